Context: an optimization exercise on an open-source flow, tuned for small area, a short achievable clock period and few clock cycles per item. The choices shown serve that exercise and are no tape-out recipe.
At most, simulation tests tie the RTL to the original design; equivalence was not proved.
Order is by start time. A run may have started before the one above it ended, and the first run may already hold edits.
Some runs may be left out. An edit can pass the tests and still lose a function that they never use.
No functional check of the RTL was part of runs 6 to 9.
The flow treats the clock pin as an ideal source, which a real chip does not have.

==> design.v <==
module SNN(
	clk,
	rst_n,
	in_valid,
	img,
	ker,
	weight,
	out_valid,
	out_data
);
input clk;
input rst_n;
input in_valid;
input [7:0] img;
input [7:0] ker;
input [7:0] weight;
output reg out_valid;
output reg [9:0] out_data;
reg [6:0] counter;
reg [7:0] image [0:14];
reg [7:0] ker_list [0:8];
reg [7:0] weight_list [0:3];
reg flag_feature;
reg flag_max_pool;
reg flag_swap;
reg flag_dist;
reg flag_output;
reg [7:0] feature_map[0:5];
reg [7:0] max_pool_map;
reg [7:0] quant2_map[0:3];
reg [7:0] quant2_cal[0:1];
reg [9:0] sum_l1;
reg [9:0] dist_l1;
wire feature_flag;
wire quant2_flag;
wire feature_pass;
wire max_pool_flag;
reg [7:0] feature_max,max_temp1,max_temp2;
always @(posedge clk or negedge rst_n) begin
	if(!rst_n) begin
		counter <= 7'd0;
	end
	else if(in_valid) begin
		counter <= counter + 1;
	end
	else if(out_valid) begin
		counter <= 0;
	end
	else if(flag_feature) begin
		counter <= counter + 1;
	end
end
always @(posedge clk or negedge rst_n) begin
	if(!rst_n) begin
		flag_feature <= 1'b0;
	end
	else if(in_valid) begin
		flag_feature <= 1'b1;
	end
	else if(out_valid) begin
		flag_feature <= 1'b0;
	end
end
always @(posedge clk or negedge rst_n) begin
	if(!rst_n) begin
		flag_max_pool <= 1'b0;
	end
	else if(out_valid) begin
		flag_max_pool <= 1'b0;
	end
	else if(counter == 22) begin
		flag_max_pool <= 1'b1;
	end
end
always @(posedge clk or negedge rst_n) begin
	if(!rst_n) begin
		flag_swap <= 1'b0;
	end
	else if(counter == 48) begin
		flag_swap <= 1'b1;
	end
	else begin
		flag_swap <= 1'b0;
	end
end
always @(posedge clk or negedge rst_n) begin
	if(!rst_n) begin
		flag_dist <= 1'b0;
	end
	else if((counter == 60) | (counter == 72)) begin
		flag_dist <= 1'b1;
	end
	else begin
		flag_dist <= 1'b0;
	end
end
always @(*) begin
	if(counter == 74) begin
		flag_output = 1'b1;
	end
	else begin
		flag_output = 1'b0;
	end
end
always @(posedge clk) begin
	if(in_valid) begin
		if(counter < 4) begin
			weight_list[counter] <= weight;
		end
	end
end
always @(posedge clk) begin
	if(in_valid) begin
		if(counter < 9) begin
			ker_list[counter] <= ker;
		end
	end
end
always @(posedge clk) begin
	image[0] <= image[1];
	image[1] <= image[2];
	image[2] <= image[3];
	image[3] <= image[4];
	image[4] <= image[5];
	image[5] <= image[6];
	image[6] <= image[7];
	image[7] <= image[8];
	image[8] <= image[9];
	image[9] <= image[10];
	image[10] <= image[11];
	image[11] <= image[12];
	image[12] <= image[13];
	image[13] <= image[14];
	image[14] <= img;
end
reg [7:0] sel_image [0:8];
always @(*) begin
	case(counter)
		15,16,17,18,21,22,23,24,27,28,29,30,33,34,35,36: begin
			sel_image[0] = image[0];
			sel_image[1] = image[1];
			sel_image[2] = image[2];
			sel_image[3] = image[6];
			sel_image[4] = image[7];
			sel_image[5] = image[8];
			sel_image[6] = image[12];
			sel_image[7] = image[13];
			sel_image[8] = image[14];
		end
		51,52,53,54,57,58,59,60,63,64,65,66,69,70,71,72: begin
			sel_image[0] = image[0];
			sel_image[1] = image[1];
			sel_image[2] = image[2];
			sel_image[3] = image[6];
			sel_image[4] = image[7];
			sel_image[5] = image[8];
			sel_image[6] = image[12];
			sel_image[7] = image[13];
			sel_image[8] = image[14];
		end
		default: begin
			sel_image[0] = feature_map[5];
			sel_image[1] = feature_map[5];
			sel_image[2] = feature_map[5];
			sel_image[3] = feature_map[5];
			sel_image[4] = feature_map[5];
			sel_image[5] = feature_map[5];
			sel_image[6] = feature_map[5];
			sel_image[7] = feature_map[5];
			sel_image[8] = feature_map[5];
		end
	endcase
end
assign feature_flag = ((counter > 14) & (counter < 19)) | ((counter > 20) & (counter < 25)) | ((counter > 26) & (counter < 31)) | ((counter > 32) & (counter < 37)) | ((counter > 50) & (counter < 55)) | ((counter > 56) & (counter < 61)) | ((counter > 62) & (counter < 67)) | ((counter > 68) & (counter < 73));
assign quant2_flag = (counter == 25) | (counter == 37) | (counter == 61) | (counter == 73);
assign feature_pass = ((counter > 15) & (counter < 20)) | ((counter > 21) & (counter < 25)) | ((counter > 27) & (counter < 32)) | ((counter > 33) & (counter < 37)) | ((counter > 51) & (counter < 56)) | ((counter > 57) & (counter < 61)) | ((counter > 63) & (counter < 68)) | ((counter > 69) & (counter < 73));
always @(posedge clk) begin
	feature_map[5] <= (sel_image[0] * ker_list[0] + sel_image[1] * ker_list[1] + sel_image[2] * ker_list[2] + 
					sel_image[3] * ker_list[3] + sel_image[4] * ker_list[4] + sel_image[5] * ker_list[5] + 
					sel_image[6] * ker_list[6] + sel_image[7] * ker_list[7] + sel_image[8] * ker_list[8]) / 'd2295;
end
always @(posedge clk or negedge rst_n) begin
	if(!rst_n) begin
		feature_map[0] <= 0;
		feature_map[1] <= 0;
		feature_map[2] <= 0;
		feature_map[3] <= 0;
		feature_map[4] <= 0;
	end
	else begin
		if(feature_pass) begin
			feature_map[0] <= feature_map[1];
			feature_map[1] <= feature_map[2];
			feature_map[2] <= feature_map[3];
			feature_map[3] <= feature_map[4];
			feature_map[4] <= feature_map[5];
		end
		else begin
			feature_map[0] <= feature_map[0];
			feature_map[1] <= feature_map[1];
			feature_map[2] <= feature_map[2];
			feature_map[3] <= feature_map[3];
			feature_map[4] <= feature_map[4];
		end
	end
end
always @(*) begin
	max_temp1 = (feature_map[0] > feature_map[1])? feature_map[0]:feature_map[1];
	max_temp2 = (max_temp1 > feature_map[4])? max_temp1: feature_map[4];
	feature_max = (max_temp2 > feature_map[5])? max_temp2: feature_map[5];
end
assign max_pool_flag = (counter == 23) | (counter == 29) | (counter == 35) | (counter == 41) | (counter == 53) | (counter == 59) | (counter == 65) | (counter == 71);
always @(posedge clk or negedge rst_n) begin
	if(!rst_n) begin
		max_pool_map <= 0;
	end
	else begin
		if(max_pool_flag) begin
			max_pool_map <= feature_max;
		end
	end
end
reg [7:0] sel_weight[0:3];
always @(*) begin
	if(flag_dist | quant2_flag) begin
		sel_weight[0] = weight_list[0];
		sel_weight[1] = weight_list[1];
		sel_weight[2] = weight_list[2];
		sel_weight[3] = weight_list[3];
	end
	else begin
		sel_weight[0] = feature_map[1];
		sel_weight[1] = feature_map[1];
		sel_weight[2] = feature_map[1];
		sel_weight[3] = feature_map[1];
	end
end
always @(*) begin
	quant2_cal[0] = (max_pool_map * sel_weight[0] + feature_max * sel_weight[2]) / 'd510;
	quant2_cal[1] = (max_pool_map * sel_weight[1] + feature_max * sel_weight[3]) / 'd510;
end
always @(posedge clk or negedge rst_n) begin
	if(!rst_n) begin
		quant2_map[0] <= 0;
		quant2_map[1] <= 0;
		quant2_map[2] <= 0;
		quant2_map[3] <= 0;
	end
	else begin
		if(flag_dist) begin
			quant2_map[0] <= (quant2_cal[0] > quant2_map[2])? quant2_cal[0] - quant2_map[2]: quant2_map[2] - quant2_cal[0];
			quant2_map[1] <= (quant2_cal[1] > quant2_map[3])? quant2_cal[1] - quant2_map[3]: quant2_map[3] - quant2_cal[1];
			quant2_map[2] <= quant2_map[0];
			quant2_map[3] <= quant2_map[1];
		end
		else if(flag_swap) begin
			quant2_map[0] <= quant2_map[2];
			quant2_map[1] <= quant2_map[3];
			quant2_map[2] <= quant2_map[0];
			quant2_map[3] <= quant2_map[1];
		end
		else if(quant2_flag) begin
			quant2_map[0] <= quant2_map[2];
			quant2_map[1] <= quant2_map[3];
			quant2_map[2] <= quant2_cal[0];
			quant2_map[3] <= quant2_cal[1];
		end
	end
end
always @(*) begin
	sum_l1 = quant2_map[0] + quant2_map[1] + quant2_map[2] + quant2_map[3];
	dist_l1 = (sum_l1 < 16)? 0:sum_l1;
end
always @(*) begin
	if(flag_output) begin
		out_valid = 1'b1;
		out_data = dist_l1;
	end
	else begin
		out_valid = 1'b0;
		out_data = 10'h000;
	end
end
endmodule
==> run.sh <==
#!/bin/bash
# synth_recipe.tcl (not shown) runs the flow's synth.tcl, then flattens the netlist and writes it again
# the make line also repeats each setting of config.mk as NAME=value (left out here)
make -C /OpenROAD-flow-scripts/flow DESIGN_CONFIG=/design/flow/config.mk WORK_HOME=/design/flow/orfs CLKGATE_MAP_FILE= SYNTH_SCRIPT=/design/flow/synth_recipe.tcl finish
==> config.mk <==
export PLATFORM = sky130hd
export DESIGN_NAME = SNN
export DESIGN_NICKNAME = SNN
export VERILOG_FILES = /design/flow/design.v
export SDC_FILE = /design/flow/constraint.sdc
export NUM_CORES = 4
export LEC_CHECK = 0
export CAP_MARGIN = 20
export CORE_MARGIN = 2
export CORE_UTILIZATION = 40
export SLEW_MARGIN = 20
==> constraint.sdc <==
create_clock -name core_clock -period 25.0 [get_ports {clk}]
set_input_delay 5.0000 -clock core_clock [delete_from_list [all_inputs] [get_ports {clk}]]
set_output_delay 5.0000 -clock core_clock [all_outputs]
set_load 0.01 [all_outputs]
==> results.yml, run 1 <==
synth:
  async_flop_share_pct: 28.0
  ys_seq_elements: 322
  netlist_instances: 5399
  syn_avg_cell_area_um2: 9.11
  ys_seq_area_share_pct: 16.1
  synth_ff_type: "dfxtp_1"
  ys_types: 129
  synth_area_mm2: 0.0492
  yosysWarningCount: 7
  synth_edf_count: 104
floorplan:
  die_w_um: 355
  die-area_mm2: 0.126
  core_area_mm2: 0.122
  chipHeight_um: 355
  fp-row-count: 128
  start_util_pct: 40.3
  pin_count: 38
timing:
  rsz0062_at_grt: "false"
  finClkSkew_ps: 49.6
  maxSlewHeadroom_pct: 18.8
  fmax_mhz: 43.8
  period_share_pct: 91.2
  hold_violations: 0
  setup_viol: 0
  finalSetupTns_ps: 0
  tightestPinTransition_ps: 1210
  slew_viol_final: 0
  fin_crit_ps: 22810
run:
  cap_viol_max_count: 0
setup_path:
  cp-end-kind: "flop"
  path_max_fanout: 17
  arrival_ps: 23370
  worst_ep_required_time_ps: 25550
  crit_type: "flop to flop"
  reg2reg_from: "feature_map[1][1]"
  crit_top_cell: "o21ai_0"
  start_kind: "flop"
  worstSetupStartpoint: "feature_map[1][1]"
  cp_slowest_cell: "or4b_2"
  max_stage_delay_ps: 650
clock_network:
  cts_resized: 0
  cts_root_buffer: "clkbuf_16"
  cts_tree: "yes"
  clk_pin_slew_ps: 60
  cts_max_path_buffers: 3
  cts-buffers-inserted: 45
  h-tree-depth: 2
  cts.sinks: 322
  insertion_delay_ps: 650
  post_cts_buffers: 0
  cts_hold_buf: 0
place:
  hpwl_um: 113000
  placed_area_mm2: 0.0515
  io_buffers: 37
  place.gp.congestion: 0.904
global_route:
  antenna_found_initial: 4
  grt_usage_pct: 22.0
  grt_overflow: 0
  grt_pass1_vias: 38129
  grt_pass1_wl_um: 218000
  grt_max_degree: 62
routing:
  antenna_left: 0
  vias: 37144
  wl_per_cell_um: 19.0
  drc_errors: 0
  viasPerCell: 5.24
  first_pass_iters: 5
  wl_um: 135000
  first_iter_violations: 2792
min_path:
  hold_start: "image[4][6]"
  hold_class: "flop to flop"
outcome:
  status: "timing/DRC/antenna clean"
cells_and_area:
  syn2layout_area_growth_pct: 8.25
  layout.nets: 6670
  design_area_mm2: 0.0532
  drive_above_1_share_pct: 5.73
  post-route-util_pct: 43.7
## cell type report
cell class                 instances  area (um2)
fill                           11867       68700
multi-input combinational       3894       36800
sequential                       322        7940
inverter                        1084        4070
tap                             1625        2030
clock buffer                      51        1220
timing repair buffer              83         713
clock inverter                    32         459
antenna                            2        5.00
## placed cells by master, fill, tap and decap left out, types with 28 or more instances in the layout
cell type        netlist  layout
buf_4                  4      47
clkbuf_16              0      47
nand2_1              585     585
xor2_1                45      45
mux2i_1               51      50
mux2_2                41      41
and2_1               357     357
a21oi_1              171     171
o21ai_0              180     178
dfxtp_1              128     128
fa_1                 757     757
xnor2_1              104     104
dfrtp_1               90      90
a21o_1                54      54
edfxtp_1             104     104
nor2_1               307     307
or2_2                 45      45
nor3_1                56      56
inv_1               1081    1081
nand3_1               53      53
ha_1                 456     456
clkdlybuf4s50_1        0      36
nor2b_1               28      28
o21ai_1               78      80
or3_1                 29      29
## cells in the mapped netlist, types with 45 or more instances
master | instances | area (um2)
inv_1 | 1081 | 4060
fa_1 | 757 | 15200
nand2_1 | 585 | 2200
ha_1 | 456 | 5710
and2_1 | 357 | 2230
nor2_1 | 307 | 1150
o21ai_0 | 180 | 901
a21oi_1 | 171 | 856
dfxtp_1 | 128 | 2560
edfxtp_1 | 104 | 3120
xnor2_1 | 104 | 911
dfrtp_1 | 90 | 2250
o21ai_1 | 78 | 390
clkbuf_1 | 71 | 267
nor3_1 | 56 | 280
a21o_1 | 54 | 405
nand3_1 | 53 | 265
mux2i_1 | 51 | 510
or2_2 | 45 | 282
xor2_1 | 45 | 394
## kinds of logic (layout without fill, tap and decap cells)
| group | after synthesis | count (layout) | share of synthesized area (%) |
|---|---|---|---|
| simple gates | 1614 | 1614 | 16.1 |
| fa+ha+maj | 1222 | 1222 | 42.6 |
| buf+inv | 1183 | 1250 | 9.14 |
| compound gates | 809 | 809 | 11.1 |
| flops | 322 | 322 | 16.1 |
| xor+xnor | 154 | 154 | 2.85 |
| mux | 95 | 95 | 2.06 |
| other cells | 0 | 2 | 0 |
## critical path: cells and delay by family, from the launching register on
family                   cells  cell delay, ps
buffers and inverters        8            1000
adder cells (fa/ha/maj)     12            4860
XOR/XNOR                     3             920
multiplexers                 5            1300
AND/OR/NAND/NOR             15            4280
AO/OA/AOI/OAI               45            9930
flip-flops                   1             390
## final timing paths
kind | to | slack [ps] | cells after the start
setup / recovery | quant2_map[0][5] | 2190 | 88
hold / removal | image[3][6] | 320 | 0
setup reg to reg | quant2_map[0][5] | 2190 | 88
hold reg to reg | image[3][6] | 320 | 0
max in group asynchronous | quant2_map[0][1] | 19470 | 2
min in group asynchronous | feature_map[0][7] | 4300 | 1
## through the flow
step	worst slack [ps]	hold WS (ps)	instances
3_5_place_dp	2430	312	7008
4_1_cts	2340	318	7091
2_1_floorplan	4530	310	5399
6_report	2190	316	7093
3_3_place_gp	2420	310	7008
5_1_grt	437	329	7091
## per-layer routing
layer / GRT usage, % / wire (um) / vias to the layer above
li1: - / - / 17392
met1: 31.9 / 61800 / 18382
met2: 33.5 / 59200 / 1204
met3: 4.81 / 10700 / 162
met4: 5.07 / 3310 / 4
met5: 0 / 26 / -
## sequential cells by signal, indices dropped and copies added, names as in the netlist
name	flops
quant2_map	32
ker_list	72
image	120
counter	7
feature_map	48
max_pool_map	8
weight_list	32
flag_dist	1
flag_swap	1
flag_feature	1
Testbench counts, summed over its fixed seeds: cycles 9,600, items 128.
Power of run 1 is left out: the tool's default activity adds up to more than one toggle a clock period on the data nets, which glitch-free logic cannot reach.
==> run 2: changes to the inputs <==
==> design.v (replaced) <==
module SNN(
	clk,
	rst_n,
	in_valid,
	img,
	ker,
	weight,
	out_valid,
	out_data
);
input clk;
input rst_n;
input in_valid;
input [7:0] img;
input [7:0] ker;
input [7:0] weight;
output reg out_valid;
output reg [9:0] out_data;
reg [6:0] cnt;
reg [2:0] dec_d;
always @(*) begin
  case (cnt)
    7'd16: dec_d = 3'b110;
    7'd17: dec_d = 3'b100;
    7'd18: dec_d = 3'b111;
    7'd19: dec_d = 3'b101;
    7'd22: dec_d = 3'b100;
    7'd23: dec_d = 3'b100;
    7'd24: dec_d = 3'b101;
    7'd25: dec_d = 3'b101;
    7'd28: dec_d = 3'b110;
    7'd29: dec_d = 3'b100;
    7'd30: dec_d = 3'b111;
    7'd31: dec_d = 3'b101;
    7'd34: dec_d = 3'b100;
    7'd35: dec_d = 3'b100;
    7'd36: dec_d = 3'b101;
    7'd37: dec_d = 3'b101;
    7'd52: dec_d = 3'b110;
    7'd53: dec_d = 3'b100;
    7'd54: dec_d = 3'b111;
    7'd55: dec_d = 3'b101;
    7'd58: dec_d = 3'b100;
    7'd59: dec_d = 3'b100;
    7'd60: dec_d = 3'b101;
    7'd61: dec_d = 3'b101;
    7'd64: dec_d = 3'b110;
    7'd65: dec_d = 3'b100;
    7'd66: dec_d = 3'b111;
    7'd67: dec_d = 3'b101;
    7'd70: dec_d = 3'b100;
    7'd71: dec_d = 3'b100;
    7'd72: dec_d = 3'b101;
    7'd73: dec_d = 3'b101;
    default: dec_d = 3'b000;
  endcase
end
reg [1:0] dec_fc;
always @(*) begin
  case (cnt)
    7'd24: dec_fc = 2'b10;
    7'd26: dec_fc = 2'b11;
    7'd36: dec_fc = 2'b10;
    7'd38: dec_fc = 2'b11;
    7'd60: dec_fc = 2'b10;
    7'd62: dec_fc = 2'b11;
    7'd72: dec_fc = 2'b10;
    7'd74: dec_fc = 2'b11;
    default: dec_fc = 2'b00;
  endcase
end
reg [2:0] dec_dist;
always @(*) begin
  case (cnt)
    7'd28: dec_dist = 3'b100;
    7'd40: dec_dist = 3'b110;
    7'd64: dec_dist = 3'b100;
    7'd76: dec_dist = 3'b111;
    default: dec_dist = 3'b000;
  endcase
end
always @(posedge clk or negedge rst_n) begin
	if (!rst_n) cnt <= 7'd0;
	else if (cnt == 7'd76) cnt <= 7'd0;
	else if (in_valid || cnt != 7'd0) cnt <= cnt + 7'd1;
end
reg [7:0] k0, k1, k2, k3, k4, k5, k6, k7, k8;
reg [7:0] w0, w1, w2, w3;
always @(posedge clk) begin
	if (cnt < 7'd9) begin
		k0 <= k1; k1 <= k2; k2 <= k3; k3 <= k4; k4 <= k5;
		k5 <= k6; k6 <= k7; k7 <= k8; k8 <= ker;
	end
end
always @(posedge clk) begin
	if (cnt < 7'd4) begin
		w0 <= w1; w1 <= w2; w2 <= w3; w3 <= weight;
	end
end
reg [7:0] sr [0:13];
integer i;
always @(posedge clk) begin
	sr[0] <= img;
	for (i = 1; i < 14; i = i + 1) sr[i] <= sr[i-1];
end
reg [18:0] acc_a;
reg [19:0] acc_s;
always @(posedge clk) begin
	acc_a <= k0 * sr[13] + k1 * sr[12] + k2 * sr[11] + k3 * sr[7] + k4 * sr[6];
	acc_s <= acc_a + k5 * sr[6] + k6 * sr[2] + k7 * sr[1] + k8 * sr[0];
end
wire [37:0] s_x = {18'd0, acc_s};
wire [37:0] q_prod = (s_x << 18) - (s_x << 15) + (s_x << 12) + (s_x << 9)
                   - (s_x << 6) + (s_x << 4) - (s_x << 2) - s_x;
wire [7:0] fq = q_prod[36:29];
reg [7:0] pm0, pm1;
wire [7:0] pm_cur = dec_d[0] ? pm1 : pm0;
wire [7:0] pm_new = (dec_d[1] || fq > pm_cur) ? fq : pm_cur;
always @(posedge clk) begin
	if (dec_d[2] && !dec_d[0]) pm0 <= pm_new;
	if (dec_d[2] && dec_d[0]) pm1 <= pm_new;
end
reg [16:0] n0, n1;
wire [7:0] fp = dec_fc[0] ? pm1 : pm0;
wire [7:0] fwa = dec_fc[0] ? w2 : w0;
wire [7:0] fwb = dec_fc[0] ? w3 : w1;
always @(posedge clk) begin
	if (dec_fc[1]) begin
		n0 <= (dec_fc[0] ? n0 : 17'd0) + fp * fwa;
		n1 <= (dec_fc[0] ? n1 : 17'd0) + fp * fwb;
	end
end
wire [30:0] m0 = {15'd0, n0[16:1]};
wire [30:0] m1 = {15'd0, n1[16:1]};
wire [30:0] t0 = (m0 << 15) + (m0 << 7) + m0;
wire [30:0] t1 = (m1 << 15) + (m1 << 7) + m1;
reg [7:0] v0, v1;
always @(posedge clk) begin
	v0 <= t0[30:23];
	v1 <= t1[30:23];
end
reg [7:0] q0a, q0b, q1a, q1b;
reg [9:0] d;
wire [7:0] da = (v0 > q1a) ? v0 - q1a : q1a - v0;
wire [7:0] db = (v1 > q1b) ? v1 - q1b : q1b - v1;
wire [9:0] dsum = (dec_dist[1] ? d : 10'd0) + da + db;
always @(posedge clk) begin
	if (dec_dist[2]) begin
		q0a <= v0; q0b <= v1;
		q1a <= q0a; q1b <= q0b;
		d <= dsum;
	end
end
always @(posedge clk or negedge rst_n) begin
	if (!rst_n) begin
		out_valid <= 1'b0;
		out_data <= 10'd0;
	end else begin
		out_valid <= dec_dist[0];
		out_data <= (dec_dist[0] && dsum >= 10'd16) ? dsum : 10'd0;
	end
end
endmodule
==> run 2 against run 1 <==
Design area shrank 10%. Area after synthesis shrank 11%. Sequential share of layout area grew 5.4 points. Worst hold slack gained 3.8 ps. Utilization grew 0.17 points. Critical endpoint is now n0[16]. Largest cell class unchanged.
==> results.yml, run 2 <==
outcome:
  status: "timing/DRC/antenna clean"
cells_and_area:
  largest_reg_flops: 112
  syn2layout_area_growth_pct: 8.82
  drive_above_1_share_pct: 3.37
  largest-register: "sr"
  layout.nets: 5561
  top_regs: "sr x112, acc_s x20, acc_a x19"
  final_cell_mix: "inv_1, fa_1, ha_1"
  layout_commonest_cell: "inv_1"
setup_path:
  start_kind: "flop"
  worst_ep_required_time_ps: 25390
  max_stage_delay_ps: 680
  cp_cell_sequence: "inv_1, nor3_1, a31oi_1, o32ai_1, buf_4, and2_2, buf_4, mux2i_1, buf_4, nor2_1, fa_1, inv_1, fa_1, fa_1, inv_1, fa_1, ha_1, and3_1, a31o_2, o41ai_1, o21bai_1, a21oi_1, xnor2_1"
  arrival_ps: 8200
  critical_path_buf_inv_count: 6
  cp_slowest_cell: "mux2i_1"
  cp-end-kind: "flop"
  r2r_setup_slack_ps: 17190
  path_max_fanout: 34
  worstSetupStartpoint: "cnt[2]"
  path_delay_family: "adder cells"
  reg2reg_from: "cnt[2]"
  crit_type: "flop to flop"
  crit_top_cell: "fa_1"
synth:
  synth.area.top_cells: "fa_1, ha_1, edfxtp_1"
  synth_ff_type: "edfxtp_1"
  synth_edf_count: 196
  synth_area_mm2: 0.0438
  yosysMostFrequentCell: "inv_1"
  yosysWarningCount: 2
  ys_types: 71
  async_flop_share_pct: 4.72
  synth_common_cells: "inv_1, fa_1, ha_1"
  syn_avg_cell_area_um2: 10.5
  synth_top_area_share_pct: 33.7
  yosys.area.top_type: "fa_1"
  ys_seq_area_share_pct: 22.1
  netlist_instances: 4166
  ys_seq_elements: 381
clock_network:
  insertion_delay_ps: 650
  h-tree-depth: 2
  cts_resized: 0
  cts_hold_buf: 0
  cts_tree: "yes"
  cts_root_buffer: "clkbuf_16"
  post_cts_buffers: 0
  cts-buffers-inserted: 52
  cts.sinks: 381
  cts_max_path_buffers: 3
  clk_pin_slew_ps: 60
place:
  place.gp.congestion: 0.863
  hpwl_um: 79000
  io_buffers: 37
  place_ws_ps: 17220
routing:
  first_pass_iters: 5
  antenna_left: 0
  vias: 27495
  wl_per_cell_um: 16.9
  first_iter_violations: 1411
  viasPerCell: 4.84
  wl_um: 96400
  drc_errors: 0
timing:
  slew_viol_final: 0
  finalSetupTns_ps: 0
  hold_violations: 0
  fmax_mhz: 128
  tightestPinTransition_ps: 942
  fin_ws_ps: 17190
  setup_viol: 0
  fin_crit_ps: 7810
  period_share_pct: 31.2
  maxSlewHeadroom_pct: 35.4
  finClkSkew_ps: 30.1
  rsz0062_at_grt: "false"
floorplan:
  chipHeight_um: 335
  die-area_mm2: 0.112
  die_w_um: 335
  core_area_mm2: 0.109
  start_util_pct: 40.3
  fp-row-count: 121
  pin_count: 38
global_route:
  grt_max_degree: 50
  grt_pass1_vias: 29907
  grt_usage_pct: 18.2
  grt_pass1_wl_um: 162000
  antenna_found_initial: 0
  grt_overflow: 0
min_path:
  hold_class: "flop to flop"
  hold_start: "sr[5][7]"
run:
  cap_viol_max_count: 0
run 2: cell types whose count changed after synthesis, sizes merged, moves of 92 or more:
cell    change
nor2      -183
edfxtp     +92
nand2     -234
a21oi     -110
ha        +113
o21ai     -222
run 2: cell families (layout without fill, tap and decap cells):
kind of cell / count (synthesis) / count (layout) / synth area share [%]
buf+inv: 1074 / 1177 / 9.29
fa+ha+maj: 1307 / 1307 / 49.9
mux: 63 / 63 / 1.51
flops: 381 / 381 / 22.1
compound gates: 259 / 259 / 4.01
xor+xnor: 100 / 100 / 2.00
other cells: 0 / 2 / 0
simple gates: 982 / 982 / 11.2
run 2: through the flow:
step / area, um2 / std cells / hold WS (ps) / utilization, %
finish: 47700 / 5685 / 320 / 43.8
global route: 47700 / 5683 / 328 / 43.8
CTS: 47700 / 5683 / 319 / 43.8
detailed placement: 45900 / 5587 / 312 / 42.2
global placement: 45900 / 5587 / 310 / 42.2
floorplan: 43800 / 4166 / 310 / -
run 2: path summary, 6_finish.rpt:
check                              endpoint  cells after the start
worst max-delay path                 n0[16]                     23
worst min-delay path               sr[6][7]                      0
worst max register to register       n0[16]                     23
worst min register to register     sr[6][7]                      0
max in group asynchronous       out_data[4]                      1
min in group asynchronous            cnt[0]                      1
run 2: cell type report:
| cell class | instances | area, um2 |
|---|---|---|
| inverters | 1035 | 3880 |
| flip-flops and latches | 381 | 9680 |
| clock inverters | 37 | 468 |
| multi-input cells | 2711 | 30100 |
| well taps | 1414 | 1770 |
| fillers | 10266 | 61100 |
| clock buffers | 59 | 1340 |
| diodes | 2 | 5.00 |
| repair buffers | 46 | 438 |
run 2: worst reg2reg max path: stages, from the launching register on:
cell      delay, ps
dfrtp_1         660
inv_1           280
nor3_1          240
a31oi_1          70
o32ai_1         180
buf_4           230
and2_2          580
buf_4           550
mux2i_1         700
buf_4           280
nor2_1           80
fa_1            560
inv_1            60
fa_1            480
fa_1            500
inv_1            50
fa_1            430
ha_1            350
and3_1          200
a31o_2          250
o41ai_1         450
o21bai_1        110
a21oi_1         190
xnor2_1          70
run 2: per-layer routing:
layer / wire (um) / track usage (%) / vias to the layer above / part of all wire, %
met3: 3690 / 1.99 / 108 / 3.8
met2: 45500 / 30.0 / 449 / 47
li1: - / - / 12973 / -
met4: 2010 / 4.32 / 0 / 2.1
met1: 45200 / 25.8 / 13965 / 47
met5: 0 / 0 / - / 0
Testbench counts for the RTL of run 2, summed over its fixed seeds: cycles 9,984, items 128.
Power of run 2 is left out for the same reason.
--- run 3: outline of the changes from run 2 ---
design.v: 163 -> 1645 lines; modules unchanged: 0
  SNN: edited, 163 -> 1642 lines, shown in part
  FA: new, 3 lines
==> module SNN as of run 3, first 37 of 1642 lines <==
module SNN(
	clk,
	rst_n,
	in_valid,
	img,
	ker,
	weight,
	out_valid,
	out_data
);
input clk;
input rst_n;
input in_valid;
input [7:0] img;
input [7:0] ker;
input [7:0] weight;
output reg out_valid;
output reg [9:0] out_data;
reg [6:0] cnt;
always @(posedge clk or negedge rst_n) begin
	if (!rst_n) cnt <= 7'd0;
	else if (cnt == 7'd76) cnt <= 7'd0;
	else if (in_valid || cnt != 7'd0) cnt <= cnt + 7'd1;
end
reg d_en0, d_en1, d_first, fc_psel, fc_add, fc_rot, di_en, di_k, di_first, di_final;
reg n_d_en0, n_d_en1, n_d_first, n_fc_psel, n_fc_add, n_fc_rot, n_di_en, n_di_k, n_di_first, n_di_final;
always @(*) begin
	{n_d_en0, n_d_en1, n_d_first, n_fc_psel, n_fc_add, n_fc_rot, n_di_en, n_di_k, n_di_first, n_di_final} = 10'd0;
	case (cnt)
		7'd15: {n_d_en0, n_d_en1, n_d_first, n_fc_psel, n_fc_add, n_fc_rot, n_di_en, n_di_k, n_di_first, n_di_final} = 10'b1010000000;
		7'd16: {n_d_en0, n_d_en1, n_d_first, n_fc_psel, n_fc_add, n_fc_rot, n_di_en, n_di_k, n_di_first, n_di_final} = 10'b1000000000;
		7'd17: {n_d_en0, n_d_en1, n_d_first, n_fc_psel, n_fc_add, n_fc_rot, n_di_en, n_di_k, n_di_first, n_di_final} = 10'b0110000000;
		7'd18: {n_d_en0, n_d_en1, n_d_first, n_fc_psel, n_fc_add, n_fc_rot, n_di_en, n_di_k, n_di_first, n_di_final} = 10'b0100000000;
		7'd21: {n_d_en0, n_d_en1, n_d_first, n_fc_psel, n_fc_add, n_fc_rot, n_di_en, n_di_k, n_di_first, n_di_final} = 10'b1000000000;
		7'd22: {n_d_en0, n_d_en1, n_d_first, n_fc_psel, n_fc_add, n_fc_rot, n_di_en, n_di_k, n_di_first, n_di_final} = 10'b1000000000;
		7'd23: {n_d_en0, n_d_en1, n_d_first, n_fc_psel, n_fc_add, n_fc_rot, n_di_en, n_di_k, n_di_first, n_di_final} = 10'b0100010000;
		7'd24: {n_d_en0, n_d_en1, n_d_first, n_fc_psel, n_fc_add, n_fc_rot, n_di_en, n_di_k, n_di_first, n_di_final} = 10'b0100010000;
==> module FA as of run 3 <==
module FA(input a, input b, input c, output s, output co);
assign {co, s} = a + b + c;
endmodule
--- a/config.mk
+++ b/config.mk
@@ -11 +11,2 @@
 export SLEW_MARGIN = 20
+export SYNTH_HIERARCHICAL = 1
==> run 3 against run 2 <==
Worst hold slack lost 11 ps. Maximum frequency is 18% higher. Sequential share of layout area is 7.2 points higher. Non-clock buffer count is 3 lower. Design area fell by 27%. Critical path type unchanged. Highest routed layer unchanged.
==> results.yml, run 3 <==
timing:
  hold_violations: 0
  fin_crit_ps: 6620
  rsz0062_at_grt: "false"
  maxSlewHeadroom_pct: 48.1
  setup_viol: 0
  period_share_pct: 26.5
  fmax_mhz: 151
  finalSetupTns_ps: 0
  finClkSkew_ps: 33.3
  slew_viol_final: 0
  tightestPinTransition_ps: 778
synth:
  synth_top_family_by_area: "adder cells"
  ys_seq_elements: 391
  synth_top_area_share_pct: 41.5
  synth.area.mux_share_pct: 0.589
  yosysMostFrequentCell: "fa_1"
  synth_ff_type: "dfxtp_1"
  synth_common_cells: "fa_1, nand2_1, inv_1"
  synth_simple_gate_area_share_pct: 11.4
  yosys.area_share.xor_xnor_pct: 1.77
  synth_compound_area_share_pct: 3.65
  synth_edf_count: 162
  synth_fa_ha_area_share_pct: 47.8
  synth_area_mm2: 0.0321
  synth.area.top_cells: "fa_1, edfxtp_1, dfxtp_1"
  yosysWarningCount: 7
  netlist_instances: 2742
  ys_seq_area_share_pct: 29.9
  yosys.area.top_type: "fa_1"
  syn_avg_cell_area_um2: 11.7
  async_flop_share_pct: 6.91
  ys_types: 70
setup_path:
  crit_top_cell: "fa_1"
  arrival_ps: 7110
  max_stage_delay_ps: 790
  r2r_setup_slack_ps: 18380
  worstSetupStartpoint: "sr1[6]"
  cp_cell_sequence: "nand2_1, fa_1, fa_1, fa_1, fa_1, fa_1, fa_1, inv_1, ha_1, a21oi_1, nor2b_1, o21ai_0, o211ai_1, a21oi_1, o22ai_1, o41ai_1, o21bai_1, a41o_1"
  reg2reg_from: "sr1[6]"
  start_kind: "flop"
  worst_ep_required_time_ps: 25490
  cp_slowest_cell: "dfxtp_1"
  crit_type: "flop to flop"
  critical_path_buf_inv_count: 1
  path_delay_family: "adder cells"
  cp-end-kind: "flop"
  path_max_fanout: 17
run:
  cap_viol_max_count: 0
cells_and_area:
  largest-register: "acc_s"
  layout_commonest_cell: "fa_1"
  final_cell_mix: "fa_1, nand2_1, inv_1"
  design_area_mm2: 0.0349
  instances_no_fill: 3773
  fillCellCount: 7305
  largest_reg_flops: 20
  drive_above_1_share_pct: 4.33
  top_regs: "acc_s x20, cs0 x18, cs1 x18"
  layout.nets: 3539
  antennaDiodeCount: 0
  syn2layout_area_growth_pct: 8.67
global_route:
  grt_pass1_wl_um: 121000
  grt_pass1_vias: 21395
  grt_overflow: 0
  grt_usage_pct: 19.2
  grt_max_degree: 48
  antenna_found_initial: 1
place:
  dp_cells: 3687
  place.gp.congestion: 0.863
  placed_area_mm2: 0.0333
  io_buffers: 37
  hpwl_um: 61600
clock_network:
  h-tree-depth: 2
  post_cts_buffers: 0
  insertion_delay_ps: 610
  cts_tree: "yes"
  cts-buffers-inserted: 46
  cts_root_buffer: "clkbuf_16"
  cts_max_path_buffers: 3
  clk_pin_slew_ps: 60
  cts_hold_buf: 0
  cts_resized: 0
  cts.sinks: 391
floorplan:
  chipHeight_um: 287
  fp-row-count: 103
  die-area_mm2: 0.0825
  core_area_mm2: 0.0791
  start_util_pct: 40.5
  pin_count: 38
  die_w_um: 287
routing:
  antenna_left: 0
  first_iter_violations: 1242
  viasPerCell: 5.07
  first_pass_iters: 7
  wl_um: 75600
  wl_per_cell_um: 20.0
  vias: 19132
  drc_errors: 0
min_path:
  hold_start: "sr2[2]"
  hold_class: "flop to flop"
outcome:
  status: "timing/DRC/antenna clean"
-- run 3: cell types whose count changed in the layout (fill, tap and decap cells not counted), sizes merged, moves of 12 or more --
cell and delta:
nand2 +289, edfxtp -34, a21o -17, mux2 -12, dfxtp +35, xnor2 -31
nor2 -78, ha -407, a21oi -16, inv -763, fa -73, and2 -294
o21ai -16, mux2i -34
-- run 3: cells by family (layout without fill, tap and decap cells) --
family,Yosys count,in the layout
simple gates,862,862
mux,17,17
fa+ha+maj,827,827
buf+inv,418,399
compound gates,164,164
flops,391,391
xor+xnor,63,63
-- run 3: worst paths after layout --
check | end | depth (start not counted)
min | sr3[2] | 0
max | acc_s[19] | 18
min in group asynchronous | cnt[4] | 2
max reg2reg | acc_s[19] | 18
max in group asynchronous | di_final | 2
min reg2reg | sr3[2] | 0
-- run 3: routing by layer --
| layer | global-route usage (%) | part of all wire [%] |
|---|---|---|
| met3 | 2.71 | 5.5 |
| met2 | 32.0 | 49 |
| met1 | 26.4 | 43 |
| met4 | 5.12 | 2.5 |
| met5 | 0.174 | 0 |
-- run 3: area by class of cell --
class | instances | area, um2 | area share, %
tap | 1050 | 1310 | 3.77
sequential | 391 | 9580 | 27.5
timing repair buffer | 43 | 415 | 1.19
inverter | 270 | 1010 | 2.91
multi-input combinational | 1933 | 20900 | 60.0
clock buffer | 64 | 1330 | 3.80
clock inverter | 22 | 274 | 0.786
-- run 3: per-module statistics from Yosys, one instance, submodules excluded --
| module | area (um2) | times used |
|---|---|---|
| FA | 20.0 | 662 |
| SNN | 18800 | 1 |
-- run 3: through the flow --
| stage | worst slack, ps | hold slack (ps) | utilization [%] |
|---|---|---|---|
| floorplan | 19000 | 310 | - |
| global placement | 18420 | 311 | 42.0 |
| detailed placement | 18300 | 312 | 42.0 |
| CTS | 18300 | 307 | 44.1 |
| global route | 17780 | 307 | 44.1 |
| finish | 18380 | 309 | 44.1 |
Testbench counts for the RTL of run 3, summed over its fixed seeds: cycles 9,984, items 128.
Power of run 3 is not shown: the default activity estimate is doubtful for this run.
==> run 4: changes to the inputs <==
--- a/config.mk
+++ b/config.mk
@@ -9,3 +9,4 @@
 export CORE_MARGIN = 2
-export CORE_UTILIZATION = 40
+export CORE_UTILIZATION = 55
+export GPL_TIMING_DRIVEN = 0
 export SLEW_MARGIN = 20
==> run 4 against run 3 <==
Utilization is 16 points higher. Worst hold slack improved by 16 ps. Critical endpoint is now acc_s[18]. Via count is 3.7% higher. Register-to-register slack worse by 630 ps. Still clean on timing, DRC and antenna. Cell count down 3.9%. Critical path depth up 1. Flip-flop and latch count unchanged.
==> results.yml, run 4 <==
outcome:
  status: "timing/DRC/antenna clean"
global_route:
  grt_usage_pct: 27.7
  grt_pass1_vias: 22379
  grt_overflow: 0
  grt_max_degree: 40
  antenna_found_initial: 0
  grt_pass1_wl_um: 125000
cells_and_area:
  multi_input_area_mm2: 0.0209
  layout_commonest_cell: "fa_1"
  fillCellCount: 4754
  top_regs: "acc_s x20, cs0 x18, cs1 x18"
  final_cell_mix: "fa_1, nand2_1, inv_1"
  antennaDiodeCount: 0
  layout.nets: 3681
  largest-register: "acc_s"
  syn2layout_area_growth_pct: 8.88
  drive_above_1_share_pct: 3.74
  largest_reg_flops: 20
  ff_latch_area_mm2: 0.00959
min_path:
  hold_class: "flop to flop"
  hold_depth: 0
timing:
  maxSlewHeadroom_pct: 35.6
  period_share_pct: 29.0
  finClkSkew_ps: 17.0
  hold_violations: 0
  tightestPinTransition_ps: 954
  setup_viol: 0
  slew_viol_final: 0
  finalSetupTns_ps: 0
  fin_crit_ps: 7250
  fmax_mhz: 138
  rsz0062_at_grt: "false"
synth:
  synth_edf_count: 162
  ys_types: 70
  ys_seq_elements: 391
  netlist_instances: 2742
  synth_top_area_share_pct: 41.5
  yosysWarningCount: 7
  syn_avg_cell_area_um2: 11.7
  synth_ff_type: "dfxtp_1"
  synth_area_mm2: 0.0321
  yosysMostFrequentCell: "fa_1"
  yosys.area.top_type: "fa_1"
  synth.area.top_cells: "fa_1, edfxtp_1, dfxtp_1"
  async_flop_share_pct: 6.91
  synth_common_cells: "fa_1, nand2_1, inv_1"
  ys_seq_area_share_pct: 29.9
setup_path:
  path_max_fanout: 10
  cp-end-kind: "flop"
  arrival_ps: 7650
  crit_type: "flop to flop"
  worst_ep_required_time_ps: 25400
  rr_worst_depth: 19
  start_kind: "flop"
clock_network:
  clk_pin_slew_ps: 60
  cts_root_buffer: "clkbuf_16"
  cts_tree: "yes"
  cts_resized: 0
  post_cts_buffers: 0
  insertion_delay_ps: 570
  cts_max_path_buffers: 3
  h-tree-depth: 2
  cts.sinks: 391
  cts-buffers-inserted: 44
  cts_hold_buf: 0
place:
  hpwl_um: 65400
  place.gp.congestion: 0.902
  io_buffers: 37
floorplan:
  pin_count: 38
  die-area_mm2: 0.0603
  start_util_pct: 55.6
  fp-row-count: 88
  chipHeight_um: 246
  core_area_mm2: 0.0577
  die_w_um: 246
run:
  cap_viol_max_count: 0
routing:
  first_pass_iters: 5
  viasPerCell: 5.47
  wl_per_cell_um: 21.7
  vias: 19834
  drc_errors: 0
  antenna_left: 0
  wl_um: 78800
  first_iter_violations: 1198
[run 4: final cells by class]
class                      count  share of cell area (%)
buffer                       148                    1.59
clock buffer                  65                    3.80
clock inverter                15                   0.401
inverter                     270                    2.90
multi-input combinational   1933                    59.9
sequential                   391                    27.4
tap                          765                    2.74
timing repair buffer          39                    1.18
[run 4: worst paths after layout]
check	startpoint	to	slack [ps]
hold reg to reg	sr9[1]	sr10[1]	320
max in group asynchronous	rst_n	di_en	20080
hold / removal	sr9[1]	sr10[1]	320
setup / recovery	sr1[7]	acc_s[18]	17750
setup reg to reg	sr1[7]	acc_s[18]	17750
min in group asynchronous	rst_n	out_data[5]	4450
[run 4: cells by family after synthesis]
logic type,count (synthesis),synth area share (%)
flip-flops,391,29.9
XOR/XNOR,63,1.77
buffers and inverters,418,4.89
AO/OA/AOI/OAI,164,3.65
AND/OR/NAND/NOR,862,11.4
multiplexers,17,0.589
adder cells (fa/ha/maj),827,47.8
[run 4: critical path, cell delays in order, from the launching register on]
cell and delay (ps):
dfxtp_1 330, clkbuf_1 440, clkbuf_1 480, nand2_1 150
fa_1 530, fa_1 540, fa_1 520, fa_1 530
fa_1 520, fa_1 560, inv_1 50, ha_1 340
and3_1 210, a21oi_1 120, o21ai_1 180, o41a_1 400
and4_1 250, a2111oi_4 370, a21oi_1 140, xor2_1 420
[run 4: modules after synthesis (local to each module, per instance)]
module | area, um2 | times used
FA | 20.0 | 662
SNN | 18800 | 1
[run 4: stage by stage]
step | area (um2) | hold slack (ps) | worst slack, ps | std cells | utilization (%)
detailed placement | 33500 | 313 | 17810 | 3546 | 58.0
floorplan | 32100 | 310 | 19000 | 2742 | -
global placement | 33400 | 311 | 17850 | 3544 | 57.9
CTS | 34900 | 327 | 17760 | 3626 | 60.5
finish | 34900 | 324 | 17750 | 3626 | 60.5
global route | 34900 | 329 | 17470 | 3626 | 60.5
[run 4: per-layer routing]
layer	track usage (%)	vias to the layer above	routed length, um
met5	0	-	0
met4	12.9	0	4170
met3	3.68	163	3790
met2	49.0	606	41500
met1	33.7	10352	29400
li1	-	8713	-
Power of run 4 is not shown: the default activity estimate is doubtful for this run.
==> run 5: changes to the inputs <==
==> flow/run.sh (new file) <==
#!/bin/bash
set -o pipefail
cp standard.sh standard_sh.log
export BUFFER_PORTS_ARGS="-buffer_cell sky130_fd_sc_hd__buf_2"
bash standard.sh > standard.log 2>&1
==> standard.sh (new file) <==
#!/bin/bash
# synth_recipe.tcl (not shown) runs the flow's synth.tcl, then flattens the netlist and writes it again
# the make line also repeats each setting of config.mk as NAME=value (left out here)
make -C /OpenROAD-flow-scripts/flow DESIGN_CONFIG=/design/flow/config.mk WORK_HOME=/design/flow/orfs CLKGATE_MAP_FILE= SYNTH_SCRIPT=/design/flow/synth_recipe.tcl "${@:-finish}"
--- a/config.mk
+++ b/config.mk
@@ -9,4 +9,3 @@
 export CORE_MARGIN = 2
-export CORE_UTILIZATION = 55
-export GPL_TIMING_DRIVEN = 0
+export CORE_UTILIZATION = 40
 export SLEW_MARGIN = 20
removed: run.sh
==> run 5 against run 4 <==
Utilization fell by 17 points. Highest routed layer is now met5. Maximum frequency rose by 9.5%. Still clean on timing, DRC and antenna. Non-clock buffer count fell by 145. Critical path depth rose by 4. Global-route usage fell by 8.5 points.
==> results.yml, run 5 <==
floorplan:
  start_util_pct: 40.5
  die_w_um: 287
  chipHeight_um: 287
  core_area_mm2: 0.0791
  fp-row-count: 103
  pin_count: 38
  die-area_mm2: 0.0825
synth:
  netlist_instances: 2742
  yosysMostFrequentCell: "fa_1"
  synth_edf_count: 162
  yosysWarningCount: 7
  synth_ff_type: "dfxtp_1"
  synth_fa_ha_area_share_pct: 47.8
  synth.area.mux_share_pct: 0.589
  synth.area.top_cells: "fa_1, edfxtp_1, dfxtp_1"
  synth_simple_gate_area_share_pct: 11.4
  ys_seq_area_share_pct: 29.9
  yosys.area.top_type: "fa_1"
  synth_top_area_share_pct: 41.5
  synth_compound_area_share_pct: 3.65
  synth_common_cells: "fa_1, nand2_1, inv_1"
  ys_types: 70
  synth_top_family_by_area: "adder cells"
  async_flop_share_pct: 6.91
  yosys.area_share.xor_xnor_pct: 1.77
  synth_area_mm2: 0.0321
  syn_avg_cell_area_um2: 11.7
  ys_seq_elements: 391
place:
  io_buffers: 37
  placed_area_mm2: 0.0331
  place.gp.congestion: 0.864
  hpwl_um: 61800
  place_ws_ps: 18310
  dp_cells: 3686
timing:
  hold_violations: 0
  setup_viol: 0
  fin_crit_ps: 6620
  finalSetupTns_ps: 0
  rsz0062_at_grt: "false"
  period_share_pct: 26.5
  finClkSkew_ps: 35.8
  fin_ws_ps: 18380
  fmax_mhz: 151
  tightestPinTransition_ps: 766
  maxSlewHeadroom_pct: 48.6
  slew_viol_final: 0
cells_and_area:
  design_area_mm2: 0.0347
  largest_reg_flops: 20
  top_regs: "acc_s x20, cs0 x18, cs1 x18"
  instances_no_fill: 3772
  largest-register: "acc_s"
  layout.nets: 3538
  layout_commonest_cell: "fa_1"
  syn2layout_area_growth_pct: 8.20
  drive_above_1_share_pct: 5.66
  final_cell_mix: "fa_1, nand2_1, inv_1"
setup_path:
  path_delay_family: "adder cells"
  worst_ep_required_time_ps: 25320
  path_max_fanout: 8
  max_stage_delay_ps: 680
  r2r-end: "pm0[6]"
  reg2reg_from: "acc_s[18]"
  start_kind: "flop"
  rr_worst_depth: 23
  cp_slowest_cell: "dfxtp_1"
  arrival_ps: 6940
  cp_cell_sequence: "inv_1, fa_1, fa_1, fa_1, fa_1, inv_1, ha_1, a21oi_1, o22ai_1, o21ai_0, nand2b_1, a21oi_1, o41ai_1, a221o_1, o41a_1, a21oi_1, xnor2_1, ha_1, nand3_1, nor2_1, a211oi_1, a21oi_1, o21a_1"
  r2r_setup_slack_ps: 18380
  crit_type: "flop to flop"
  worstSetupStartpoint: "acc_s[18]"
  critical_path_buf_inv_count: 2
  cp-end-kind: "flop"
routing:
  wl_um: 75500
  first_pass_iters: 5
  viasPerCell: 5.13
  antenna_left: 0
  first_iter_violations: 1357
  drc_errors: 0
  wl_per_cell_um: 20.0
  vias: 19339
global_route:
  grt_overflow: 0
  grt_pass1_wl_um: 122000
  grt_usage_pct: 19.3
  grt_max_degree: 48
  grt_pass1_vias: 21748
  antenna_found_initial: 3
clock_network:
  cts.sinks: 391
  h-tree-depth: 2
  cts_max_path_buffers: 3
  cts-buffers-inserted: 46
  cts_root_buffer: "clkbuf_16"
  cts_resized: 0
  cts_tree: "yes"
  clk_pin_slew_ps: 60
  post_cts_buffers: 0
  insertion_delay_ps: 620
  cts_hold_buf: 0
run:
  cap_viol_max_count: 0
min_path:
  hold_depth: 0
  hold_class: "flop to flop"
  min_to: "sr5[5]"
  hold_start: "sr4[5]"
outcome:
  status: "timing/DRC/antenna clean"
## run 5: cell count changes in the layout (fill, tap and decap cells not counted), moves of 2 or more
cell / before / now
clkinv_16: 0 / 2
buf_1: 9 / 0
bufinv_16: 2 / 6
inv_8: 1 / 3
buf_2: 1 / 37
clkbuf_8: 4 / 6
clkbuf_1: 151 / 8
buf_4: 0 / 5
clkbuf_16: 49 / 46
clkdlybuf4s50_1: 36 / 0
## run 5: cell families (layout without fill, tap and decap cells)
kind of cell | after synthesis | count (layout)
buffers and inverters | 418 | 397
and+or+nand+nor | 862 | 862
DFF | 391 | 391
muxes | 17 | 17
other | 0 | 1
AOI/OAI and AO/OA | 164 | 164
adders and majority gates | 827 | 827
xor gates and xnor gates | 63 | 63
## run 5: worst max path at each step
stage	cells past startpoint	endpoint	slack (ps)
after global placement	23	pm1[1]	18440
after CTS	23	pm0[7]	18330
after detailed placement	23	pm0[1]	18310
after floorplan	19	acc_s[18]	19000
after global routing	23	pm1[5]	17890
final	23	pm0[6]	18380
## run 5: per-module statistics from Yosys, one instance, submodules excluded
module | flops+latches | cells inside | area (um2)
FA | 0 | 1 | 20.0
SNN | 391 | 2080 | 18800
## run 5: stage by stage
| step | utilization [%] | hold slack, ps |
|---|---|---|
| 6_report | 43.9 | 312 |
| 5_1_grt | 43.9 | 324 |
| 4_1_cts | 43.9 | 317 |
| 3_5_place_dp | 41.8 | 312 |
| 3_3_place_gp | 41.8 | 311 |
| 2_1_floorplan | - | 310 |
## run 5: metal layers
| metal | wire, um | track usage [%] | up-vias | share of wire, % |
|---|---|---|---|---|
| li1 | - | - | 8420 | - |
| met1 | 32000 | 26.2 | 10199 | 42 |
| met2 | 36600 | 31.6 | 597 | 48 |
| met3 | 4540 | 3.15 | 121 | 6.0 |
| met4 | 2380 | 6.18 | 2 | 3.2 |
| met5 | 12 | 0 | - | 0.016 |
## run 5: cell type report
class,count,area [um2]
clock inverter,24,369
clock buffer,61,1270
multi-input combinational,1933,20900
antenna,1,2.50
sequential,391,9580
tap,1050,1310
inverter,270,1010
fill,7379,44400
timing repair buffer,42,223
Power of run 5 is not shown: the default activity estimate is doubtful for this run.
==> run 6: changes to the inputs <==
--- a/design.v
+++ b/design.v
@@ -113,5 +113,6 @@
 end
+reg [7:0] sr1b;
 reg [7:0] sr0, sr1, sr2, sr3, sr4, sr5, sr6, sr7, sr8, sr9, sr10, sr11, sr12, sr13;
 always @(posedge clk) begin
-	sr0 <= img; sr1 <= sr0; sr2 <= sr1; sr3 <= sr2; sr4 <= sr3; sr5 <= sr4; sr6 <= sr5;
+	sr0 <= img; sr1 <= sr0; sr1b <= sr0; sr2 <= sr1; sr3 <= sr2; sr4 <= sr3; sr5 <= sr4; sr6 <= sr5;
 	sr7 <= sr6; sr8 <= sr7; sr9 <= sr8; sr10 <= sr9; sr11 <= sr10; sr12 <= sr11; sr13 <= sr12;
@@ -121,3 +122,4 @@
 wire [7:0] qsub = q3 & {8{di_k}};
-reg [19:0] acc_s;
+reg [9:0] acc_hi, acc_lo;
+reg acc_c;
 reg [7:0] pm0, pm1;
@@ -987,14 +989,14 @@
 wire [19:0] m1_r1 = {1'b1, 1'b1, n858, n856, n854, n852, n850, n848, n846, n844, n842, n840, n838, n836, n834, n832, n830, n828, n826, ~(k6[0] & sr1[0])};
-wire n859 = ~(~(k7[0] & sr1[5]) ^ ~(k7[1] & sr1[4]));
-wire n860 = ~(k7[0] & sr1[5]) | ~(k7[1] & sr1[4]);
+wire n859 = ~(~(k7[0] & sr1b[5]) ^ ~(k7[1] & sr1b[4]));
+wire n860 = ~(k7[0] & sr1b[5]) | ~(k7[1] & sr1b[4]);
 wire n861, n862;
-FA u_n861 (.a(~(k7[0] & sr1[6])), .b(~(k7[1] & sr1[5])), .c(~(k7[2] & sr1[4])), .s(n861), .co(n862));
+FA u_n861 (.a(~(k7[0] & sr1b[6])), .b(~(k7[1] & sr1b[5])), .c(~(k7[2] & sr1b[4])), .s(n861), .co(n862));
 wire n863, n864;
-FA u_n863 (.a(~(k7[3] & sr1[3])), .b(~(k7[4] & sr1[2])), .c(~(k7[5] & sr1[1])), .s(n863), .co(n864));
+FA u_n863 (.a(~(k7[3] & sr1b[3])), .b(~(k7[4] & sr1b[2])), .c(~(k7[5] & sr1b[1])), .s(n863), .co(n864));
 wire n865, n866;
-FA u_n865 (.a(~(k7[0] & sr1[7])), .b(~(k7[1] & sr1[6])), .c(~(k7[2] & sr1[5])), .s(n865), .co(n866));
+FA u_n865 (.a(~(k7[0] & sr1b[7])), .b(~(k7[1] & sr1b[6])), .c(~(k7[2] & sr1b[5])), .s(n865), .co(n866));
 wire n867, n868;
-FA u_n867 (.a(~(k7[3] & sr1[4])), .b(~(k7[4] & sr1[3])), .c(~(k7[5] & sr1[2])), .s(n867), .co(n868));
+FA u_n867 (.a(~(k7[3] & sr1b[4])), .b(~(k7[4] & sr1b[3])), .c(~(k7[5] & sr1b[2])), .s(n867), .co(n868));
 wire n869, n870;
-FA u_n869 (.a(~(k7[6] & sr1[1])), .b(~(k7[7] & sr1[0])), .c(~(k8[0] & sr0[7])), .s(n869), .co(n870));
+FA u_n869 (.a(~(k7[6] & sr1b[1])), .b(~(k7[7] & sr1b[0])), .c(~(k8[0] & sr0[7])), .s(n869), .co(n870));
 wire n871 = ~(~(k8[1] & sr0[6]) ^ ~(k8[2] & sr0[5]));
@@ -1002,7 +1004,7 @@
 wire n873, n874;
-FA u_n873 (.a(~(k7[1] & sr1[7])), .b(~(k7[2] & sr1[6])), .c(~(k7[3] & sr1[5])), .s(n873), .co(n874));
+FA u_n873 (.a(~(k7[1] & sr1b[7])), .b(~(k7[2] & sr1b[6])), .c(~(k7[3] & sr1b[5])), .s(n873), .co(n874));
 wire n875, n876;
-FA u_n875 (.a(~(k7[4] & sr1[4])), .b(~(k7[5] & sr1[3])), .c(~(k7[6] & sr1[2])), .s(n875), .co(n876));
+FA u_n875 (.a(~(k7[4] & sr1b[4])), .b(~(k7[5] & sr1b[3])), .c(~(k7[6] & sr1b[2])), .s(n875), .co(n876));
 wire n877, n878;
-FA u_n877 (.a(~(k7[7] & sr1[1])), .b(~(k8[1] & sr0[7])), .c(~(k8[2] & sr0[6])), .s(n877), .co(n878));
+FA u_n877 (.a(~(k7[7] & sr1b[1])), .b(~(k8[1] & sr0[7])), .c(~(k8[2] & sr0[6])), .s(n877), .co(n878));
 wire n879 = ~(~(k8[3] & sr0[5]) ^ ~(k8[4] & sr0[4]));
@@ -1010,5 +1012,5 @@
 wire n881, n882;
-FA u_n881 (.a(~(k7[2] & sr1[7])), .b(~(k7[3] & sr1[6])), .c(~(k7[4] & sr1[5])), .s(n881), .co(n882));
+FA u_n881 (.a(~(k7[2] & sr1b[7])), .b(~(k7[3] & sr1b[6])), .c(~(k7[4] & sr1b[5])), .s(n881), .co(n882));
 wire n883, n884;
-FA u_n883 (.a(~(k7[5] & sr1[4])), .b(~(k7[6] & sr1[3])), .c(~(k7[7] & sr1[2])), .s(n883), .co(n884));
+FA u_n883 (.a(~(k7[5] & sr1b[4])), .b(~(k7[6] & sr1b[3])), .c(~(k7[7] & sr1b[2])), .s(n883), .co(n884));
 wire n885 = ~(~(k8[2] & sr0[7]) ^ ~(k8[3] & sr0[6]));
@@ -1016,13 +1018,13 @@
 wire n887, n888;
-FA u_n887 (.a(~(k7[3] & sr1[7])), .b(~(k7[4] & sr1[6])), .c(~(k7[5] & sr1[5])), .s(n887), .co(n888));
-wire n889 = ~(~(k7[0] & sr1[3]) ^ ~(k7[1] & sr1[2]));
-wire n890 = ~(k7[0] & sr1[3]) | ~(k7[1] & sr1[2]);
+FA u_n887 (.a(~(k7[3] & sr1b[7])), .b(~(k7[4] & sr1b[6])), .c(~(k7[5] & sr1b[5])), .s(n887), .co(n888));
+wire n889 = ~(~(k7[0] & sr1b[3]) ^ ~(k7[1] & sr1b[2]));
+wire n890 = ~(k7[0] & sr1b[3]) | ~(k7[1] & sr1b[2]);
 wire n891, n892;
-FA u_n891 (.a(~(k7[0] & sr1[4])), .b(~(k7[1] & sr1[3])), .c(~(k7[2] & sr1[2])), .s(n891), .co(n892));
+FA u_n891 (.a(~(k7[0] & sr1b[4])), .b(~(k7[1] & sr1b[3])), .c(~(k7[2] & sr1b[2])), .s(n891), .co(n892));
 wire n893, n894;
-FA u_n893 (.a(~(k7[3] & sr1[1])), .b(~(k7[4] & sr1[0])), .c(~(k8[0] & sr0[4])), .s(n893), .co(n894));
+FA u_n893 (.a(~(k7[3] & sr1b[1])), .b(~(k7[4] & sr1b[0])), .c(~(k8[0] & sr0[4])), .s(n893), .co(n894));
 wire n895, n896;
-FA u_n895 (.a(n859), .b(~(k7[2] & sr1[3])), .c(~(k7[3] & sr1[2])), .s(n895), .co(n896));
+FA u_n895 (.a(n859), .b(~(k7[2] & sr1b[3])), .c(~(k7[3] & sr1b[2])), .s(n895), .co(n896));
 wire n897, n898;
-FA u_n897 (.a(~(k7[4] & sr1[1])), .b(~(k7[5] & sr1[0])), .c(~(k8[0] & sr0[5])), .s(n897), .co(n898));
+FA u_n897 (.a(~(k7[4] & sr1b[1])), .b(~(k7[5] & sr1b[0])), .c(~(k8[0] & sr0[5])), .s(n897), .co(n898));
 wire n899, n900;
@@ -1030,3 +1032,3 @@
 wire n901, n902;
-FA u_n901 (.a(n861), .b(n863), .c(~(k7[6] & sr1[0])), .s(n901), .co(n902));
+FA u_n901 (.a(n861), .b(n863), .c(~(k7[6] & sr1b[0])), .s(n901), .co(n902));
 wire n903, n904;
@@ -1062,3 +1064,3 @@
 wire n933, n934;
-FA u_n933 (.a(n887), .b(~(k7[6] & sr1[4])), .c(~(k7[7] & sr1[3])), .s(n933), .co(n934));
+FA u_n933 (.a(n887), .b(~(k7[6] & sr1b[4])), .c(~(k7[7] & sr1b[3])), .s(n933), .co(n934));
 wire n935, n936;
@@ -1070,5 +1072,5 @@
 wire n941, n942;
-FA u_n941 (.a(~(k7[4] & sr1[7])), .b(~(k7[5] & sr1[6])), .c(~(k7[6] & sr1[5])), .s(n941), .co(n942));
+FA u_n941 (.a(~(k7[4] & sr1b[7])), .b(~(k7[5] & sr1b[6])), .c(~(k7[6] & sr1b[5])), .s(n941), .co(n942));
 wire n943, n944;
-FA u_n943 (.a(~(k7[7] & sr1[4])), .b(~(k8[4] & sr0[7])), .c(~(k8[5] & sr0[6])), .s(n943), .co(n944));
+FA u_n943 (.a(~(k7[7] & sr1b[4])), .b(~(k8[4] & sr0[7])), .c(~(k8[5] & sr0[6])), .s(n943), .co(n944));
 wire n945, n946;
@@ -1076,7 +1078,7 @@
 wire n947, n948;
-FA u_n947 (.a(~(k7[5] & sr1[7])), .b(~(k7[6] & sr1[6])), .c(~(k7[7] & sr1[5])), .s(n947), .co(n948));
+FA u_n947 (.a(~(k7[5] & sr1b[7])), .b(~(k7[6] & sr1b[6])), .c(~(k7[7] & sr1b[5])), .s(n947), .co(n948));
 wire n949, n950;
-FA u_n949 (.a(~(k7[0] & sr1[2])), .b(~(k7[1] & sr1[1])), .c(~(k7[2] & sr1[0])), .s(n949), .co(n950));
+FA u_n949 (.a(~(k7[0] & sr1b[2])), .b(~(k7[1] & sr1b[1])), .c(~(k7[2] & sr1b[0])), .s(n949), .co(n950));
 wire n951, n952;
-FA u_n951 (.a(n889), .b(~(k7[2] & sr1[1])), .c(~(k7[3] & sr1[0])), .s(n951), .co(n952));
+FA u_n951 (.a(n889), .b(~(k7[2] & sr1b[1])), .c(~(k7[3] & sr1b[0])), .s(n951), .co(n952));
 wire n953, n954;
@@ -1138,3 +1140,3 @@
 wire n1009, n1010;
-FA u_n1009 (.a(~(k7[6] & sr1[7])), .b(~(k7[7] & sr1[6])), .c(~(k8[6] & sr0[7])), .s(n1009), .co(n1010));
+FA u_n1009 (.a(~(k7[6] & sr1b[7])), .b(~(k7[7] & sr1b[6])), .c(~(k8[6] & sr0[7])), .s(n1009), .co(n1010));
 wire n1011, n1012;
@@ -1142,3 +1144,3 @@
 wire n1013, n1014;
-FA u_n1013 (.a(~(k7[0] & sr1[1])), .b(~(k7[1] & sr1[0])), .c(~(k8[0] & sr0[1])), .s(n1013), .co(n1014));
+FA u_n1013 (.a(~(k7[0] & sr1b[1])), .b(~(k7[1] & sr1b[0])), .c(~(k8[0] & sr0[1])), .s(n1013), .co(n1014));
 wire n1015, n1016;
@@ -1192,7 +1194,7 @@
 wire n1063, n1064;
-FA u_n1063 (.a(~(k7[7] & sr1[7])), .b(~(k8[7] & sr0[7])), .c(cs0[14]), .s(n1063), .co(n1064));
+FA u_n1063 (.a(~(k7[7] & sr1b[7])), .b(~(k8[7] & sr0[7])), .c(cs0[14]), .s(n1063), .co(n1064));
 wire n1065, n1066;
 FA u_n1065 (.a(cs1[14]), .b(n1010), .c(n1012), .s(n1065), .co(n1066));
-wire n1067 = ~(~(k7[0] & sr1[0]) ^ ~(k8[0] & sr0[0]));
-wire n1068 = ~(k7[0] & sr1[0]) | ~(k8[0] & sr0[0]);
+wire n1067 = ~(~(k7[0] & sr1b[0]) ^ ~(k8[0] & sr0[0]));
+wire n1068 = ~(k7[0] & sr1b[0]) | ~(k8[0] & sr0[0]);
 wire n1069, n1070;
@@ -1263,347 +1265,381 @@
 wire n1134 = cs0[17] | cs1[17];
-wire [19:0] m2_sum_r0 = ~{1'b1, n1134, n1133, n1131, n1129, n1127, n1125, n1123, n1121, n1119, n1117, n1115, n1113, n1111, n1109, n1107, n1105, n1103, n1101, n1099};
-wire [19:0] m2_sum_r1 = ~{1'b1, 1'b1, n1132, n1130, n1128, n1126, n1124, n1122, n1120, n1118, n1116, n1114, n1112, n1110, n1108, n1106, n1104, n1102, n1100, cs1[0]};
-wire [19:0] m2_sum = m2_sum_r0 + m2_sum_r1;
-wire n1135 = ~(acc_s[19]);
-wire n1136 = ~(acc_s[18]);
-wire n1137 = ~(acc_s[19]);
-wire n1138 = ~(~(acc_s[19]));
-wire n1139 = ~(acc_s[18]);
-wire n1140 = ~(acc_s[19]);
-wire n1141 = ~(~(acc_s[18]));
-wire n1142 = ~(~(acc_s[19]));
-wire n1143 = ~(~(acc_s[17]));
-wire n1144 = ~(~(acc_s[18]));
-wire n1145 = ~(~(acc_s[19]));
-wire n1146 = ~(acc_s[17]);
-wire n1147 = ~(acc_s[18]);
-wire n1148 = ~(acc_s[19]);
-wire n1149 = ~(~(acc_s[18]));
-wire n1150, n1151;
-FA u_n1150 (.a(acc_s[18]), .b(acc_s[15]), .c(acc_s[13]), .s(n1150), .co(n1151));
-wire n1152, n1153;
-FA u_n1152 (.a(acc_s[16]), .b(acc_s[14]), .c(~(acc_s[12])), .s(n1152), .co(n1153));
-wire n1154 = ~(acc_s[10] ^ ~(acc_s[7]));
-wire n1155 = acc_s[10] | ~(acc_s[7]);
-wire n1156, n1157;
-FA u_n1156 (.a(acc_s[17]), .b(acc_s[15]), .c(~(acc_s[13])), .s(n1156), .co(n1157));
-wire n1158, n1159;
-FA u_n1158 (.a(acc_s[11]), .b(~(acc_s[8])), .c(~(acc_s[5])), .s(n1158), .co(n1159));
-wire n1160, n1161;
-FA u_n1160 (.a(acc_s[18]), .b(acc_s[16]), .c(~(acc_s[14])), .s(n1160), .co(n1161));
-wire n1162, n1163;
-FA u_n1162 (.a(acc_s[12]), .b(~(acc_s[9])), .c(~(acc_s[6])), .s(n1162), .co(n1163));
-wire n1164, n1165;
-FA u_n1164 (.a(acc_s[19]), .b(acc_s[17]), .c(~(acc_s[15])), .s(n1164), .co(n1165));
-wire n1166, n1167;
-FA u_n1166 (.a(acc_s[13]), .b(~(acc_s[10])), .c(~(acc_s[7])), .s(n1166), .co(n1167));
-wire n1168, n1169;
-FA u_n1168 (.a(~(acc_s[16])), .b(acc_s[14]), .c(~(acc_s[11])), .s(n1168), .co(n1169));
-wire n1170 = ~(~(acc_s[8]) ^ acc_s[5]);
-wire n1171 = ~(acc_s[8]) | acc_s[5];
-wire n1172, n1173;
-FA u_n1172 (.a(~(acc_s[17])), .b(acc_s[15]), .c(~(acc_s[12])), .s(n1172), .co(n1173));
-wire n1174, n1175;
-FA u_n1174 (.a(~(acc_s[9])), .b(acc_s[6]), .c(~(acc_s[3])), .s(n1174), .co(n1175));
-wire n1176, n1177;
-FA u_n1176 (.a(~(acc_s[18])), .b(acc_s[16]), .c(~(acc_s[13])), .s(n1176), .co(n1177));
-wire n1178 = ~(~(acc_s[10]) ^ acc_s[7]);
-wire n1179 = ~(acc_s[10]) | acc_s[7];
-wire n1180, n1181;
-FA u_n1180 (.a(acc_s[17]), .b(~(acc_s[14])), .c(~(acc_s[11])), .s(n1180), .co(n1181));
-wire n1182 = ~(~(acc_s[15]) ^ ~(acc_s[12]));
-wire n1183 = ~(acc_s[15]) | ~(acc_s[12]);
-wire n1184 = ~(~(acc_s[16]) ^ ~(acc_s[13]));
-wire n1185 = ~(acc_s[16]) | ~(acc_s[13]);
-wire n1186, n1187;
-FA u_n1186 (.a(n1150), .b(~(acc_s[11])), .c(acc_s[9]), .s(n1186), .co(n1187));
-wire n1188, n1189;
-FA u_n1188 (.a(n1152), .b(n1154), .c(~(acc_s[4])), .s(n1188), .co(n1189));
-wire n1190 = ~(acc_s[1] ^ n1135);
-wire n1191 = acc_s[1] | n1135;
-wire n1192, n1193;
-FA u_n1192 (.a(n1156), .b(n1158), .c(acc_s[2]), .s(n1192), .co(n1193));
-wire n1194, n1195;
-FA u_n1194 (.a(acc_s[19]), .b(n1153), .c(n1155), .s(n1194), .co(n1195));
-wire n1196, n1197;
-FA u_n1196 (.a(n1160), .b(n1162), .c(acc_s[3]), .s(n1196), .co(n1197));
-wire n1198, n1199;
-FA u_n1198 (.a(~(acc_s[0])), .b(n1157), .c(n1159), .s(n1198), .co(n1199));
-wire n1200, n1201;
-FA u_n1200 (.a(n1164), .b(n1166), .c(acc_s[4]), .s(n1200), .co(n1201));
-wire n1202, n1203;
-FA u_n1202 (.a(~(acc_s[1])), .b(n1161), .c(n1163), .s(n1202), .co(n1203));
-wire n1204, n1205;
-FA u_n1204 (.a(n1168), .b(n1170), .c(~(acc_s[2])), .s(n1204), .co(n1205));
-wire n1206, n1207;
-FA u_n1206 (.a(n1136), .b(n1165), .c(n1167), .s(n1206), .co(n1207));
-wire n1208, n1209;
-FA u_n1208 (.a(n1172), .b(n1174), .c(acc_s[18]), .s(n1208), .co(n1209));
-wire n1210, n1211;
-FA u_n1210 (.a(n1137), .b(n1169), .c(n1171), .s(n1210), .co(n1211));
-wire n1212, n1213;
-FA u_n1212 (.a(n1176), .b(n1178), .c(~(acc_s[4])), .s(n1212), .co(n1213));
-wire n1214, n1215;
-FA u_n1214 (.a(acc_s[19]), .b(n1173), .c(n1175), .s(n1214), .co(n1215));
-wire n1216, n1217;
-FA u_n1216 (.a(n1180), .b(acc_s[8]), .c(~(acc_s[5])), .s(n1216), .co(n1217));
-wire n1218, n1219;
-FA u_n1218 (.a(n1138), .b(n1177), .c(n1179), .s(n1218), .co(n1219));
-wire n1220, n1221;
-FA u_n1220 (.a(n1182), .b(acc_s[9]), .c(~(acc_s[6])), .s(n1220), .co(n1221));
-wire n1222, n1223;
-FA u_n1222 (.a(~(acc_s[19])), .b(n1139), .c(n1181), .s(n1222), .co(n1223));
-wire n1224, n1225;
-FA u_n1224 (.a(n1184), .b(acc_s[10]), .c(~(acc_s[7])), .s(n1224), .co(n1225));
-wire n1226, n1227;
-FA u_n1226 (.a(acc_s[18]), .b(n1140), .c(n1183), .s(n1226), .co(n1227));
-wire n1228, n1229;
-FA u_n1228 (.a(~(acc_s[17])), .b(~(acc_s[14])), .c(acc_s[11]), .s(n1228), .co(n1229));
-wire n1230, n1231;
-FA u_n1230 (.a(~(acc_s[8])), .b(acc_s[19]), .c(n1185), .s(n1230), .co(n1231));
-wire n1232, n1233;
-FA u_n1232 (.a(~(acc_s[15])), .b(acc_s[12]), .c(~(acc_s[9])), .s(n1232), .co(n1233));
-wire n1234, n1235;
-FA u_n1234 (.a(~(acc_s[16])), .b(acc_s[13]), .c(~(acc_s[10])), .s(n1234), .co(n1235));
-wire n1236 = ~(acc_s[14] ^ ~(acc_s[11]));
-wire n1237 = acc_s[14] | ~(acc_s[11]);
-wire n1238 = ~(acc_s[15] ^ ~(acc_s[12]));
-wire n1239 = acc_s[15] | ~(acc_s[12]);
-wire n1240 = ~(acc_s[16] ^ ~(acc_s[13]));
-wire n1241 = acc_s[16] | ~(acc_s[13]);
-wire n1242 = ~(n1186 ^ ~(acc_s[6]));
-wire n1243 = n1186 | ~(acc_s[6]);
-wire n1244, n1245;
-FA u_n1244 (.a(n1188), .b(n1190), .c(n1151), .s(n1244), .co(n1245));
-wire n1246, n1247;
-FA u_n1246 (.a(n1192), .b(n1194), .c(n1189), .s(n1246), .co(n1247));
-wire n1248, n1249;
-FA u_n1248 (.a(n1196), .b(n1198), .c(n1193), .s(n1248), .co(n1249));
-wire n1250, n1251;
-FA u_n1250 (.a(n1200), .b(n1202), .c(n1197), .s(n1250), .co(n1251));
-wire n1252, n1253;
-FA u_n1252 (.a(n1204), .b(n1206), .c(n1201), .s(n1252), .co(n1253));
-wire n1254, n1255;
-FA u_n1254 (.a(n1208), .b(n1210), .c(n1205), .s(n1254), .co(n1255));
-wire n1256, n1257;
-FA u_n1256 (.a(n1212), .b(n1214), .c(n1209), .s(n1256), .co(n1257));
-wire n1258, n1259;
-FA u_n1258 (.a(n1216), .b(n1218), .c(n1213), .s(n1258), .co(n1259));
-wire n1260, n1261;
-FA u_n1260 (.a(n1220), .b(n1222), .c(n1217), .s(n1260), .co(n1261));
-wire n1262, n1263;
-FA u_n1262 (.a(n1224), .b(n1226), .c(n1221), .s(n1262), .co(n1263));
-wire n1264, n1265;
-FA u_n1264 (.a(n1228), .b(n1230), .c(n1225), .s(n1264), .co(n1265));
-wire n1266, n1267;
-FA u_n1266 (.a(n1232), .b(n1141), .c(n1229), .s(n1266), .co(n1267));
-wire n1268, n1269;
-FA u_n1268 (.a(n1234), .b(~(acc_s[18])), .c(n1142), .s(n1268), .co(n1269));
-wire n1270, n1271;
-FA u_n1270 (.a(n1236), .b(~(acc_s[19])), .c(n1143), .s(n1270), .co(n1271));
-wire n1272, n1273;
-FA u_n1272 (.a(n1238), .b(~(acc_s[17])), .c(n1144), .s(n1272), .co(n1273));
-wire n1274, n1275;
-FA u_n1274 (.a(n1240), .b(~(acc_s[18])), .c(n1145), .s(n1274), .co(n1275));
-wire n1276, n1277;
-FA u_n1276 (.a(~(acc_s[14])), .b(~(acc_s[19])), .c(n1146), .s(n1276), .co(n1277));
-wire n1278 = ~(~(acc_s[15]) ^ acc_s[17]);
-wire n1279 = ~(acc_s[15]) | acc_s[17];
-wire n1280 = ~(~(acc_s[16]) ^ acc_s[18]);
-wire n1281 = ~(acc_s[16]) | acc_s[18];
-wire n1282 = ~(n1242 ^ ~(acc_s[3]));
-wire n1283 = n1242 | ~(acc_s[3]);
-wire n1284, n1285;
-FA u_n1284 (.a(n1244), .b(n1187), .c(n1243), .s(n1284), .co(n1285));
-wire n1286, n1287;
-FA u_n1286 (.a(n1246), .b(n1191), .c(n1245), .s(n1286), .co(n1287));
-wire n1288, n1289;
-FA u_n1288 (.a(n1248), .b(n1195), .c(n1247), .s(n1288), .co(n1289));
-wire n1290, n1291;
-FA u_n1290 (.a(n1250), .b(n1199), .c(n1249), .s(n1290), .co(n1291));
-wire n1292, n1293;
-FA u_n1292 (.a(n1252), .b(n1203), .c(n1251), .s(n1292), .co(n1293));
-wire n1294, n1295;
-FA u_n1294 (.a(n1254), .b(n1207), .c(n1253), .s(n1294), .co(n1295));
-wire n1296, n1297;
-FA u_n1296 (.a(n1256), .b(n1211), .c(n1255), .s(n1296), .co(n1297));
-wire n1298, n1299;
-FA u_n1298 (.a(n1258), .b(n1215), .c(n1257), .s(n1298), .co(n1299));
-wire n1300, n1301;
-FA u_n1300 (.a(n1260), .b(n1219), .c(n1259), .s(n1300), .co(n1301));
-wire n1302, n1303;
-FA u_n1302 (.a(n1262), .b(n1223), .c(n1261), .s(n1302), .co(n1303));
-wire n1304, n1305;
-FA u_n1304 (.a(n1264), .b(n1227), .c(n1263), .s(n1304), .co(n1305));
-wire n1306, n1307;
-FA u_n1306 (.a(n1266), .b(n1231), .c(n1265), .s(n1306), .co(n1307));
-wire n1308, n1309;
-FA u_n1308 (.a(n1268), .b(n1233), .c(n1267), .s(n1308), .co(n1309));
-wire n1310, n1311;
-FA u_n1310 (.a(n1270), .b(n1235), .c(n1269), .s(n1310), .co(n1311));
-wire n1312, n1313;
-FA u_n1312 (.a(n1272), .b(n1237), .c(n1271), .s(n1312), .co(n1313));
-wire n1314, n1315;
-FA u_n1314 (.a(n1274), .b(n1239), .c(n1273), .s(n1314), .co(n1315));
-wire n1316, n1317;
-FA u_n1316 (.a(n1276), .b(n1241), .c(n1275), .s(n1316), .co(n1317));
-wire n1318, n1319;
-FA u_n1318 (.a(n1278), .b(n1147), .c(n1277), .s(n1318), .co(n1319));
-wire n1320, n1321;
-FA u_n1320 (.a(n1280), .b(n1148), .c(n1279), .s(n1320), .co(n1321));
-wire n1322, n1323;
-FA u_n1322 (.a(~(acc_s[17])), .b(acc_s[19]), .c(n1281), .s(n1322), .co(n1323));
-wire [21:0] fq_full_r0 = ~{n1149, n1322, n1320, n1318, n1316, n1314, n1312, n1310, n1308, n1306, n1304, n1302, n1300, n1298, n1296, n1294, n1292, n1290, n1288, n1286, n1284, n1282};
-wire [21:0] fq_full_r1 = ~{n1323, n1321, n1319, n1317, n1315, n1313, n1311, n1309, n1307, n1305, n1303, n1301, n1299, n1297, n1295, n1293, n1291, n1289, n1287, n1285, n1283, acc_s[0]};
-wire [21:0] fq_full = fq_full_r0 + fq_full_r1;
-wire [7:0] fq = fq_full[21:14];
-wire n1324 = ~(~(fc_p[0] & w0[5]) ^ ~(fc_p[1] & w0[4]));
-wire n1325 = ~(fc_p[0] & w0[5]) | ~(fc_p[1] & w0[4]);
-wire n1326, n1327;
-FA u_n1326 (.a(~(fc_p[0] & w0[6])), .b(~(fc_p[1] & w0[5])), .c(~(fc_p[2] & w0[4])), .s(n1326), .co(n1327));
-wire n1328 = ~(~(fc_p[3] & w0[3]) ^ ~(fc_p[4] & w0[2]));
-wire n1329 = ~(fc_p[3] & w0[3]) | ~(fc_p[4] & w0[2]);
-wire n1330, n1331;
-FA u_n1330 (.a(~(fc_p[0] & w0[7])), .b(~(fc_p[1] & w0[6])), .c(~(fc_p[2] & w0[5])), .s(n1330), .co(n1331));
-wire n1332, n1333;
-FA u_n1332 (.a(~(fc_p[3] & w0[4])), .b(~(fc_p[4] & w0[3])), .c(~(fc_p[5] & w0[2])), .s(n1332), .co(n1333));
-wire n1334 = ~(~(fc_p[6] & w0[1]) ^ ~(fc_p[7] & w0[0]));
-wire n1335 = ~(fc_p[6] & w0[1]) | ~(fc_p[7] & w0[0]);
-wire n1336, n1337;
-FA u_n1336 (.a(~(fc_p[1] & w0[7])), .b(~(fc_p[2] & w0[6])), .c(~(fc_p[3] & w0[5])), .s(n1336), .co(n1337));
-wire n1338, n1339;
-FA u_n1338 (.a(~(fc_p[4] & w0[4])), .b(~(fc_p[5] & w0[3])), .c(~(fc_p[6] & w0[2])), .s(n1338), .co(n1339));
-wire n1340 = ~(~(fc_p[7] & w0[1]) ^ ~(x2g[8]));
-wire n1341 = ~(fc_p[7] & w0[1]) | ~(x2g[8]);
-wire n1342, n1343;
-FA u_n1342 (.a(~(fc_p[2] & w0[7])), .b(~(fc_p[3] & w0[6])), .c(~(fc_p[4] & w0[5])), .s(n1342), .co(n1343));
-wire n1344, n1345;
-FA u_n1344 (.a(~(fc_p[5] & w0[4])), .b(~(fc_p[6] & w0[3])), .c(~(fc_p[7] & w0[2])), .s(n1344), .co(n1345));
-wire n1346, n1347;
-FA u_n1346 (.a(~(fc_p[3] & w0[7])), .b(~(fc_p[4] & w0[6])), .c(~(fc_p[5] & w0[5])), .s(n1346), .co(n1347));
-wire n1348 = ~(~(fc_p[0] & w0[3]) ^ ~(fc_p[1] & w0[2]));
-wire n1349 = ~(fc_p[0] & w0[3]) | ~(fc_p[1] & w0[2]);
-wire n1350, n1351;
-FA u_n1350 (.a(~(fc_p[0] & w0[4])), .b(~(fc_p[1] & w0[3])), .c(~(fc_p[2] & w0[2])), .s(n1350), .co(n1351));
-wire n1352 = ~(~(fc_p[3] & w0[1]) ^ ~(fc_p[4] & w0[0]));
-wire n1353 = ~(fc_p[3] & w0[1]) | ~(fc_p[4] & w0[0]);
-wire n1354, n1355;
-FA u_n1354 (.a(n1324), .b(~(fc_p[2] & w0[3])), .c(~(fc_p[3] & w0[2])), .s(n1354), .co(n1355));
-wire n1356, n1357;
-FA u_n1356 (.a(~(fc_p[4] & w0[1])), .b(~(fc_p[5] & w0[0])), .c(~(x2g[5])), .s(n1356), .co(n1357));
-wire n1358, n1359;
-FA u_n1358 (.a(n1326), .b(n1328), .c(~(fc_p[5] & w0[1])), .s(n1358), .co(n1359));
-wire n1360, n1361;
-FA u_n1360 (.a(~(fc_p[6] & w0[0])), .b(~(x2g[6])), .c(n1325), .s(n1360), .co(n1361));
-wire n1362, n1363;
-FA u_n1362 (.a(n1330), .b(n1332), .c(n1334), .s(n1362), .co(n1363));
-wire n1364, n1365;
-FA u_n1364 (.a(~(x2g[7])), .b(n1327), .c(n1329), .s(n1364), .co(n1365));
-wire n1366, n1367;
-FA u_n1366 (.a(n1336), .b(n1338), .c(n1340), .s(n1366), .co(n1367));
-wire n1368, n1369;
-FA u_n1368 (.a(n1331), .b(n1333), .c(n1335), .s(n1368), .co(n1369));
-wire n1370, n1371;
-FA u_n1370 (.a(n1342), .b(n1344), .c(~(x2g[9])), .s(n1370), .co(n1371));
-wire n1372, n1373;
-FA u_n1372 (.a(n1337), .b(n1339), .c(n1341), .s(n1372), .co(n1373));
-wire n1374, n1375;
-FA u_n1374 (.a(n1346), .b(~(fc_p[6] & w0[4])), .c(~(fc_p[7] & w0[3])), .s(n1374), .co(n1375));
-wire n1376, n1377;
-FA u_n1376 (.a(~(x2g[10])), .b(n1343), .c(n1345), .s(n1376), .co(n1377));
-wire n1378, n1379;
-FA u_n1378 (.a(~(fc_p[4] & w0[7])), .b(~(fc_p[5] & w0[6])), .c(~(fc_p[6] & w0[5])), .s(n1378), .co(n1379));
-wire n1380, n1381;
-FA u_n1380 (.a(~(fc_p[7] & w0[4])), .b(~(x2g[11])), .c(n1347), .s(n1380), .co(n1381));
-wire n1382, n1383;
-FA u_n1382 (.a(~(fc_p[5] & w0[7])), .b(~(fc_p[6] & w0[6])), .c(~(fc_p[7] & w0[5])), .s(n1382), .co(n1383));
-wire n1384 = ~(~(fc_p[0] & w0[2]) ^ ~(fc_p[1] & w0[1]));
-wire n1385 = ~(fc_p[0] & w0[2]) | ~(fc_p[1] & w0[1]);
-wire n1386, n1387;
-FA u_n1386 (.a(n1348), .b(~(fc_p[2] & w0[1])), .c(~(fc_p[3] & w0[0])), .s(n1386), .co(n1387));
-wire n1388, n1389;
-FA u_n1388 (.a(n1350), .b(n1352), .c(~(x2g[4])), .s(n1388), .co(n1389));
-wire n1390, n1391;
-FA u_n1390 (.a(n1354), .b(n1356), .c(n1351), .s(n1390), .co(n1391));
-wire n1392, n1393;
-FA u_n1392 (.a(n1358), .b(n1360), .c(n1355), .s(n1392), .co(n1393));
-wire n1394, n1395;
-FA u_n1394 (.a(n1362), .b(n1364), .c(n1359), .s(n1394), .co(n1395));
-wire n1396, n1397;
-FA u_n1396 (.a(n1366), .b(n1368), .c(n1363), .s(n1396), .co(n1397));
-wire n1398, n1399;
-FA u_n1398 (.a(n1370), .b(n1372), .c(n1367), .s(n1398), .co(n1399));
-wire n1400, n1401;
-FA u_n1400 (.a(n1374), .b(n1376), .c(n1371), .s(n1400), .co(n1401));
-wire n1402, n1403;
-FA u_n1402 (.a(n1378), .b(n1380), .c(n1375), .s(n1402), .co(n1403));
-wire n1404, n1405;
-FA u_n1404 (.a(n1382), .b(~(x2g[12])), .c(n1379), .s(n1404), .co(n1405));
-wire n1406, n1407;
-FA u_n1406 (.a(~(fc_p[6] & w0[7])), .b(~(fc_p[7] & w0[6])), .c(~(x2g[13])), .s(n1406), .co(n1407));
-wire n1408 = ~(~(fc_p[0] & w0[1]) ^ ~(fc_p[1] & w0[0]));
-wire n1409 = ~(fc_p[0] & w0[1]) | ~(fc_p[1] & w0[0]);
-wire n1410, n1411;
-FA u_n1410 (.a(n1384), .b(~(fc_p[2] & w0[0])), .c(~(x2g[2])), .s(n1410), .co(n1411));
-wire n1412, n1413;
-FA u_n1412 (.a(n1386), .b(~(x2g[3])), .c(n1385), .s(n1412), .co(n1413));
-wire n1414, n1415;
-FA u_n1414 (.a(n1388), .b(n1349), .c(n1387), .s(n1414), .co(n1415));
-wire n1416, n1417;
-FA u_n1416 (.a(n1390), .b(n1353), .c(n1389), .s(n1416), .co(n1417));
-wire n1418, n1419;
-FA u_n1418 (.a(n1392), .b(n1357), .c(n1391), .s(n1418), .co(n1419));
-wire n1420, n1421;
-FA u_n1420 (.a(n1394), .b(n1361), .c(n1393), .s(n1420), .co(n1421));
-wire n1422, n1423;
-FA u_n1422 (.a(n1396), .b(n1365), .c(n1395), .s(n1422), .co(n1423));
-wire n1424, n1425;
-FA u_n1424 (.a(n1398), .b(n1369), .c(n1397), .s(n1424), .co(n1425));
-wire n1426, n1427;
-FA u_n1426 (.a(n1400), .b(n1373), .c(n1399), .s(n1426), .co(n1427));
-wire n1428, n1429;
-FA u_n1428 (.a(n1402), .b(n1377), .c(n1401), .s(n1428), .co(n1429));
-wire n1430, n1431;
-FA u_n1430 (.a(n1404), .b(n1381), .c(n1403), .s(n1430), .co(n1431));
-wire n1432, n1433;
-FA u_n1432 (.a(n1406), .b(n1383), .c(n1405), .s(n1432), .co(n1433));
-wire n1434, n1435;
-FA u_n1434 (.a(~(fc_p[7] & w0[7])), .b(~(x2g[14])), .c(n1407), .s(n1434), .co(n1435));
-wire [16:0] fc_sum_r0 = ~{~(x2g[16]), ~(x2g[15]), n1434, n1432, n1430, n1428, n1426, n1424, n1422, n1420, n1418, n1416, n1414, n1412, n1410, n1408, ~(fc_p[0] & w0[0])};
-wire [16:0] fc_sum_r1 = ~{1'b1, n1435, n1433, n1431, n1429, n1427, n1425, n1423, n1421, n1419, n1417, n1415, n1413, n1411, n1409, ~(x2g[1]), ~(x2g[0])};
+wire [19:0] m2_r0 = ~{1'b1, n1134, n1133, n1131, n1129, n1127, n1125, n1123, n1121, n1119, n1117, n1115, n1113, n1111, n1109, n1107, n1105, n1103, n1101, n1099};
+wire [19:0] m2_r1 = ~{1'b1, 1'b1, n1132, n1130, n1128, n1126, n1124, n1122, n1120, n1118, n1116, n1114, n1112, n1110, n1108, n1106, n1104, n1102, n1100, cs1[0]};
+wire [10:0] m2_lo = m2_r0[9:0] + m2_r1[9:0];
+wire [9:0] m2_hi = m2_r0[19:10] + m2_r1[19:10];
+wire n1135 = ~(acc_hi[8]);
+wire n1136 = ~(acc_hi[7]);
+wire n1137 = ~(acc_hi[8]);
+wire n1138 = ~(acc_hi[9]);
+wire n1139 = ~(acc_hi[9]);
+wire n1140 = ~(~(acc_hi[9]));
+wire n1141 = ~(acc_hi[8]);
+wire n1142 = ~(~(acc_hi[8]));
+wire n1143 = ~(~(acc_hi[9]));
+wire n1144 = ~(~(acc_hi[7]));
+wire n1145 = ~(~(acc_hi[8]));
+wire n1146 = ~(~(acc_hi[9]));
+wire n1147 = ~(acc_hi[7]);
+wire n1148 = ~(acc_hi[8]);
+wire n1149 = ~(acc_hi[9]);
+wire n1150 = ~(~(acc_hi[8]));
+wire n1151 = ~(~(acc_hi[9]));
+wire n1152 = ~(~(acc_hi[9]));
+wire n1153 = ~(acc_hi[9] ^ acc_hi[6]);
+wire n1154 = acc_hi[9] | acc_hi[6];
+wire n1155 = ~(acc_hi[7] ^ ~(acc_hi[5]));
+wire n1156 = acc_hi[7] | ~(acc_hi[5]);
+wire n1157, n1158;
+FA u_n1157 (.a(acc_hi[7]), .b(acc_hi[4]), .c(acc_hi[2]), .s(n1157), .co(n1158));
+wire n1159, n1160;
+FA u_n1159 (.a(acc_hi[5]), .b(acc_hi[3]), .c(~(acc_hi[1])), .s(n1159), .co(n1160));
+wire n1161 = ~(acc_lo[9] ^ ~(acc_lo[6]));
+wire n1162 = acc_lo[9] | ~(acc_lo[6]);
+wire n1163, n1164;
+FA u_n1163 (.a(n1153), .b(acc_hi[4]), .c(~(acc_hi[2])), .s(n1163), .co(n1164));
+wire n1165, n1166;
+FA u_n1165 (.a(acc_hi[0]), .b(acc_c), .c(~(acc_lo[7])), .s(n1165), .co(n1166));
+wire n1167 = ~(~(acc_lo[4]) ^ acc_lo[1]);
+wire n1168 = ~(acc_lo[4]) | acc_lo[1];
+wire n1169, n1170;
+FA u_n1169 (.a(acc_hi[5]), .b(~(acc_hi[3])), .c(acc_hi[1]), .s(n1169), .co(n1170));
+wire n1171, n1172;
+FA u_n1171 (.a(~(acc_lo[8])), .b(~(acc_lo[5])), .c(acc_lo[2]), .s(n1171), .co(n1172));
+wire n1173 = ~(n1136 ^ n1154);
+wire n1174 = n1136 | n1154;
+wire n1175, n1176;
+FA u_n1175 (.a(acc_hi[6]), .b(~(acc_hi[4])), .c(acc_hi[2]), .s(n1175), .co(n1176));
+wire n1177, n1178;
+FA u_n1177 (.a(~(acc_lo[9])), .b(~(acc_lo[6])), .c(acc_lo[3]), .s(n1177), .co(n1178));
+wire n1179, n1180;
+FA u_n1179 (.a(~(acc_lo[0])), .b(acc_hi[7]), .c(n1137), .s(n1179), .co(n1180));
+wire n1181, n1182;
+FA u_n1181 (.a(n1155), .b(acc_hi[3]), .c(~(acc_hi[0])), .s(n1181), .co(n1182));
+wire n1183, n1184;
+FA u_n1183 (.a(~(acc_c)), .b(~(acc_lo[7])), .c(acc_lo[4]), .s(n1183), .co(n1184));
+wire n1185, n1186;
+FA u_n1185 (.a(~(acc_lo[1])), .b(acc_hi[8]), .c(n1138), .s(n1185), .co(n1186));
+wire n1187, n1188;
+FA u_n1187 (.a(acc_hi[8]), .b(~(acc_hi[6])), .c(acc_hi[4]), .s(n1187), .co(n1188));
+wire n1189, n1190;
+FA u_n1189 (.a(~(acc_hi[1])), .b(~(acc_lo[8])), .c(acc_lo[5]), .s(n1189), .co(n1190));
+wire n1191, n1192;
+FA u_n1191 (.a(~(acc_lo[2])), .b(acc_hi[9]), .c(n1156), .s(n1191), .co(n1192));
+wire n1193, n1194;
+FA u_n1193 (.a(~(acc_hi[7])), .b(acc_hi[5]), .c(~(acc_hi[2])), .s(n1193), .co(n1194));
+wire n1195, n1196;
+FA u_n1195 (.a(~(acc_lo[9])), .b(acc_lo[6]), .c(~(acc_lo[3])), .s(n1195), .co(n1196));
+wire n1197, n1198;
+FA u_n1197 (.a(~(acc_hi[8])), .b(acc_hi[6]), .c(~(acc_hi[3])), .s(n1197), .co(n1198));
+wire n1199, n1200;
+FA u_n1199 (.a(~(acc_hi[0])), .b(~(acc_c)), .c(acc_lo[7]), .s(n1199), .co(n1200));
+wire n1201, n1202;
+FA u_n1201 (.a(acc_hi[7]), .b(~(acc_hi[4])), .c(~(acc_hi[1])), .s(n1201), .co(n1202));
+wire n1203 = ~(~(acc_hi[5]) ^ ~(acc_hi[2]));
+wire n1204 = ~(acc_hi[5]) | ~(acc_hi[2]);
+wire n1205, n1206;
+FA u_n1205 (.a(acc_hi[9]), .b(~(acc_hi[6])), .c(~(acc_hi[3])), .s(n1205), .co(n1206));
+wire n1207, n1208;
+FA u_n1207 (.a(n1157), .b(~(acc_hi[0])), .c(~(acc_c)), .s(n1207), .co(n1208));
+wire n1209, n1210;
+FA u_n1209 (.a(n1159), .b(n1161), .c(~(acc_lo[3])), .s(n1209), .co(n1210));
+wire n1211 = ~(acc_lo[0] ^ n1135);
+wire n1212 = acc_lo[0] | n1135;
+wire n1213, n1214;
+FA u_n1213 (.a(n1163), .b(n1165), .c(n1167), .s(n1213), .co(n1214));
+wire n1215, n1216;
+FA u_n1215 (.a(acc_hi[8]), .b(n1160), .c(n1162), .s(n1215), .co(n1216));
+wire n1217, n1218;
+FA u_n1217 (.a(n1169), .b(n1171), .c(n1173), .s(n1217), .co(n1218));
+wire n1219, n1220;
+FA u_n1219 (.a(n1164), .b(n1166), .c(n1168), .s(n1219), .co(n1220));
+wire n1221, n1222;
+FA u_n1221 (.a(n1175), .b(n1177), .c(n1179), .s(n1221), .co(n1222));
+wire n1223, n1224;
+FA u_n1223 (.a(n1170), .b(n1172), .c(n1174), .s(n1223), .co(n1224));
+wire n1225, n1226;
+FA u_n1225 (.a(n1181), .b(n1183), .c(n1185), .s(n1225), .co(n1226));
+wire n1227, n1228;
+FA u_n1227 (.a(n1176), .b(n1178), .c(n1180), .s(n1227), .co(n1228));
+wire n1229, n1230;
+FA u_n1229 (.a(n1187), .b(n1189), .c(n1191), .s(n1229), .co(n1230));
+wire n1231, n1232;
+FA u_n1231 (.a(n1182), .b(n1184), .c(n1186), .s(n1231), .co(n1232));
+wire n1233, n1234;
+FA u_n1233 (.a(n1193), .b(n1195), .c(n1139), .s(n1233), .co(n1234));
+wire n1235, n1236;
+FA u_n1235 (.a(n1188), .b(n1190), .c(n1192), .s(n1235), .co(n1236));
+wire n1237, n1238;
+FA u_n1237 (.a(n1197), .b(n1199), .c(~(acc_lo[4])), .s(n1237), .co(n1238));
+wire n1239, n1240;
+FA u_n1239 (.a(acc_hi[9]), .b(n1194), .c(n1196), .s(n1239), .co(n1240));
+wire n1241, n1242;
+FA u_n1241 (.a(n1201), .b(acc_lo[8]), .c(~(acc_lo[5])), .s(n1241), .co(n1242));
+wire n1243, n1244;
+FA u_n1243 (.a(n1140), .b(n1198), .c(n1200), .s(n1243), .co(n1244));
+wire n1245, n1246;
+FA u_n1245 (.a(n1203), .b(acc_lo[9]), .c(~(acc_lo[6])), .s(n1245), .co(n1246));
+wire n1247, n1248;
+FA u_n1247 (.a(~(acc_hi[9])), .b(n1141), .c(n1202), .s(n1247), .co(n1248));
+wire n1249, n1250;
+FA u_n1249 (.a(n1205), .b(acc_hi[0]), .c(acc_c), .s(n1249), .co(n1250));
+wire n1251, n1252;
+FA u_n1251 (.a(~(acc_lo[7])), .b(acc_hi[8]), .c(n1204), .s(n1251), .co(n1252));
+wire n1253, n1254;
+FA u_n1253 (.a(~(acc_hi[7])), .b(~(acc_hi[4])), .c(acc_hi[1]), .s(n1253), .co(n1254));
+wire n1255 = ~(~(acc_lo[8]) ^ n1206);
+wire n1256 = ~(acc_lo[8]) | n1206;
+wire n1257, n1258;
+FA u_n1257 (.a(~(acc_hi[5])), .b(acc_hi[2]), .c(~(acc_lo[9])), .s(n1257), .co(n1258));
+wire n1259, n1260;
+FA u_n1259 (.a(~(acc_hi[6])), .b(acc_hi[3]), .c(~(acc_hi[0])), .s(n1259), .co(n1260));
+wire n1261 = ~(~(acc_c) ^ ~(acc_hi[8]));
+wire n1262 = ~(acc_c) | ~(acc_hi[8]);
+wire n1263, n1264;
+FA u_n1263 (.a(acc_hi[4]), .b(~(acc_hi[1])), .c(~(acc_hi[9])), .s(n1263), .co(n1264));
+wire n1265 = ~(acc_hi[5] ^ ~(acc_hi[2]));
+wire n1266 = acc_hi[5] | ~(acc_hi[2]);
+wire n1267 = ~(acc_hi[6] ^ ~(acc_hi[3]));
+wire n1268 = acc_hi[6] | ~(acc_hi[3]);
+wire n1269 = ~(n1207 ^ acc_lo[8]);
+wire n1270 = n1207 | acc_lo[8];
+wire n1271, n1272;
+FA u_n1271 (.a(n1209), .b(n1211), .c(n1158), .s(n1271), .co(n1272));
+wire n1273, n1274;
+FA u_n1273 (.a(n1213), .b(n1215), .c(n1210), .s(n1273), .co(n1274));
+wire n1275, n1276;
+FA u_n1275 (.a(n1217), .b(n1219), .c(n1214), .s(n1275), .co(n1276));
+wire n1277, n1278;
+FA u_n1277 (.a(n1221), .b(n1223), .c(n1218), .s(n1277), .co(n1278));
+wire n1279, n1280;
+FA u_n1279 (.a(n1225), .b(n1227), .c(n1222), .s(n1279), .co(n1280));
+wire n1281, n1282;
+FA u_n1281 (.a(n1229), .b(n1231), .c(n1226), .s(n1281), .co(n1282));
+wire n1283, n1284;
+FA u_n1283 (.a(n1233), .b(n1235), .c(n1230), .s(n1283), .co(n1284));
+wire n1285, n1286;
+FA u_n1285 (.a(n1237), .b(n1239), .c(n1234), .s(n1285), .co(n1286));
+wire n1287, n1288;
+FA u_n1287 (.a(n1241), .b(n1243), .c(n1238), .s(n1287), .co(n1288));
+wire n1289, n1290;
+FA u_n1289 (.a(n1245), .b(n1247), .c(n1242), .s(n1289), .co(n1290));
+wire n1291, n1292;
+FA u_n1291 (.a(n1249), .b(n1251), .c(n1246), .s(n1291), .co(n1292));
+wire n1293, n1294;
+FA u_n1293 (.a(n1253), .b(n1255), .c(n1250), .s(n1293), .co(n1294));
+wire n1295, n1296;
+FA u_n1295 (.a(n1257), .b(n1142), .c(n1254), .s(n1295), .co(n1296));
+wire n1297, n1298;
+FA u_n1297 (.a(n1259), .b(n1261), .c(n1143), .s(n1297), .co(n1298));
+wire n1299, n1300;
+FA u_n1299 (.a(n1263), .b(n1144), .c(n1260), .s(n1299), .co(n1300));
+wire n1301, n1302;
+FA u_n1301 (.a(n1265), .b(~(acc_hi[7])), .c(n1145), .s(n1301), .co(n1302));
+wire n1303, n1304;
+FA u_n1303 (.a(n1267), .b(~(acc_hi[8])), .c(n1146), .s(n1303), .co(n1304));
+wire n1305, n1306;
+FA u_n1305 (.a(~(acc_hi[4])), .b(~(acc_hi[9])), .c(n1147), .s(n1305), .co(n1306));
+wire n1307 = ~(~(acc_hi[5]) ^ acc_hi[7]);
+wire n1308 = ~(acc_hi[5]) | acc_hi[7];
+wire n1309 = ~(~(acc_hi[6]) ^ acc_hi[8]);
+wire n1310 = ~(acc_hi[6]) | acc_hi[8];
+wire n1311 = ~(n1269 ^ ~(acc_lo[5]));
+wire n1312 = n1269 | ~(acc_lo[5]);
+wire n1313, n1314;
+FA u_n1313 (.a(n1271), .b(n1208), .c(n1270), .s(n1313), .co(n1314));
+wire n1315, n1316;
+FA u_n1315 (.a(n1273), .b(n1212), .c(n1272), .s(n1315), .co(n1316));
+wire n1317, n1318;
+FA u_n1317 (.a(n1275), .b(n1216), .c(n1274), .s(n1317), .co(n1318));
+wire n1319, n1320;
+FA u_n1319 (.a(n1277), .b(n1220), .c(n1276), .s(n1319), .co(n1320));
+wire n1321, n1322;
+FA u_n1321 (.a(n1279), .b(n1224), .c(n1278), .s(n1321), .co(n1322));
+wire n1323, n1324;
+FA u_n1323 (.a(n1281), .b(n1228), .c(n1280), .s(n1323), .co(n1324));
+wire n1325, n1326;
+FA u_n1325 (.a(n1283), .b(n1232), .c(n1282), .s(n1325), .co(n1326));
+wire n1327, n1328;
+FA u_n1327 (.a(n1285), .b(n1236), .c(n1284), .s(n1327), .co(n1328));
+wire n1329, n1330;
+FA u_n1329 (.a(n1287), .b(n1240), .c(n1286), .s(n1329), .co(n1330));
+wire n1331, n1332;
+FA u_n1331 (.a(n1289), .b(n1244), .c(n1288), .s(n1331), .co(n1332));
+wire n1333, n1334;
+FA u_n1333 (.a(n1291), .b(n1248), .c(n1290), .s(n1333), .co(n1334));
+wire n1335, n1336;
+FA u_n1335 (.a(n1293), .b(n1252), .c(n1292), .s(n1335), .co(n1336));
+wire n1337, n1338;
+FA u_n1337 (.a(n1295), .b(n1256), .c(n1294), .s(n1337), .co(n1338));
+wire n1339, n1340;
+FA u_n1339 (.a(n1297), .b(n1258), .c(n1296), .s(n1339), .co(n1340));
+wire n1341, n1342;
+FA u_n1341 (.a(n1299), .b(n1262), .c(n1298), .s(n1341), .co(n1342));
+wire n1343, n1344;
+FA u_n1343 (.a(n1301), .b(n1264), .c(n1300), .s(n1343), .co(n1344));
+wire n1345, n1346;
+FA u_n1345 (.a(n1303), .b(n1266), .c(n1302), .s(n1345), .co(n1346));
+wire n1347, n1348;
+FA u_n1347 (.a(n1305), .b(n1268), .c(n1304), .s(n1347), .co(n1348));
+wire n1349, n1350;
+FA u_n1349 (.a(n1307), .b(n1148), .c(n1306), .s(n1349), .co(n1350));
+wire n1351, n1352;
+FA u_n1351 (.a(n1309), .b(n1149), .c(n1308), .s(n1351), .co(n1352));
+wire n1353, n1354;
+FA u_n1353 (.a(~(acc_hi[7])), .b(acc_hi[9]), .c(n1310), .s(n1353), .co(n1354));
+wire [24:0] dv_r0 = ~{n1152, ~(acc_hi[8]), n1150, n1353, n1351, n1349, n1347, n1345, n1343, n1341, n1339, n1337, n1335, n1333, n1331, n1329, n1327, n1325, n1323, n1321, n1319, n1317, n1315, n1313, n1311};
+wire [24:0] dv_r1 = ~{1'b1, n1151, n1354, n1352, n1350, n1348, n1346, n1344, n1342, n1340, n1338, n1336, n1334, n1332, n1330, n1328, n1326, n1324, n1322, n1320, n1318, n1316, n1314, n1312, ~(acc_lo[2])};
+wire [15:0] dv_lo = dv_r0[14:0] + dv_r1[14:0];
+wire dv_c = dv_lo[15];
+wire [9:0] dv_h0 = dv_r0[24:15];
+wire [9:0] dv_h1 = dv_r1[24:15];
+wire n1355 = ~(~(fc_p[0] & w0[5]) ^ ~(fc_p[1] & w0[4]));
+wire n1356 = ~(fc_p[0] & w0[5]) | ~(fc_p[1] & w0[4]);
+wire n1357, n1358;
+FA u_n1357 (.a(~(fc_p[0] & w0[6])), .b(~(fc_p[1] & w0[5])), .c(~(fc_p[2] & w0[4])), .s(n1357), .co(n1358));
+wire n1359 = ~(~(fc_p[3] & w0[3]) ^ ~(fc_p[4] & w0[2]));
+wire n1360 = ~(fc_p[3] & w0[3]) | ~(fc_p[4] & w0[2]);
+wire n1361, n1362;
+FA u_n1361 (.a(~(fc_p[0] & w0[7])), .b(~(fc_p[1] & w0[6])), .c(~(fc_p[2] & w0[5])), .s(n1361), .co(n1362));
+wire n1363, n1364;
+FA u_n1363 (.a(~(fc_p[3] & w0[4])), .b(~(fc_p[4] & w0[3])), .c(~(fc_p[5] & w0[2])), .s(n1363), .co(n1364));
+wire n1365 = ~(~(fc_p[6] & w0[1]) ^ ~(fc_p[7] & w0[0]));
+wire n1366 = ~(fc_p[6] & w0[1]) | ~(fc_p[7] & w0[0]);
+wire n1367, n1368;
+FA u_n1367 (.a(~(fc_p[1] & w0[7])), .b(~(fc_p[2] & w0[6])), .c(~(fc_p[3] & w0[5])), .s(n1367), .co(n1368));
+wire n1369, n1370;
+FA u_n1369 (.a(~(fc_p[4] & w0[4])), .b(~(fc_p[5] & w0[3])), .c(~(fc_p[6] & w0[2])), .s(n1369), .co(n1370));
+wire n1371 = ~(~(fc_p[7] & w0[1]) ^ ~(x2g[8]));
+wire n1372 = ~(fc_p[7] & w0[1]) | ~(x2g[8]);
+wire n1373, n1374;
+FA u_n1373 (.a(~(fc_p[2] & w0[7])), .b(~(fc_p[3] & w0[6])), .c(~(fc_p[4] & w0[5])), .s(n1373), .co(n1374));
+wire n1375, n1376;
+FA u_n1375 (.a(~(fc_p[5] & w0[4])), .b(~(fc_p[6] & w0[3])), .c(~(fc_p[7] & w0[2])), .s(n1375), .co(n1376));
+wire n1377, n1378;
+FA u_n1377 (.a(~(fc_p[3] & w0[7])), .b(~(fc_p[4] & w0[6])), .c(~(fc_p[5] & w0[5])), .s(n1377), .co(n1378));
+wire n1379 = ~(~(fc_p[0] & w0[3]) ^ ~(fc_p[1] & w0[2]));
+wire n1380 = ~(fc_p[0] & w0[3]) | ~(fc_p[1] & w0[2]);
+wire n1381, n1382;
+FA u_n1381 (.a(~(fc_p[0] & w0[4])), .b(~(fc_p[1] & w0[3])), .c(~(fc_p[2] & w0[2])), .s(n1381), .co(n1382));
+wire n1383 = ~(~(fc_p[3] & w0[1]) ^ ~(fc_p[4] & w0[0]));
+wire n1384 = ~(fc_p[3] & w0[1]) | ~(fc_p[4] & w0[0]);
+wire n1385, n1386;
+FA u_n1385 (.a(n1355), .b(~(fc_p[2] & w0[3])), .c(~(fc_p[3] & w0[2])), .s(n1385), .co(n1386));
+wire n1387, n1388;
+FA u_n1387 (.a(~(fc_p[4] & w0[1])), .b(~(fc_p[5] & w0[0])), .c(~(x2g[5])), .s(n1387), .co(n1388));
+wire n1389, n1390;
+FA u_n1389 (.a(n1357), .b(n1359), .c(~(fc_p[5] & w0[1])), .s(n1389), .co(n1390));
+wire n1391, n1392;
+FA u_n1391 (.a(~(fc_p[6] & w0[0])), .b(~(x2g[6])), .c(n1356), .s(n1391), .co(n1392));
+wire n1393, n1394;
+FA u_n1393 (.a(n1361), .b(n1363), .c(n1365), .s(n1393), .co(n1394));
+wire n1395, n1396;
+FA u_n1395 (.a(~(x2g[7])), .b(n1358), .c(n1360), .s(n1395), .co(n1396));
+wire n1397, n1398;
+FA u_n1397 (.a(n1367), .b(n1369), .c(n1371), .s(n1397), .co(n1398));
+wire n1399, n1400;
+FA u_n1399 (.a(n1362), .b(n1364), .c(n1366), .s(n1399), .co(n1400));
+wire n1401, n1402;
+FA u_n1401 (.a(n1373), .b(n1375), .c(~(x2g[9])), .s(n1401), .co(n1402));
+wire n1403, n1404;
+FA u_n1403 (.a(n1368), .b(n1370), .c(n1372), .s(n1403), .co(n1404));
+wire n1405, n1406;
+FA u_n1405 (.a(n1377), .b(~(fc_p[6] & w0[4])), .c(~(fc_p[7] & w0[3])), .s(n1405), .co(n1406));
+wire n1407, n1408;
+FA u_n1407 (.a(~(x2g[10])), .b(n1374), .c(n1376), .s(n1407), .co(n1408));
+wire n1409, n1410;
+FA u_n1409 (.a(~(fc_p[4] & w0[7])), .b(~(fc_p[5] & w0[6])), .c(~(fc_p[6] & w0[5])), .s(n1409), .co(n1410));
+wire n1411, n1412;
+FA u_n1411 (.a(~(fc_p[7] & w0[4])), .b(~(x2g[11])), .c(n1378), .s(n1411), .co(n1412));
+wire n1413, n1414;
+FA u_n1413 (.a(~(fc_p[5] & w0[7])), .b(~(fc_p[6] & w0[6])), .c(~(fc_p[7] & w0[5])), .s(n1413), .co(n1414));
+wire n1415 = ~(~(fc_p[0] & w0[2]) ^ ~(fc_p[1] & w0[1]));
+wire n1416 = ~(fc_p[0] & w0[2]) | ~(fc_p[1] & w0[1]);
+wire n1417, n1418;
+FA u_n1417 (.a(n1379), .b(~(fc_p[2] & w0[1])), .c(~(fc_p[3] & w0[0])), .s(n1417), .co(n1418));
+wire n1419, n1420;
+FA u_n1419 (.a(n1381), .b(n1383), .c(~(x2g[4])), .s(n1419), .co(n1420));
+wire n1421, n1422;
+FA u_n1421 (.a(n1385), .b(n1387), .c(n1382), .s(n1421), .co(n1422));
+wire n1423, n1424;
+FA u_n1423 (.a(n1389), .b(n1391), .c(n1386), .s(n1423), .co(n1424));
+wire n1425, n1426;
+FA u_n1425 (.a(n1393), .b(n1395), .c(n1390), .s(n1425), .co(n1426));
+wire n1427, n1428;
+FA u_n1427 (.a(n1397), .b(n1399), .c(n1394), .s(n1427), .co(n1428));
+wire n1429, n1430;
+FA u_n1429 (.a(n1401), .b(n1403), .c(n1398), .s(n1429), .co(n1430));
+wire n1431, n1432;
+FA u_n1431 (.a(n1405), .b(n1407), .c(n1402), .s(n1431), .co(n1432));
+wire n1433, n1434;
+FA u_n1433 (.a(n1409), .b(n1411), .c(n1406), .s(n1433), .co(n1434));
+wire n1435, n1436;
+FA u_n1435 (.a(n1413), .b(~(x2g[12])), .c(n1410), .s(n1435), .co(n1436));
+wire n1437, n1438;
+FA u_n1437 (.a(~(fc_p[6] & w0[7])), .b(~(fc_p[7] & w0[6])), .c(~(x2g[13])), .s(n1437), .co(n1438));
+wire n1439 = ~(~(fc_p[0] & w0[1]) ^ ~(fc_p[1] & w0[0]));
+wire n1440 = ~(fc_p[0] & w0[1]) | ~(fc_p[1] & w0[0]);
+wire n1441, n1442;
+FA u_n1441 (.a(n1415), .b(~(fc_p[2] & w0[0])), .c(~(x2g[2])), .s(n1441), .co(n1442));
+wire n1443, n1444;
+FA u_n1443 (.a(n1417), .b(~(x2g[3])), .c(n1416), .s(n1443), .co(n1444));
+wire n1445, n1446;
+FA u_n1445 (.a(n1419), .b(n1380), .c(n1418), .s(n1445), .co(n1446));
+wire n1447, n1448;
+FA u_n1447 (.a(n1421), .b(n1384), .c(n1420), .s(n1447), .co(n1448));
+wire n1449, n1450;
+FA u_n1449 (.a(n1423), .b(n1388), .c(n1422), .s(n1449), .co(n1450));
+wire n1451, n1452;
+FA u_n1451 (.a(n1425), .b(n1392), .c(n1424), .s(n1451), .co(n1452));
+wire n1453, n1454;
+FA u_n1453 (.a(n1427), .b(n1396), .c(n1426), .s(n1453), .co(n1454));
+wire n1455, n1456;
+FA u_n1455 (.a(n1429), .b(n1400), .c(n1428), .s(n1455), .co(n1456));
+wire n1457, n1458;
+FA u_n1457 (.a(n1431), .b(n1404), .c(n1430), .s(n1457), .co(n1458));
+wire n1459, n1460;
+FA u_n1459 (.a(n1433), .b(n1408), .c(n1432), .s(n1459), .co(n1460));
+wire n1461, n1462;
+FA u_n1461 (.a(n1435), .b(n1412), .c(n1434), .s(n1461), .co(n1462));
+wire n1463, n1464;
+FA u_n1463 (.a(n1437), .b(n1414), .c(n1436), .s(n1463), .co(n1464));
+wire n1465, n1466;
+FA u_n1465 (.a(~(fc_p[7] & w0[7])), .b(~(x2g[14])), .c(n1438), .s(n1465), .co(n1466));
+wire [16:0] fc_sum_r0 = ~{~(x2g[16]), ~(x2g[15]), n1465, n1463, n1461, n1459, n1457, n1455, n1453, n1451, n1449, n1447, n1445, n1443, n1441, n1439, ~(fc_p[0] & w0[0])};
+wire [16:0] fc_sum_r1 = ~{1'b1, n1466, n1464, n1462, n1460, n1458, n1456, n1454, n1452, n1450, n1448, n1446, n1444, n1442, n1440, ~(x2g[1]), ~(x2g[0])};
 wire [16:0] fc_sum = fc_sum_r0 + fc_sum_r1;
-wire n1436 = ~(~(x1h[8]));
-wire n1437 = ~(~(x1h[8]));
-wire n1438 = ~(~(x1h[9]) ^ ~(x1h[1]));
-wire n1439 = ~(x1h[9]) | ~(x1h[1]);
-wire n1440 = ~(~(x1h[10]) ^ ~(x1h[2]));
-wire n1441 = ~(x1h[10]) | ~(x1h[2]);
-wire n1442 = ~(~(x1h[11]) ^ ~(x1h[3]));
-wire n1443 = ~(x1h[11]) | ~(x1h[3]);
-wire n1444 = ~(~(x1h[12]) ^ ~(x1h[4]));
-wire n1445 = ~(x1h[12]) | ~(x1h[4]);
-wire n1446 = ~(~(x1h[13]) ^ ~(x1h[5]));
-wire n1447 = ~(x1h[13]) | ~(x1h[5]);
-wire n1448 = ~(~(x1h[14]) ^ ~(x1h[6]));
-wire n1449 = ~(x1h[14]) | ~(x1h[6]);
-wire n1450 = ~(~(x1h[15]) ^ ~(x1h[7]));
-wire n1451 = ~(x1h[15]) | ~(x1h[7]);
-wire n1452 = ~(qsub[0] ^ n1437);
-wire n1453 = qsub[0] | n1437;
-wire n1454, n1455;
-FA u_n1454 (.a(~(x1h[9])), .b(qsub[1]), .c(~(x1h[8])), .s(n1454), .co(n1455));
-wire n1456 = ~(~(x1h[10]) ^ qsub[2]);
-wire n1457 = ~(x1h[10]) | qsub[2];
-wire n1458 = ~(~(x1h[11]) ^ qsub[3]);
-wire n1459 = ~(x1h[11]) | qsub[3];
-wire n1460 = ~(~(x1h[12]) ^ qsub[4]);
-wire n1461 = ~(x1h[12]) | qsub[4];
-wire n1462 = ~(~(x1h[13]) ^ qsub[5]);
-wire n1463 = ~(x1h[13]) | qsub[5];
-wire n1464 = ~(~(x1h[14]) ^ qsub[6]);
-wire n1465 = ~(x1h[14]) | qsub[6];
-wire n1466 = ~(~(x1h[15]) ^ qsub[7]);
-wire n1467 = ~(x1h[15]) | qsub[7];
-wire [16:0] vdiff_full_r0 = ~{1'b0, n1466, n1464, n1462, n1460, n1458, n1456, n1454, n1452, n1450, n1448, n1446, n1444, n1442, n1440, n1438, ~(x1h[0])};
-wire [16:0] vdiff_full_r1 = ~{n1467, n1465, n1463, n1461, n1459, n1457, n1455, n1453, n1451, n1449, n1447, n1445, n1443, n1441, n1439, ~(x1h[8]), n1436};
+wire n1467 = ~(~(x1h[8]));
+wire n1468 = ~(~(x1h[8]));
+wire n1469 = ~(~(x1h[9]) ^ ~(x1h[1]));
+wire n1470 = ~(x1h[9]) | ~(x1h[1]);
+wire n1471 = ~(~(x1h[10]) ^ ~(x1h[2]));
+wire n1472 = ~(x1h[10]) | ~(x1h[2]);
+wire n1473 = ~(~(x1h[11]) ^ ~(x1h[3]));
+wire n1474 = ~(x1h[11]) | ~(x1h[3]);
+wire n1475 = ~(~(x1h[12]) ^ ~(x1h[4]));
+wire n1476 = ~(x1h[12]) | ~(x1h[4]);
+wire n1477 = ~(~(x1h[13]) ^ ~(x1h[5]));
+wire n1478 = ~(x1h[13]) | ~(x1h[5]);
+wire n1479 = ~(~(x1h[14]) ^ ~(x1h[6]));
+wire n1480 = ~(x1h[14]) | ~(x1h[6]);
+wire n1481 = ~(~(x1h[15]) ^ ~(x1h[7]));
+wire n1482 = ~(x1h[15]) | ~(x1h[7]);
+wire n1483 = ~(qsub[0] ^ n1468);
+wire n1484 = qsub[0] | n1468;
+wire n1485, n1486;
+FA u_n1485 (.a(~(x1h[9])), .b(qsub[1]), .c(~(x1h[8])), .s(n1485), .co(n1486));
+wire n1487 = ~(~(x1h[10]) ^ qsub[2]);
+wire n1488 = ~(x1h[10]) | qsub[2];
+wire n1489 = ~(~(x1h[11]) ^ qsub[3]);
+wire n1490 = ~(x1h[11]) | qsub[3];
+wire n1491 = ~(~(x1h[12]) ^ qsub[4]);
+wire n1492 = ~(x1h[12]) | qsub[4];
+wire n1493 = ~(~(x1h[13]) ^ qsub[5]);
+wire n1494 = ~(x1h[13]) | qsub[5];
+wire n1495 = ~(~(x1h[14]) ^ qsub[6]);
+wire n1496 = ~(x1h[14]) | qsub[6];
+wire n1497 = ~(~(x1h[15]) ^ qsub[7]);
+wire n1498 = ~(x1h[15]) | qsub[7];
+wire [16:0] vdiff_full_r0 = ~{1'b0, n1497, n1495, n1493, n1491, n1489, n1487, n1485, n1483, n1481, n1479, n1477, n1475, n1473, n1471, n1469, ~(x1h[0])};
+wire [16:0] vdiff_full_r1 = ~{n1498, n1496, n1494, n1492, n1490, n1488, n1486, n1484, n1482, n1480, n1478, n1476, n1474, n1472, n1470, ~(x1h[8]), n1467};
 wire [16:0] vdiff_full = vdiff_full_r0 + vdiff_full_r1;
@@ -1613,7 +1649,17 @@
 	cs1 <= m1_r1;
-	acc_s <= m2_sum;
+	acc_hi <= m2_hi;
+	acc_lo <= m2_lo[9:0];
+	acc_c <= m2_lo[10];
 end
+wire [7:0] fqa, fqb;
+ADD8 u_fqa (.a(dv_h0[7:0]), .b(dv_h1[7:0]), .y(fqa));
+ADD8P1 u_fqb (.a(dv_h0[7:0]), .b(dv_h1[7:0]), .y(fqb));
+wire [7:0] fq = dv_c ? fqb : fqa;
+wire [7:0] pms = d_en1 ? pm1 : pm0;
+wire [9:0] cmp0 = dv_h0 + dv_h1 + {2'b11, ~pms};
+wire [9:0] cmp1 = dv_h0 + dv_h1 + {2'b11, ~pms} + 10'd1;
+wire fgt = dv_c ? ~cmp1[9] : ~cmp0[9];
 always @(posedge clk) begin
-	if (d_en0) pm0 <= (d_first || fq > pm0) ? fq : pm0;
-	if (d_en1) pm1 <= (d_first || fq > pm1) ? fq : pm1;
+	if (d_en0 && (d_first || fgt)) pm0 <= fq;
+	if (d_en1 && (d_first || fgt)) pm1 <= fq;
 end
@@ -1645 +1691,7 @@
 endmodule
+module ADD8(input [7:0] a, input [7:0] b, output [7:0] y);
+assign y = a + b;
+endmodule
+module ADD8P1(input [7:0] a, input [7:0] b, output [7:0] y);
+assign y = a + b + 8'd1;
+endmodule
==> run 6 against run 5 <==
Via count up 2.8%. Synthesized cell count up 2.6%. Critical path type unchanged. Critical endpoint is now pm0[5]. Clock-buffer cell count down 3. Setup slack better by 310 ps. Global-route usage up 0.26 points. Design area up 2.3%. Worst hold slack better by 7.5 ps. Register-to-register slack better by 310 ps. Utilization down 0.41 points.
==> results.yml, run 6 <==
global_route:
  grt_overflow: 0
  grt_pass1_vias: 22581
  antenna_found_initial: 2
  grt_max_degree: 48
  grt_usage_pct: 19.5
  grt_pass1_wl_um: 128000
synth:
  netlist_instances: 2812
  synth_top_area_share_pct: 41.9
  yosysMostFrequentCell: "fa_1"
  synth_fa_ha_area_share_pct: 48.2
  ys_seq_elements: 392
  synth_compound_area_share_pct: 3.68
  ys_types: 70
  synth_area_mm2: 0.0329
  ys_seq_area_share_pct: 29.2
  synth_common_cells: "fa_1, nand2_1, inv_1"
  async_flop_share_pct: 6.89
  synth_edf_count: 162
  yosys.area_share.xor_xnor_pct: 2.00
  yosysWarningCount: 7
  synth_simple_gate_area_share_pct: 10.7
  synth.area.top_cells: "fa_1, edfxtp_1, dfxtp_1"
  synth.area.mux_share_pct: 1.28
  yosys.area.top_type: "fa_1"
  synth_top_family_by_area: "adder cells"
  syn_avg_cell_area_um2: 11.7
  synth_ff_type: "dfxtp_1"
place:
  hpwl_um: 64000
  place.gp.congestion: 0.875
  io_buffers: 37
  place_ws_ps: 18300
floorplan:
  die_w_um: 291
  fp-row-count: 105
  chipHeight_um: 291
  start_util_pct: 40.3
  die-area_mm2: 0.0846
  core_area_mm2: 0.0817
  pin_count: 38
setup_path:
  max_stage_delay_ps: 700
  cp-end-kind: "flop"
  worst_ep_required_time_ps: 25210
  critical_path_buf_inv_count: 2
  cp.depth: 17
  cp_cell_sequence: "inv_1, fa_1, fa_1, fa_1, fa_1, inv_1, ha_1, fa_1, a21o_1, a21o_1, a21o_1, a21o_1, a21o_1, a21oi_1, xnor2_1, xnor2_1, a21boi_1"
  rr_worst_depth: 17
  r2r-end: "pm0[5]"
  cp_slowest_cell: "a21boi_1"
  arrival_ps: 6530
  path_max_fanout: 9
  crit_type: "flop to flop"
  r2r_setup_slack_ps: 18690
  crit_path_end: "pm0[5]"
  worstSetupStartpoint: "acc_hi[9]"
  reg2reg_from: "acc_hi[9]"
  path_delay_family: "adder cells"
  start_kind: "flop"
timing:
  setup_viol: 0
  fin_crit_ps: 6310
  fmax_mhz: 158
  slew_viol_final: 0
  period_share_pct: 25.3
  finClkSkew_ps: 21.1
  fin_ws_ps: 18690
  hold_violations: 0
  rsz0062_at_grt: "false"
  finalSetupTns_ps: 0
  tightestPinTransition_ps: 896
  maxSlewHeadroom_pct: 40.1
cells_and_area:
  final_cell_mix: "fa_1, nand2_1, inv_1"
  top_regs: "cs0 x18, cs1 x18"
  layout_commonest_cell: "fa_1"
  fillCellCount: 7579
  layout.nets: 3633
  syn2layout_area_growth_pct: 7.92
  drive_above_1_share_pct: 6.13
  antennaDiodeCount: 0
routing:
  drc_errors: 0
  first_iter_violations: 1172
  viasPerCell: 5.15
  antenna_left: 0
  first_pass_iters: 5
  wl_per_cell_um: 20.6
  vias: 19889
  wl_um: 79400
clock_network:
  insertion_delay_ps: 600
  cts_max_path_buffers: 3
  h-tree-depth: 2
  clk_pin_slew_ps: 70
  cts.sinks: 392
  cts-buffers-inserted: 46
  cts_tree: "yes"
  cts_resized: 0
  cts_root_buffer: "clkbuf_16"
  cts_hold_buf: 0
  post_cts_buffers: 0
outcome:
  status: "timing/DRC/antenna clean"
run:
  cap_viol_max_count: 0
min_path:
  hold_class: "flop to flop"
  hold_depth: 0
run 6: changes by cell type in the layout (fill, tap and decap cells not counted), sizes merged, moves of 8 or more:
cell / change
fa: +24
o21a: -8
nor2: -13
inv: +22
a21o: +12
xnor2: +12
mux2: +21
nor3: -10
run 6: metal layers:
layer	share of wire (%)	wire, um	GRT usage, %	up-vias
li1	-	-	-	8631
met4	3.9	3130	7.53	0
met1	41	32500	25.6	10498
met2	50	39300	32.6	606
met3	5.6	4470	3.18	154
met5	0	0	0	-
run 6: cell families after synthesis:
logic type                 count (synthesis)
xor gates and xnor gates                  75
DFF                                      392
buffers and inverters                    439
and+or+nand+nor                          834
adders and majority gates                853
AOI/OAI and AO/OA                        181
muxes                                     38
run 6: worst min-delay path by stage:
stage           start  endpoint  slack [ps]
3_5_place_dp   sr3[0]    sr4[0]         310
2_1_floorplan  sr9[0]   sr10[0]         310
4_1_cts        sr3[3]    sr4[3]         320
6_report       sr3[3]    sr4[3]         320
3_3_place_gp   sr2[2]    sr3[2]         310
5_1_grt        sr3[3]    sr4[3]         330
run 6: worst reg2reg max path, cell delays in order (launching register included):
cell,delay (ps)
dfxtp_1,680
inv_1,370
fa_1,550
fa_1,520
fa_1,480
fa_1,540
inv_1,40
ha_1,210
fa_1,410
a21o_1,190
a21o_1,210
a21o_1,190
a21o_1,180
a21o_1,170
a21oi_1,170
xnor2_1,160
xnor2_1,150
a21boi_1,700
run 6: modules after synthesis (local to each module, per instance):
| module | area (um2) | cells |
|---|---|---|
| ADD8 | 332 | 42 |
| FA | 20.0 | 1 |
| SNN | 18700 | 2049 |
| ADD8P1 | 332 | 47 |
run 6: cell type report:
type	count	area, um2	area share (%)
Timing Repair Buffer	41	215	0.606
Clock buffer	58	1270	3.58
Tap cell	1070	1340	3.77
Multi-Input combinational cell	1981	21700	61.0
Inverter	291	1090	3.08
Sequential cell	392	9600	27.0
Clock inverter	28	332	0.934
run 6: metrics by stage:
stage               area [um2]  utilization (%)  std cells  hold slack, ps
floorplan                32900                -       2812             310
global placement         33900             41.5       3775             310
detailed placement       33900             41.5       3775             312
CTS                      35500             43.5       3861             318
global route             35500             43.5       3861             325
finish                   35500             43.5       3861             319
Power of run 6 is not shown: the default activity estimate is doubtful for this run.
==> run 7: changes to the inputs <==
--- a/config.mk
+++ b/config.mk
@@ -7,6 +7,6 @@
 export LEC_CHECK = 0
-export CAP_MARGIN = 20
+export CAP_MARGIN = 70
 export CORE_MARGIN = 2
 export CORE_UTILIZATION = 40
-export SLEW_MARGIN = 20
+export SLEW_MARGIN = 85
 export SYNTH_HIERARCHICAL = 1
==> run 7 against run 6 <==
Setup slack got worse by 6500 ps. Synthesized cell count unchanged. Design area increased by 7.6%. Area after synthesis unchanged. Utilization increased by 3.3 points. Die area unchanged. Critical path type unchanged. Highest routed layer unchanged.
==> results.yml, run 7 <==
routing:
  wl_per_cell_um: 19.7
  wl_um: 81400
  vias: 20751
  viasPerCell: 5.03
  antenna_left: 0
  drc_errors: 0
  first_pass_iters: 7
  first_iter_violations: 1232
run:
  cap_viol_max_count: 0
clock_network:
  post_cts_buffers: 0
  clk_pin_slew_ps: 60
  cts_resized: 0
  h-tree-depth: 2
  insertion_delay_ps: 590
  cts_max_path_buffers: 3
  cts.sinks: 392
  cts-buffers-inserted: 46
  cts_tree: "yes"
  cts_root_buffer: "clkbuf_16"
  cts_hold_buf: 0
setup_path:
  crit_type: "flop to flop"
  reg2reg_from: "di_k"
  cp_slowest_cell: "clkdlybuf4s50_1"
  arrival_ps: 13250
  worstSetupStartpoint: "di_k"
  crit_top_cell: "clkdlybuf4s50_1"
  path_max_fanout: 8
  worst_ep_required_time_ps: 25460
  max_stage_delay_ps: 550
  cp-end-kind: "flop"
  start_kind: "flop"
synth:
  synth.area.top_cells: "fa_1, edfxtp_1, dfxtp_1"
  synth_area_mm2: 0.0329
  synth_edf_count: 162
  ys_seq_elements: 392
  synth_ff_type: "dfxtp_1"
  ys_seq_area_share_pct: 29.2
  synth_top_area_share_pct: 41.9
  synth_common_cells: "fa_1, nand2_1, inv_1"
  yosysWarningCount: 7
  async_flop_share_pct: 6.89
  ys_types: 70
  yosys.area.top_type: "fa_1"
  syn_avg_cell_area_um2: 11.7
  yosysMostFrequentCell: "fa_1"
  netlist_instances: 2812
timing:
  rsz0062_at_grt: "false"
  hold_violations: 0
  finClkSkew_ps: 16.5
  fin_ws_ps: 12210
  fin_crit_ps: 12790
  whs_ps: 323
  fmax_mhz: 78.2
  tightestPinTransition_ps: 262
  setup_viol: 0
  maxSlewHeadroom_pct: 82.5
  period_share_pct: 51.2
  slew_viol_final: 0
  finalSetupTns_ps: 0
global_route:
  grt_usage_pct: 19.7
  grt_max_degree: 26
  grt_pass1_vias: 23644
  grt_pass1_wl_um: 130000
  grt_overflow: 0
  antenna_found_initial: 1
floorplan:
  chipHeight_um: 291
  start_util_pct: 40.3
  core_area_mm2: 0.0817
  die_w_um: 291
  fp-row-count: 105
  pin_count: 38
  die-area_mm2: 0.0846
min_path:
  hold_start: "sr4[0]"
  hold_class: "flop to flop"
cells_and_area:
  layout_commonest_cell: "fa_1"
  post-route-util_pct: 46.8
  final_cell_mix: "fa_1, nand2_1, inv_1"
  drive_above_1_share_pct: 17.4
  layout.nets: 3898
  antennaDiodeCount: 0
  top_regs: "cs0 x18, cs1 x18"
  syn2layout_area_growth_pct: 16.2
place:
  io_buffers: 37
  hpwl_um: 67600
  place.gp.congestion: 0.875
  place_ws_ps: 14710
outcome:
  status: "timing/DRC/antenna clean"
run 7: cell counts after synthesis:
No cell type changed its count.
run 7: cell families (layout without fill, tap and decap cells):
family | after synthesis | count (layout) | share of synthesized area [%]
DFF | 392 | 392 | 29.2
adders and majority gates | 853 | 853 | 48.2
and+or+nand+nor | 834 | 834 | 10.7
AOI/OAI and AO/OA | 181 | 181 | 3.68
muxes | 38 | 38 | 1.28
xor gates and xnor gates | 75 | 75 | 2.00
buffers and inverters | 439 | 682 | 5.01
run 7: stage by stage:
step,instances,instance area [um2]
after detailed placement,4020,35900
after global routing,4125,38200
after CTS,4105,37600
final,4125,38200
after global placement,3775,33900
after floorplan,2812,32900
run 7: worst max-delay path: cells and delay by family (launching register included):
family                     cells  cell delay [ps]
buffers and inverters         20             8510
AOI/OAI and AO/OA              7             1410
DFF                            1              450
xor gates and xnor gates       2              290
adders and majority gates      3             1230
and+or+nand+nor                4              770
run 7: per-layer routing:
layer	share of wire [%]	global-route usage, %
met1	41	25.9
met2	50	33.8
met3	5.0	2.39
met4	3.5	6.76
met5	0	0
run 7: final timing paths:
check	slack (ps)	end	cells after the start
worst max register to register	12210	out_data[3]	36
max in group asynchronous	20470	di_k	2
worst min-delay path	320	sr5[0]	0
min in group asynchronous	4210	out_data[8]	1
worst min register to register	320	sr5[0]	0
worst max-delay path	12210	out_data[3]	36
run 7: layout make-up:
type / count / area [um2]
Clock buffer: 56 / 1250
Clock inverter: 29 / 399
Fill cell: 7345 / 43500
Inverter: 291 / 1100
Multi-Input combinational cell: 1981 / 22400
Sequential cell: 392 / 9890
Tap cell: 1070 / 1340
Timing Repair Buffer: 306 / 1800
run 7: per-module statistics from Yosys (local to each module, per instance):
module	flops+latches	cell area, um2
ADD8	0	332
ADD8P1	0	332
SNN	392	18700
FA	0	20.0
Power of run 7 is not shown: the default activity estimate is doubtful for this run.
==> run 8: changes to the inputs <==
--- a/config.mk
+++ b/config.mk
@@ -7,6 +7,6 @@
 export LEC_CHECK = 0
-export CAP_MARGIN = 70
+export CAP_MARGIN = 40
 export CORE_MARGIN = 2
 export CORE_UTILIZATION = 40
-export SLEW_MARGIN = 85
+export SLEW_MARGIN = 60
 export SYNTH_HIERARCHICAL = 1
==> run 8 against run 7 <==
Via count decreased by 4.2%. Die area unchanged. Routed wire length decreased by 2.6%. Critical path depth decreased by 35. Worst hold slack got worse by 13 ps. Utilization decreased by 3.2 points. Non-clock buffer count decreased by 264. Flip-flop and latch count unchanged. Clock-buffer cell count increased by 5. Register-to-register slack improved by 7000 ps.
==> results.yml, run 8 <==
setup_path:
  worst_ep_required_time_ps: 20000
  cp_slowest_cell: "dfrtp_1"
  path_max_fanout: 1
  arrival_ps: 1110
  start_kind: "flop"
  crit_type: "flop to output pin"
  cp_cell_sequence: "buf_2"
  max_stage_delay_ps: 360
  path_delay_family: "flip-flops"
  critical_path_buf_inv_count: 1
  cp-end-kind: "output pin"
timing:
  fmax_mhz: 164
  hold_violations: 0
  period_share_pct: 24.4
  finalSetupTns_ps: 0
  finClkSkew_ps: 64.9
  maxSlewHeadroom_pct: 58.5
  setup_viol: 0
  tightestPinTransition_ps: 621
  rsz0062_at_grt: "false"
  slew_viol_final: 0
  whs_ps: 310
  fin_crit_ps: 6110
cells_and_area:
  antennaDiodeCount: 0
  instances_no_fill: 3864
  final_cell_mix: "fa_1, nand2_1, inv_1"
  top_regs: "cs0 x18, cs1 x18"
  syn2layout_area_growth_pct: 8.31
  drive_above_1_share_pct: 6.87
  multi_input_area_mm2: 0.0217
  fillCellCount: 7526
  design_area_mm2: 0.0356
  layout_commonest_cell: "fa_1"
  ff_latch_area_mm2: 0.00962
  layout.nets: 3635
synth:
  async_flop_share_pct: 6.89
  ys_seq_area_share_pct: 29.2
  yosysWarningCount: 7
  synth_top_area_share_pct: 41.9
  yosysMostFrequentCell: "fa_1"
  syn_avg_cell_area_um2: 11.7
  synth_ff_type: "dfxtp_1"
  synth_edf_count: 162
  ys_seq_elements: 392
  netlist_instances: 2812
  ys_types: 70
  synth_area_mm2: 0.0329
  yosys.area.top_type: "fa_1"
  synth_common_cells: "fa_1, nand2_1, inv_1"
  synth.area.top_cells: "fa_1, edfxtp_1, dfxtp_1"
clock_network:
  cts-buffers-inserted: 47
  cts_max_path_buffers: 3
  insertion_delay_ps: 610
  cts.sinks: 392
  cts_hold_buf: 0
  clk_pin_slew_ps: 60
  cts_tree: "yes"
  post_cts_buffers: 0
  h-tree-depth: 2
  cts_root_buffer: "clkbuf_16"
  cts_resized: 0
place:
  io_buffers: 37
  dp_cells: 3775
  placed_area_mm2: 0.0339
  place.gp.congestion: 0.875
  hpwl_um: 64000
floorplan:
  fp-row-count: 105
  pin_count: 38
  start_util_pct: 40.3
  die_w_um: 291
  core_area_mm2: 0.0817
  chipHeight_um: 291
  die-area_mm2: 0.0846
min_path:
  hold_class: "flop to flop"
routing:
  first_iter_violations: 1303
  wl_um: 79300
  first_pass_iters: 5
  vias: 19873
  drc_errors: 0
  wl_per_cell_um: 20.5
  viasPerCell: 5.14
  antenna_left: 0
run:
  cap_viol_max_count: 0
global_route:
  antenna_found_initial: 2
  grt_max_degree: 48
  grt_overflow: 0
  grt_pass1_vias: 22721
  grt_usage_pct: 19.5
  grt_pass1_wl_um: 128000
outcome:
  status: "timing/DRC/antenna clean"
[run 8: path summary, 6_finish.rpt]
path	from	endpoint	slack, ps	cells past startpoint
max	out_data[1]	out_data[1]	18890	1
min	sr10[2]	sr11[2]	310	0
max reg2reg	k7[3]	acc_hi[9]	19230	17
min reg2reg	sr10[2]	sr11[2]	310	0
max in group asynchronous	rst_n	cnt[2]	20390	1
min in group asynchronous	rst_n	out_data[5]	4310	1
[run 8: cell type report]
cell class | count | share of cell area (%)
Clock buffer | 61 | 3.75
Clock inverter | 27 | 0.899
Inverter | 291 | 3.07
Multi-Input combinational cell | 1981 | 60.9
Sequential cell | 392 | 27.0
Tap cell | 1070 | 3.76
Timing Repair Buffer | 42 | 0.653
[run 8: through the flow]
step                      worst slack, ps  util (%)
after global routing                18840      43.6
after CTS                           18850      43.6
final                               18890      43.6
after detailed placement            18900      41.5
after global placement              18660      41.5
after floorplan                     19180         -
[run 8: cell families (layout without fill, tap and decap cells)]
logic type | count (synthesis) | count (layout) | share of synthesized area (%)
adder cells (fa/ha/maj) | 853 | 853 | 48.2
AND/OR/NAND/NOR | 834 | 834 | 10.7
buffers and inverters | 439 | 421 | 5.01
flip-flops | 392 | 392 | 29.2
AO/OA/AOI/OAI | 181 | 181 | 3.68
XOR/XNOR | 75 | 75 | 2.00
multiplexers | 38 | 38 | 1.28
[run 8: layer usage]
| metal | track usage (%) | routed length, um | vias up |
|---|---|---|---|
| met5 | 0 | 0 | - |
| met4 | 7.08 | 2840 | 0 |
| met3 | 2.98 | 4210 | 144 |
| met2 | 32.9 | 39500 | 612 |
| met1 | 25.5 | 32700 | 10470 |
| li1 | - | - | 8647 |
[run 8: per-module statistics from Yosys (local to each module, per instance)]
module / copies in the design / flops+latches / area (um2)
SNN: 1 / 392 / 18700
ADD8P1: 1 / 0 / 332
FA: 674 / 0 / 20.0
ADD8: 1 / 0 / 332
Power of run 8 is not shown: the default activity estimate is doubtful for this run.
==> run 9: changes to the inputs <==
--- a/design.v
+++ b/design.v
@@ -19,6 +19,11 @@
 reg [6:0] cnt;
+reg iv1;
+always @(posedge clk or negedge rst_n) begin
+	if (!rst_n) iv1 <= 1'b0;
+	else iv1 <= in_valid;
+end
 always @(posedge clk or negedge rst_n) begin
 	if (!rst_n) cnt <= 7'd0;
-	else if (cnt == 7'd76) cnt <= 7'd0;
-	else if (in_valid || cnt != 7'd0) cnt <= cnt + 7'd1;
+	else if (cnt == 7'd75) cnt <= 7'd0;
+	else if (iv1 || cnt != 7'd0) cnt <= cnt + 7'd1;
 end
@@ -29,44 +34,44 @@
 	case (cnt)
-		7'd15: {n_d_en0, n_d_en1, n_d_first, n_fc_psel, n_fc_add, n_fc_rot, n_di_en, n_di_k, n_di_first, n_di_final} = 10'b1010000000;
-		7'd16: {n_d_en0, n_d_en1, n_d_first, n_fc_psel, n_fc_add, n_fc_rot, n_di_en, n_di_k, n_di_first, n_di_final} = 10'b1000000000;
-		7'd17: {n_d_en0, n_d_en1, n_d_first, n_fc_psel, n_fc_add, n_fc_rot, n_di_en, n_di_k, n_di_first, n_di_final} = 10'b0110000000;
-		7'd18: {n_d_en0, n_d_en1, n_d_first, n_fc_psel, n_fc_add, n_fc_rot, n_di_en, n_di_k, n_di_first, n_di_final} = 10'b0100000000;
+		7'd14: {n_d_en0, n_d_en1, n_d_first, n_fc_psel, n_fc_add, n_fc_rot, n_di_en, n_di_k, n_di_first, n_di_final} = 10'b1010000000;
+		7'd15: {n_d_en0, n_d_en1, n_d_first, n_fc_psel, n_fc_add, n_fc_rot, n_di_en, n_di_k, n_di_first, n_di_final} = 10'b1000000000;
+		7'd16: {n_d_en0, n_d_en1, n_d_first, n_fc_psel, n_fc_add, n_fc_rot, n_di_en, n_di_k, n_di_first, n_di_final} = 10'b0110000000;
+		7'd17: {n_d_en0, n_d_en1, n_d_first, n_fc_psel, n_fc_add, n_fc_rot, n_di_en, n_di_k, n_di_first, n_di_final} = 10'b0100000000;
+		7'd20: {n_d_en0, n_d_en1, n_d_first, n_fc_psel, n_fc_add, n_fc_rot, n_di_en, n_di_k, n_di_first, n_di_final} = 10'b1000000000;
 		7'd21: {n_d_en0, n_d_en1, n_d_first, n_fc_psel, n_fc_add, n_fc_rot, n_di_en, n_di_k, n_di_first, n_di_final} = 10'b1000000000;
-		7'd22: {n_d_en0, n_d_en1, n_d_first, n_fc_psel, n_fc_add, n_fc_rot, n_di_en, n_di_k, n_di_first, n_di_final} = 10'b1000000000;
+		7'd22: {n_d_en0, n_d_en1, n_d_first, n_fc_psel, n_fc_add, n_fc_rot, n_di_en, n_di_k, n_di_first, n_di_final} = 10'b0100010000;
 		7'd23: {n_d_en0, n_d_en1, n_d_first, n_fc_psel, n_fc_add, n_fc_rot, n_di_en, n_di_k, n_di_first, n_di_final} = 10'b0100010000;
-		7'd24: {n_d_en0, n_d_en1, n_d_first, n_fc_psel, n_fc_add, n_fc_rot, n_di_en, n_di_k, n_di_first, n_di_final} = 10'b0100010000;
-		7'd25: {n_d_en0, n_d_en1, n_d_first, n_fc_psel, n_fc_add, n_fc_rot, n_di_en, n_di_k, n_di_first, n_di_final} = 10'b0001110000;
-		7'd26: {n_d_en0, n_d_en1, n_d_first, n_fc_psel, n_fc_add, n_fc_rot, n_di_en, n_di_k, n_di_first, n_di_final} = 10'b0001111010;
-		7'd27: {n_d_en0, n_d_en1, n_d_first, n_fc_psel, n_fc_add, n_fc_rot, n_di_en, n_di_k, n_di_first, n_di_final} = 10'b1010001000;
-		7'd28: {n_d_en0, n_d_en1, n_d_first, n_fc_psel, n_fc_add, n_fc_rot, n_di_en, n_di_k, n_di_first, n_di_final} = 10'b1000000000;
-		7'd29: {n_d_en0, n_d_en1, n_d_first, n_fc_psel, n_fc_add, n_fc_rot, n_di_en, n_di_k, n_di_first, n_di_final} = 10'b0110000000;
-		7'd30: {n_d_en0, n_d_en1, n_d_first, n_fc_psel, n_fc_add, n_fc_rot, n_di_en, n_di_k, n_di_first, n_di_final} = 10'b0100000000;
+		7'd24: {n_d_en0, n_d_en1, n_d_first, n_fc_psel, n_fc_add, n_fc_rot, n_di_en, n_di_k, n_di_first, n_di_final} = 10'b0001110000;
+		7'd25: {n_d_en0, n_d_en1, n_d_first, n_fc_psel, n_fc_add, n_fc_rot, n_di_en, n_di_k, n_di_first, n_di_final} = 10'b0001111010;
+		7'd26: {n_d_en0, n_d_en1, n_d_first, n_fc_psel, n_fc_add, n_fc_rot, n_di_en, n_di_k, n_di_first, n_di_final} = 10'b1010001000;
+		7'd27: {n_d_en0, n_d_en1, n_d_first, n_fc_psel, n_fc_add, n_fc_rot, n_di_en, n_di_k, n_di_first, n_di_final} = 10'b1000000000;
+		7'd28: {n_d_en0, n_d_en1, n_d_first, n_fc_psel, n_fc_add, n_fc_rot, n_di_en, n_di_k, n_di_first, n_di_final} = 10'b0110000000;
+		7'd29: {n_d_en0, n_d_en1, n_d_first, n_fc_psel, n_fc_add, n_fc_rot, n_di_en, n_di_k, n_di_first, n_di_final} = 10'b0100000000;
+		7'd32: {n_d_en0, n_d_en1, n_d_first, n_fc_psel, n_fc_add, n_fc_rot, n_di_en, n_di_k, n_di_first, n_di_final} = 10'b1000000000;
 		7'd33: {n_d_en0, n_d_en1, n_d_first, n_fc_psel, n_fc_add, n_fc_rot, n_di_en, n_di_k, n_di_first, n_di_final} = 10'b1000000000;
-		7'd34: {n_d_en0, n_d_en1, n_d_first, n_fc_psel, n_fc_add, n_fc_rot, n_di_en, n_di_k, n_di_first, n_di_final} = 10'b1000000000;
+		7'd34: {n_d_en0, n_d_en1, n_d_first, n_fc_psel, n_fc_add, n_fc_rot, n_di_en, n_di_k, n_di_first, n_di_final} = 10'b0100010000;
 		7'd35: {n_d_en0, n_d_en1, n_d_first, n_fc_psel, n_fc_add, n_fc_rot, n_di_en, n_di_k, n_di_first, n_di_final} = 10'b0100010000;
-		7'd36: {n_d_en0, n_d_en1, n_d_first, n_fc_psel, n_fc_add, n_fc_rot, n_di_en, n_di_k, n_di_first, n_di_final} = 10'b0100010000;
-		7'd37: {n_d_en0, n_d_en1, n_d_first, n_fc_psel, n_fc_add, n_fc_rot, n_di_en, n_di_k, n_di_first, n_di_final} = 10'b0001110000;
-		7'd38: {n_d_en0, n_d_en1, n_d_first, n_fc_psel, n_fc_add, n_fc_rot, n_di_en, n_di_k, n_di_first, n_di_final} = 10'b0001111000;
-		7'd39: {n_d_en0, n_d_en1, n_d_first, n_fc_psel, n_fc_add, n_fc_rot, n_di_en, n_di_k, n_di_first, n_di_final} = 10'b0000001000;
-		7'd51: {n_d_en0, n_d_en1, n_d_first, n_fc_psel, n_fc_add, n_fc_rot, n_di_en, n_di_k, n_di_first, n_di_final} = 10'b1010000000;
-		7'd52: {n_d_en0, n_d_en1, n_d_first, n_fc_psel, n_fc_add, n_fc_rot, n_di_en, n_di_k, n_di_first, n_di_final} = 10'b1000000000;
-		7'd53: {n_d_en0, n_d_en1, n_d_first, n_fc_psel, n_fc_add, n_fc_rot, n_di_en, n_di_k, n_di_first, n_di_final} = 10'b0110000000;
-		7'd54: {n_d_en0, n_d_en1, n_d_first, n_fc_psel, n_fc_add, n_fc_rot, n_di_en, n_di_k, n_di_first, n_di_final} = 10'b0100000000;
+		7'd36: {n_d_en0, n_d_en1, n_d_first, n_fc_psel, n_fc_add, n_fc_rot, n_di_en, n_di_k, n_di_first, n_di_final} = 10'b0001110000;
+		7'd37: {n_d_en0, n_d_en1, n_d_first, n_fc_psel, n_fc_add, n_fc_rot, n_di_en, n_di_k, n_di_first, n_di_final} = 10'b0001111000;
+		7'd38: {n_d_en0, n_d_en1, n_d_first, n_fc_psel, n_fc_add, n_fc_rot, n_di_en, n_di_k, n_di_first, n_di_final} = 10'b0000001000;
+		7'd50: {n_d_en0, n_d_en1, n_d_first, n_fc_psel, n_fc_add, n_fc_rot, n_di_en, n_di_k, n_di_first, n_di_final} = 10'b1010000000;
+		7'd51: {n_d_en0, n_d_en1, n_d_first, n_fc_psel, n_fc_add, n_fc_rot, n_di_en, n_di_k, n_di_first, n_di_final} = 10'b1000000000;
+		7'd52: {n_d_en0, n_d_en1, n_d_first, n_fc_psel, n_fc_add, n_fc_rot, n_di_en, n_di_k, n_di_first, n_di_final} = 10'b0110000000;
+		7'd53: {n_d_en0, n_d_en1, n_d_first, n_fc_psel, n_fc_add, n_fc_rot, n_di_en, n_di_k, n_di_first, n_di_final} = 10'b0100000000;
+		7'd56: {n_d_en0, n_d_en1, n_d_first, n_fc_psel, n_fc_add, n_fc_rot, n_di_en, n_di_k, n_di_first, n_di_final} = 10'b1000000000;
 		7'd57: {n_d_en0, n_d_en1, n_d_first, n_fc_psel, n_fc_add, n_fc_rot, n_di_en, n_di_k, n_di_first, n_di_final} = 10'b1000000000;
-		7'd58: {n_d_en0, n_d_en1, n_d_first, n_fc_psel, n_fc_add, n_fc_rot, n_di_en, n_di_k, n_di_first, n_di_final} = 10'b1000000000;
+		7'd58: {n_d_en0, n_d_en1, n_d_first, n_fc_psel, n_fc_add, n_fc_rot, n_di_en, n_di_k, n_di_first, n_di_final} = 10'b0100010000;
 		7'd59: {n_d_en0, n_d_en1, n_d_first, n_fc_psel, n_fc_add, n_fc_rot, n_di_en, n_di_k, n_di_first, n_di_final} = 10'b0100010000;
-		7'd60: {n_d_en0, n_d_en1, n_d_first, n_fc_psel, n_fc_add, n_fc_rot, n_di_en, n_di_k, n_di_first, n_di_final} = 10'b0100010000;
-		7'd61: {n_d_en0, n_d_en1, n_d_first, n_fc_psel, n_fc_add, n_fc_rot, n_di_en, n_di_k, n_di_first, n_di_final} = 10'b0001110000;
-		7'd62: {n_d_en0, n_d_en1, n_d_first, n_fc_psel, n_fc_add, n_fc_rot, n_di_en, n_di_k, n_di_first, n_di_final} = 10'b0001111110;
-		7'd63: {n_d_en0, n_d_en1, n_d_first, n_fc_psel, n_fc_add, n_fc_rot, n_di_en, n_di_k, n_di_first, n_di_final} = 10'b1010001100;
-		7'd64: {n_d_en0, n_d_en1, n_d_first, n_fc_psel, n_fc_add, n_fc_rot, n_di_en, n_di_k, n_di_first, n_di_final} = 10'b1000000000;
-		7'd65: {n_d_en0, n_d_en1, n_d_first, n_fc_psel, n_fc_add, n_fc_rot, n_di_en, n_di_k, n_di_first, n_di_final} = 10'b0110000000;
-		7'd66: {n_d_en0, n_d_en1, n_d_first, n_fc_psel, n_fc_add, n_fc_rot, n_di_en, n_di_k, n_di_first, n_di_final} = 10'b0100000000;
+		7'd60: {n_d_en0, n_d_en1, n_d_first, n_fc_psel, n_fc_add, n_fc_rot, n_di_en, n_di_k, n_di_first, n_di_final} = 10'b0001110000;
+		7'd61: {n_d_en0, n_d_en1, n_d_first, n_fc_psel, n_fc_add, n_fc_rot, n_di_en, n_di_k, n_di_first, n_di_final} = 10'b0001111110;
+		7'd62: {n_d_en0, n_d_en1, n_d_first, n_fc_psel, n_fc_add, n_fc_rot, n_di_en, n_di_k, n_di_first, n_di_final} = 10'b1010001100;
+		7'd63: {n_d_en0, n_d_en1, n_d_first, n_fc_psel, n_fc_add, n_fc_rot, n_di_en, n_di_k, n_di_first, n_di_final} = 10'b1000000000;
+		7'd64: {n_d_en0, n_d_en1, n_d_first, n_fc_psel, n_fc_add, n_fc_rot, n_di_en, n_di_k, n_di_first, n_di_final} = 10'b0110000000;
+		7'd65: {n_d_en0, n_d_en1, n_d_first, n_fc_psel, n_fc_add, n_fc_rot, n_di_en, n_di_k, n_di_first, n_di_final} = 10'b0100000000;
+		7'd68: {n_d_en0, n_d_en1, n_d_first, n_fc_psel, n_fc_add, n_fc_rot, n_di_en, n_di_k, n_di_first, n_di_final} = 10'b1000000000;
 		7'd69: {n_d_en0, n_d_en1, n_d_first, n_fc_psel, n_fc_add, n_fc_rot, n_di_en, n_di_k, n_di_first, n_di_final} = 10'b1000000000;
-		7'd70: {n_d_en0, n_d_en1, n_d_first, n_fc_psel, n_fc_add, n_fc_rot, n_di_en, n_di_k, n_di_first, n_di_final} = 10'b1000000000;
+		7'd70: {n_d_en0, n_d_en1, n_d_first, n_fc_psel, n_fc_add, n_fc_rot, n_di_en, n_di_k, n_di_first, n_di_final} = 10'b0100010000;
 		7'd71: {n_d_en0, n_d_en1, n_d_first, n_fc_psel, n_fc_add, n_fc_rot, n_di_en, n_di_k, n_di_first, n_di_final} = 10'b0100010000;
-		7'd72: {n_d_en0, n_d_en1, n_d_first, n_fc_psel, n_fc_add, n_fc_rot, n_di_en, n_di_k, n_di_first, n_di_final} = 10'b0100010000;
-		7'd73: {n_d_en0, n_d_en1, n_d_first, n_fc_psel, n_fc_add, n_fc_rot, n_di_en, n_di_k, n_di_first, n_di_final} = 10'b0001110000;
-		7'd74: {n_d_en0, n_d_en1, n_d_first, n_fc_psel, n_fc_add, n_fc_rot, n_di_en, n_di_k, n_di_first, n_di_final} = 10'b0001111100;
-		7'd75: {n_d_en0, n_d_en1, n_d_first, n_fc_psel, n_fc_add, n_fc_rot, n_di_en, n_di_k, n_di_first, n_di_final} = 10'b0000001101;
+		7'd72: {n_d_en0, n_d_en1, n_d_first, n_fc_psel, n_fc_add, n_fc_rot, n_di_en, n_di_k, n_di_first, n_di_final} = 10'b0001110000;
+		7'd73: {n_d_en0, n_d_en1, n_d_first, n_fc_psel, n_fc_add, n_fc_rot, n_di_en, n_di_k, n_di_first, n_di_final} = 10'b0001111100;
+		7'd74: {n_d_en0, n_d_en1, n_d_first, n_fc_psel, n_fc_add, n_fc_rot, n_di_en, n_di_k, n_di_first, n_di_final} = 10'b0000001101;
 		default: ;
@@ -102,3 +107,3 @@
 always @(posedge clk) begin
-	if (cnt < 7'd9) begin
+	if (cnt < 7'd8) begin
 		k0 <= k1; k1 <= k2; k2 <= k3; k3 <= k4; k4 <= k5;
@@ -107,3 +112,3 @@
 end
-wire w_load = (cnt < 7'd4);
+wire w_load = (cnt < 7'd3);
 always @(posedge clk) begin
@@ -120,11 +125,11 @@
 reg [19:0] cs0, cs1;
-reg [7:0] q0, q1, q2, q3;
-wire [7:0] qsub = q3 & {8{di_k}};
-reg [9:0] acc_hi, acc_lo;
-reg acc_c;
+reg [7:0] q0_n, q1_n, q2_n, q3_n;    
+wire [7:0] qsub = ~q3_n & {8{di_k}};
+reg [9:0] acc_hi_n, acc_lo_n;    
+reg acc_c_n;
 reg [7:0] pm0, pm1;
-reg [16:0] x1, x2;
+reg [16:0] x1_n, x2_n;    
 wire [7:0] fc_p = fc_psel ? pm1 : pm0;
-wire [16:0] x2g = x2 & {17{fc_add}};
-wire [15:0] x1h = x1[16:1];
+wire [16:0] x2gc = x2_n | {17{~fc_add}};    
+wire [15:0] x1h_n = x1_n[16:1];
 wire n1, n2;
@@ -1265,44 +1270,44 @@
 wire n1134 = cs0[17] | cs1[17];
-wire [19:0] m2_r0 = ~{1'b1, n1134, n1133, n1131, n1129, n1127, n1125, n1123, n1121, n1119, n1117, n1115, n1113, n1111, n1109, n1107, n1105, n1103, n1101, n1099};
-wire [19:0] m2_r1 = ~{1'b1, 1'b1, n1132, n1130, n1128, n1126, n1124, n1122, n1120, n1118, n1116, n1114, n1112, n1110, n1108, n1106, n1104, n1102, n1100, cs1[0]};
-wire [10:0] m2_lo = m2_r0[9:0] + m2_r1[9:0];
-wire [9:0] m2_hi = m2_r0[19:10] + m2_r1[19:10];
-wire n1135 = ~(acc_hi[8]);
-wire n1136 = ~(acc_hi[7]);
-wire n1137 = ~(acc_hi[8]);
-wire n1138 = ~(acc_hi[9]);
-wire n1139 = ~(acc_hi[9]);
-wire n1140 = ~(~(acc_hi[9]));
-wire n1141 = ~(acc_hi[8]);
-wire n1142 = ~(~(acc_hi[8]));
-wire n1143 = ~(~(acc_hi[9]));
-wire n1144 = ~(~(acc_hi[7]));
-wire n1145 = ~(~(acc_hi[8]));
-wire n1146 = ~(~(acc_hi[9]));
-wire n1147 = ~(acc_hi[7]);
-wire n1148 = ~(acc_hi[8]);
-wire n1149 = ~(acc_hi[9]);
-wire n1150 = ~(~(acc_hi[8]));
-wire n1151 = ~(~(acc_hi[9]));
-wire n1152 = ~(~(acc_hi[9]));
-wire n1153 = ~(acc_hi[9] ^ acc_hi[6]);
-wire n1154 = acc_hi[9] | acc_hi[6];
-wire n1155 = ~(acc_hi[7] ^ ~(acc_hi[5]));
-wire n1156 = acc_hi[7] | ~(acc_hi[5]);
+wire [19:0] m2_c0 = {1'b1, n1134, n1133, n1131, n1129, n1127, n1125, n1123, n1121, n1119, n1117, n1115, n1113, n1111, n1109, n1107, n1105, n1103, n1101, n1099};
+wire [19:0] m2_c1 = {1'b1, 1'b1, n1132, n1130, n1128, n1126, n1124, n1122, n1120, n1118, n1116, n1114, n1112, n1110, n1108, n1106, n1104, n1102, n1100, cs1[0]};
+wire [10:0] m2_lo_n = {1'b0, m2_c0[9:0]} - {1'b1, ~m2_c1[9:0]};
+wire [9:0] m2_hi_n = m2_c0[19:10] - ~m2_c1[19:10];
+wire n1135 = ~(~(acc_hi_n[8]));
+wire n1136 = ~(~(acc_hi_n[7]));
+wire n1137 = ~(~(acc_hi_n[8]));
+wire n1138 = ~(~(acc_hi_n[9]));
+wire n1139 = ~(~(acc_hi_n[9]));
+wire n1140 = ~(acc_hi_n[9]);
+wire n1141 = ~(~(acc_hi_n[8]));
+wire n1142 = ~(acc_hi_n[8]);
+wire n1143 = ~(acc_hi_n[9]);
+wire n1144 = ~(acc_hi_n[7]);
+wire n1145 = ~(acc_hi_n[8]);
+wire n1146 = ~(acc_hi_n[9]);
+wire n1147 = ~(~(acc_hi_n[7]));
+wire n1148 = ~(~(acc_hi_n[8]));
+wire n1149 = ~(~(acc_hi_n[9]));
+wire n1150 = ~(acc_hi_n[8]);
+wire n1151 = ~(acc_hi_n[9]);
+wire n1152 = ~(acc_hi_n[9]);
+wire n1153 = ~(~(acc_hi_n[9]) ^ ~(acc_hi_n[6]));
+wire n1154 = ~(acc_hi_n[9]) | ~(acc_hi_n[6]);
+wire n1155 = ~(~(acc_hi_n[7]) ^ acc_hi_n[5]);
+wire n1156 = ~(acc_hi_n[7]) | acc_hi_n[5];
 wire n1157, n1158;
-FA u_n1157 (.a(acc_hi[7]), .b(acc_hi[4]), .c(acc_hi[2]), .s(n1157), .co(n1158));
+FA u_n1157 (.a(~(acc_hi_n[7])), .b(~(acc_hi_n[4])), .c(~(acc_hi_n[2])), .s(n1157), .co(n1158));
 wire n1159, n1160;
-FA u_n1159 (.a(acc_hi[5]), .b(acc_hi[3]), .c(~(acc_hi[1])), .s(n1159), .co(n1160));
-wire n1161 = ~(acc_lo[9] ^ ~(acc_lo[6]));
-wire n1162 = acc_lo[9] | ~(acc_lo[6]);
+FA u_n1159 (.a(~(acc_hi_n[5])), .b(~(acc_hi_n[3])), .c(acc_hi_n[1]), .s(n1159), .co(n1160));
+wire n1161 = ~(~(acc_lo_n[9]) ^ acc_lo_n[6]);
+wire n1162 = ~(acc_lo_n[9]) | acc_lo_n[6];
 wire n1163, n1164;
-FA u_n1163 (.a(n1153), .b(acc_hi[4]), .c(~(acc_hi[2])), .s(n1163), .co(n1164));
+FA u_n1163 (.a(n1153), .b(~(acc_hi_n[4])), .c(acc_hi_n[2]), .s(n1163), .co(n1164));
 wire n1165, n1166;
-FA u_n1165 (.a(acc_hi[0]), .b(acc_c), .c(~(acc_lo[7])), .s(n1165), .co(n1166));
-wire n1167 = ~(~(acc_lo[4]) ^ acc_lo[1]);
-wire n1168 = ~(acc_lo[4]) | acc_lo[1];
+FA u_n1165 (.a(~(acc_hi_n[0])), .b(~(acc_c_n)), .c(acc_lo_n[7]), .s(n1165), .co(n1166));
+wire n1167 = ~(acc_lo_n[4] ^ ~(acc_lo_n[1]));
+wire n1168 = acc_lo_n[4] | ~(acc_lo_n[1]);
 wire n1169, n1170;
-FA u_n1169 (.a(acc_hi[5]), .b(~(acc_hi[3])), .c(acc_hi[1]), .s(n1169), .co(n1170));
+FA u_n1169 (.a(~(acc_hi_n[5])), .b(acc_hi_n[3]), .c(~(acc_hi_n[1])), .s(n1169), .co(n1170));
 wire n1171, n1172;
-FA u_n1171 (.a(~(acc_lo[8])), .b(~(acc_lo[5])), .c(acc_lo[2]), .s(n1171), .co(n1172));
+FA u_n1171 (.a(acc_lo_n[8]), .b(acc_lo_n[5]), .c(~(acc_lo_n[2])), .s(n1171), .co(n1172));
 wire n1173 = ~(n1136 ^ n1154);
@@ -1310,39 +1315,39 @@
 wire n1175, n1176;
-FA u_n1175 (.a(acc_hi[6]), .b(~(acc_hi[4])), .c(acc_hi[2]), .s(n1175), .co(n1176));
+FA u_n1175 (.a(~(acc_hi_n[6])), .b(acc_hi_n[4]), .c(~(acc_hi_n[2])), .s(n1175), .co(n1176));
 wire n1177, n1178;
-FA u_n1177 (.a(~(acc_lo[9])), .b(~(acc_lo[6])), .c(acc_lo[3]), .s(n1177), .co(n1178));
+FA u_n1177 (.a(acc_lo_n[9]), .b(acc_lo_n[6]), .c(~(acc_lo_n[3])), .s(n1177), .co(n1178));
 wire n1179, n1180;
-FA u_n1179 (.a(~(acc_lo[0])), .b(acc_hi[7]), .c(n1137), .s(n1179), .co(n1180));
+FA u_n1179 (.a(acc_lo_n[0]), .b(~(acc_hi_n[7])), .c(n1137), .s(n1179), .co(n1180));
 wire n1181, n1182;
-FA u_n1181 (.a(n1155), .b(acc_hi[3]), .c(~(acc_hi[0])), .s(n1181), .co(n1182));
+FA u_n1181 (.a(n1155), .b(~(acc_hi_n[3])), .c(acc_hi_n[0]), .s(n1181), .co(n1182));
 wire n1183, n1184;
-FA u_n1183 (.a(~(acc_c)), .b(~(acc_lo[7])), .c(acc_lo[4]), .s(n1183), .co(n1184));
+FA u_n1183 (.a(acc_c_n), .b(acc_lo_n[7]), .c(~(acc_lo_n[4])), .s(n1183), .co(n1184));
 wire n1185, n1186;
-FA u_n1185 (.a(~(acc_lo[1])), .b(acc_hi[8]), .c(n1138), .s(n1185), .co(n1186));
+FA u_n1185 (.a(acc_lo_n[1]), .b(~(acc_hi_n[8])), .c(n1138), .s(n1185), .co(n1186));
 wire n1187, n1188;
-FA u_n1187 (.a(acc_hi[8]), .b(~(acc_hi[6])), .c(acc_hi[4]), .s(n1187), .co(n1188));
+FA u_n1187 (.a(~(acc_hi_n[8])), .b(acc_hi_n[6]), .c(~(acc_hi_n[4])), .s(n1187), .co(n1188));
 wire n1189, n1190;
-FA u_n1189 (.a(~(acc_hi[1])), .b(~(acc_lo[8])), .c(acc_lo[5]), .s(n1189), .co(n1190));
+FA u_n1189 (.a(acc_hi_n[1]), .b(acc_lo_n[8]), .c(~(acc_lo_n[5])), .s(n1189), .co(n1190));
 wire n1191, n1192;
-FA u_n1191 (.a(~(acc_lo[2])), .b(acc_hi[9]), .c(n1156), .s(n1191), .co(n1192));
+FA u_n1191 (.a(acc_lo_n[2]), .b(~(acc_hi_n[9])), .c(n1156), .s(n1191), .co(n1192));
 wire n1193, n1194;
-FA u_n1193 (.a(~(acc_hi[7])), .b(acc_hi[5]), .c(~(acc_hi[2])), .s(n1193), .co(n1194));
+FA u_n1193 (.a(acc_hi_n[7]), .b(~(acc_hi_n[5])), .c(acc_hi_n[2]), .s(n1193), .co(n1194));
 wire n1195, n1196;
-FA u_n1195 (.a(~(acc_lo[9])), .b(acc_lo[6]), .c(~(acc_lo[3])), .s(n1195), .co(n1196));
+FA u_n1195 (.a(acc_lo_n[9]), .b(~(acc_lo_n[6])), .c(acc_lo_n[3]), .s(n1195), .co(n1196));
 wire n1197, n1198;
-FA u_n1197 (.a(~(acc_hi[8])), .b(acc_hi[6]), .c(~(acc_hi[3])), .s(n1197), .co(n1198));
+FA u_n1197 (.a(acc_hi_n[8]), .b(~(acc_hi_n[6])), .c(acc_hi_n[3]), .s(n1197), .co(n1198));
 wire n1199, n1200;
-FA u_n1199 (.a(~(acc_hi[0])), .b(~(acc_c)), .c(acc_lo[7]), .s(n1199), .co(n1200));
+FA u_n1199 (.a(acc_hi_n[0]), .b(acc_c_n), .c(~(acc_lo_n[7])), .s(n1199), .co(n1200));
 wire n1201, n1202;
-FA u_n1201 (.a(acc_hi[7]), .b(~(acc_hi[4])), .c(~(acc_hi[1])), .s(n1201), .co(n1202));
-wire n1203 = ~(~(acc_hi[5]) ^ ~(acc_hi[2]));
-wire n1204 = ~(acc_hi[5]) | ~(acc_hi[2]);
+FA u_n1201 (.a(~(acc_hi_n[7])), .b(acc_hi_n[4]), .c(acc_hi_n[1]), .s(n1201), .co(n1202));
+wire n1203 = ~(acc_hi_n[5] ^ acc_hi_n[2]);
+wire n1204 = acc_hi_n[5] | acc_hi_n[2];
 wire n1205, n1206;
-FA u_n1205 (.a(acc_hi[9]), .b(~(acc_hi[6])), .c(~(acc_hi[3])), .s(n1205), .co(n1206));
+FA u_n1205 (.a(~(acc_hi_n[9])), .b(acc_hi_n[6]), .c(acc_hi_n[3]), .s(n1205), .co(n1206));
 wire n1207, n1208;
-FA u_n1207 (.a(n1157), .b(~(acc_hi[0])), .c(~(acc_c)), .s(n1207), .co(n1208));
+FA u_n1207 (.a(n1157), .b(acc_hi_n[0]), .c(acc_c_n), .s(n1207), .co(n1208));
 wire n1209, n1210;
-FA u_n1209 (.a(n1159), .b(n1161), .c(~(acc_lo[3])), .s(n1209), .co(n1210));
-wire n1211 = ~(acc_lo[0] ^ n1135);
-wire n1212 = acc_lo[0] | n1135;
+FA u_n1209 (.a(n1159), .b(n1161), .c(acc_lo_n[3]), .s(n1209), .co(n1210));
+wire n1211 = ~(~(acc_lo_n[0]) ^ n1135);
+wire n1212 = ~(acc_lo_n[0]) | n1135;
 wire n1213, n1214;
@@ -1350,3 +1355,3 @@
 wire n1215, n1216;
-FA u_n1215 (.a(acc_hi[8]), .b(n1160), .c(n1162), .s(n1215), .co(n1216));
+FA u_n1215 (.a(~(acc_hi_n[8])), .b(n1160), .c(n1162), .s(n1215), .co(n1216));
 wire n1217, n1218;
@@ -1372,7 +1377,7 @@
 wire n1237, n1238;
-FA u_n1237 (.a(n1197), .b(n1199), .c(~(acc_lo[4])), .s(n1237), .co(n1238));
+FA u_n1237 (.a(n1197), .b(n1199), .c(acc_lo_n[4]), .s(n1237), .co(n1238));
 wire n1239, n1240;
-FA u_n1239 (.a(acc_hi[9]), .b(n1194), .c(n1196), .s(n1239), .co(n1240));
+FA u_n1239 (.a(~(acc_hi_n[9])), .b(n1194), .c(n1196), .s(n1239), .co(n1240));
 wire n1241, n1242;
-FA u_n1241 (.a(n1201), .b(acc_lo[8]), .c(~(acc_lo[5])), .s(n1241), .co(n1242));
+FA u_n1241 (.a(n1201), .b(~(acc_lo_n[8])), .c(acc_lo_n[5]), .s(n1241), .co(n1242));
 wire n1243, n1244;
@@ -1380,27 +1385,27 @@
 wire n1245, n1246;
-FA u_n1245 (.a(n1203), .b(acc_lo[9]), .c(~(acc_lo[6])), .s(n1245), .co(n1246));
+FA u_n1245 (.a(n1203), .b(~(acc_lo_n[9])), .c(acc_lo_n[6]), .s(n1245), .co(n1246));
 wire n1247, n1248;
-FA u_n1247 (.a(~(acc_hi[9])), .b(n1141), .c(n1202), .s(n1247), .co(n1248));
+FA u_n1247 (.a(acc_hi_n[9]), .b(n1141), .c(n1202), .s(n1247), .co(n1248));
 wire n1249, n1250;
-FA u_n1249 (.a(n1205), .b(acc_hi[0]), .c(acc_c), .s(n1249), .co(n1250));
+FA u_n1249 (.a(n1205), .b(~(acc_hi_n[0])), .c(~(acc_c_n)), .s(n1249), .co(n1250));
 wire n1251, n1252;
-FA u_n1251 (.a(~(acc_lo[7])), .b(acc_hi[8]), .c(n1204), .s(n1251), .co(n1252));
+FA u_n1251 (.a(acc_lo_n[7]), .b(~(acc_hi_n[8])), .c(n1204), .s(n1251), .co(n1252));
 wire n1253, n1254;
-FA u_n1253 (.a(~(acc_hi[7])), .b(~(acc_hi[4])), .c(acc_hi[1]), .s(n1253), .co(n1254));
-wire n1255 = ~(~(acc_lo[8]) ^ n1206);
-wire n1256 = ~(acc_lo[8]) | n1206;
+FA u_n1253 (.a(acc_hi_n[7]), .b(acc_hi_n[4]), .c(~(acc_hi_n[1])), .s(n1253), .co(n1254));
+wire n1255 = ~(acc_lo_n[8] ^ n1206);
+wire n1256 = acc_lo_n[8] | n1206;
 wire n1257, n1258;
-FA u_n1257 (.a(~(acc_hi[5])), .b(acc_hi[2]), .c(~(acc_lo[9])), .s(n1257), .co(n1258));
+FA u_n1257 (.a(acc_hi_n[5]), .b(~(acc_hi_n[2])), .c(acc_lo_n[9]), .s(n1257), .co(n1258));
 wire n1259, n1260;
-FA u_n1259 (.a(~(acc_hi[6])), .b(acc_hi[3]), .c(~(acc_hi[0])), .s(n1259), .co(n1260));
-wire n1261 = ~(~(acc_c) ^ ~(acc_hi[8]));
-wire n1262 = ~(acc_c) | ~(acc_hi[8]);
+FA u_n1259 (.a(acc_hi_n[6]), .b(~(acc_hi_n[3])), .c(acc_hi_n[0]), .s(n1259), .co(n1260));
+wire n1261 = ~(acc_c_n ^ acc_hi_n[8]);
+wire n1262 = acc_c_n | acc_hi_n[8];
 wire n1263, n1264;
-FA u_n1263 (.a(acc_hi[4]), .b(~(acc_hi[1])), .c(~(acc_hi[9])), .s(n1263), .co(n1264));
-wire n1265 = ~(acc_hi[5] ^ ~(acc_hi[2]));
-wire n1266 = acc_hi[5] | ~(acc_hi[2]);
-wire n1267 = ~(acc_hi[6] ^ ~(acc_hi[3]));
-wire n1268 = acc_hi[6] | ~(acc_hi[3]);
-wire n1269 = ~(n1207 ^ acc_lo[8]);
-wire n1270 = n1207 | acc_lo[8];
+FA u_n1263 (.a(~(acc_hi_n[4])), .b(acc_hi_n[1]), .c(acc_hi_n[9]), .s(n1263), .co(n1264));
+wire n1265 = ~(~(acc_hi_n[5]) ^ acc_hi_n[2]);
+wire n1266 = ~(acc_hi_n[5]) | acc_hi_n[2];
+wire n1267 = ~(~(acc_hi_n[6]) ^ acc_hi_n[3]);
+wire n1268 = ~(acc_hi_n[6]) | acc_hi_n[3];
+wire n1269 = ~(n1207 ^ ~(acc_lo_n[8]));
+wire n1270 = n1207 | ~(acc_lo_n[8]);
 wire n1271, n1272;
@@ -1436,13 +1441,13 @@
 wire n1301, n1302;
-FA u_n1301 (.a(n1265), .b(~(acc_hi[7])), .c(n1145), .s(n1301), .co(n1302));
+FA u_n1301 (.a(n1265), .b(acc_hi_n[7]), .c(n1145), .s(n1301), .co(n1302));
 wire n1303, n1304;
-FA u_n1303 (.a(n1267), .b(~(acc_hi[8])), .c(n1146), .s(n1303), .co(n1304));
+FA u_n1303 (.a(n1267), .b(acc_hi_n[8]), .c(n1146), .s(n1303), .co(n1304));
 wire n1305, n1306;
-FA u_n1305 (.a(~(acc_hi[4])), .b(~(acc_hi[9])), .c(n1147), .s(n1305), .co(n1306));
-wire n1307 = ~(~(acc_hi[5]) ^ acc_hi[7]);
-wire n1308 = ~(acc_hi[5]) | acc_hi[7];
-wire n1309 = ~(~(acc_hi[6]) ^ acc_hi[8]);
-wire n1310 = ~(acc_hi[6]) | acc_hi[8];
-wire n1311 = ~(n1269 ^ ~(acc_lo[5]));
-wire n1312 = n1269 | ~(acc_lo[5]);
+FA u_n1305 (.a(acc_hi_n[4]), .b(acc_hi_n[9]), .c(n1147), .s(n1305), .co(n1306));
+wire n1307 = ~(acc_hi_n[5] ^ ~(acc_hi_n[7]));
+wire n1308 = acc_hi_n[5] | ~(acc_hi_n[7]);
+wire n1309 = ~(acc_hi_n[6] ^ ~(acc_hi_n[8]));
+wire n1310 = acc_hi_n[6] | ~(acc_hi_n[8]);
+wire n1311 = ~(n1269 ^ acc_lo_n[5]);
+wire n1312 = n1269 | acc_lo_n[5];
 wire n1313, n1314;
@@ -1488,7 +1493,7 @@
 wire n1353, n1354;
-FA u_n1353 (.a(~(acc_hi[7])), .b(acc_hi[9]), .c(n1310), .s(n1353), .co(n1354));
-wire [24:0] dv_r0 = ~{n1152, ~(acc_hi[8]), n1150, n1353, n1351, n1349, n1347, n1345, n1343, n1341, n1339, n1337, n1335, n1333, n1331, n1329, n1327, n1325, n1323, n1321, n1319, n1317, n1315, n1313, n1311};
-wire [24:0] dv_r1 = ~{1'b1, n1151, n1354, n1352, n1350, n1348, n1346, n1344, n1342, n1340, n1338, n1336, n1334, n1332, n1330, n1328, n1326, n1324, n1322, n1320, n1318, n1316, n1314, n1312, ~(acc_lo[2])};
-wire [15:0] dv_lo = dv_r0[14:0] + dv_r1[14:0];
-wire dv_c = dv_lo[15];
+FA u_n1353 (.a(acc_hi_n[7]), .b(~(acc_hi_n[9])), .c(n1310), .s(n1353), .co(n1354));
+wire [24:0] dv_r0 = {n1152, acc_hi_n[8], n1150, n1353, n1351, n1349, n1347, n1345, n1343, n1341, n1339, n1337, n1335, n1333, n1331, n1329, n1327, n1325, n1323, n1321, n1319, n1317, n1315, n1313, n1311};
+wire [24:0] dv_r1 = {1'b1, n1151, n1354, n1352, n1350, n1348, n1346, n1344, n1342, n1340, n1338, n1336, n1334, n1332, n1330, n1328, n1326, n1324, n1322, n1320, n1318, n1316, n1314, n1312, acc_lo_n[2]};
+wire [15:0] dv_lo_n = {1'b0, dv_r0[14:0]} - {1'b1, ~dv_r1[14:0]};
+wire dv_c = ~dv_lo_n[15];
 wire [9:0] dv_h0 = dv_r0[24:15];
@@ -1511,4 +1516,4 @@
 FA u_n1369 (.a(~(fc_p[4] & w0[4])), .b(~(fc_p[5] & w0[3])), .c(~(fc_p[6] & w0[2])), .s(n1369), .co(n1370));
-wire n1371 = ~(~(fc_p[7] & w0[1]) ^ ~(x2g[8]));
-wire n1372 = ~(fc_p[7] & w0[1]) | ~(x2g[8]);
+wire n1371 = ~(~(fc_p[7] & w0[1]) ^ x2gc[8]);
+wire n1372 = ~(fc_p[7] & w0[1]) | x2gc[8];
 wire n1373, n1374;
@@ -1528,3 +1533,3 @@
 wire n1387, n1388;
-FA u_n1387 (.a(~(fc_p[4] & w0[1])), .b(~(fc_p[5] & w0[0])), .c(~(x2g[5])), .s(n1387), .co(n1388));
+FA u_n1387 (.a(~(fc_p[4] & w0[1])), .b(~(fc_p[5] & w0[0])), .c(x2gc[5]), .s(n1387), .co(n1388));
 wire n1389, n1390;
@@ -1532,3 +1537,3 @@
 wire n1391, n1392;
-FA u_n1391 (.a(~(fc_p[6] & w0[0])), .b(~(x2g[6])), .c(n1356), .s(n1391), .co(n1392));
+FA u_n1391 (.a(~(fc_p[6] & w0[0])), .b(x2gc[6]), .c(n1356), .s(n1391), .co(n1392));
 wire n1393, n1394;
@@ -1536,3 +1541,3 @@
 wire n1395, n1396;
-FA u_n1395 (.a(~(x2g[7])), .b(n1358), .c(n1360), .s(n1395), .co(n1396));
+FA u_n1395 (.a(x2gc[7]), .b(n1358), .c(n1360), .s(n1395), .co(n1396));
 wire n1397, n1398;
@@ -1542,3 +1547,3 @@
 wire n1401, n1402;
-FA u_n1401 (.a(n1373), .b(n1375), .c(~(x2g[9])), .s(n1401), .co(n1402));
+FA u_n1401 (.a(n1373), .b(n1375), .c(x2gc[9]), .s(n1401), .co(n1402));
 wire n1403, n1404;
@@ -1548,3 +1553,3 @@
 wire n1407, n1408;
-FA u_n1407 (.a(~(x2g[10])), .b(n1374), .c(n1376), .s(n1407), .co(n1408));
+FA u_n1407 (.a(x2gc[10]), .b(n1374), .c(n1376), .s(n1407), .co(n1408));
 wire n1409, n1410;
@@ -1552,3 +1557,3 @@
 wire n1411, n1412;
-FA u_n1411 (.a(~(fc_p[7] & w0[4])), .b(~(x2g[11])), .c(n1378), .s(n1411), .co(n1412));
+FA u_n1411 (.a(~(fc_p[7] & w0[4])), .b(x2gc[11]), .c(n1378), .s(n1411), .co(n1412));
 wire n1413, n1414;
@@ -1560,3 +1565,3 @@
 wire n1419, n1420;
-FA u_n1419 (.a(n1381), .b(n1383), .c(~(x2g[4])), .s(n1419), .co(n1420));
+FA u_n1419 (.a(n1381), .b(n1383), .c(x2gc[4]), .s(n1419), .co(n1420));
 wire n1421, n1422;
@@ -1576,5 +1581,5 @@
 wire n1435, n1436;
-FA u_n1435 (.a(n1413), .b(~(x2g[12])), .c(n1410), .s(n1435), .co(n1436));
+FA u_n1435 (.a(n1413), .b(x2gc[12]), .c(n1410), .s(n1435), .co(n1436));
 wire n1437, n1438;
-FA u_n1437 (.a(~(fc_p[6] & w0[7])), .b(~(fc_p[7] & w0[6])), .c(~(x2g[13])), .s(n1437), .co(n1438));
+FA u_n1437 (.a(~(fc_p[6] & w0[7])), .b(~(fc_p[7] & w0[6])), .c(x2gc[13]), .s(n1437), .co(n1438));
 wire n1439 = ~(~(fc_p[0] & w0[1]) ^ ~(fc_p[1] & w0[0]));
@@ -1582,5 +1587,5 @@
 wire n1441, n1442;
-FA u_n1441 (.a(n1415), .b(~(fc_p[2] & w0[0])), .c(~(x2g[2])), .s(n1441), .co(n1442));
+FA u_n1441 (.a(n1415), .b(~(fc_p[2] & w0[0])), .c(x2gc[2]), .s(n1441), .co(n1442));
 wire n1443, n1444;
-FA u_n1443 (.a(n1417), .b(~(x2g[3])), .c(n1416), .s(n1443), .co(n1444));
+FA u_n1443 (.a(n1417), .b(x2gc[3]), .c(n1416), .s(n1443), .co(n1444));
 wire n1445, n1446;
@@ -1606,22 +1611,22 @@
 wire n1465, n1466;
-FA u_n1465 (.a(~(fc_p[7] & w0[7])), .b(~(x2g[14])), .c(n1438), .s(n1465), .co(n1466));
-wire [16:0] fc_sum_r0 = ~{~(x2g[16]), ~(x2g[15]), n1465, n1463, n1461, n1459, n1457, n1455, n1453, n1451, n1449, n1447, n1445, n1443, n1441, n1439, ~(fc_p[0] & w0[0])};
-wire [16:0] fc_sum_r1 = ~{1'b1, n1466, n1464, n1462, n1460, n1458, n1456, n1454, n1452, n1450, n1448, n1446, n1444, n1442, n1440, ~(x2g[1]), ~(x2g[0])};
-wire [16:0] fc_sum = fc_sum_r0 + fc_sum_r1;
-wire n1467 = ~(~(x1h[8]));
-wire n1468 = ~(~(x1h[8]));
-wire n1469 = ~(~(x1h[9]) ^ ~(x1h[1]));
-wire n1470 = ~(x1h[9]) | ~(x1h[1]);
-wire n1471 = ~(~(x1h[10]) ^ ~(x1h[2]));
-wire n1472 = ~(x1h[10]) | ~(x1h[2]);
-wire n1473 = ~(~(x1h[11]) ^ ~(x1h[3]));
-wire n1474 = ~(x1h[11]) | ~(x1h[3]);
-wire n1475 = ~(~(x1h[12]) ^ ~(x1h[4]));
-wire n1476 = ~(x1h[12]) | ~(x1h[4]);
-wire n1477 = ~(~(x1h[13]) ^ ~(x1h[5]));
-wire n1478 = ~(x1h[13]) | ~(x1h[5]);
-wire n1479 = ~(~(x1h[14]) ^ ~(x1h[6]));
-wire n1480 = ~(x1h[14]) | ~(x1h[6]);
-wire n1481 = ~(~(x1h[15]) ^ ~(x1h[7]));
-wire n1482 = ~(x1h[15]) | ~(x1h[7]);
+FA u_n1465 (.a(~(fc_p[7] & w0[7])), .b(x2gc[14]), .c(n1438), .s(n1465), .co(n1466));
+wire [16:0] fc_c0 = {x2gc[16], x2gc[15], n1465, n1463, n1461, n1459, n1457, n1455, n1453, n1451, n1449, n1447, n1445, n1443, n1441, n1439, ~(fc_p[0] & w0[0])};
+wire [16:0] fc_c1 = {1'b1, n1466, n1464, n1462, n1460, n1458, n1456, n1454, n1452, n1450, n1448, n1446, n1444, n1442, n1440, x2gc[1], x2gc[0]};
+wire [16:0] fc_sum_n = fc_c0 - ~fc_c1;
+wire n1467 = ~(x1h_n[8]);
+wire n1468 = ~(x1h_n[8]);
+wire n1469 = ~(x1h_n[9] ^ x1h_n[1]);
+wire n1470 = x1h_n[9] | x1h_n[1];
+wire n1471 = ~(x1h_n[10] ^ x1h_n[2]);
+wire n1472 = x1h_n[10] | x1h_n[2];
+wire n1473 = ~(x1h_n[11] ^ x1h_n[3]);
+wire n1474 = x1h_n[11] | x1h_n[3];
+wire n1475 = ~(x1h_n[12] ^ x1h_n[4]);
+wire n1476 = x1h_n[12] | x1h_n[4];
+wire n1477 = ~(x1h_n[13] ^ x1h_n[5]);
+wire n1478 = x1h_n[13] | x1h_n[5];
+wire n1479 = ~(x1h_n[14] ^ x1h_n[6]);
+wire n1480 = x1h_n[14] | x1h_n[6];
+wire n1481 = ~(x1h_n[15] ^ x1h_n[7]);
+wire n1482 = x1h_n[15] | x1h_n[7];
 wire n1483 = ~(qsub[0] ^ n1468);
@@ -1629,19 +1634,19 @@
 wire n1485, n1486;
-FA u_n1485 (.a(~(x1h[9])), .b(qsub[1]), .c(~(x1h[8])), .s(n1485), .co(n1486));
-wire n1487 = ~(~(x1h[10]) ^ qsub[2]);
-wire n1488 = ~(x1h[10]) | qsub[2];
-wire n1489 = ~(~(x1h[11]) ^ qsub[3]);
-wire n1490 = ~(x1h[11]) | qsub[3];
-wire n1491 = ~(~(x1h[12]) ^ qsub[4]);
-wire n1492 = ~(x1h[12]) | qsub[4];
-wire n1493 = ~(~(x1h[13]) ^ qsub[5]);
-wire n1494 = ~(x1h[13]) | qsub[5];
-wire n1495 = ~(~(x1h[14]) ^ qsub[6]);
-wire n1496 = ~(x1h[14]) | qsub[6];
-wire n1497 = ~(~(x1h[15]) ^ qsub[7]);
-wire n1498 = ~(x1h[15]) | qsub[7];
-wire [16:0] vdiff_full_r0 = ~{1'b0, n1497, n1495, n1493, n1491, n1489, n1487, n1485, n1483, n1481, n1479, n1477, n1475, n1473, n1471, n1469, ~(x1h[0])};
-wire [16:0] vdiff_full_r1 = ~{n1498, n1496, n1494, n1492, n1490, n1488, n1486, n1484, n1482, n1480, n1478, n1476, n1474, n1472, n1470, ~(x1h[8]), n1467};
-wire [16:0] vdiff_full = vdiff_full_r0 + vdiff_full_r1;
-wire [8:0] vdiff = vdiff_full[16:8];
+FA u_n1485 (.a(x1h_n[9]), .b(qsub[1]), .c(x1h_n[8]), .s(n1485), .co(n1486));
+wire n1487 = ~(x1h_n[10] ^ qsub[2]);
+wire n1488 = x1h_n[10] | qsub[2];
+wire n1489 = ~(x1h_n[11] ^ qsub[3]);
+wire n1490 = x1h_n[11] | qsub[3];
+wire n1491 = ~(x1h_n[12] ^ qsub[4]);
+wire n1492 = x1h_n[12] | qsub[4];
+wire n1493 = ~(x1h_n[13] ^ qsub[5]);
+wire n1494 = x1h_n[13] | qsub[5];
+wire n1495 = ~(x1h_n[14] ^ qsub[6]);
+wire n1496 = x1h_n[14] | qsub[6];
+wire n1497 = ~(x1h_n[15] ^ qsub[7]);
+wire n1498 = x1h_n[15] | qsub[7];
+wire [16:0] vdiff_c0 = {1'b0, n1497, n1495, n1493, n1491, n1489, n1487, n1485, n1483, n1481, n1479, n1477, n1475, n1473, n1471, n1469, x1h_n[0]};
+wire [16:0] vdiff_c1 = {n1498, n1496, n1494, n1492, n1490, n1488, n1486, n1484, n1482, n1480, n1478, n1476, n1474, n1472, n1470, x1h_n[8], n1467};
+wire [16:0] vdiff_full_n = vdiff_c0 - ~vdiff_c1;
+wire [8:0] vdiff_n = vdiff_full_n[16:8];
 always @(posedge clk) begin
@@ -1649,14 +1654,25 @@
 	cs1 <= m1_r1;
-	acc_hi <= m2_hi;
-	acc_lo <= m2_lo[9:0];
-	acc_c <= m2_lo[10];
+	acc_hi_n <= m2_hi_n;
+	acc_lo_n <= m2_lo_n[9:0];
+	acc_c_n <= m2_lo_n[10];
 end
-wire [7:0] fqa, fqb;
-ADD8 u_fqa (.a(dv_h0[7:0]), .b(dv_h1[7:0]), .y(fqa));
-ADD8P1 u_fqb (.a(dv_h0[7:0]), .b(dv_h1[7:0]), .y(fqb));
-wire [7:0] fq = dv_c ? fqb : fqa;
+wire [7:0] fqa_n, fqb_n;
+ADD8P1 u_fqa (.a(dv_h0[7:0]), .b(dv_h1[7:0]), .y(fqa_n));
+ADD8 u_fqb (.a(dv_h0[7:0]), .b(dv_h1[7:0]), .y(fqb_n));
+wire [7:0] fq = ~(dv_c ? fqb_n : fqa_n);
 wire [7:0] pms = d_en1 ? pm1 : pm0;
-wire [9:0] cmp0 = dv_h0 + dv_h1 + {2'b11, ~pms};
-wire [9:0] cmp1 = dv_h0 + dv_h1 + {2'b11, ~pms} + 10'd1;
-wire fgt = dv_c ? ~cmp1[9] : ~cmp0[9];
+wire [9:0] cmp_s, cmp_c;
+genvar gi;
+generate for (gi = 0; gi < 10; gi = gi + 1) begin : g_cmp
+	if (gi < 8) begin : g_fa
+		FA u_fa (.a(dv_h0[gi]), .b(dv_h1[gi]), .c(pms[gi]), .s(cmp_s[gi]), .co(cmp_c[gi]));
+	end else begin : g_ha
+		assign cmp_s[gi] = dv_h0[gi] ^ dv_h1[gi];
+		assign cmp_c[gi] = dv_h0[gi] & dv_h1[gi];
+	end
+end endgenerate
+wire cmp1, cmp2;
+SGN1 u_cmp1 (.a(cmp_s), .b({cmp_c[8:0], 1'b0}), .y(cmp1));
+SGN2 u_cmp2 (.a(cmp_s), .b({cmp_c[8:0], 1'b0}), .y(cmp2));
+wire fgt = dv_c ? cmp1 : cmp2;
 always @(posedge clk) begin
@@ -1666,11 +1682,11 @@
 always @(posedge clk) begin
-	x1 <= fc_sum;
-	x2 <= x1;
+	x1_n <= fc_sum_n;
+	x2_n <= x1_n;
 end
 reg [9:0] d;
-wire vneg = vdiff[8];
-wire [9:0] dsum = (di_first ? 10'd0 : d) + {2'b00, vdiff[7:0] ^ {8{vneg}}} + {9'd0, vneg};
+wire vneg = ~vdiff_n[8];
+wire [9:0] dsum = (di_first ? 10'd0 : d) + {2'b00, vdiff_n[7:0] ^ {8{vdiff_n[8]}}} + {9'd0, vneg};
 always @(posedge clk) begin
 	if (di_en) begin
-		q0 <= vdiff[7:0]; q1 <= q0; q2 <= q1; q3 <= q2;
+		q0_n <= vdiff_n[7:0]; q1_n <= q0_n; q2_n <= q1_n; q3_n <= q2_n;
 		d <= dsum;
@@ -1695,3 +1711,11 @@
 module ADD8P1(input [7:0] a, input [7:0] b, output [7:0] y);
-assign y = a + b + 8'd1;
+assign y = a - ~b;
+endmodule
+module SGN1(input [9:0] a, input [9:0] b, output y);
+wire [9:0] t = a - ~b;
+assign y = t[9];
+endmodule
+module SGN2(input [9:0] a, input [9:0] b, output y);
+wire [9:0] t = a + b + 10'd2;
+assign y = t[9];
 endmodule
==> run 9 against run 8 <==
Sequential share of layout area fell by 0.074 points. Worst hold slack better by 11 ps. Critical path type unchanged. Via count increased by 1.5%. Utilization is 0.071 points higher. Critical endpoint is now out_data[3]. First-iteration DRC count up 7.4%. Maximum frequency up 0.48%. Critical path depth is the same. Register-to-register slack worse by 100 ps. Synthesized cell count barely moved. Clock-buffer cell count grew 1.
==> results.yml, run 9 <==
outcome:
  status: "timing/DRC/antenna clean"
routing:
  first_iter_violations: 1400
  vias: 20179
  first_pass_iters: 6
  antenna_left: 0
  drc_errors: 0
  viasPerCell: 5.22
  wl_um: 80000
  wl_per_cell_um: 20.7
timing:
  finClkSkew_ps: 30.9
  setup_viol: 0
  finalSetupTns_ps: 0
  hold_violations: 0
  slew_viol_final: 0
  fin_crit_ps: 6080
  fmax_mhz: 165
  tightestPinTransition_ps: 585
  period_share_pct: 24.3
  maxSlewHeadroom_pct: 60.9
  rsz0062_at_grt: "false"
synth:
  yosysWarningCount: 7
  synth_top_area_share_pct: 41.6
  synth.area.top_cells: "fa_1, edfxtp_1, dfxtp_1"
  synth_common_cells: "fa_1, nand2_1, inv_1"
  yosysMostFrequentCell: "fa_1"
  ys_types: 72
  async_flop_share_pct: 7.12
  syn_avg_cell_area_um2: 11.8
  synth_ff_type: "dfxtp_1"
  yosys.area.top_type: "fa_1"
  ys_seq_elements: 393
  synth_edf_count: 162
  synth_area_mm2: 0.0331
  netlist_instances: 2811
  ys_seq_area_share_pct: 29.1
setup_path:
  cp_cell_sequence: "buf_2"
  arrival_ps: 1080
  crit_type: "flop to output pin"
  path_max_fanout: 1
  cp_slowest_cell: "dfrtp_1"
  critical_path_buf_inv_count: 1
  worst_ep_required_time_ps: 20000
  path_delay_family: "flip-flops"
  start_kind: "flop"
  cp-end-kind: "output pin"
  max_stage_delay_ps: 360
global_route:
  grt_max_degree: 43
  grt_usage_pct: 19.4
  grt_overflow: 0
  grt_pass1_vias: 22786
  antenna_found_initial: 2
  grt_pass1_wl_um: 128000
floorplan:
  fp-row-count: 105
  core_area_mm2: 0.0820
  die-area_mm2: 0.0851
  die_w_um: 292
  start_util_pct: 40.4
  pin_count: 38
  chipHeight_um: 292
cells_and_area:
  fillCellCount: 7583
  final_cell_mix: "fa_1, nand2_1, inv_1"
  layout_commonest_cell: "fa_1"
  drive_above_1_share_pct: 6.90
  layout.nets: 3654
  top_regs: "cs0 x18, cs1 x18"
  ff_latch_area_mm2: 0.00964
  syn2layout_area_growth_pct: 8.17
  multi_input_area_mm2: 0.0221
  antennaDiodeCount: 0
clock_network:
  insertion_delay_ps: 600
  cts_tree: "yes"
  h-tree-depth: 2
  cts.sinks: 393
  post_cts_buffers: 0
  clk_pin_slew_ps: 60
  cts_hold_buf: 0
  cts_root_buffer: "clkbuf_16"
  cts_resized: 0
  cts_max_path_buffers: 3
  cts-buffers-inserted: 46
min_path:
  hold_class: "flop to flop"
run:
  cap_viol_max_count: 0
place:
  io_buffers: 37
  hpwl_um: 64700
  place.gp.congestion: 0.895
run 9: final cells by class:
class,instances,area share [%]
sequential,393,26.9
timing repair buffer,47,0.723
tap,1070,3.74
multi-input combinational,2037,61.7
clock buffer,62,3.82
clock inverter,24,0.604
inverter,234,2.45
run 9: per-layer routing:
metal	track usage, %	part of all wire [%]	vias to the layer above	wire length (um)
met4	6.93	3.7	0	2960
li1	-	-	8762	-
met1	24.7	39	10601	31400
met5	0	0	-	0
met3	3.22	6.0	156	4810
met2	33.5	51	660	40800
run 9: logic make-up (layout without fill, tap and decap cells):
group	Yosys count	after routing	synth area share (%)
compound gates	190	190	3.89
xor+xnor	59	59	1.58
fa+ha+maj	868	868	48.4
buf+inv	382	367	4.34
flops	393	393	29.1
mux	38	38	1.25
other cells	1	2	0.0113
simple gates	880	880	11.4
run 9: worst paths after layout:
path / from / endpoint / slack (ps) / depth (start not counted)
worst min-delay path: sr10[4] / sr11[4] / 320 / 0
worst min register to register: sr10[4] / sr11[4] / 320 / 0
worst max-delay path: out_data[3] / out_data[3] / 18920 / 1
min in group asynchronous: rst_n / out_data[6] / 4350 / 1
worst max register to register: sr1[7] / acc_hi_n[8] / 19130 / 19
max in group asynchronous: rst_n / cnt[5] / 20330 / 1
run 9: Yosys stat by module, one instance, submodules excluded:
module,flip-flops and latches,copies in the design
ADD8,0,1
SGN1,0,1
SGN2,0,1
FA,0,682
SNN,393,1
ADD8P1,0,1
run 9: through the flow:
step | cell area [um2] | hold WS, ps | worst slack (ps) | util (%) | std cells
after floorplan | 33100 | 310 | 18470 | - | 2812
after global placement | 34100 | 310 | 18960 | 41.6 | 3776
after detailed placement | 34200 | 312 | 19180 | 41.7 | 3781
after CTS | 35800 | 321 | 18880 | 43.7 | 3867
after global routing | 35800 | 324 | 18820 | 43.7 | 3867
final | 35800 | 320 | 18920 | 43.7 | 3867
Power of run 9 is left out: the tool's default activity adds up to more than one toggle a clock period on the data nets, which glitch-free logic cannot reach.
==> run 10: changes to the inputs <==
--- a/design.v
+++ b/design.v
@@ -1675,3 +1675,3 @@
 SGN1 u_cmp1 (.a(cmp_s), .b({cmp_c[8:0], 1'b0}), .y(cmp1));
-SGN2 u_cmp2 (.a(cmp_s), .b({cmp_c[8:0], 1'b0}), .y(cmp2));
+SGN1 u_cmp2 (.a(cmp_s), .b({cmp_c[8:0], 1'b1}), .y(cmp2));
 wire fgt = dv_c ? cmp1 : cmp2;
@@ -1716,6 +1716,2 @@
 assign y = t[9];
-endmodule
-module SGN2(input [9:0] a, input [9:0] b, output y);
-wire [9:0] t = a + b + 10'd2;
-assign y = t[9];
 endmodule
--- a/config.mk
+++ b/config.mk
@@ -9,3 +9,3 @@
 export CORE_MARGIN = 2
-export CORE_UTILIZATION = 40
+export CORE_UTILIZATION = 65
 export SLEW_MARGIN = 60
==> run 10 against run 9 <==
Critical path depth rose by 18. Via count barely moved. Still clean on timing, DRC and antenna. First-iteration DRC count rose by 2.9%.
==> results.yml, run 10 <==
outcome:
  status: "timing/DRC/antenna clean"
global_route:
  grt_max_degree: 43
  antenna_found_initial: 0
  grt_overflow: 0
  grt_pass1_vias: 22987
  grt_usage_pct: 32.1
  grt_pass1_wl_um: 127000
setup_path:
  cp_slowest_cell: "dfxtp_2"
  worst_ep_required_time_ps: 25420
  cp_cell_sequence: "nand2_1, fa_1, fa_1, fa_1, fa_1, fa_1, fa_1, inv_1, ha_1, inv_1, fa_1, nand2_1, nand2_1, a21oi_1, o21bai_1, a21oi_1, o21bai_1, a21oi_1, xnor2_1"
  reg2reg_from: "sr1[7]"
  arrival_ps: 6540
  worstSetupStartpoint: "sr1[7]"
  cp.depth: 19
  crit_type: "flop to flop"
  path_max_fanout: 17
  critical_path_buf_inv_count: 2
  start_kind: "flop"
  cp-end-kind: "flop"
  crit_top_cell: "fa_1"
  max_stage_delay_ps: 590
  path_delay_family: "adder cells"
  rr_worst_depth: 19
routing:
  viasPerCell: 5.87
  wl_met3_um: 4640
  first_iter_violations: 1441
  vias: 20161
  wl_per_cell_um: 23.0
  wl_met1_um: 29600
  wl_met2_um: 40100
  first_pass_iters: 7
  drc_errors: 0
  topRoutingLayerUsed: "met4"
  antenna_left: 0
  wl_um: 79100
timing:
  maxSlewHeadroom_pct: 60.3
  finalSetupTns_ps: 0
  whs_ps: 323
  slew_viol_final: 0
  tightestPinTransition_ps: 593
  period_share_pct: 24.5
  finClkSkew_ps: 26.1
  fin_crit_ps: 6120
  hold_violations: 0
  setup_viol: 0
  fmax_mhz: 163
  rsz0062_at_grt: "false"
floorplan:
  core_area_mm2: 0.0501
  pin_count: 38
  die-area_mm2: 0.0525
  fp-row-count: 82
  start_util_pct: 65.8
  chipHeight_um: 229
  die_w_um: 229
cells_and_area:
  syn2layout_area_growth_pct: 6.60
  antennaDiodeCount: 0
  top_regs: "cs0 x18, cs1 x18"
  layout_commonest_cell: "fa_1"
  fillCellCount: 3629
  drive_above_1_share_pct: 6.52
  layout.nets: 3615
  final_cell_mix: "fa_1, nand2_1, inv_1"
synth:
  ys_seq_area_share_pct: 29.2
  ys_seq_elements: 393
  synth_area_mm2: 0.0330
  synth_edf_count: 162
  synth_ff_type: "dfxtp_1"
  yosys.area.top_type: "fa_1"
  ys_types: 71
  synth.area.top_cells: "fa_1, edfxtp_1, dfxtp_1"
  syn_avg_cell_area_um2: 11.8
  yosysWarningCount: 7
  synth_common_cells: "fa_1, nand2_1, inv_1"
  netlist_instances: 2782
  async_flop_share_pct: 7.12
  synth_top_area_share_pct: 41.8
  yosysMostFrequentCell: "fa_1"
min_path:
  hold_class: "flop to flop"
  hold_depth: 0
  hold_start: "sr8[2]"
clock_network:
  cts_resized: 0
  clk_pin_slew_ps: 60
  insertion_delay_ps: 580
  h-tree-depth: 2
  cts_max_path_buffers: 3
  cts_hold_buf: 0
  cts_root_buffer: "clkbuf_16"
  cts-buffers-inserted: 44
  cts_tree: "yes"
  cts.sinks: 393
  post_cts_buffers: 0
place:
  io_buffers: 37
  place.gp.congestion: 0.944
  hpwl_um: 62700
run:
  cap_viol_max_count: 0
run 10: changes by cell type after synthesis, moves of 7 or more:
cell and change:
inv_1 -12, o211ai_1 -7, o21ai_0 -10, o21ai_1 +7
nand2_1 -13, and3_1 +8, a211oi_1 -8, nor2_1 +14
run 10: routing by layer:
layer / vias up / global-route usage (%)
met5: - / 0
met4: 0 / 16.9
met3: 256 / 5.37
met2: 792 / 53.7
met1: 10478 / 40.6
li1: 8635 / -
run 10: logic make-up (layout without fill, tap and decap cells):
group	count (synthesis)	in the layout	synth area share [%]
AOI/OAI and AO/OA	172	172	3.59
adders and majority gates	862	862	48.4
and+or+nand+nor	883	883	11.5
buffers and inverters	368	348	4.19
other	2	2	0.0228
muxes	40	40	1.34
DFF	393	393	29.2
xor gates and xnor gates	62	62	1.71
run 10: through the flow:
| stage | utilization (%) | instances | area, um2 | setup WS (ps) |
|---|---|---|---|---|
| floorplan | - | 2782 | 33000 | 18580 |
| finish | 70.2 | 3434 | 35100 | 18880 |
| global route | 70.2 | 3434 | 35100 | 18580 |
| detailed placement | 67.0 | 3351 | 33500 | 19100 |
| CTS | 70.1 | 3433 | 35100 | 18880 |
| global placement | 66.9 | 3349 | 33500 | 18960 |
run 10: area by class of cell:
| cell class | instances | area [um2] | area share (%) |
|---|---|---|---|
| clock buffers | 60 | 1280 | 3.66 |
| repair buffers | 45 | 262 | 0.744 |
| flip-flops and latches | 393 | 9640 | 27.4 |
| well taps | 672 | 841 | 2.39 |
| clock inverters | 22 | 267 | 0.758 |
| multi-input cells | 2021 | 22000 | 62.6 |
| inverters | 221 | 830 | 2.36 |
run 10: worst register-to-register path, stage by stage, from the launching register on:
cell and delay (ps):
dfxtp_2 590, nand2_1 150, fa_1 520, fa_1 530
fa_1 520, fa_1 520, fa_1 520, fa_1 490
inv_1 80, ha_1 170, inv_1 60, fa_1 390
nand2_1 90, nand2_1 50, a21oi_1 260, o21bai_1 100
a21oi_1 320, o21bai_1 120, a21oi_1 200, xnor2_1 280
run 10: worst paths after layout:
| kind | endpoint | slack, ps |
|---|---|---|
| worst max-delay path | acc_hi_n[8] | 18880 |
| worst min register to register | sr9[2] | 320 |
| worst max register to register | acc_hi_n[8] | 18880 |
| min in group asynchronous | cnt[0] | 4330 |
| max in group asynchronous | cnt[5] | 20380 |
| worst min-delay path | sr9[2] | 320 |
run 10: per-module statistics from Yosys, one instance, submodules excluded:
module,cell area (um2),cells,flip-flops and latches
ADD8,332,42,0
FA,20.0,1,0
SGN1,189,21,0
ADD8P1,347,49,0
SNN,18300,1967,393
Testbench counts for the RTL of run 10, summed over its fixed seeds: cycles 9,984, items 128.
Power of run 10 is left out for the same reason.
==> run 11: changes to the inputs <==
--- a/config.mk
+++ b/config.mk
@@ -10,2 +10,3 @@
 export CORE_UTILIZATION = 65
+export CTS_BUF_LIST = sky130_fd_sc_hd__clkbuf_8
 export SLEW_MARGIN = 60
==> run 11 against run 10 <==
Highest routed layer unchanged. Still clean. Cell count rose by 1.2%. First-iteration DRC count rose by 3.5%. Critical path type is now flop to output pin. Design area fell by 0.65%.
==> results.yml, run 11 <==
setup_path:
  start_kind: "flop"
  critical_path_buf_inv_count: 1
  path_max_fanout: 1
  path_delay_family: "flip-flops"
  cp-end-kind: "output pin"
  reg2reg_from: "sr1[7]"
  cp_slowest_cell: "dfrtp_1"
  arrival_ps: 1160
  worst_ep_required_time_ps: 20000
  worstSetupStartpoint: "out_data[6]"
  max_stage_delay_ps: 370
  cp_cell_sequence: "buf_2"
  crit_type: "flop to output pin"
cells_and_area:
  multi_input_area_mm2: 0.0220
  fillCellCount: 3707
  instances_no_fill: 3475
  antennaDiodeCount: 0
  ff_latch_area_mm2: 0.00964
  top_regs: "cs0 x18, cs1 x18"
  syn2layout_area_growth_pct: 5.91
  layout.nets: 3637
  final_cell_mix: "fa_1, nand2_1, inv_1"
  layout_commonest_cell: "fa_1"
  drive_above_1_share_pct: 7.14
place:
  place.gp.congestion: 0.944
  io_buffers: 37
  hpwl_um: 62700
  dp_cells: 3351
clock_network:
  cts_resized: 0
  insertion_delay_ps: 670
  cts-buffers-inserted: 67
  cts_tree: "yes"
  cts_root_buffer: "clkbuf_8"
  post_cts_buffers: 0
  cts.sinks: 393
  h-tree-depth: 3
  cts_hold_buf: 0
  clk_pin_slew_ps: 60
  cts_max_path_buffers: 3
global_route:
  grt_pass1_wl_um: 128000
  grt_pass1_vias: 23092
  grt_max_degree: 43
  antenna_found_initial: 0
  grt_overflow: 0
  grt_usage_pct: 32.3
synth:
  yosysWarningCount: 7
  synth_common_cells: "fa_1, nand2_1, inv_1"
  synth_top_area_share_pct: 41.8
  synth_ff_type: "dfxtp_1"
  ys_seq_elements: 393
  ys_types: 71
  ys_seq_area_share_pct: 29.2
  synth_area_mm2: 0.0330
  syn_avg_cell_area_um2: 11.8
  synth_edf_count: 162
  synth.area.top_cells: "fa_1, edfxtp_1, dfxtp_1"
  yosysMostFrequentCell: "fa_1"
  async_flop_share_pct: 7.12
  yosys.area.top_type: "fa_1"
  netlist_instances: 2782
timing:
  period_share_pct: 24.6
  maxSlewHeadroom_pct: 60.3
  fin_crit_ps: 6160
  fmax_mhz: 162
  hold_violations: 0
  setup_viol: 0
  slew_viol_final: 0
  finalSetupTns_ps: 0
  rsz0062_at_grt: "false"
  finClkSkew_ps: 30.1
  whs_ps: 309
  tightestPinTransition_ps: 591
outcome:
  status: "timing/DRC/antenna clean"
floorplan:
  die_w_um: 229
  fp-row-count: 82
  core_area_mm2: 0.0501
  start_util_pct: 65.8
  chipHeight_um: 229
  die-area_mm2: 0.0525
  pin_count: 38
routing:
  drc_errors: 0
  wl_per_cell_um: 22.8
  first_iter_violations: 1491
  vias: 20224
  wl_um: 79100
  antenna_left: 0
  first_pass_iters: 6
  viasPerCell: 5.82
min_path:
  hold_start: "sr4[2]"
  hold_class: "flop to flop"
run:
  cap_viol_max_count: 0
[run 11: cell counts after synthesis]
No cell type changed its count.
[run 11: per-module statistics from Yosys, one instance, submodules excluded]
module / copies in the design / cells / flip-flops and latches / cell area, um2
FA: 682 / 1 / 0 / 20.0
ADD8P1: 1 / 49 / 0 / 347
SNN: 1 / 1967 / 393 / 18300
ADD8: 1 / 42 / 0 / 332
SGN1: 2 / 21 / 0 / 189
[run 11: layer usage]
metal,part of all wire [%],vias up,global-route usage (%)
met1,37,10459,41.0
met3,6.4,255,5.70
met4,5.8,0,17.1
met5,0,-,0
met2,51,823,53.6
li1,-,8687,-
[run 11: logic make-up (layout without fill, tap and decap cells)]
family	Yosys count	count (layout)	share of synthesized area, %
other	2	2	0.0228
flip-flops	393	393	29.2
multiplexers	40	40	1.34
AO/OA/AOI/OAI	172	172	3.59
buffers and inverters	368	389	4.19
XOR/XNOR	62	62	1.71
adder cells (fa/ha/maj)	862	862	48.4
AND/OR/NAND/NOR	883	883	11.5
[run 11: final cells by class]
class	instances	share of cell area, %
clock buffer	79	3.11
clock inverter	45	0.778
inverter	221	2.38
multi-input combinational	2021	63.0
sequential	393	27.6
tap	672	2.41
timing repair buffer	44	0.692
[run 11: stage by stage]
stage | setup WS, ps | util (%) | cell area, um2
5_1_grt | 18670 | 69.7 | 34900
4_1_cts | 18780 | 69.7 | 34900
3_3_place_gp | 18960 | 66.9 | 33500
6_report | 18840 | 69.7 | 34900
3_5_place_dp | 19100 | 67.0 | 33500
2_1_floorplan | 18580 | - | 33000
[run 11: path summary, 6_finish.rpt]
check                         endpoint  slack [ps]  cells past startpoint
min in group asynchronous       cnt[0]        4260                      1
hold reg to reg                 sr5[2]         310                      0
setup reg to reg           acc_hi_n[8]       19020                     19
setup / recovery           out_data[6]       18840                      1
max in group asynchronous       cnt[5]       20440                      1
hold / removal                  sr5[2]         310                      0
Power of run 11 is left out for the same reason.
==> run 12: changes to the inputs <==
--- a/config.mk
+++ b/config.mk
@@ -9,4 +9,3 @@
 export CORE_MARGIN = 2
-export CORE_UTILIZATION = 65
-export CTS_BUF_LIST = sky130_fd_sc_hd__clkbuf_8
+export CORE_UTILIZATION = 40
 export SLEW_MARGIN = 60
==> run 12 against run 11 <==
Setup slack better by 55 ps. Worst hold slack gained 12 ps. Die area grew 61%. Area after synthesis unchanged. Utilization is 26 points lower. Clock-buffer cell count down 14. Cell count up 10%. Non-clock buffer count rose by 4. Critical path depth is the same. Clock skew is 7.8 ps higher. Critical endpoint is now out_data[4].
==> results.yml, run 12 <==
outcome:
  status: "timing/DRC/antenna clean"
place:
  hpwl_um: 64200
  place_ws_ps: 18980
  place.gp.congestion: 0.940
  io_buffers: 37
  placed_area_mm2: 0.0341
cells_and_area:
  drive_above_1_share_pct: 6.83
  top_regs: "cs0 x18, cs1 x18"
  antennaDiodeCount: 0
  layout.nets: 3619
  fillCellCount: 7473
  design_area_mm2: 0.0356
  final_cell_mix: "fa_1, nand2_1, inv_1"
  post-route-util_pct: 43.5
  syn2layout_area_growth_pct: 8.08
  layout_commonest_cell: "fa_1"
floorplan:
  pin_count: 38
  start_util_pct: 40.3
  fp-row-count: 105
  core_area_mm2: 0.0818
  chipHeight_um: 291
  die-area_mm2: 0.0847
  die_w_um: 291
clock_network:
  h-tree-depth: 2
  cts_resized: 0
  cts_root_buffer: "clkbuf_16"
  cts_tree: "yes"
  cts_hold_buf: 0
  post_cts_buffers: 0
  cts.sinks: 393
  clk_pin_slew_ps: 60
  insertion_delay_ps: 600
  cts_max_path_buffers: 3
  cts-buffers-inserted: 45
global_route:
  grt_usage_pct: 19.6
  grt_overflow: 0
  grt_max_degree: 43
  grt_pass1_wl_um: 128000
  grt_pass1_vias: 22744
  antenna_found_initial: 1
setup_path:
  rr_worst_depth: 19
  max_stage_delay_ps: 370
  cp_slowest_cell: "dfrtp_1"
  start_kind: "flop"
  path_delay_family: "flip-flops"
  cp-end-kind: "output pin"
  r2r_setup_slack_ps: 19150
  reg2reg_from: "k7[5]"
  r2r-end: "acc_hi_n[8]"
  worst_ep_required_time_ps: 20000
  crit_type: "flop to output pin"
  arrival_ps: 1100
  path_max_fanout: 1
  critical_path_buf_inv_count: 1
  cp_cell_sequence: "buf_2"
synth:
  synth_top_area_share_pct: 41.8
  synth_common_cells: "fa_1, nand2_1, inv_1"
  syn_avg_cell_area_um2: 11.8
  synth_ff_type: "dfxtp_1"
  ys_types: 71
  synth.area.top_cells: "fa_1, edfxtp_1, dfxtp_1"
  synth_edf_count: 162
  ys_seq_elements: 393
  yosys.area.top_type: "fa_1"
  synth_area_mm2: 0.0330
  ys_seq_area_share_pct: 29.2
  yosysWarningCount: 7
  async_flop_share_pct: 7.12
  yosysMostFrequentCell: "fa_1"
  netlist_instances: 2782
timing:
  fin_ws_ps: 18900
  tightestPinTransition_ps: 601
  period_share_pct: 24.4
  maxSlewHeadroom_pct: 59.9
  hold_violations: 0
  finClkSkew_ps: 37.9
  slew_viol_final: 0
  fmax_mhz: 164
  finalSetupTns_ps: 0
  rsz0062_at_grt: "false"
  setup_viol: 0
  fin_crit_ps: 6100
routing:
  first_iter_violations: 1390
  wl_um: 80200
  drc_errors: 0
  viasPerCell: 5.21
  first_pass_iters: 9
  wl_per_cell_um: 20.9
  antenna_left: 0
  vias: 20007
min_path:
  hold_start: "sr3[7]"
  min_to: "sr4[7]"
  hold_depth: 0
  hold_class: "flop to flop"
run:
  cap_viol_max_count: 0
==> run 12: worst max path at each step <==
| stage | cells past startpoint | startpoint | slack (ps) | to |
|---|---|---|---|---|
| floorplan | 5 | cnt[5] | 18580 | w0[0] |
| finish | 1 | out_data[4] | 18900 | out_data[4] |
| global placement | 16 | sr1[7] | 18890 | acc_hi_n[7] |
| global route | 21 | x1_n[14] | 18720 | out_data[0] |
| CTS | 1 | out_data[4] | 18850 | out_data[4] |
| detailed placement | 16 | sr1[7] | 18980 | acc_hi_n[7] |
==> run 12: modules after synthesis (local to each module, per instance) <==
module  cell area [um2]  flops+latches  times used
ADD8                332              0           1
SNN               18300            393           1
ADD8P1              347              0           1
SGN1                189              0           2
FA                 20.0              0         682
==> run 12: kinds of logic after synthesis <==
family	share of synthesized area (%)
AOI/OAI and AO/OA	3.59
DFF	29.2
buffers and inverters	4.19
other	0.0228
muxes	1.34
adders and majority gates	48.4
and+or+nand+nor	11.5
xor gates and xnor gates	1.71
==> run 12: routing by layer <==
layer / wire length, um / up-vias / part of all wire, % / global-route usage [%]
met3: 4370 / 166 / 5.4 / 2.72
li1: - / 8636 / - / -
met2: 40600 / 678 / 51 / 33.6
met1: 32000 / 10527 / 40 / 25.1
met4: 3260 / 0 / 4.1 / 7.72
met5: 0 / - / 0 / 0
==> run 12: area by class of cell <==
cell class              count  area [um2]  share of cell area [%]
repair buffers             48         289                   0.811
flip-flops and latches    393        9650                    27.1
well taps                1070        1340                    3.76
clock buffers              65        1330                    3.72
clock inverters            19         190                   0.534
multi-input cells        2021       22000                    61.8
inverters                 221         830                    2.33
==> run 12: through the flow <==
| step | std cells | hold slack, ps |
|---|---|---|
| 2_1_floorplan | 2782 | 310 |
| 3_5_place_dp | 3752 | 312 |
| 5_1_grt | 3837 | 329 |
| 4_1_cts | 3836 | 322 |
| 6_report | 3837 | 321 |
| 3_3_place_gp | 3748 | 310 |
Power of run 12 is left out for the same reason.
==> run 13: changes to the inputs <==
--- a/config.mk
+++ b/config.mk
@@ -10,2 +10,4 @@
 export CORE_UTILIZATION = 40
+export CTS_CLUSTER_DIAMETER = 140
+export CTS_CLUSTER_SIZE = 26
 export SLEW_MARGIN = 60
==> run 13 against run 12 <==
Synthesized cell count is the same. Critical endpoint unchanged. Critical path type unchanged. Critical path depth stayed put. Design area fell by 2.5%. Utilization shrank 1.1 points. Cell count fell by 1.3%. Still clean.
==> results.yml, run 13 <==
routing:
  wl_per_cell_um: 20.9
  vias: 19827
  wl_um: 79300
  first_iter_violations: 1408
  first_pass_iters: 5
  viasPerCell: 5.23
  antenna_left: 0
  drc_errors: 0
clock_network:
  cts_resized: 0
  h-tree-depth: 1
  post_cts_buffers: 0
  cts_max_path_buffers: 3
  cts_hold_buf: 0
  cts_tree: "yes"
  clk_pin_slew_ps: 100
  cts.sinks: 393
  cts_root_buffer: "clkbuf_16"
  cts-buffers-inserted: 20
  insertion_delay_ps: 590
cells_and_area:
  layout.nets: 3594
  fillCellCount: 7526
  layout_commonest_cell: "fa_1"
  instances_no_fill: 3789
  final_cell_mix: "fa_1, nand2_1, inv_1"
  syn2layout_area_growth_pct: 5.33
  drive_above_1_share_pct: 5.08
  antennaDiodeCount: 0
  top_regs: "cs0 x18, cs1 x18"
floorplan:
  start_util_pct: 40.3
  die_w_um: 291
  pin_count: 38
  chipHeight_um: 291
  fp-row-count: 105
  core_area_mm2: 0.0818
  die-area_mm2: 0.0847
synth:
  yosys.area.top_type: "fa_1"
  synth_area_mm2: 0.0330
  yosysMostFrequentCell: "fa_1"
  synth.area.top_cells: "fa_1, edfxtp_1, dfxtp_1"
  synth_top_area_share_pct: 41.8
  synth_ff_type: "dfxtp_1"
  ys_seq_area_share_pct: 29.2
  ys_seq_elements: 393
  synth_edf_count: 162
  synth_common_cells: "fa_1, nand2_1, inv_1"
  ys_types: 71
  async_flop_share_pct: 7.12
  netlist_instances: 2782
  syn_avg_cell_area_um2: 11.8
  yosysWarningCount: 7
setup_path:
  path_max_fanout: 1
  cp-end-kind: "output pin"
  start_kind: "flop"
  critical_path_buf_inv_count: 1
  worst_ep_required_time_ps: 20000
  arrival_ps: 1110
  path_delay_family: "flip-flops"
  crit_type: "flop to output pin"
  max_stage_delay_ps: 390
  cp_cell_sequence: "buf_2"
  cp_slowest_cell: "dfrtp_1"
global_route:
  grt_pass1_wl_um: 127000
  grt_pass1_vias: 22552
  grt_usage_pct: 19.3
  grt_max_degree: 43
  grt_overflow: 0
  antenna_found_initial: 1
timing:
  fin_ws_ps: 18890
  finClkSkew_ps: 28.6
  tightestPinTransition_ps: 626
  slew_viol_final: 0
  maxSlewHeadroom_pct: 58.0
  whs_ps: 320
  setup_viol: 0
  hold_violations: 0
  period_share_pct: 24.4
  fmax_mhz: 164
  fin_crit_ps: 6110
  rsz0062_at_grt: "false"
  finalSetupTns_ps: 0
place:
  hpwl_um: 64200
  dp_cells: 3752
  place_ws_ps: 18980
  place.gp.congestion: 0.940
  io_buffers: 37
run:
  cap_viol_max_count: 0
outcome:
  status: "timing/DRC/antenna clean"
min_path:
  hold_class: "flop to flop"
run 13: cell count changes in the layout (fill, tap and decap cells not counted), sizes merged:
cell	previous run	this run
inv	228	223
clkinv	11	4
clkbuf	65	30
clkinvlp	1	0
run 13: final timing paths:
kind / from / to / slack, ps / cells after the start
worst max register to register: k7[3] / acc_hi_n[7] / 19160 / 16
worst min register to register: sr10[2] / sr11[2] / 320 / 0
worst max-delay path: out_data[4] / out_data[4] / 18890 / 1
worst min-delay path: sr10[2] / sr11[2] / 320 / 0
min in group asynchronous: rst_n / out_data[0] / 4330 / 1
max in group asynchronous: rst_n / cnt[5] / 20360 / 1
run 13: logic make-up (layout without fill, tap and decap cells):
logic type,Yosys count,count (layout),share of synthesized area (%)
AO/OA/AOI/OAI,172,172,3.59
XOR/XNOR,62,62,1.71
flip-flops,393,393,29.2
other,2,2,0.0228
multiplexers,40,40,1.34
adder cells (fa/ha/maj),862,862,48.4
AND/OR/NAND/NOR,883,883,11.5
buffers and inverters,368,305,4.19
run 13: metal layers:
metal | track usage, % | up-vias | routed length (um)
li1 | - | 8557 | -
met1 | 25.3 | 10478 | 31900
met2 | 33.6 | 642 | 40500
met3 | 2.02 | 150 | 3930
met4 | 6.55 | 0 | 2980
met5 | 0 | - | 0
run 13: layout make-up:
| class | instances | area [um2] | area share, % |
|---|---|---|---|
| Tap cell | 1070 | 1340 | 3.86 |
| Sequential cell | 393 | 9650 | 27.8 |
| Timing Repair Buffer | 48 | 289 | 0.832 |
| Inverter | 221 | 830 | 2.39 |
| Clock buffer | 30 | 538 | 1.55 |
| Clock inverter | 6 | 80.1 | 0.231 |
| Multi-Input combinational cell | 2021 | 22000 | 63.4 |
run 13: per-module statistics from Yosys, one instance, submodules excluded:
module / cells inside / cell area, um2
ADD8P1: 49 / 347
ADD8: 42 / 332
FA: 1 / 20.0
SGN1: 21 / 189
SNN: 1967 / 18300
run 13: metrics by stage:
stage / util [%] / area (um2)
4_1_cts: 42.4 / 34700
5_1_grt: 42.4 / 34700
3_3_place_gp: 41.5 / 34000
3_5_place_dp: 41.6 / 34100
2_1_floorplan: - / 33000
6_report: 42.4 / 34700
Power of run 13 is left out for the same reason.
==> run 14: changes to the inputs <==
--- a/config.mk
+++ b/config.mk
@@ -10,4 +10,4 @@
 export CORE_UTILIZATION = 40
-export CTS_CLUSTER_DIAMETER = 140
-export CTS_CLUSTER_SIZE = 26
+export CTS_CLUSTER_DIAMETER = 100
+export CTS_CLUSTER_SIZE = 22
 export SLEW_MARGIN = 60
==> run 14 against run 13 <==
Still clean. Maximum frequency is essentially flat. Register-to-register slack barely moved. Non-clock buffer count grew 1. Setup slack better by 5.8 ps. Critical path type unchanged.
==> results.yml, run 14 <==
routing:
  vias: 19841
  viasPerCell: 5.22
  first_iter_violations: 1391
  drc_errors: 0
  first_pass_iters: 5
  antenna_left: 0
  wl_um: 79300
  wl_per_cell_um: 20.9
clock_network:
  cts_root_buffer: "clkbuf_16"
  cts_max_path_buffers: 3
  post_cts_buffers: 0
  cts.sinks: 393
  h-tree-depth: 1
  cts_resized: 0
  cts_hold_buf: 0
  insertion_delay_ps: 600
  clk_pin_slew_ps: 90
  cts-buffers-inserted: 26
  cts_tree: "yes"
timing:
  slew_viol_final: 0
  finClkSkew_ps: 23.0
  hold_violations: 0
  tightestPinTransition_ps: 626
  period_share_pct: 24.4
  setup_viol: 0
  finalSetupTns_ps: 0
  rsz0062_at_grt: "false"
  maxSlewHeadroom_pct: 58.0
  fin_crit_ps: 6100
  fmax_mhz: 164
setup_path:
  cp_slowest_cell: "dfrtp_1"
  critical_path_buf_inv_count: 1
  path_max_fanout: 1
  max_stage_delay_ps: 370
  crit_type: "flop to output pin"
  arrival_ps: 1100
  cp-end-kind: "output pin"
  worst_ep_required_time_ps: 20000
  start_kind: "flop"
  cp_cell_sequence: "buf_2"
  path_delay_family: "flip-flops"
outcome:
  status: "timing/DRC/antenna clean"
synth:
  ys_types: 71
  synth_simple_gate_area_share_pct: 11.5
  synth.area.top_cells: "fa_1, edfxtp_1, dfxtp_1"
  synth_ff_type: "dfxtp_1"
  yosys.area.top_type: "fa_1"
  yosysMostFrequentCell: "fa_1"
  async_flop_share_pct: 7.12
  netlist_instances: 2782
  syn_avg_cell_area_um2: 11.8
  ys_seq_elements: 393
  synth_edf_count: 162
  synth_fa_ha_area_share_pct: 48.4
  synth_top_area_share_pct: 41.8
  synth.area.mux_share_pct: 1.34
  synth_top_family_by_area: "adder cells"
  synth_common_cells: "fa_1, nand2_1, inv_1"
  synth_area_mm2: 0.0330
  yosysWarningCount: 7
  yosys.area_share.xor_xnor_pct: 1.71
  ys_seq_area_share_pct: 29.2
  synth_compound_area_share_pct: 3.59
global_route:
  antenna_found_initial: 1
  grt_usage_pct: 19.3
  grt_pass1_vias: 22529
  grt_pass1_wl_um: 127000
  grt_max_degree: 43
  grt_overflow: 0
cells_and_area:
  layout_commonest_cell: "fa_1"
  antennaDiodeCount: 0
  fillCellCount: 7498
  syn2layout_area_growth_pct: 6.23
  top_regs: "cs0 x18, cs1 x18"
  layout.nets: 3601
  drive_above_1_share_pct: 5.53
  final_cell_mix: "fa_1, nand2_1, inv_1"
floorplan:
  die_w_um: 291
  chipHeight_um: 291
  start_util_pct: 40.3
  die-area_mm2: 0.0847
  fp-row-count: 105
  pin_count: 38
  core_area_mm2: 0.0818
place:
  hpwl_um: 64200
  io_buffers: 37
  place.gp.congestion: 0.940
run:
  cap_viol_max_count: 0
min_path:
  hold_class: "flop to flop"
## run 14: cell counts after synthesis
No cell type changed its count.
## run 14: per-stage QoR
stage          hold WS (ps)  setup WS (ps)  cells  cell area [um2]  util (%)
2_1_floorplan           310          18580   2782            33000         -
3_3_place_gp            310          18890   3748            34000      41.5
3_5_place_dp            312          18980   3752            34100      41.6
4_1_cts                 332          18850   3800            35000      42.7
5_1_grt                 337          18730   3802            35000      42.8
6_report                329          18900   3802            35000      42.8
## run 14: per-module statistics from Yosys, one instance, submodules excluded
module,area [um2],times used
ADD8,332,1
ADD8P1,347,1
FA,20.0,682
SGN1,189,2
SNN,18300,1
## run 14: final cells by class
cell class / count / area, um2 / area share [%]
Clock inverter: 9 / 145 / 0.414
Inverter: 221 / 830 / 2.37
Multi-Input combinational cell: 2021 / 22000 / 62.8
Timing Repair Buffer: 49 / 297 / 0.847
Sequential cell: 393 / 9650 / 27.5
Clock buffer: 39 / 763 / 2.18
Tap cell: 1070 / 1340 / 3.82
## run 14: worst paths after layout
path                             start  slack (ps)  depth (start not counted)          end
setup / recovery           out_data[2]       18900                          1  out_data[2]
hold / removal                  sr4[7]         330                          0       sr5[7]
setup reg to reg                 k7[5]       19170                         16  acc_hi_n[7]
hold reg to reg                 sr4[7]         330                          0       sr5[7]
max in group asynchronous        rst_n       20360                          1      fc_psel
min in group asynchronous        rst_n        4320                          1  out_data[0]
## run 14: cells by family (layout without fill, tap and decap cells)
| family | Yosys count | count (layout) |
|---|---|---|
| fa+ha+maj | 862 | 862 |
| other cells | 2 | 2 |
| compound gates | 172 | 172 |
| simple gates | 883 | 883 |
| flops | 393 | 393 |
| xor+xnor | 62 | 62 |
| buf+inv | 368 | 318 |
| mux | 40 | 40 |
## run 14: metal layers
metal	vias to the layer above	track usage [%]	part of all wire, %
met1	10448	25.1	40
met2	667	33.7	51
met3	141	2.21	5.1
li1	8585	-	-
met4	0	6.36	3.7
met5	-	0	0
Power of run 14 is left out for the same reason.
==> run 15: changes to the inputs <==
--- a/config.mk
+++ b/config.mk
@@ -10,4 +10,4 @@
 export CORE_UTILIZATION = 40
-export CTS_CLUSTER_DIAMETER = 100
-export CTS_CLUSTER_SIZE = 22
+export CTS_CLUSTER_DIAMETER = 120
+export CTS_CLUSTER_SIZE = 20
 export SLEW_MARGIN = 60
==> run 15 against run 14 <==
Non-clock buffer count did not move. Clock-buffer cell count rose by 4. Area after synthesis did not move. Worst hold slack barely moved. Routed wire length rose by 0.15%. Critical path depth did not move. Register-to-register slack got worse by 30 ps. Maximum frequency rose by 0.16%. Die area did not move. Cell count did not move. Via count fell by 0.17%. Sequential share of layout area rose by 0.050 points. Critical path type unchanged. Critical endpoint is now out_data[4]. Highest routed layer unchanged.
==> results.yml, run 15 <==
synth:
  synth_fa_ha_area_share_pct: 48.4
  async_flop_share_pct: 7.12
  yosys.area.top_type: "fa_1"
  synth_edf_count: 162
  synth_area_mm2: 0.0330
  synth_top_area_share_pct: 41.8
  synth.area.top_cells: "fa_1, edfxtp_1, dfxtp_1"
  synth_top_family_by_area: "adder cells"
  yosysWarningCount: 7
  synth.area.mux_share_pct: 1.34
  yosys.area_share.xor_xnor_pct: 1.71
  ys_types: 71
  netlist_instances: 2782
  ys_seq_elements: 393
  synth_simple_gate_area_share_pct: 11.5
  yosysMostFrequentCell: "fa_1"
  ys_seq_area_share_pct: 29.2
  syn_avg_cell_area_um2: 11.8
  synth_ff_type: "dfxtp_1"
  synth_compound_area_share_pct: 3.59
  synth_common_cells: "fa_1, nand2_1, inv_1"
global_route:
  grt_max_degree: 43
  grt_pass1_vias: 22554
  grt_usage_pct: 19.3
  antenna_found_initial: 1
  grt_overflow: 0
  grt_pass1_wl_um: 127000
place:
  dp_cells: 3752
  place.gp.congestion: 0.940
  io_buffers: 37
  hpwl_um: 64200
  place_ws_ps: 18980
timing:
  fin_crit_ps: 6090
  slew_viol_final: 0
  fin_ws_ps: 18910
  setup_viol: 0
  rsz0062_at_grt: "false"
  period_share_pct: 24.4
  hold_violations: 0
  fmax_mhz: 164
  finalSetupTns_ps: 0
  maxSlewHeadroom_pct: 61.1
  tightestPinTransition_ps: 580
  whs_ps: 329
  finClkSkew_ps: 23.2
floorplan:
  start_util_pct: 40.3
  fp-row-count: 105
  die_w_um: 291
  pin_count: 38
  chipHeight_um: 291
  core_area_mm2: 0.0818
  die-area_mm2: 0.0847
routing:
  wl_met3_um: 3930
  antenna_left: 0
  drc_errors: 0
  wl_per_cell_um: 20.9
  wl_met1_um: 32000
  vias: 19807
  wl_um: 79400
  topRoutingLayerUsed: "met4"
  viasPerCell: 5.21
  first_pass_iters: 5
  first_iter_violations: 1349
  wl_met2_um: 40100
clock_network:
  cts-buffers-inserted: 26
  cts_tree: "yes"
  cts_max_path_buffers: 3
  insertion_delay_ps: 600
  cts_resized: 0
  cts_root_buffer: "clkbuf_16"
  cts_hold_buf: 0
  cts.sinks: 393
  h-tree-depth: 1
  post_cts_buffers: 0
  clk_pin_slew_ps: 80
setup_path:
  path_max_fanout: 1
  start_kind: "flop"
  cp-end-kind: "output pin"
  cp_cell_sequence: "buf_2"
  crit_type: "flop to output pin"
  arrival_ps: 1090
  critical_path_buf_inv_count: 1
  cp_slowest_cell: "dfrtp_1"
  max_stage_delay_ps: 380
  worst_ep_required_time_ps: 20000
  path_delay_family: "flip-flops"
run:
  cap_viol_max_count: 0
cells_and_area:
  drive_above_1_share_pct: 5.42
  instances_no_fill: 3802
  final_cell_mix: "fa_1, nand2_1, inv_1"
  top_regs: "cs0 x18, cs1 x18"
  layout_commonest_cell: "fa_1"
  fillCellCount: 7526
  syn2layout_area_growth_pct: 6.04
  antennaDiodeCount: 0
  layout.nets: 3601
outcome:
  status: "timing/DRC/antenna clean"
min_path:
  hold_class: "flop to flop"
run 15: cell count changes in the layout (fill, tap and decap cells not counted):
| cell | before | now |
|---|---|---|
| inv_16 | 2 | 1 |
| xnor2_1 | 48 | 47 |
| bufinv_16 | 1 | 0 |
| clkbuf_1 | 10 | 14 |
| xnor2_2 | 1 | 2 |
| inv_8 | 1 | 0 |
| clkbuf_16 | 29 | 28 |
| inv_6 | 1 | 2 |
| inv_4 | 1 | 0 |
| clkbuf_8 | 0 | 1 |
| inv_12 | 2 | 1 |
run 15: path summary, 6_finish.rpt:
check / from / end / slack, ps / depth (start not counted)
worst max register to register: k7[5] / acc_hi_n[8] / 19140 / 19
worst min-delay path: sr4[7] / sr5[7] / 330 / 0
worst max-delay path: out_data[4] / out_data[4] / 18910 / 1
max in group asynchronous: rst_n / fc_psel / 20350 / 1
worst min register to register: sr4[7] / sr5[7] / 330 / 0
min in group asynchronous: rst_n / out_data[0] / 4330 / 1
run 15: modules after synthesis, one instance, submodules excluded:
module  flip-flops and latches  cells inside  times used  cell area [um2]
FA                           0             1         682             20.0
ADD8                         0            42           1              332
SGN1                         0            21           2              189
SNN                        393          1967           1            18300
ADD8P1                       0            49           1              347
run 15: layout make-up:
cell class                 count  area [um2]  area share [%]
clock inverter                 5        70.1           0.200
clock buffer                  43         767            2.19
tap                         1070        1340            3.83
multi-input combinational   2021       22000            63.0
timing repair buffer          49         297           0.848
inverter                     221         830            2.37
sequential                   393        9650            27.6
run 15: per-stage QoR:
stage / utilization (%) / area (um2)
2_1_floorplan: - / 33000
3_3_place_gp: 41.5 / 34000
3_5_place_dp: 41.6 / 34100
4_1_cts: 42.6 / 34900
5_1_grt: 42.7 / 35000
6_report: 42.7 / 35000
run 15: routing by layer:
layer	track usage, %	vias up
met3	2.51	158
met2	33.1	596
met5	0	-
met1	25.0	10470
li1	-	8583
met4	7.46	0
run 15: logic make-up after synthesis:
group	Yosys count
simple gates	883
fa+ha+maj	862
flops	393
buf+inv	368
compound gates	172
xor+xnor	62
mux	40
other cells	2
Power of run 15 is left out for the same reason.
==> run 16: changes to the inputs <==
==> flow/run.sh (replaced) <==
#!/bin/bash
set -eo pipefail
cp standard.sh standard_sh.log
export BUFFER_PORTS_ARGS="-buffer_cell sky130_fd_sc_hd__buf_2"
bash standard.sh cts > standard_cts.log 2>&1
ODB=$(ls orfs/results/*/SNN/base/4_cts.odb)
ODB=$ODB openroad -no_init -exit flow/unroot.tcl > unroot.log 2>&1
bash standard.sh finish > standard_finish.log 2>&1
==> flow/unroot.tcl (new file) <==
# Drop the clock tree's root buffer: the clock port then drives the first
# level of the tree directly (it has only a few loads there).
set f $::env(ODB)
read_db $f
set block [ord::get_db_block]
set clk_bterm [$block findBTerm clk]
set clk_net [$clk_bterm getNet]
set loads {}
foreach it [$clk_net getITerms] { lappend loads $it }
if {[llength $loads] != 1} { puts "UNROOT: clock port has [llength $loads] loads, left as is"; exit 0 }
set root [[lindex $loads 0] getInst]
set master [[$root getMaster] getName]
if {![string match "sky130_fd_sc_hd__clkbuf_*" $master]} { puts "UNROOT: root is $master, left as is"; exit 0 }
set out_net ""
foreach it [$root getITerms] {
  if {[$it isOutputSignal]} { set out_net [$it getNet] }
}
set moved {}
foreach it [$out_net getITerms] {
  if {[$it getInst] != $root} { lappend moved $it }
}
if {[llength $moved] > 4} { puts "UNROOT: root drives [llength $moved] cells, left as is"; exit 0 }
foreach it $moved {
  $it disconnect
  $it connect $clk_net
}
puts "UNROOT: removed [$root getName] ($master), clock port now drives [llength $moved] cells"
odb::dbInst_destroy $root
odb::dbNet_destroy $out_net
write_db $f
==> run 16 against run 15 <==
Cell count about the same. Critical path depth stayed put. Register-to-register slack hardly changed. Non-clock buffer count stayed put. Design area about the same. Synthesized cell count stayed put. Flip-flop and latch count is the same. Global-route usage about the same. Routed wire length is 0.12% lower.
==> results.yml, run 16 <==
outcome:
  status: "timing/DRC/antenna clean"
floorplan:
  chipHeight_um: 291
  fp-row-count: 105
  core_area_mm2: 0.0818
  start_util_pct: 40.3
  die_w_um: 291
  pin_count: 38
  die-area_mm2: 0.0847
setup_path:
  path_delay_family: "flip-flops"
  cp-end-kind: "output pin"
  cp_cell_sequence: "buf_2"
  crit_type: "flop to output pin"
  arrival_ps: 950
  cp_slowest_cell: "dfrtp_1"
  r2r-end: "acc_hi_n[8]"
  r2r_setup_slack_ps: 19140
  reg2reg_from: "k7[5]"
  path_max_fanout: 1
  worst_ep_required_time_ps: 20000
  rr_worst_depth: 19
  start_kind: "flop"
  max_stage_delay_ps: 370
  critical_path_buf_inv_count: 1
min_path:
  min_to: "sr5[7]"
  hold_depth: 0
  hold_start: "sr4[7]"
  hold_class: "flop to flop"
place:
  place.gp.congestion: 0.940
  io_buffers: 37
  dp_cells: 3752
  hpwl_um: 64200
clock_network:
  cts_hold_buf: 0
  cts_tree: "yes"
  cts.sinks: 393
  insertion_delay_ps: 460
  clk_pin_slew_ps: 80
  cts_resized: 0
  h-tree-depth: 1
  cts_max_path_buffers: 3
  cts_root_buffer: "clkbuf_16"
  post_cts_buffers: 0
  cts-buffers-inserted: 26
synth:
  synth_edf_count: 162
  ys_seq_elements: 393
  async_flop_share_pct: 7.12
  yosysMostFrequentCell: "fa_1"
  synth_ff_type: "dfxtp_1"
  synth_common_cells: "fa_1, nand2_1, inv_1"
  ys_types: 71
  synth.area.top_cells: "fa_1, edfxtp_1, dfxtp_1"
  synth_area_mm2: 0.0330
  yosys.area.top_type: "fa_1"
  synth_top_area_share_pct: 41.8
  syn_avg_cell_area_um2: 11.8
  yosysWarningCount: 7
  netlist_instances: 2782
  ys_seq_area_share_pct: 29.2
timing:
  maxSlewHeadroom_pct: 60.7
  period_share_pct: 23.8
  finClkSkew_ps: 23.6
  setup_viol: 0
  slew_viol_final: 0
  rsz0062_at_grt: "false"
  finalSetupTns_ps: 0
  whs_ps: 329
  tightestPinTransition_ps: 585
  hold_violations: 0
  fin_crit_ps: 5950
  fmax_mhz: 168
cells_and_area:
  drive_above_1_share_pct: 5.38
  instances_no_fill: 3801
  post-route-util_pct: 42.7
  multi_input_area_mm2: 0.0220
  ff_latch_area_mm2: 0.00965
  top_regs: "cs0 x18, cs1 x18"
  layout.nets: 3600
  antennaDiodeCount: 0
  final_cell_mix: "fa_1, nand2_1, inv_1"
  syn2layout_area_growth_pct: 5.96
  layout_commonest_cell: "fa_1"
  fillCellCount: 7528
global_route:
  grt_max_degree: 43
  grt_overflow: 0
  grt_usage_pct: 19.3
  grt_pass1_vias: 22547
  grt_pass1_wl_um: 127000
  antenna_found_initial: 1
routing:
  first_iter_violations: 1404
  first_pass_iters: 5
  wl_per_cell_um: 20.9
  vias: 19810
  wl_um: 79300
  drc_errors: 0
  viasPerCell: 5.21
  antenna_left: 0
run:
  cap_viol_max_count: 0
-- run 16: layer usage --
layer	share of wire [%]	GRT usage, %	wire length [um]
met2	50	33.1	39900
met4	4.3	7.43	3420
met3	5.1	2.41	4010
met1	40	25.0	31900
met5	0	0	0
-- run 16: area by class of cell --
cell class / count / area share [%]
Multi-Input combinational cell: 2021 / 63.0
Clock inverter: 5 / 0.201
Timing Repair Buffer: 49 / 0.849
Inverter: 221 / 2.38
Tap cell: 1070 / 3.83
Sequential cell: 393 / 27.6
Clock buffer: 42 / 2.12
-- run 16: metrics by stage --
| step | cell area, um2 | setup slack (ps) |
|---|---|---|
| 6_report | 34900 | 19050 |
| 2_1_floorplan | 33000 | 18580 |
| 5_1_grt | 34900 | 18730 |
| 3_5_place_dp | 34100 | 18980 |
| 4_1_cts | 34900 | 18860 |
| 3_3_place_gp | 34000 | 18890 |
-- run 16: per-module statistics from Yosys, one instance, submodules excluded --
module | flip-flops and latches | cells inside | cell area (um2)
SGN1 | 0 | 21 | 189
ADD8P1 | 0 | 49 | 347
ADD8 | 0 | 42 | 332
FA | 0 | 1 | 20.0
SNN | 393 | 1967 | 18300
-- run 16: logic make-up after synthesis --
logic type      after synthesis  synth area share (%)
buf+inv                     368                  4.19
xor+xnor                     62                  1.71
mux                          40                  1.34
compound gates              172                  3.59
simple gates                883                  11.5
fa+ha+maj                   862                  48.4
flops                       393                  29.2
other cells                   2                0.0228
-- run 16: worst max path at each step --
stage	start	to	slack, ps	cells after the start
after floorplan	cnt[5]	w0[0]	18580	5
after global placement	sr1[7]	acc_hi_n[7]	18890	16
after detailed placement	sr1[7]	acc_hi_n[7]	18980	16
after CTS	out_data[4]	out_data[4]	18860	1
after global routing	x1_n[14]	out_data[2]	18730	21
final	out_data[4]	out_data[4]	19050	1
Power of run 16 is left out for the same reason.
==> run 17: changes to the inputs <==
--- a/config.mk
+++ b/config.mk
@@ -7,3 +7,3 @@
 export LEC_CHECK = 0
-export CAP_MARGIN = 40
+export CAP_MARGIN = 20
 export CORE_MARGIN = 2
@@ -12,3 +12,3 @@
 export CTS_CLUSTER_SIZE = 20
-export SLEW_MARGIN = 60
+export SLEW_MARGIN = 20
 export SYNTH_HIERARCHICAL = 1
==> run 17 against run 16 <==
Still clean. Register-to-register slack worse by 460 ps. Synthesized cell count did not move. Cell count decreased by 0.16%. Critical path depth is 15 higher. Flip-flop and latch count is the same. Global-route usage is essentially flat. Non-clock buffer count fell by 5. Largest cell class unchanged.
==> results.yml, run 17 <==
clock_network:
  cts.sinks: 393
  cts-buffers-inserted: 25
  insertion_delay_ps: 460
  cts_tree: "yes"
  cts_resized: 0
  cts_max_path_buffers: 3
  cts_hold_buf: 0
  cts_root_buffer: "clkbuf_16"
  h-tree-depth: 1
  clk_pin_slew_ps: 90
  post_cts_buffers: 0
cells_and_area:
  layout_commonest_cell: "fa_1"
  layout.nets: 3594
  top_regs: "cs0 x18, cs1 x18"
  post-route-util_pct: 42.5
  final_cell_mix: "fa_1, nand2_1, inv_1"
  syn2layout_area_growth_pct: 5.42
  drive_above_1_share_pct: 4.33
synth:
  synth_ff_type: "dfxtp_1"
  ys_types: 71
  yosysWarningCount: 7
  yosys.area.top_type: "fa_1"
  ys_seq_elements: 393
  synth_area_mm2: 0.0330
  async_flop_share_pct: 7.12
  synth.area.top_cells: "fa_1, edfxtp_1, dfxtp_1"
  netlist_instances: 2782
  synth_top_area_share_pct: 41.8
  synth_common_cells: "fa_1, nand2_1, inv_1"
  synth_edf_count: 162
  yosysMostFrequentCell: "fa_1"
  syn_avg_cell_area_um2: 11.8
  ys_seq_area_share_pct: 29.2
global_route:
  antenna_found_initial: 1
  grt_pass1_vias: 22532
  grt_pass1_wl_um: 127000
  grt_max_degree: 43
  grt_overflow: 0
  grt_usage_pct: 19.3
outcome:
  status: "timing/DRC/antenna clean"
floorplan:
  pin_count: 38
  die_w_um: 291
  die-area_mm2: 0.0847
  chipHeight_um: 291
  fp-row-count: 105
  start_util_pct: 40.3
  core_area_mm2: 0.0818
setup_path:
  cp-end-kind: "flop"
  arrival_ps: 6590
  crit_top_cell: "fa_1"
  cp_cell_sequence: "nand2_1, fa_1, fa_1, fa_1, fa_1, fa_1, fa_1, ha_1, nor2b_1, o21ai_0, a21boi_0, o21a_1, nor2_1, o21bai_1, a21o_1, xor2_1"
  crit_type: "flop to flop"
  path_max_fanout: 17
  critical_path_buf_inv_count: 0
  worstSetupStartpoint: "sr1[7]"
  path_delay_family: "adder cells"
  cp_slowest_cell: "dfxtp_1"
  reg2reg_from: "sr1[7]"
  start_kind: "flop"
  worst_ep_required_time_ps: 25280
  max_stage_delay_ps: 770
timing:
  fmax_mhz: 158
  rsz0062_at_grt: "false"
  fin_crit_ps: 6320
  tightestPinTransition_ps: 900
  setup_viol: 0
  hold_violations: 0
  finalSetupTns_ps: 0
  period_share_pct: 25.3
  finClkSkew_ps: 27.4
  slew_viol_final: 0
  maxSlewHeadroom_pct: 40.0
routing:
  wl_per_cell_um: 20.8
  first_pass_iters: 7
  antenna_left: 0
  wl_um: 79000
  drc_errors: 0
  vias: 19771
  first_iter_violations: 1301
  viasPerCell: 5.21
place:
  hpwl_um: 64100
  io_buffers: 37
  place.gp.congestion: 0.940
min_path:
  hold_start: "sr10[6]"
  hold_class: "flop to flop"
run:
  cap_viol_max_count: 0
[run 17: final cells by class]
cell class,instances,area [um2]
Fill cell,7641,47100
Multi-Input combinational cell,2021,22000
Sequential cell,393,9630
Tap cell,1070,1340
Inverter,221,830
Clock buffer,39,657
Timing Repair Buffer,44,250
Clock inverter,6,73.8
Antenna cell,1,2.50
[run 17: kinds of logic after synthesis]
kind of cell | share of synthesized area [%]
buffers and inverters | 4.19
other | 0.0228
AOI/OAI and AO/OA | 3.59
adders and majority gates | 48.4
and+or+nand+nor | 11.5
xor gates and xnor gates | 1.71
muxes | 1.34
DFF | 29.2
[run 17: routing by layer]
layer / share of wire (%) / vias up / track usage (%)
met3: 4.9 / 154 / 2.31
met4: 4.3 / 0 / 7.48
met2: 50 / 615 / 33.1
met1: 40 / 10414 / 25.1
li1: - / 8588 / -
met5: 0 / - / 0
[run 17: metrics by stage]
| step | cells | instance area [um2] | setup slack, ps | hold WS (ps) |
|---|---|---|---|---|
| after global routing | 3794 | 34700 | 18360 | 332 |
| after global placement | 3748 | 34000 | 18890 | 310 |
| after CTS | 3794 | 34700 | 18750 | 330 |
| final | 3795 | 34700 | 18680 | 330 |
| after floorplan | 2782 | 33000 | 18580 | 310 |
| after detailed placement | 3748 | 34000 | 18770 | 313 |
[run 17: per-module statistics from Yosys (local to each module, per instance)]
module	area, um2	times used
ADD8	332	1
ADD8P1	347	1
FA	20.0	682
SGN1	189	2
SNN	18300	1
[run 17: final timing paths]
path,slack [ps],endpoint,depth (start not counted)
min in group asynchronous,4570,out_data[2],1
max,18680,acc_hi_n[7],16
max reg2reg,18680,acc_hi_n[7],16
max in group asynchronous,19990,fc_psel,1
min reg2reg,330,sr11[6],0
min,330,sr11[6],0
[run 17: worst reg2reg max path, delay by kind of cell, from the launching register on]
| family | cells | cell delay [ps] |
|---|---|---|
| AND/OR/NAND/NOR | 3 | 500 |
| AO/OA/AOI/OAI | 5 | 880 |
| adder cells (fa/ha/maj) | 7 | 3400 |
| flip-flops | 1 | 770 |
| XOR/XNOR | 1 | 560 |
Power of run 17 is left out for the same reason.
==> run 18: changes to the inputs <==
--- a/design.v
+++ b/design.v
@@ -1614,3 +1614,4 @@
 wire [16:0] fc_c1 = {1'b1, n1466, n1464, n1462, n1460, n1458, n1456, n1454, n1452, n1450, n1448, n1446, n1444, n1442, n1440, x2gc[1], x2gc[0]};
-wire [16:0] fc_sum_n = fc_c0 - ~fc_c1;
+wire [16:0] fc_sum_n;
+ADDBK17 u_fc (.a(fc_c0), .b(fc_c1), .y(fc_sum_n));
 wire n1467 = ~(x1h_n[8]);
@@ -1708,6 +1709,103 @@
 module ADD8(input [7:0] a, input [7:0] b, output [7:0] y);
-assign y = a + b;
+wire [7:0] p = a ^ b;
+wire [7:0] g = a & b;
+wire G0_1 = g[1] | (p[1] & g[0]);
+wire P0_1 = p[1] & p[0];
+wire G0_3 = g[3] | (p[3] & g[2]);
+wire P0_3 = p[3] & p[2];
+wire G0_5 = g[5] | (p[5] & g[4]);
+wire P0_5 = p[5] & p[4];
+wire G0_7 = g[7] | (p[7] & g[6]);
+wire P0_7 = p[7] & p[6];
+wire G1_2 = g[2] | (p[2] & G0_1);
+wire P1_2 = p[2] & P0_1;
+wire G1_3 = G0_3 | (P0_3 & G0_1);
+wire P1_3 = P0_3 & P0_1;
+wire G1_6 = g[6] | (p[6] & G0_5);
+wire P1_6 = p[6] & P0_5;
+wire G1_7 = G0_7 | (P0_7 & G0_5);
+wire P1_7 = P0_7 & P0_5;
+wire G2_4 = g[4] | (p[4] & G1_3);
+wire P2_4 = p[4] & P1_3;
+wire G2_5 = G0_5 | (P0_5 & G1_3);
+wire P2_5 = P0_5 & P1_3;
+wire G2_6 = G1_6 | (P1_6 & G1_3);
+wire P2_6 = P1_6 & P1_3;
+wire G2_7 = G1_7 | (P1_7 & G1_3);
+wire P2_7 = P1_7 & P1_3;
+assign y = p ^ {G2_6, G2_5, G2_4, G1_3, G1_2, G0_1, g[0], 1'b0};
 endmodule
 module ADD8P1(input [7:0] a, input [7:0] b, output [7:0] y);
-assign y = a - ~b;
+wire [7:0] p = a ^ b;
+wire [7:0] g = a & b;
+wire g0c = g[0] | p[0];
+wire G0_1 = g[1] | (p[1] & g0c);
+wire P0_1 = p[1] & p[0];
+wire G0_3 = g[3] | (p[3] & g[2]);
+wire P0_3 = p[3] & p[2];
+wire G0_5 = g[5] | (p[5] & g[4]);
+wire P0_5 = p[5] & p[4];
+wire G0_7 = g[7] | (p[7] & g[6]);
+wire P0_7 = p[7] & p[6];
+wire G1_2 = g[2] | (p[2] & G0_1);
+wire P1_2 = p[2] & P0_1;
+wire G1_3 = G0_3 | (P0_3 & G0_1);
+wire P1_3 = P0_3 & P0_1;
+wire G1_6 = g[6] | (p[6] & G0_5);
+wire P1_6 = p[6] & P0_5;
+wire G1_7 = G0_7 | (P0_7 & G0_5);
+wire P1_7 = P0_7 & P0_5;
+wire G2_4 = g[4] | (p[4] & G1_3);
+wire P2_4 = p[4] & P1_3;
+wire G2_5 = G0_5 | (P0_5 & G1_3);
+wire P2_5 = P0_5 & P1_3;
+wire G2_6 = G1_6 | (P1_6 & G1_3);
+wire P2_6 = P1_6 & P1_3;
+wire G2_7 = G1_7 | (P1_7 & G1_3);
+wire P2_7 = P1_7 & P1_3;
+assign y = p ^ {G2_6, G2_5, G2_4, G1_3, G1_2, G0_1, g0c, 1'b1};
+endmodule
+module ADDBK17(input [16:0] a, input [16:0] b, output [16:0] y);
+wire [16:0] p = a ^ b;
+wire [16:0] g = a & b;
+wire g0c = g[0] | p[0];
+wire G_1_0 = g[1] | (p[1] & g0c);
+wire G_3_2 = g[3] | (p[3] & g[2]);
+wire P_3_2 = p[3] & p[2];
+wire G_5_4 = g[5] | (p[5] & g[4]);
+wire P_5_4 = p[5] & p[4];
+wire G_7_6 = g[7] | (p[7] & g[6]);
+wire P_7_6 = p[7] & p[6];
+wire G_9_8 = g[9] | (p[9] & g[8]);
+wire P_9_8 = p[9] & p[8];
+wire G_11_10 = g[11] | (p[11] & g[10]);
+wire P_11_10 = p[11] & p[10];
+wire G_13_12 = g[13] | (p[13] & g[12]);
+wire P_13_12 = p[13] & p[12];
+wire G_15_14 = g[15] | (p[15] & g[14]);
+wire P_15_14 = p[15] & p[14];
+wire G_3_0 = G_3_2 | (P_3_2 & G_1_0);
+wire G_7_4 = G_7_6 | (P_7_6 & G_5_4);
+wire P_7_4 = P_7_6 & P_5_4;
+wire G_11_8 = G_11_10 | (P_11_10 & G_9_8);
+wire P_11_8 = P_11_10 & P_9_8;
+wire G_15_12 = G_15_14 | (P_15_14 & G_13_12);
+wire P_15_12 = P_15_14 & P_13_12;
+wire G_7_0 = G_7_4 | (P_7_4 & G_3_0);
+wire G_15_8 = G_15_12 | (P_15_12 & G_11_8);
+wire P_15_8 = P_15_12 & P_11_8;
+wire G_15_0 = G_15_8 | (P_15_8 & G_7_0);
+wire G_11_0 = G_11_8 | (P_11_8 & G_7_0);
+wire G_5_0 = G_5_4 | (P_5_4 & G_3_0);
+wire G_9_0 = G_9_8 | (P_9_8 & G_7_0);
+wire G_13_0 = G_13_12 | (P_13_12 & G_11_0);
+wire G_2_0 = g[2] | (p[2] & G_1_0);
+wire G_4_0 = g[4] | (p[4] & G_3_0);
+wire G_6_0 = g[6] | (p[6] & G_5_0);
+wire G_8_0 = g[8] | (p[8] & G_7_0);
+wire G_10_0 = g[10] | (p[10] & G_9_0);
+wire G_12_0 = g[12] | (p[12] & G_11_0);
+wire G_14_0 = g[14] | (p[14] & G_13_0);
+wire G_16_0 = g[16] | (p[16] & G_15_0);
+assign y[16:0] = p ^ {G_15_0, G_14_0, G_13_0, G_12_0, G_11_0, G_10_0, G_9_0, G_8_0, G_7_0, G_6_0, G_5_0, G_4_0, G_3_0, G_2_0, G_1_0, g0c, 1'b1};
 endmodule
--- a/config.mk
+++ b/config.mk
@@ -7,3 +7,3 @@
 export LEC_CHECK = 0
-export CAP_MARGIN = 20
+export CAP_MARGIN = 40
 export CORE_MARGIN = 2
@@ -12,3 +12,3 @@
 export CTS_CLUSTER_SIZE = 20
-export SLEW_MARGIN = 20
+export SLEW_MARGIN = 60
 export SYNTH_HIERARCHICAL = 1
==> run 18 against run 17 <==
Critical path depth decreased by 15. Setup slack better by 350 ps. Highest routed layer unchanged. Clock-buffer cell count is 1 lower. First-iteration DRC count is 9.5% lower. Design area down 0.28%. Maximum frequency up 5.8%. Register-to-register slack gained 460 ps. Critical path type is now flop to output pin. Via count is 3.0% lower. Non-clock buffer count down 3. Area after synthesis shrank 0.57%. Still clean.
==> results.yml, run 18 <==
outcome:
  status: "timing/DRC/antenna clean"
setup_path:
  cp_slowest_cell: "dfrtp_1"
  critical_path_buf_inv_count: 1
  worst_ep_required_time_ps: 20000
  start_kind: "flop"
  path_max_fanout: 1
  cp_cell_sequence: "buf_2"
  cp-end-kind: "output pin"
  crit_type: "flop to output pin"
  arrival_ps: 970
  path_delay_family: "flip-flops"
  max_stage_delay_ps: 370
timing:
  rsz0062_at_grt: "false"
  slew_viol_final: 0
  fin_ws_ps: 19030
  maxSlewHeadroom_pct: 63.0
  setup_viol: 0
  finClkSkew_ps: 38.6
  tightestPinTransition_ps: 540
  fmax_mhz: 168
  finalSetupTns_ps: 0
  fin_crit_ps: 5970
  hold_violations: 0
  period_share_pct: 23.9
floorplan:
  start_util_pct: 40.6
  pin_count: 38
  fp-row-count: 104
  die-area_mm2: 0.0842
  core_area_mm2: 0.0808
  chipHeight_um: 290
  die_w_um: 290
place:
  place.gp.congestion: 0.882
  place_ws_ps: 19150
  hpwl_um: 63800
  io_buffers: 37
cells_and_area:
  final_cell_mix: "fa_1, nand2_1, inv_1"
  layout.nets: 3549
  layout_commonest_cell: "fa_1"
  syn2layout_area_growth_pct: 5.72
  top_regs: "cs0 x18, cs1 x18"
  drive_above_1_share_pct: 5.43
  antennaDiodeCount: 0
synth:
  synth_area_mm2: 0.0328
  synth_ff_type: "dfxtp_1"
  synth_top_area_share_pct: 42.7
  yosysWarningCount: 7
  netlist_instances: 2732
  yosys.area.top_type: "fa_1"
  synth.area.top_cells: "fa_1, edfxtp_1, dfxtp_1"
  synth_edf_count: 162
  ys_seq_area_share_pct: 29.4
  yosysMostFrequentCell: "fa_1"
  synth_common_cells: "fa_1, nand2_1, inv_1"
  ys_types: 68
  ys_seq_elements: 393
  syn_avg_cell_area_um2: 12.0
  async_flop_share_pct: 7.12
clock_network:
  cts_root_buffer: "clkbuf_16"
  cts_hold_buf: 0
  cts_resized: 0
  cts.sinks: 393
  h-tree-depth: 1
  cts-buffers-inserted: 26
  clk_pin_slew_ps: 90
  cts_tree: "yes"
  post_cts_buffers: 0
  insertion_delay_ps: 460
  cts_max_path_buffers: 3
routing:
  viasPerCell: 5.14
  antenna_left: 0
  vias: 19178
  wl_um: 78300
  drc_errors: 0
  first_pass_iters: 5
  wl_per_cell_um: 21.0
  first_iter_violations: 1177
min_path:
  hold_class: "flop to flop"
global_route:
  grt_pass1_wl_um: 126000
  antenna_found_initial: 2
  grt_overflow: 0
  grt_max_degree: 43
  grt_pass1_vias: 21995
  grt_usage_pct: 19.2
run:
  cap_viol_max_count: 0
[run 18: through the flow]
| step | util [%] | std cells | hold WS, ps | instance area, um2 |
|---|---|---|---|---|
| after global routing | 42.9 | 3731 | 316 | 34700 |
| after CTS | 42.9 | 3732 | 308 | 34600 |
| final | 42.9 | 3731 | 326 | 34700 |
| after global placement | 41.8 | 3685 | 310 | 33800 |
| after detailed placement | 41.9 | 3686 | 312 | 33900 |
| after floorplan | - | 2733 | 310 | 32800 |
[run 18: cells by family after synthesis]
| logic type | synth area share [%] |
|---|---|
| flip-flops | 29.4 |
| adder cells (fa/ha/maj) | 49.2 |
| buffers and inverters | 4.49 |
| AND/OR/NAND/NOR | 10.2 |
| XOR/XNOR | 1.73 |
| multiplexers | 1.35 |
| AO/OA/AOI/OAI | 3.60 |
| other | 0.0229 |
[run 18: cell type report]
type / count / area [um2]
fill: 7400 / 46200
multi-input combinational: 1948 / 21800
sequential: 393 / 9650
tap: 1060 / 1330
inverter: 244 / 916
clock buffer: 38 / 674
timing repair buffer: 41 / 233
clock inverter: 7 / 88.8
[run 18: modules after synthesis, one instance, submodules excluded]
module	cell area [um2]	cells
FA	20.0	1
ADD8P1	273	32
ADDBK17	679	78
SNN	17500	1870
ADD8	258	28
SGN1	189	21
[run 18: worst paths after layout]
kind,from,to,slack [ps],cells past startpoint
worst max-delay path,out_valid,out_valid,19030,1
worst min-delay path,sr3[0],sr4[0],330,0
worst max register to register,k7[3],acc_hi_n[8],19140,19
worst min register to register,sr3[0],sr4[0],330,0
max in group asynchronous,rst_n,cnt[5],20240,1
min in group asynchronous,rst_n,out_data[0],4450,1
[run 18: layer usage]
metal / track usage [%] / up-vias / part of all wire, %
li1: - / 8339 / -
met3: 1.95 / 113 / 4.3
met2: 34.2 / 538 / 52
met5: 0 / - / 0
met4: 5.26 / 0 / 3.2
met1: 25.1 / 10188 / 41
Testbench counts for the RTL of run 18, summed over its fixed seeds: cycles 9,984, items 128.
Power of run 18 is left out for the same reason.
==> run 19: changes to the inputs <==
--- a/config.mk
+++ b/config.mk
@@ -10,4 +10,4 @@
 export CORE_UTILIZATION = 40
-export CTS_CLUSTER_DIAMETER = 120
-export CTS_CLUSTER_SIZE = 20
+export CTS_CLUSTER_DIAMETER = 130
+export CTS_CLUSTER_SIZE = 24
 export SLEW_MARGIN = 60
==> run 19 against run 18 <==
Highest routed layer unchanged. Cell count is 0.16% lower. Worst hold slack worse by 5.6 ps. Area after synthesis stayed put. Die area stayed put. Non-clock buffer count stayed put. Routed wire length is 0.32% lower. Maximum frequency is 0.11% higher. Global-route usage is 0.097 points lower. Synthesized cell count stayed put. Largest cell class unchanged. Utilization is 0.13 points lower. Via count hardly changed. Sequential share of layout area is 0.086 points higher.
==> results.yml, run 19 <==
clock_network:
  insertion_delay_ps: 450
  cts_root_buffer: "clkbuf_16"
  cts_max_path_buffers: 3
  cts-buffers-inserted: 22
  cts_tree: "yes"
  cts_hold_buf: 0
  cts.sinks: 393
  clk_pin_slew_ps: 100
  post_cts_buffers: 0
  h-tree-depth: 1
  cts_resized: 0
synth:
  syn_avg_cell_area_um2: 12.0
  synth_common_cells: "fa_1, nand2_1, inv_1"
  ys_types: 68
  yosysMostFrequentCell: "fa_1"
  synth_area_mm2: 0.0328
  yosys.area.top_type: "fa_1"
  synth_edf_count: 162
  synth_ff_type: "dfxtp_1"
  synth_top_area_share_pct: 42.7
  ys_seq_elements: 393
  synth.area.top_cells: "fa_1, edfxtp_1, dfxtp_1"
  yosysWarningCount: 7
  async_flop_share_pct: 7.12
  ys_seq_area_share_pct: 29.4
  netlist_instances: 2732
setup_path:
  max_stage_delay_ps: 380
  start_kind: "flop"
  path_delay_family: "flip-flops"
  cp_slowest_cell: "dfrtp_1"
  critical_path_buf_inv_count: 1
  cp-end-kind: "output pin"
  worst_ep_required_time_ps: 20000
  cp_cell_sequence: "buf_2"
  arrival_ps: 960
  path_max_fanout: 1
  crit_type: "flop to output pin"
timing:
  tightestPinTransition_ps: 539
  rsz0062_at_grt: "false"
  finalSetupTns_ps: 0
  fmax_mhz: 168
  maxSlewHeadroom_pct: 63.0
  finClkSkew_ps: 24.7
  slew_viol_final: 0
  fin_crit_ps: 5960
  hold_violations: 0
  setup_viol: 0
  period_share_pct: 23.9
place:
  place.gp.congestion: 0.882
  hpwl_um: 63800
  io_buffers: 37
cells_and_area:
  antennaDiodeCount: 0
  top_regs: "cs0 x18, cs1 x18"
  final_cell_mix: "fa_1, nand2_1, inv_1"
  syn2layout_area_growth_pct: 5.40
  fillCellCount: 7415
  layout_commonest_cell: "fa_1"
  layout.nets: 3545
  drive_above_1_share_pct: 5.25
floorplan:
  pin_count: 38
  die-area_mm2: 0.0842
  start_util_pct: 40.6
  die_w_um: 290
  chipHeight_um: 290
  core_area_mm2: 0.0808
  fp-row-count: 104
routing:
  wl_per_cell_um: 21.0
  vias: 19177
  wl_um: 78100
  first_iter_violations: 1370
  first_pass_iters: 5
  antenna_left: 0
  drc_errors: 0
  viasPerCell: 5.15
global_route:
  grt_overflow: 0
  grt_usage_pct: 19.1
  grt_max_degree: 43
  grt_pass1_wl_um: 125000
  grt_pass1_vias: 21832
  antenna_found_initial: 2
outcome:
  status: "timing/DRC/antenna clean"
run:
  cap_viol_max_count: 0
min_path:
  hold_class: "flop to flop"
[run 19: cell types whose count changed in the layout (fill, tap and decap cells not counted)]
cell       delta
inv_4         -1
inv_16        +1
inv_12        -1
clkbuf_1      -1
clkbuf_16     -4
[run 19: metal layers]
metal / track usage (%) / part of all wire [%] / up-vias
li1: - / - / 8326
met1: 25.0 / 40 / 10175
met5: 0 / 0 / -
met4: 4.94 / 2.9 / 0
met2: 34.0 / 52 / 569
met3: 2.10 / 4.9 / 107
[run 19: layout make-up]
class	count	area, um2	area share, %
clock buffer	33	571	1.65
clock inverter	6	86.3	0.250
inverter	244	916	2.65
multi-input combinational	1948	21800	63.0
sequential	393	9650	27.9
tap	1060	1330	3.84
timing repair buffer	41	233	0.674
[run 19: path summary, 6_finish.rpt]
| kind | cells past startpoint | start | endpoint | slack (ps) |
|---|---|---|---|---|
| worst max-delay path | 1 | out_data[8] | out_data[8] | 19040 |
| worst min-delay path | 0 | sr4[6] | sr5[6] | 320 |
| worst max register to register | 19 | k7[5] | acc_hi_n[8] | 19110 |
| worst min register to register | 0 | sr4[6] | sr5[6] | 320 |
| max in group asynchronous | 1 | rst_n | cnt[5] | 20240 |
| min in group asynchronous | 1 | rst_n | out_data[0] | 4460 |
[run 19: per-module statistics from Yosys (local to each module, per instance)]
module   area [um2]  cells  flip-flops and latches  times used
ADD8            258     28                       0           1
ADD8P1          273     32                       0           1
SNN           17500   1870                     393           1
ADDBK17         679     78                       0           1
SGN1            189     21                       0           2
FA             20.0      1                       0         682
[run 19: metrics by stage]
step	setup slack (ps)	std cells	cell area, um2	hold slack [ps]	utilization [%]
after floorplan	15420	2733	32800	310	-
after global placement	18410	3685	33800	310	41.8
after detailed placement	19150	3686	33900	312	41.9
after CTS	18850	3726	34500	326	42.7
after global routing	18830	3725	34500	329	42.7
final	19040	3725	34500	321	42.7
[run 19: cells by family after synthesis]
logic type      after synthesis  synth area share (%)
fa+ha+maj                   869                  49.2
simple gates                808                  10.2
flops                       393                  29.4
buf+inv                     392                  4.49
compound gates              164                  3.60
xor+xnor                     63                  1.73
mux                          41                  1.35
other cells                   2                0.0229
Power of run 19 is left out for the same reason.

what the ideal ports hide:
Ports are ideal in the flow. The routed layouts listed here were re-timed in OpenROAD.
Step 1 assumes that a clkbuf_16 drives the clock port and a buf_2 every other input.
Step 2 also shifts input and output timing later by t, the mid clock arrival at the registers, as if the neighbouring blocks saw the same clock.
a / b / c = ideal / step 1 / step 2; a / b = the first two.
run | t, ns | setup slack, ns | latest minus earliest clock arrival (ns) | worst data-port slew with drivers (ns) | pins driven straight from the clock port
run 1 | 0.704 | 2.188 / 2.188 / 2.188 | 0.064 / 0.064 | 0.06 | 1
run 2 | 0.696 | 17.189 / 17.189 / 17.189 | 0.034 / 0.033 | 0.05 | 1
run 3 | 0.665 | 18.379 / 18.340 / 18.379 | 0.034 / 0.035 | 0.10 | 1
run 4 | 0.626 | 17.754 / 17.754 / 17.754 | 0.017 / 0.016 | 0.04 | 1
run 5 | 0.670 | 18.380 / 18.380 / 18.380 | 0.039 / 0.039 | 0.10 | 1
run 6 | 0.653 | 18.687 / 18.687 / 18.687 | 0.024 / 0.023 | 0.06 | 1
run 7 | 0.647 | 12.210 / 12.210 / 12.210 | 0.018 / 0.018 | 0.07 | 1
run 8 | 0.637 | 18.894 / 18.835 / 19.218 | 0.067 / 0.067 | 0.06 | 1
run 9 | 0.641 | 18.923 / 18.863 / 19.135 | 0.038 / 0.037 | 0.04 | 1
run 10 | 0.633 | 18.879 / 18.857 / 18.879 | 0.027 / 0.027 | 0.05 | 1
run 11 | 0.708 | 18.841 / 18.785 / 19.021 | 0.030 / 0.031 | 0.05 | 1
run 12 | 0.643 | 18.897 / 18.837 / 19.154 | 0.041 / 0.041 | 0.09 | 1
run 13 | 0.633 | 18.895 / 18.833 / 19.157 | 0.035 / 0.034 | 0.08 | 1
run 14 | 0.647 | 18.900 / 18.839 / 19.173 | 0.028 / 0.029 | 0.09 | 1
run 15 | 0.643 | 18.910 / 18.850 / 19.142 | 0.036 / 0.036 | 0.09 | 1
run 16 | 0.522 | 19.051 / 18.972 / 19.142 | 0.037 / 0.037 | 0.09 | 2
run 17 | 0.523 | 18.684 / 18.684 / 18.684 | 0.028 / 0.028 | 0.09 | 2
run 18 | 0.514 | 19.030 / 18.955 / 19.139 | 0.041 / 0.041 | 0.04 | 2
run 19 | 0.512 | 19.037 / 18.958 / 19.107 | 0.025 / 0.025 | 0.04 | 2
After both steps setup and hold are still met in every run listed.
